Context: an optimization exercise on an open-source flow, tuned for small area and a short achievable clock period. The choices shown serve that exercise and are no tape-out recipe.
Where RTL was checked, it was by simulation tests only, not by an equivalence proof against the original.
The runs stand in the order in which they began. Some may have run side by side, so a run need not build on the results above it, and the first need not be the original design.
Some runs may be left out. An edit can pass the tests and still lose a function that they never use.
Function not checked in runs 12 to 15 and 17 to 22: the RTL went through the layout flow alone.
No driver is modelled on the clock port, so clocking that relies on it looks cheaper here than on a real chip.
Power figures rest on the tool's default switching activity, not on a simulated workload.

==> flow/design.v <==
module memory_design(output reg [7:0] data_output, input [7:0] data_input, input [5:0] address, input enable, read_write, clk);
    reg [7:0] memory[63:0];
    always @(posedge clk)
	begin
	    if (enable) 
		begin
		    if (read_write)
			memory[address] <= data_input;
		    else 
			data_output <= memory[address];
		end
	end
endmodule
==> flow/run.sh <==
#!/bin/bash
# synth_recipe.tcl (not shown) runs the flow's synth.tcl, then flattens the netlist and writes it again
# the make line also repeats each setting of config.mk as NAME=value (left out here)
make -C /OpenROAD-flow-scripts/flow DESIGN_CONFIG=/design/flow/config.mk WORK_HOME=/design/flow/orfs CLKGATE_MAP_FILE= SYNTH_SCRIPT=/design/flow/synth_recipe.tcl finish
==> flow/config.mk <==
export PLATFORM = sky130hd
export DESIGN_NAME = memory_design
export DESIGN_NICKNAME = memory_design
export VERILOG_FILES = /design/flow/design.v
export SDC_FILE = /design/flow/constraint.sdc
export NUM_CORES = 4
export LEC_CHECK = 0
export CAP_MARGIN = 20
export CORE_MARGIN = 2
export CORE_UTILIZATION = 40
export SLEW_MARGIN = 20
==> flow/constraint.sdc <==
create_clock -name core_clock -period 3.0 [get_ports {clk}]
set_input_delay 0.6000 -clock core_clock [delete_from_list [all_inputs] [get_ports {clk}]]
set_output_delay 0.6000 -clock core_clock [all_outputs]
set_load 0.01 [all_outputs]
==> flow_summary.ini, run 1 <==
[sta]
skew_ps = 24.91
worst_slew_pin_slew_ps = 1065
final_max_slew_viol_count = 0
hold_viol = 0
finalSetupViolCount = 0
maxSlewHeadroom_pct = 28.44
tns_ps = 0
fin_crit_ps = 2414
fmax_mhz = 414.3
fin_crit_sh_pct = 80.46
grt_setup_unrepaired = false

[logic_synthesis]
ys_ff_latch = 520
synth_most_common_cell = edfxtp_1
synthesis.nets = 1161
avgSynthCellArea_um2 = 17.86
seq_area_frac_synth_pct = 76.44
synth.top_cell.area_share_pct = 76.44
synthArstFlopShare_pct = 0
synth_area_um2 = 20430
synth_edf_count = 520
yosys_most_used_dff = edfxtp_1
synth_commonest_cells = 520 x edfxtp_1, 78 x nor2_1, 67 x a22oi_1, 56 x a221oi_1, 43 x mux2_2
synthCells = 1144
synthTopCellsByArea = edfxtp_1 76%, mux4_2 3.9%, a22oi_1 2.5%
ys_warn_count = 1
post-synth-top-area-cell = edfxtp_1
ys_types = 53

[floorplan]
die_w_um = 230.0
initial_core_util_pct = 40.63
rows = 82
core-area_um2 = 50270
dieArea_um2 = 52900
io_pins = 25
die_y_um = 230.0

[critical_path]
cp-end-kind = register
worstPathArrival_ps = 2760
crit_path_top_delay_cell = a2111oi_1
crit_chain = buf_4, buf_4, mux4_2, nand2_1, a21oi_1, a2111oi_1, buf_4, nand4b_1
cp_max_fo = 17
cp_data_required_time_ps = 3350
cp-start-kind = input pin
path_common_cell = buf_4
cpPeakStageDelay_ps = 570
critical_path_class = in -> reg

[placed_design]
dp_hpwl_um = 36870
gp_congestion = 0.9267
portBuffers = 24

[clock_network]
postCtsHoldBufs = 0
cts_tree = yes
clk_pin_slew_ps = 60
cts_sinks = 520
htree_levels = 2
numCtsBuffers = 53
cts_root_buf = clkbuf_16
clock_latency_ps = 610
clockBufferDepth = 3
post_cts_resized = 0
post-cts-setup-buffer-count = 0

[global_routing]
antenna_found_initial = 1
grt_max_degree = 65
gr-usage-all-layers_pct = 21.30
grt_pass1_wl_um = 81900
overflow = 0
grt_pass1_vias = 11863

[finish]
post-route-util_pct = 48.43
drive_gt1_share_pct = 26.15
nFillCells = 4234
num_antenna_cells = 0
final_nets = 1339
areaGrowthSynthToFinish_pct = 19.18

[route]
ant_nets = 0
vias_per_cell = 5.873
wirelength_um = 55850
drt_pre_antenna_iters = 7
drc_errors = 0
wl_per_cell_um = 27.42
vias = 11963
drtIter0Drc = 1451

[power]
powerDensity_nw_per_um2 = 635.0
ir_drop_mv = 0.4497
p_leak_nw = 7.945
finalPower_w = 0.01546

[run]
max_cap_viol_count = 0

[hold_path]
min_path_type = in -> reg

[outcome]
outcome = complete, no violations
[metrics by stage]
stage | instances | hold WS [ps] | setup WS, ps | cell area (um2)
6_report | 2037 | 550.6 | 586.2 | 24350
5_1_grt | 2037 | 545.0 | 508.4 | 24350
4_1_cts | 2037 | 523.7 | 642.6 | 24350
3_5_place_dp | 1939 | 809.8 | 9.516 | 22650
3_3_place_gp | 1939 | 787.8 | 10.20 | 22650
2_1_floorplan | 1144 | 677.2 | 594.7 | 20430
[cells in the final DEF (no fill, tap or decap), types with 4 or more instances in the layout]
cell type / synthesis / layout
buf_2: 32 / 8
a221o_1: 19 / 19
a22oi_1: 67 / 67
buf_12: 0 / 20
a211oi_1: 11 / 11
o211ai_1: 4 / 4
clkbuf_16: 0 / 55
nor2b_1: 7 / 6
a221oi_1: 56 / 56
clkdlybuf4s50_1: 0 / 13
clkinv_1: 2 / 16
o21ai_0: 16 / 16
and3_1: 8 / 8
nand2_1: 34 / 34
o22ai_1: 16 / 16
a21oi_1: 15 / 15
buf_4: 9 / 168
nand4_1: 5 / 5
o221ai_1: 6 / 6
clkinv_2: 0 / 11
mux4_2: 35 / 35
mux2_2: 43 / 43
nand2b_1: 7 / 7
o2bb2ai_1: 8 / 8
a22o_1: 9 / 9
and3b_1: 5 / 5
nor3_1: 12 / 12
nor3b_1: 6 / 6
bufinv_16: 0 / 5
o32ai_1: 4 / 4
a21boi_0: 4 / 4
mux2i_1: 25 / 25
edfxtp_1: 520 / 520
clkbuf_1: 33 / 9
nor2_1: 78 / 77
a311oi_1: 4 / 4
[power by group]
group	switching [W]	leakage, nW	total (W)	internal [W]
Sequential	0.0000147	4.68	0.00805	0.00803
Clock	0.00272	0.829	0.00648	0.00376
Combinational	0.000590	2.44	0.000935	0.000345
Total	0.00332	7.94	0.0155	0.0121
[worst paths after layout]
kind            startpoint             end  slack [ps]  cells after the start
max reg2reg  memory[31][0]  data_output[0]         810                      6
min          data_input[7]   memory[10][7]         550                      1
max             address[0]  data_output[0]         590                      8
min reg2reg   memory[0][0]  data_output[0]         820                      4
[registers in the layout (all words and copies together) (netlist names)]
name / flops
data_output: 8
memory: 512
[kinds of logic (layout without fill, tap and decap cells)]
family	Yosys count	after routing	share of synthesized area [%]
compound gates	252	252	9.610
simple gates	179	179	4.183
mux	103	103	7.454
flops	520	520	76.44
buf+inv	90	311	2.315
[worst max-delay path, delay by kind of cell]
family | cells | cell delay [ps]
buffers and inverters | 3 | 760
AO/OA/AOI/OAI | 2 | 680
multiplexers | 1 | 530
AND/OR/NAND/NOR | 2 | 180
[layout make-up]
cell class,instances,area [um2],area share [%]
sequential,520,15620,64.13
multi-input combinational,534,4345,17.85
clock inverter,34,289.0,1.187
inverter,4,15.01,0.06167
tap,672,840.8,3.453
timing repair buffer,209,1832,7.524
clock buffer,64,1410,5.792
[routing by layer]
metal	part of all wire (%)	GRT usage, %
met3	8.2	4.390
met5	0.029	0
met1	42	29.77
met4	3.2	7.298
met2	46	33.33
==> run 2, diff against run 1 <==
--- a/flow/config.mk
+++ b/flow/config.mk
@@ -7,5 +7,7 @@
 export LEC_CHECK = 0
 export CAP_MARGIN = 20
 export CORE_MARGIN = 2
-export CORE_UTILIZATION = 40
+export CORE_UTILIZATION = 65
+export CTS_BUF_LIST = sky130_fd_sc_hd__clkbuf_4 sky130_fd_sc_hd__clkbuf_8
+export SETUP_SLACK_MARGIN = 1.0
 export SLEW_MARGIN = 20
==> run 2 against run 1 <==
Net effect:
- still clean on timing, DRC and antenna
- utilization grew 31 points
- clock skew is 2.0 ps lower
- die area down 38%
- non-clock buffer count decreased by 51
- critical path depth decreased by 4
- wire length is 1.0% lower
- flip-flop and latch count unchanged
- first-iteration DRC count increased by 17%
- sequential share of layout area is 0.053 points lower
- highest routed layer is now met4
==> flow_summary.ini, run 2 <==
[clock_network]
clk_pin_slew_ps = 60
numCtsBuffers = 80
cts_sinks = 520
clockBufferDepth = 3
clock_latency_ps = 610
htree_levels = 3
cts_tree = yes
cts_root_buf = clkbuf_8

[critical_path]
cp-end-kind = register
cp_num_buf_inv = 0
critical_path_class = reg -> reg
worstPathArrival_ps = 2360
cp_max_fo = 2
cp_data_required_time_ps = 3320
cp-start-kind = register
crit_chain = mux2_2, a221o_2, a2111oi_4, nand4b_1
cp_top_family = compound AO/OA/AOI/OAI gates
cpPeakStageDelay_ps = 500
crit_path_top_delay_cell = a2111oi_4

[sta]
skew_ps = 22.88
maxSlewHeadroom_pct = 32.46
worst_slew_pin_slew_ps = 1012
hold_viol = 0
tns_ps = 0
final_max_slew_viol_count = 0
grt_setup_unrepaired = true
finalSetupViolCount = 0
fin_crit_sh_pct = 68.25
fin_crit_ps = 2047
fmax_mhz = 488.4

[global_routing]
grt_pass1_vias = 11924
grt_pass1_wl_um = 79940
grt_max_degree = 65
overflow = 0
antenna_found_initial = 2
gr-usage-all-layers_pct = 34.26

[power]
powerDensity_nw_per_um2 = 596.3
p_leak_nw = 7.852
p_sw_share_pct = 22.63
p_clk_share_pct = 37.5
ir_drop_mv = 0.4893
p_switching_w = 0.003288
intPower_w = 0.01124
p_seq_share_pct = 55.4
pwr-share-comb_pct = 7.1

[finish]
nFillCells = 1688
register_area_um2 = 15620
final_common_cell = edfxtp_1
final_nets = 1317
areaGrowthSynthToFinish_pct = 19.28
mostFrequentLayoutCells = 520 x edfxtp_1, 97 x buf_4, 80 x clkbuf_8
regMostFlops = memory
drive_gt1_share_pct = 32.92
reg_top3 = memory x512, data_output x8
fin_cells = 1756
multiInputGateArea_um2 = 5085
largest_reg_flops = 512

[floorplan]
dieArea_um2 = 32860
rows = 64
initial_core_util_pct = 66.43
io_pins = 25
die_w_um = 181.3
die_y_um = 181.3
core-area_um2 = 30750

[logic_synthesis]
synthAdderAreaFrac_pct = 0
avgSynthCellArea_um2 = 17.86
synth_commonest_cells = 520 x edfxtp_1, 78 x nor2_1, 67 x a22oi_1, 56 x a221oi_1, 43 x mux2_2
synth.area.mux_share_pct = 7.454
synth.top_cell.area_share_pct = 76.44
synth_xor_area_share_pct = 0
synth_area_um2 = 20430
synthCells = 1144
yosys_most_used_dff = edfxtp_1
synth_top_family_by_area = compound AO/OA/AOI/OAI gates
synthArstFlopShare_pct = 0
ys_ff_latch = 520
synthTopCellsByArea = edfxtp_1 76%, mux4_2 3.9%, a22oi_1 2.5%
seq_area_frac_synth_pct = 76.44
ys_types = 53
synth-simple-area-share_pct = 4.183
synth_compound_area_share_pct = 9.610
synth_edf_count = 520
synthesis.nets = 1161
post-synth-top-area-cell = edfxtp_1
ys_warn_count = 1
synth_most_common_cell = edfxtp_1

[placed_design]
dp_hpwl_um = 35040
portBuffers = 24
dp.cells = 1604
gp_congestion = 0.8904

[run]
max_cap_viol_count = 0

[outcome]
outcome = complete, no violations

[route]
drtIter0Drc = 1697
ant_nets = 0
wirelength_um = 55270
drt_pre_antenna_iters = 6
drc_errors = 0
wl_per_cell_um = 31.48
vias = 12239
vias_per_cell = 6.970

[hold_path]
min_path_type = in -> reg
==> run 2: layout make-up <==
cell class | count | share of cell area, %
inverter | 4 | 0.09756
antenna | 2 | 0.02054
tap | 396 | 2.033
multi-input combinational | 536 | 20.87
timing repair buffer | 158 | 6.922
sequential | 520 | 64.08
clock inverter | 40 | 0.8421
clock buffer | 100 | 5.135
==> run 2: worst register-to-register path: cells and delay by family (launching register included) <==
kind | cells | cell delay, ps
flops | 1 | 390
simple gates | 1 | 170
compound gates | 2 | 940
mux | 1 | 270
==> run 2: path summary, 6_finish.rpt <==
check	startpoint	to	slack (ps)	cells after the start
worst min-delay path	data_input[5]	memory[57][5]	370	1
worst min register to register	memory[9][1]	data_output[1]	810	4
worst max-delay path	memory[25][4]	data_output[4]	950	4
worst max register to register	memory[25][4]	data_output[4]	950	4
==> run 2: power groups by stage <==
stage	clock network, W	logic, W	registers [W]
final	0.00545	0.00103	0.00805
after global routing	0.00580	0.00107	0.00804
after CTS	0.00550	0.000981	0.00805
after detailed placement	0	0.000945	0.00820
after global placement	0	0.000934	0.00820
after floorplan	0	0.000502	0.00820
==> run 2: timing repair <==
action / CTS / global route
setup buffers: 2 / 2
cloned: 3 / 3
endpoints found under the setup margin: 442 / 116
resized for setup: 54 / 28
pin swaps: 6 / 12
hold buffers: 0 / 0
==> run 2: cell families after synthesis <==
kind of cell | after synthesis
AO/OA/AOI/OAI | 252
buffers and inverters | 90
flip-flops | 520
multiplexers | 103
AND/OR/NAND/NOR | 179
==> run 2: metrics by stage <==
step | util, % | setup slack (ps) | hold WS, ps | instance area (um2) | total power [W]
floorplan | - | 727.4 | 668.6 | 21140 | 0.008699
global placement | 72.96 | -218.6 | 779.1 | 22430 | 0.009132
detailed placement | 72.96 | -254.2 | 794.3 | 22430 | 0.009143
CTS | 78.44 | 927.6 | 342.3 | 24120 | 0.01452
global route | 79.23 | 926.9 | 370.5 | 24360 | 0.01491
finish | 79.24 | 952.6 | 370.3 | 24370 | 0.01453
==> run 2: layer usage <==
metal	GRT usage, %	up-vias	share of wire (%)
met5	0	-	0
li1	-	5076	-
met1	48.23	6147	38
met3	8.385	162	11
met4	13.46	0	4.3
met2	52.66	854	47
==> run 3, diff against run 2 <==
--- a/flow/config.mk
+++ b/flow/config.mk
@@ -7,7 +7,6 @@
 export LEC_CHECK = 0
 export CAP_MARGIN = 20
 export CORE_MARGIN = 2
-export CORE_UTILIZATION = 65
-export CTS_BUF_LIST = sky130_fd_sc_hd__clkbuf_4 sky130_fd_sc_hd__clkbuf_8
+export CORE_UTILIZATION = 40
 export SETUP_SLACK_MARGIN = 1.0
 export SLEW_MARGIN = 20
==> run 3 against run 2 <==
Net effect:
- register-to-register slack improved by 160 ps
- power increased by 4.8%
- synthesized cell count unchanged
- count of clock-buffer cells in the layout decreased by 37
- sequential share of layout area decreased by 2.9 points
- wire length increased by 4.1%
- area after synthesis unchanged
- via count decreased by 2.5%
- clock skew increased by 9.2 ps
- combinational power increased by 5%
- critical path type is now in -> reg
- largest power group unchanged
==> flow_summary.ini, run 3 <==
[outcome]
outcome = complete, no violations

[logic_synthesis]
synth_area_um2 = 20430
synthArstFlopShare_pct = 0
synthesis.nets = 1161
yosys_most_used_dff = edfxtp_1
synthTopCellsByArea = edfxtp_1 76%, mux4_2 3.9%, a22oi_1 2.5%
ys_warn_count = 1
avgSynthCellArea_um2 = 17.86
ys_ff_latch = 520
post-synth-top-area-cell = edfxtp_1
seq_area_frac_synth_pct = 76.44
synth_edf_count = 520
synth_commonest_cells = 520 x edfxtp_1, 78 x nor2_1, 67 x a22oi_1, 56 x a221oi_1, 43 x mux2_2
synthCells = 1144
synth_most_common_cell = edfxtp_1
ys_types = 53
synth.top_cell.area_share_pct = 76.44

[global_routing]
grt_pass1_wl_um = 81970
antenna_found_initial = 2
grt_max_degree = 65
grt_pass1_vias = 11703
gr-usage-all-layers_pct = 21.35
overflow = 0

[sta]
hold_viol = 0
fin_crit_sh_pct = 66.89
fin_crit_ps = 2007
fmax_mhz = 498.3
setup_slack_ps = 993.4
worst_slew_pin_slew_ps = 1030
finalSetupViolCount = 0
tns_ps = 0
maxSlewHeadroom_pct = 31.02
final_max_slew_viol_count = 0
skew_ps = 32.07
grt_setup_unrepaired = true

[finish]
final_nets = 1333
mostFrequentLayoutCells = 520 x edfxtp_1, 114 x buf_4, 66 x a22oi_1
drive_gt1_share_pct = 34.24
final_common_cell = edfxtp_1
reg_top3 = memory x512, data_output x8
num_antenna_cells = 0
regMostFlops = memory
nFillCells = 4045
largest_reg_flops = 512
areaGrowthSynthToFinish_pct = 25.03

[floorplan]
die_y_um = 230.0
core-area_um2 = 50270
die_w_um = 230.0
io_pins = 25
dieArea_um2 = 52900
initial_core_util_pct = 40.63
rows = 82

[route]
vias_per_cell = 5.886
drtIter0Drc = 1474
wirelength_um = 57540
vias = 11930
wl_per_cell_um = 28.39
drc_errors = 0
ant_nets = 0
drt_pre_antenna_iters = 7

[power]
p_switching_w = 0.003318
intPower_w = 0.01190
ir_drop_mv = 0.3865
powerDensity_nw_per_um2 = 596.0
pwr-share-comb_pct = 7.1
p_leak_nw = 8.202
p_sw_share_pct = 21.80
p_seq_share_pct = 52.8
p_clk_share_pct = 40.1

[critical_path]
r2r_start = memory[38][3]
cp_data_required_time_ps = 3340
cp-start-kind = input pin
r2r.worst_path.cells = 6
cp_max_fo = 20
r2r_slack_ps = 1110
reg2reg_to = data_output[3]
critical_path_class = in -> reg
worstPathArrival_ps = 2350
cp-end-kind = register

[clock_network]
numCtsBuffers = 51
clk_pin_slew_ps = 60
postCtsHoldBufs = 0
cts_root_buf = clkbuf_16
clockBufferDepth = 3
clock_latency_ps = 600
cts_sinks = 520
htree_levels = 2
cts_tree = yes

[hold_path]
min_path_type = in -> reg
holdPathStages = 1
hp-start = data_input[7]
hold_end = memory[50][7]

[placed_design]
gp_congestion = 0.9166
dp_hpwl_um = 35900
post-place-ws_ps = -101.3
portBuffers = 24

[run]
max_cap_viol_count = 0
-- run 3: cell counts after synthesis --
Identical to the previous run, type by type.
-- run 3: cell families (layout without fill, tap and decap cells) --
logic type,count (synthesis),in the layout,synth area share [%]
multiplexers,103,103,7.454
AND/OR/NAND/NOR,179,181,4.183
flip-flops,520,520,76.44
buffers and inverters,90,299,2.315
AO/OA/AOI/OAI,252,252,9.610
-- run 3: layer usage --
metal	track usage, %	wire [um]	vias up
met5	0	15	-
met4	6.774	1611	2
met3	4.551	4573	108
met2	33.50	27040	560
met1	29.85	24300	6165
li1	-	-	5095
-- run 3: what timing repair did --
item | 4_1_cts | 5_1_grt
buffers inserted | 20 | 31
endpoints found under the setup margin | 528 | 316
cloned | 4 | 2
pin swaps | 14 | 35
resized for setup | 41 | 55
-- run 3: worst max-delay path: stages --
cell	delay, ps
buf_16	160
buf_12	200
nor2b_1	150
buf_4	210
a221oi_2	370
o22ai_4	160
a221oi_2	330
nand4_1	120
-- run 3: worst max path at each step --
stage	endpoint	cells past startpoint	startpoint	slack, ps
floorplan	memory[44][0]	7	address[2]	730
global placement	memory[23][2]	8	address[1]	-100
detailed placement	memory[23][4]	8	address[1]	-100
CTS	memory[23][4]	7	address[3]	910
global route	data_output[1]	8	address[1]	940
finish	data_output[1]	8	address[1]	990
-- run 3: final cells by class --
type                    instances  area [um2]  area share [%]
flip-flops and latches        520       15620           61.14
multi-input cells             536        5213           20.41
repair buffers                203        2283           8.940
clock buffers                  63        1364           5.340
well taps                     672       840.8           3.292
clock inverters                29       206.4          0.8083
inverters                       4       18.77         0.07348
-- run 3: metrics by stage --
stage	instance area, um2	total power [W]	hold slack [ps]	util [%]	cells
after floorplan	21140	0.008699	668.6	-	1144
after global placement	22730	0.009157	798.1	45.22	1878
after detailed placement	22730	0.009162	802.8	45.22	1878
after CTS	24780	0.01523	412.9	49.29	1994
after global routing	25540	0.01564	417.5	50.80	2027
final	25540	0.01522	435.9	50.80	2027
-- run 3: power by group through the flow --
stage	Clock (W)	Combinational (W)	Sequential (W)
3_3_place_gp	0	0.000960	0.00820
5_1_grt	0.00647	0.00113	0.00804
3_5_place_dp	0	0.000964	0.00820
4_1_cts	0.00618	0.00101	0.00804
6_report	0.00610	0.00108	0.00804
2_1_floorplan	0	0.000502	0.00820
==> run 4, diff against run 3 <==
==> flow/design.v (replaced) <==
module g_oai22(input a1, input a2, input b1, input b2, output y);
    assign y = ~((a1 | a2) & (b1 | b2));
endmodule
module g_nor4(input a, input b, input c, input d, output y);
    assign y = ~(a | b | c | d);
endmodule
module g_nor2(input a, input b, output y);
    assign y = ~(a | b);
endmodule
module g_oa211(input a1, input a2, input b, input c, output y);
    assign y = (a1 | a2) & b & c;
endmodule
module rd_grp(input [7:0] d, input [7:0] sel_n, output y);
    wire [3:0] z;
    g_oai22 o0(.a1(d[0]), .a2(sel_n[0]), .b1(d[1]), .b2(sel_n[1]), .y(z[0]));
    g_oai22 o1(.a1(d[2]), .a2(sel_n[2]), .b1(d[3]), .b2(sel_n[3]), .y(z[1]));
    g_oai22 o2(.a1(d[4]), .a2(sel_n[4]), .b1(d[5]), .b2(sel_n[5]), .y(z[2]));
    g_oai22 o3(.a1(d[6]), .a2(sel_n[6]), .b1(d[7]), .b2(sel_n[7]), .y(z[3]));
    g_nor4 n(.a(z[0]), .b(z[1]), .c(z[2]), .d(z[3]), .y(y));
endmodule
module rd_col(input [7:0] g, input [7:0] sel_n, input rd, input q, output y);
    wire [3:0] z;
    wire [1:0] p;
    g_oai22 o0(.a1(g[0]), .a2(sel_n[0]), .b1(g[1]), .b2(sel_n[1]), .y(z[0]));
    g_oai22 o1(.a1(g[2]), .a2(sel_n[2]), .b1(g[3]), .b2(sel_n[3]), .y(z[1]));
    g_oai22 o2(.a1(g[4]), .a2(sel_n[4]), .b1(g[5]), .b2(sel_n[5]), .y(z[2]));
    g_oai22 o3(.a1(g[6]), .a2(sel_n[6]), .b1(g[7]), .b2(sel_n[7]), .y(z[3]));
    g_nor2 n0(.a(z[0]), .b(z[1]), .y(p[0]));
    g_nor2 n1(.a(z[2]), .b(z[3]), .y(p[1]));
    g_oa211 f(.a1(q), .a2(rd), .b(p[0]), .c(p[1]), .y(y));
endmodule
module dec_lo(input [2:0] a, output [7:0] lo_n);
    assign lo_n = ~(8'b1 << a);
endmodule
module dec_hi(input [2:0] a, input enable, input read_write,
              output [7:0] hi_n, output [7:0] hw_n, output rd);
    wire wr = enable & read_write;
    assign rd = enable & ~read_write;
    wire [7:0] hi = 8'b1 << a;
    assign hi_n = ~(hi & {8{rd}});
    assign hw_n = ~(hi & {8{wr}});
endmodule
module memory_design(output reg [7:0] data_output, input [7:0] data_input, input [5:0] address, input enable, read_write, clk);
    wire [7:0] lo_n [0:3];
    wire [7:0] hi_n, hw_n;
    wire       rd;
    dec_hi dh(.a(address[5:3]), .enable(enable), .read_write(read_write),
              .hi_n(hi_n), .hw_n(hw_n), .rd(rd));
    wire [7:0] word [0:63];
    wire [7:0] grp  [0:7];
    wire [7:0] nxt;
    genvar i, j, b;
    generate
        for (j = 0; j < 4; j = j + 1) begin : dl
            dec_lo m(.a(address[2:0]), .lo_n(lo_n[j]));
        end
        for (i = 0; i < 64; i = i + 1) begin : w
            reg [7:0] q;
            always @(posedge clk)
                if (~(hw_n[i/8] | lo_n[i/16][i%8]))
                    q <= data_input;
            assign word[i] = q;
        end
        for (j = 0; j < 8; j = j + 1) begin : g
            for (b = 0; b < 8; b = b + 1) begin : c
                rd_grp m(.d({word[8*j+7][b], word[8*j+6][b], word[8*j+5][b], word[8*j+4][b],
                             word[8*j+3][b], word[8*j+2][b], word[8*j+1][b], word[8*j][b]}),
                         .sel_n(lo_n[j/2]), .y(grp[j][b]));
            end
        end
        for (b = 0; b < 8; b = b + 1) begin : r
            rd_col m(.g({grp[7][b], grp[6][b], grp[5][b], grp[4][b],
                         grp[3][b], grp[2][b], grp[1][b], grp[0][b]}),
                     .sel_n(hi_n), .rd(rd), .q(data_output[b]), .y(nxt[b]));
        end
    endgenerate
    always @(posedge clk)
        data_output <= nxt;
endmodule
--- a/flow/config.mk
+++ b/flow/config.mk
@@ -7,6 +7,7 @@
 export LEC_CHECK = 0
 export CAP_MARGIN = 20
 export CORE_MARGIN = 2
-export CORE_UTILIZATION = 40
-export SETUP_SLACK_MARGIN = 1.0
+export CORE_UTILIZATION = 60
+export SETUP_SLACK_MARGIN = 1.2
 export SLEW_MARGIN = 20
+export SYNTH_HIERARCHICAL = 1
==> run 4 against run 3 <==
Net effect:
- setup slack gained 50 ps
- power decreased by 2.2%
- flip-flop and latch count is the same
- area after synthesis down 6.6%
- combinational power fell by 6%
- clock power is 4.8% lower
- non-clock buffer count decreased by 25
- sequential share of layout area grew 3.2 points
- sequential power hardly changed
- wire length is 12% lower
- via count is 3.1% lower
- largest power group unchanged
==> flow_summary.ini, run 4 <==
[critical_path]
worstPathArrival_ps = 2400
cp_data_required_time_ps = 3440
r2r_start = w[57].q[2]
r2r_slack_ps = 1570
critPathLaunch = read_write
cp_max_fo = 8
endpoint = data_output[2]
r2r.worst_path.cells = 6
crit_path_top_delay_cell = clkdlybuf4s50_1
cp-start-kind = input pin
cpPeakStageDelay_ps = 500
reg2reg_to = data_output[2]
cp-end-kind = register
critical_path_class = in -> reg
crit_chain = clkdlybuf4s50_1, buf_4, and2b_2, nand2_4, o22ai_1, nor2_1, o211a_1

[floorplan]
core-area_um2 = 31390
dieArea_um2 = 33230
die_w_um = 182.3
io_pins = 25
initial_core_util_pct = 60.75
die_y_um = 182.3
rows = 65

[clock_network]
clk_pin_slew_ps = 70
clock_latency_ps = 560
postCtsHoldBufs = 0
cts_sinks = 520
clockBufferDepth = 3
numCtsBuffers = 49
htree_levels = 2
cts_root_buf = clkbuf_16
cts_tree = yes

[hold_path]
min_path_type = reg -> reg

[finish]
mostFrequentLayoutCells = 512 x edfxtp_1, 199 x o22ai_1, 107 x buf_4
drive_gt1_share_pct = 38.69
areaGrowthSynthToFinish_pct = 26.75
largest_reg_flops = 512
nFillCells = 1743
reg_top3 = w.q x512, data_output x8
final_common_cell = edfxtp_1
post-route-util_pct = 77.01
final_nets = 1274
fin_cells = 1697
num_antenna_cells = 0
regMostFlops = w.q

[logic_synthesis]
synth_area_um2 = 19070
synthAdderAreaFrac_pct = 0
synthesis.nets = 1041
synth_commonest_cells = 512 x edfxtp_1, 288 x o22ai_1, 64 x nor4_2, 44 x nor2_1, 37 x nor2_2
synthCells = 1024
synth_edf_count = 512
ys_warn_count = 7
synthArstFlopShare_pct = 0
seq_area_frac_synth_pct = 81.45
synth_top_family_by_area = compound AO/OA/AOI/OAI gates
synth_xor_area_share_pct = 0
synthTopCellsByArea = edfxtp_1 81%, o22ai_1 9.4%, nor4_2 4.2%
synth_compound_area_share_pct = 9.867
synth.area.mux_share_pct = 0
synth_most_common_cell = edfxtp_1
synth.top_cell.area_share_pct = 80.61
ys_types = 17
synth-simple-area-share_pct = 8.207
avgSynthCellArea_um2 = 18.63
yosys_most_used_dff = edfxtp_1
post-synth-top-area-cell = edfxtp_1
ys_ff_latch = 520

[power]
p_leak_nw = 7.553
ir_drop_mv = 0.6821
powerDensity_nw_per_um2 = 615.8

[sta]
fmax_mhz = 511.0
hold_viol = 0
maxSlewHeadroom_pct = 36.59
worst_slew_pin_slew_ps = 951.1
skew_ps = 17.61
fin_crit_sh_pct = 65.23
final_max_slew_viol_count = 0
grt_setup_unrepaired = true
finalSetupViolCount = 0
setup_slack_ps = 1043
fin_crit_ps = 1957
tns_ps = 0

[run]
max_cap_viol_count = 0

[route]
wirelength_um = 50610
drc_errors = 0
drt_pre_antenna_iters = 5
wl_per_cell_um = 29.82
vias = 11564
vias_per_cell = 6.814
ant_nets = 0
drtIter0Drc = 1385

[placed_design]
dp.cells = 1519
gp_congestion = 0.8199
post-place-ws_ps = -23.76
portBuffers = 24
dp_hpwl_um = 28180

[global_routing]
grt_pass1_vias = 11148
grt_max_degree = 43
gr-usage-all-layers_pct = 29.88
overflow = 0
grt_pass1_wl_um = 72230
antenna_found_initial = 0

[outcome]
outcome = complete, no violations
run 4: worst min-delay path by stage:
| stage | startpoint | slack (ps) | end | cells after the start |
|---|---|---|---|---|
| 2_1_floorplan | data_output[0] | 520 | data_output[0] | 1 |
| 3_3_place_gp | data_output[6] | 500 | data_output[6] | 1 |
| 3_5_place_dp | data_output[6] | 500 | data_output[6] | 1 |
| 4_1_cts | data_output[6] | 510 | data_output[6] | 1 |
| 5_1_grt | data_output[6] | 530 | data_output[6] | 1 |
| 6_report | data_output[6] | 510 | data_output[6] | 1 |
run 4: area by class of cell:
type / count / area [um2] / share of cell area (%)
flip-flops and latches: 520 / 15540 / 64.29
multi-input cells: 508 / 4761 / 19.69
repair buffers: 178 / 1876 / 7.758
clock buffers: 61 / 1271 / 5.259
well taps: 402 / 503.0 / 2.081
clock inverters: 28 / 221.5 / 0.9161
run 4: power breakdown:
group / switching (W) / internal [W] / total, W / leakage (nW)
clock network: 0.00248 / 0.00333 / 0.00581 / 0.725
registers: 0.0000385 / 0.00803 / 0.00807 / 4.67
logic: 0.000600 / 0.000409 / 0.00101 / 2.16
run 4: logic make-up (layout without fill, tap and decap cells):
| kind of cell | after synthesis | count (layout) |
|---|---|---|
| AND/OR/NAND/NOR | 200 | 212 |
| flip-flops | 520 | 520 |
| AO/OA/AOI/OAI | 296 | 296 |
| buffers and inverters | 8 | 267 |
run 4: metal layers:
layer  share of wire [%]  vias to the layer above  wire length, um  track usage [%]
li1                    -                     4943                -                -
met1                  42                     5915            21110            46.12
met2                  46                      619            23390            45.22
met3                 9.6                       87             4880            4.490
met4                 2.4                        0             1229            8.516
met5                   0                        -                0                0
run 4: critical path: cells and delay by family:
family | cells | cell delay [ps]
AO/OA/AOI/OAI | 2 | 450
buffers and inverters | 2 | 720
AND/OR/NAND/NOR | 3 | 630
run 4: repair_timing:
| action | 4_1_cts | 5_1_grt |
|---|---|---|
| buffers inserted | 44 | 22 |
| pin swaps | 39 | 34 |
| gates resized for setup | 181 | 75 |
| cloned | 13 | 10 |
| setup endpoints to repair | 490 | 217 |
run 4: through the flow:
stage | hold slack (ps) | power (W) | instance area, um2
2_1_floorplan | 519.5 | 0.008538 | 19230
3_3_place_gp | 504.5 | 0.008968 | 20650
3_5_place_dp | 503.6 | 0.008980 | 20650
4_1_cts | 513.4 | 0.01483 | 23450
5_1_grt | 530.1 | 0.01524 | 24170
6_report | 505.5 | 0.01489 | 24170
run 4: Yosys stat by module (local to each module, per instance), excerpt:
module | cell area (um2) | copies in the design | flops+latches
g_oai22 | 6.256 | 288 | 0
g_oa211 | 10.01 | 8 | 0
dec_hi | 131.4 | 1 | 0
dec_lo | 60.06 | 4 | 0
memory_design | 15960 | 1 | 520
g_nor2 | 3.754 | 16 | 0
g_nor4 | 12.51 | 64 | 0
==> run 5, diff against run 4 <==
--- a/flow/config.mk
+++ b/flow/config.mk
@@ -8,6 +8,8 @@
 export CAP_MARGIN = 20
 export CORE_MARGIN = 2
 export CORE_UTILIZATION = 60
+export CTS_CLUSTER_DIAMETER = 100
+export CTS_CLUSTER_SIZE = 30
 export SETUP_SLACK_MARGIN = 1.2
 export SLEW_MARGIN = 20
 export SYNTH_HIERARCHICAL = 1
==> run 5 against run 4 <==
Net effect:
- hold slack improved by 15 ps
- design area fell by 2.7%
- highest routed layer unchanged
- critical path depth did not move
- still clean
- flip-flop and latch count did not move
==> flow_summary.ini, run 5 <==
[outcome]
outcome = complete, no violations

[global_routing]
gr-usage-all-layers_pct = 29.85
gr-usage-met2_pct = 45.02
grt-busiest-layer = met1
grt_max_degree = 43
antenna_found_initial = 0
grt_pass1_vias = 10918
grtUsageMet3_pct = 4.350
grt_pass1_wl_um = 72280
overflow = 0
use_met1_pct = 47.34

[route]
vias_per_cell = 6.784
drtIter0Drc = 1273
drc_errors = 0
wirelength_um = 49330
ant_nets = 0
vias = 11254
wl_per_cell_um = 29.73
drt_pre_antenna_iters = 7

[critical_path]
r2r_slack_ps = 1570
cp-end-kind = register
reg2reg_to = data_output[5]
worstPathArrival_ps = 2350
endpoint = data_output[4]
r2r_start = w[60].q[5]
critPathLaunch = read_write
cp_max_fo = 8
cp-start-kind = input pin
cp_data_required_time_ps = 3460
r2r.worst_path.cells = 5
critical_path_class = in -> reg

[power]
ir_drop_mv = 0.5053
finalPower_w = 0.01259
p_leak_nw = 7.225
powerDensity_nw_per_um2 = 535.3

[logic_synthesis]
synth_edf_count = 512
synthArstFlopShare_pct = 0
synth_commonest_cells = 512 x edfxtp_1, 288 x o22ai_1, 64 x nor4_2, 44 x nor2_1, 37 x nor2_2
post-synth-top-area-cell = edfxtp_1
ys_warn_count = 7
ys_ff_latch = 520
synthCells = 1024
synthesis.nets = 1041
synth_area_um2 = 19070
seq_area_frac_synth_pct = 81.45
ys_types = 17
synth_most_common_cell = edfxtp_1
synthTopCellsByArea = edfxtp_1 81%, o22ai_1 9.4%, nor4_2 4.2%
yosys_most_used_dff = edfxtp_1
avgSynthCellArea_um2 = 18.63
synth.top_cell.area_share_pct = 80.61

[hold_path]
hp-start = data_output[6]
min_path_type = reg -> reg

[finish]
drive_gt1_share_pct = 38.82
num_antenna_cells = 0
regMostFlops = w.q
reg_top3 = w.q x512, data_output x8
final_nets = 1260
multiInputGateArea_um2 = 4817
largest_reg_flops = 512
nFillCells = 1867
register_area_um2 = 15550
mostFrequentLayoutCells = 512 x edfxtp_1, 193 x o22ai_1, 116 x buf_4
final_common_cell = edfxtp_1
areaGrowthSynthToFinish_pct = 23.27

[run]
max_cap_viol_count = 0

[floorplan]
rows = 65
core-area_um2 = 31390
io_pins = 25
die_y_um = 182.3
initial_core_util_pct = 60.75
dieArea_um2 = 33230
die_w_um = 182.3

[clock_network]
clock_latency_ps = 560
postCtsHoldBufs = 0
cts_sinks = 520
clk_pin_slew_ps = 120
cts_tree = yes
htree_levels = 1
numCtsBuffers = 21
clockBufferDepth = 3
cts_root_buf = clkbuf_16

[sta]
worst_slew_pin_slew_ps = 948.6
fin_crit_sh_pct = 63.00
fin_crit_ps = 1890
final_max_slew_viol_count = 0
skew_ps = 28.31
finalSetupViolCount = 0
setup_slack_ps = 1110
hold_viol = 0
maxSlewHeadroom_pct = 36.76
fmax_mhz = 529.1
grt_setup_unrepaired = true

[placed_design]
portBuffers = 24
gp_congestion = 0.8199
dp_hpwl_um = 28180
post-place-ws_ps = -23.76
==> run 5: changes by cell type in the layout (fill, tap and decap cells not counted), moves of 4 or more <==
cell,change
clkbuf_16,-34
clkinv_1,-17
buf_4,+9
o22ai_2,+8
clkinv_2,-6
o22ai_1,-6
nor4_2,-5
nor4_4,+5
buf_16,+4
or3b_4,-4
==> run 5: per-module statistics from Yosys, one instance, submodules excluded, excerpt <==
module | cells | area (um2) | times used
g_nor2 | 1 | 3.754 | 16
dec_lo | 8 | 60.06 | 4
g_oai22 | 1 | 6.256 | 288
g_nor4 | 1 | 12.51 | 64
dec_hi | 24 | 131.4 | 1
memory_design | 592 | 15960 | 1
==> run 5: metrics by stage <==
step                      setup TNS (ps)  util (%)  cells  area, um2  hold slack, ps
after detailed placement          -52.29     65.78   1519      20650           503.6
after floorplan                        0         -   1024      19230           519.5
after global placement            -58.08     65.78   1519      20650           504.5
after CTS                              0     73.50   1644      23070           520.1
final                                  0     74.89   1659      23510           520.2
after global routing                   0     74.89   1659      23510           528.5
==> run 5: timing repair <==
item,4_1_cts,5_1_grt
gates cloned,16,3
pin swaps,62,23
setup buffers,72,12
setup endpoints to repair,472,184
gates resized for setup,224,61
==> run 5: logic make-up after synthesis <==
kind of cell           after synthesis  share of synthesized area, %
buffers and inverters                8                        0.4724
AND/OR/NAND/NOR                    200                         8.207
AO/OA/AOI/OAI                      296                         9.867
flip-flops                         520                         81.45
==> run 5: worst min path at each step <==
stage	to	slack [ps]	cells after the start
after floorplan	data_output[0]	520	1
after global placement	data_output[6]	500	1
after detailed placement	data_output[6]	500	1
after CTS	data_output[4]	520	1
after global routing	data_output[4]	530	1
final	data_output[6]	520	1
==> run 5: layer usage <==
layer | wire length, um | share of wire [%]
met5 | 0 | 0
met4 | 1002 | 2.0
met3 | 4271 | 8.7
met2 | 22780 | 46
met1 | 21280 | 43
==> run 5: cell type report <==
type | count | area share, %
Clock buffer | 35 | 2.459
Clock inverter | 2 | 0.1969
Multi-Input combinational cell | 506 | 20.49
Sequential cell | 520 | 66.13
Tap cell | 402 | 2.139
Timing Repair Buffer | 194 | 8.590
==> run 5: worst max-delay path, stage by stage <==
cell and delay [ps]:
clkdlybuf4s50_1 510, buf_4 220, and2b_4 370, nand2_4 180, o22ai_2 230, nor2_1 100, o211a_1 130
==> run 5: where the power goes <==
part	total [W]	internal [W]	switching [W]
Sequential	0.00806	0.00802	0.0000354
Clock	0.00351	0.00144	0.00206
Combinational	0.00102	0.000423	0.000600
==> run 6, diff against run 5 <==
==> flow/flow/run.sh (new file) <==
#!/bin/bash
# The standard layout, with the port buffers made as buf_4 cells instead of
# the resizer's default pick (a slow delay buffer). Tool output goes to std.log.
bash standard.sh 'BUFFER_PORTS_ARGS=-buffer_cell sky130_fd_sc_hd__buf_4' finish > std.log 2>&1
==> flow/standard.sh (new file) <==
#!/bin/bash
# synth_recipe.tcl (not shown) runs the flow's synth.tcl, then flattens the netlist and writes it again
# the make line also repeats each setting of config.mk as NAME=value (left out here)
make -C /OpenROAD-flow-scripts/flow DESIGN_CONFIG=/design/flow/config.mk WORK_HOME=/design/flow/orfs CLKGATE_MAP_FILE= SYNTH_SCRIPT=/design/flow/synth_recipe.tcl "${@:-finish}"
--- a/flow/config.mk
+++ b/flow/config.mk
@@ -8,8 +8,6 @@
 export CAP_MARGIN = 20
 export CORE_MARGIN = 2
 export CORE_UTILIZATION = 60
-export CTS_CLUSTER_DIAMETER = 100
-export CTS_CLUSTER_SIZE = 30
 export SETUP_SLACK_MARGIN = 1.2
 export SLEW_MARGIN = 20
 export SYNTH_HIERARCHICAL = 1
removed: flow/run.sh
==> run 6 against run 5 <==
Net effect:
- critical endpoint is now w[29].q[6]
- hold slack improved by 4.6 ps
- global-route usage down 2.3 points
- maximum frequency is 2.3% higher
- highest routed layer is now met5
- largest power group unchanged
- wire length fell by 7.1%
- sequential share of layout area increased by 3.0 points
==> flow_summary.ini, run 6 <==
[finish]
nFillCells = 1970
largest_reg_flops = 512
final_common_cell = edfxtp_1
areaGrowthSynthToFinish_pct = 17.79
fin_cells = 1605
drive_gt1_share_pct = 29.95
register_area_um2 = 15540
final_nets = 1179
post-route-util_pct = 71.56
reg_top3 = w.q x512, data_output x8
mostFrequentLayoutCells = 512 x edfxtp_1, 247 x o22ai_1, 72 x buf_4
multiInputGateArea_um2 = 4044
regMostFlops = w.q

[placed_design]
dp_hpwl_um = 25790
portBuffers = 24
gp_congestion = 0.7823
post-place-ws_ps = 251.9
dp.cells = 1462

[sta]
final_max_slew_viol_count = 0
tns_ps = 0
worst_slew_pin_slew_ps = 832.0
skew_ps = 14.28
grt_setup_unrepaired = true
hold_viol = 0
fin_crit_ps = 1847
fin_crit_sh_pct = 61.58
fmax_mhz = 541.3
setup_slack_ps = 1153
finalSetupViolCount = 0
maxSlewHeadroom_pct = 44.53

[logic_synthesis]
synth_area_um2 = 19070
synth_most_common_cell = edfxtp_1
synthCells = 1024
synthArstFlopShare_pct = 0
seq_area_frac_synth_pct = 81.45
synth_commonest_cells = 512 x edfxtp_1, 288 x o22ai_1, 64 x nor4_2, 44 x nor2_1, 37 x nor2_2
synth.top_cell.area_share_pct = 80.61
ys_ff_latch = 520
avgSynthCellArea_um2 = 18.63
ys_types = 17
synthesis.nets = 1041
synthTopCellsByArea = edfxtp_1 81%, o22ai_1 9.4%, nor4_2 4.2%
yosys_most_used_dff = edfxtp_1
ys_warn_count = 7
synth_edf_count = 512
post-synth-top-area-cell = edfxtp_1

[global_routing]
grtUsageMet3_pct = 5.248
grt_pass1_wl_um = 66960
grt_pass1_vias = 10303
gr-usage-all-layers_pct = 27.58
gr-usage-met2_pct = 40.03
antenna_found_initial = 2
overflow = 0
use_met1_pct = 43.80
grt_max_degree = 65
grt-busiest-layer = met1

[hold_path]
holdPathStages = 1
hold_end = data_output[5]
min_path_type = reg -> reg
hp-start = data_output[5]

[power]
finalPower_w = 0.01503
powerDensity_nw_per_um2 = 669.0
ir_drop_mv = 0.5184
p_leak_nw = 6.821

[floorplan]
die_w_um = 182.3
core-area_um2 = 31390
initial_core_util_pct = 60.75
io_pins = 25
rows = 65
die_y_um = 182.3
dieArea_um2 = 33230

[critical_path]
critical_path_class = in -> reg
cp_data_required_time_ps = 3190
worstPathArrival_ps = 2040
cp-start-kind = input pin
r2r.worst_path.cells = 5
r2r_start = w[40].q[2]
r2r_slack_ps = 1500
reg2reg_to = data_output[2]
cp_max_fo = 8
cp-end-kind = register

[route]
drc_errors = 0
wl_per_cell_um = 28.57
drt_pre_antenna_iters = 5
drtIter0Drc = 1251
wirelength_um = 45850
vias = 10729
ant_nets = 0
vias_per_cell = 6.685

[clock_network]
cts_sinks = 520
numCtsBuffers = 50
clock_latency_ps = 560
cts_root_buf = clkbuf_16
htree_levels = 2
cts_tree = yes
clk_pin_slew_ps = 60
postCtsHoldBufs = 0
clockBufferDepth = 3

[outcome]
outcome = complete, no violations

[run]
max_cap_viol_count = 0
-- run 6: cell types whose count changed in the layout (fill, tap and decap cells not counted), moves of 33 or more --
cell / change
buf_4: -44
nor2_4: -35
clkbuf_16: +33
nor2_2: +35
o22ai_2: -45
o22ai_1: +54
-- run 6: layout make-up --
cell class	instances	share of cell area, %
Clock inverter	27	1.103
Clock buffer	65	6.104
Antenna cell	1	0.01114
Multi-Input combinational cell	505	18.00
Sequential cell	520	69.16
Tap cell	402	2.239
Timing Repair Buffer	85	3.381
-- run 6: layer usage --
layer	routed length (um)	vias to the layer above
li1	-	4728
met2	20280	497
met1	20310	5433
met3	4197	69
met5	13	-
met4	1040	2
-- run 6: cell families (layout without fill, tap and decap cells) --
| group | Yosys count | in the layout | synth area share (%) |
|---|---|---|---|
| buffers and inverters | 8 | 177 | 0.4724 |
| AOI/OAI and AO/OA | 296 | 296 | 9.867 |
| DFF | 520 | 520 | 81.45 |
| and+or+nand+nor | 200 | 209 | 8.207 |
| other | 0 | 1 | 0 |
-- run 6: worst max path at each step --
stage,startpoint,endpoint,cells past startpoint
global route,address[3],w[56].q[2],4
floorplan,address[0],data_output[0],6
CTS,address[1],data_output[3],7
global placement,address[2],data_output[3],8
finish,address[5],w[29].q[6],4
detailed placement,address[2],data_output[3],8
-- run 6: power by group --
| group | leakage, nW | switching (W) | internal, W |
|---|---|---|---|
| combinational | 1.36 | 0.000500 | 0.000285 |
| sequential | 4.67 | 0.0000414 | 0.00803 |
| clock | 0.792 | 0.00254 | 0.00364 |
| total | 6.82 | 0.00308 | 0.0120 |
-- run 6: through the flow --
stage	area (um2)	hold slack, ps
2_1_floorplan	19230	519.5
3_3_place_gp	19980	518.7
3_5_place_dp	19980	503.3
4_1_cts	22150	520.2
5_1_grt	22460	553.3
6_report	22470	524.8
-- run 6: worst max-delay path, stage by stage --
cell     delay, ps
buf_4          140
and2b_2        250
nand2_1        450
nor2_2         580
-- run 6: modules after synthesis, one instance, submodules excluded, a selection --
module	cells	flip-flops and latches	cell area, um2	times used
dec_hi	24	0	131.4	1
dec_lo	8	0	60.06	4
g_nor2	1	0	3.754	16
g_nor4	1	0	12.51	64
g_oa211	1	0	10.01	8
g_oai22	1	0	6.256	288
memory_design	592	520	15960	1
-- run 6: repair_timing --
action,CTS,global route
hold endpoints to repair,0,0
cloned,5,5
endpoints found under the setup margin,49,172
setup buffers,30,10
resized for setup,50,34
pin swaps,9,13
==> run 7, diff against run 6 <==
--- a/flow/config.mk
+++ b/flow/config.mk
@@ -8,6 +8,8 @@
 export CAP_MARGIN = 20
 export CORE_MARGIN = 2
 export CORE_UTILIZATION = 60
-export SETUP_SLACK_MARGIN = 1.2
+export CTS_CLUSTER_DIAMETER = 80
+export CTS_CLUSTER_SIZE = 24
+export SETUP_SLACK_MARGIN = 1.4
 export SLEW_MARGIN = 20
 export SYNTH_HIERARCHICAL = 1
==> run 7 against run 6 <==
Net effect:
- area after synthesis did not move
- still clean
- wire length rose by 11%
- critical path type unchanged
- setup slack improved by 100 ps
==> flow_summary.ini, run 7 <==
[critical_path]
crit_path_top_delay_cell = or3b_4
cp-end-kind = register
path_common_cell = o22ai_1
crit_chain = clkbuf_16, or3b_4, o22ai_1, nor4_4, o22ai_1, nor2_1, o211a_1
cp_top_family = compound AO/OA/AOI/OAI gates
worstPathArrival_ps = 2210
reg2reg_to = data_output[3]
r2r_start = w[50].q[3]
cp_num_buf_inv = 1
r2r.worst_path.cells = 5
cp_data_required_time_ps = 3470
cpPeakStageDelay_ps = 450
critical_path_class = in -> reg
r2r_slack_ps = 1520
critPathLaunch = address[0]
cp-start-kind = input pin
cp_max_fo = 7

[clock_network]
htree_levels = 1
cts_root_buf = clkbuf_16
numCtsBuffers = 25
cts_sinks = 520
cts_tree = yes
clock_latency_ps = 570
clk_pin_slew_ps = 100
clockBufferDepth = 3
postCtsHoldBufs = 0

[sta]
tns_ps = 0
finalSetupViolCount = 0
fin_crit_ps = 1744
maxSlewHeadroom_pct = 43.17
fin_crit_sh_pct = 58.12
final_max_slew_viol_count = 0
grt_setup_unrepaired = true
skew_ps = 18.27
hold_viol = 0
worst_slew_pin_slew_ps = 852.5
fmax_mhz = 573.5

[hold_path]
hold_end = data_output[2]
min_path_type = reg -> reg
holdPathStages = 1
hp-start = data_output[2]

[global_routing]
overflow = 0
grt_pass1_wl_um = 71980
gr-usage-all-layers_pct = 29.92
grt_max_degree = 65
antenna_found_initial = 1
grt_pass1_vias = 10874

[logic_synthesis]
yosys_most_used_dff = edfxtp_1
synth_commonest_cells = 512 x edfxtp_1, 288 x o22ai_1, 64 x nor4_2, 44 x nor2_1, 37 x nor2_2
synthArstFlopShare_pct = 0
avgSynthCellArea_um2 = 18.63
synth_most_common_cell = edfxtp_1
synth.top_cell.area_share_pct = 80.61
synth_area_um2 = 19070
seq_area_frac_synth_pct = 81.45
ys_warn_count = 7
synthesis.nets = 1041
synthTopCellsByArea = edfxtp_1 81%, o22ai_1 9.4%, nor4_2 4.2%
post-synth-top-area-cell = edfxtp_1
ys_types = 17
ys_ff_latch = 520
synthCells = 1024
synth_edf_count = 512

[route]
drtIter0Drc = 1264
drt_pre_antenna_iters = 5
wl_per_cell_um = 30.87
wirelength_um = 50840
drc_errors = 0
vias = 11368
vias_per_cell = 6.902
ant_nets = 0

[placed_design]
portBuffers = 24
dp_hpwl_um = 25680
dpl_cell_area_um2 = 20180
gp_congestion = 0.8023

[floorplan]
core-area_um2 = 31390
die_y_um = 182.3
die_w_um = 182.3
rows = 65
dieArea_um2 = 33230
io_pins = 25
initial_core_util_pct = 60.75

[finish]
mostFrequentLayoutCells = 512 x edfxtp_1, 150 x o22ai_1, 111 x o22ai_2
final_common_cell = edfxtp_1
final_nets = 1243
drive_gt1_share_pct = 41.37
final_area_um2 = 23920
areaGrowthSynthToFinish_pct = 25.43
largest_reg_flops = 512
regMostFlops = w.q
num_antenna_cells = 0
reg_top3 = w.q x512, data_output x8

[outcome]
outcome = complete, no violations

[run]
max_cap_viol_count = 0

[power]
finalPower_w = 0.01289
powerDensity_nw_per_um2 = 538.7
ir_drop_mv = 0.4666
p_leak_nw = 7.152
## run 7: cell counts after synthesis
No cell type changed its count.
## run 7: timing repair
action,in CTS,in global routing
buffers inserted,78,21
pin swaps,64,55
gates cloned,29,8
resized for setup,209,91
setup endpoints to repair,96,91
## run 7: where the power goes
| group | total [W] | internal (W) | switching (W) |
|---|---|---|---|
| Combinational | 0.00109 | 0.000470 | 0.000617 |
| Clock | 0.00373 | 0.00160 | 0.00213 |
| Sequential | 0.00807 | 0.00803 | 0.0000469 |
## run 7: area by class of cell
type	count	area, um2
clock buffers	44	696.9
fillers	1785	7470
multi-input cells	513	5283
flip-flops and latches	520	15560
well taps	402	503.0
repair buffers	166	1866
clock inverters	2	17.52
## run 7: metal layers
layer	GRT usage (%)	share of wire, %	routed length (um)
met2	46.75	47	23980
met4	7.516	2.3	1144
met1	45.01	41	21010
met3	4.809	9.2	4693
met5	0	0.022	11
## run 7: worst max path at each step
| stage | end | depth (start not counted) |
|---|---|---|
| after floorplan | data_output[0] | 6 |
| after global placement | data_output[3] | 8 |
| after detailed placement | data_output[3] | 8 |
| after CTS | w[29].q[1] | 4 |
| after global routing | data_output[5] | 7 |
| final | data_output[5] | 7 |
## run 7: metrics by stage
step	hold WS (ps)	worst slack [ps]	utilization (%)	cells
after detailed placement	524.1	335.9	64.29	1465
after global routing	534.4	1231	76.21	1647
after floorplan	519.5	1180	-	1024
after global placement	533.2	369.8	64.29	1465
after CTS	528.8	1292	73.31	1618
final	523.0	1256	76.21	1647
## run 7: modules after synthesis (local to each module, per instance), excerpt
module | flops+latches | copies in the design | cells | cell area, um2
memory_design | 520 | 1 | 592 | 15960
dec_lo | 0 | 4 | 8 | 60.06
g_nor4 | 0 | 64 | 1 | 12.51
g_oa211 | 0 | 8 | 1 | 10.01
g_oai22 | 0 | 288 | 1 | 6.256
g_nor2 | 0 | 16 | 1 | 3.754
## run 7: kinds of logic (layout without fill, tap and decap cells)
logic type,after synthesis,in the layout,synth area share [%]
compound gates,296,296,9.867
simple gates,200,217,8.207
flops,520,520,81.45
buf+inv,8,212,0.4724
==> run 8, diff against run 7 <==
--- a/flow/config.mk
+++ b/flow/config.mk
@@ -8,8 +8,8 @@
 export CAP_MARGIN = 20
 export CORE_MARGIN = 2
 export CORE_UTILIZATION = 60
-export CTS_CLUSTER_DIAMETER = 80
-export CTS_CLUSTER_SIZE = 24
-export SETUP_SLACK_MARGIN = 1.4
+export CTS_CLUSTER_DIAMETER = 100
+export CTS_CLUSTER_SIZE = 30
+export SETUP_SLACK_MARGIN = 1.6
 export SLEW_MARGIN = 20
 export SYNTH_HIERARCHICAL = 1
==> run 8 against run 7 <==
Net effect:
- count of clock-buffer cells in the layout shrank 8
- sequential share of layout area is 0.33 points lower
- utilization up 0.43 points
- register-to-register slack got worse by 30 ps
- synthesized cell count unchanged
- critical endpoint is now data_output[1]
==> flow_summary.ini, run 8 <==
[sta]
skew_ps = 30.78
fin_crit_ps = 1805
finalSetupViolCount = 0
final_max_slew_viol_count = 0
hold_viol = 0
hold_ws_ps = 551.7
fin_crit_sh_pct = 60.17
tns_ps = 0
worst_slew_pin_slew_ps = 816.9
grt_setup_unrepaired = true
maxSlewHeadroom_pct = 45.54
fmax_mhz = 554.0

[route]
ant_nets = 0
wl_per_cell_um = 31.09
drc_errors = 0
vias = 11698
drtIter0Drc = 1479
drt_pre_antenna_iters = 5
wirelength_um = 51730
vias_per_cell = 7.030

[critical_path]
critPathLaunch = address[1]
cp-end-kind = register
r2r_start = w[44].q[1]
critical_path_class = in -> reg
worstPathArrival_ps = 2320
cp-start-kind = input pin
cp_data_required_time_ps = 3520
cp_max_fo = 7

[hold_path]
hp-start = data_output[5]
min_path_type = reg -> reg

[placed_design]
dp.cells = 1461
portBuffers = 24
dp_hpwl_um = 25370
gp_congestion = 0.7876
dpl_cell_area_um2 = 20160

[floorplan]
rows = 65
initial_core_util_pct = 60.75
dieArea_um2 = 33230
core-area_um2 = 31390
die_w_um = 182.3
die_y_um = 182.3
io_pins = 25

[logic_synthesis]
ys_warn_count = 7
synth_top_family_by_area = compound AO/OA/AOI/OAI gates
avgSynthCellArea_um2 = 18.63
synthArstFlopShare_pct = 0
seq_area_frac_synth_pct = 81.45
synth_edf_count = 512
synthCells = 1024
synth.top_cell.area_share_pct = 80.61
synthTopCellsByArea = edfxtp_1 81%, o22ai_1 9.4%, nor4_2 4.2%
synth_commonest_cells = 512 x edfxtp_1, 288 x o22ai_1, 64 x nor4_2, 44 x nor2_1, 37 x nor2_2
synth.area.mux_share_pct = 0
ys_ff_latch = 520
synth-simple-area-share_pct = 8.207
synth_xor_area_share_pct = 0
post-synth-top-area-cell = edfxtp_1
synth_compound_area_share_pct = 9.867
synthesis.nets = 1041
synth_area_um2 = 19070
synthAdderAreaFrac_pct = 0
ys_types = 17
synth_most_common_cell = edfxtp_1
yosys_most_used_dff = edfxtp_1

[clock_network]
clk_pin_slew_ps = 120
htree_levels = 1
numCtsBuffers = 21
cts_root_buf = clkbuf_16
clock_latency_ps = 570
cts_sinks = 520
cts_tree = yes
clockBufferDepth = 3

[global_routing]
antenna_found_initial = 0
gr-usage-all-layers_pct = 29.65
grt_max_degree = 65
grt_pass1_vias = 10792
grt_pass1_wl_um = 71530
overflow = 0

[power]
finalPower_w = 0.01269
p_leak_nw = 7.306
ir_drop_mv = 0.5387
powerDensity_nw_per_um2 = 527.4

[finish]
reg_top3 = w.q x512, data_output x8
final_common_cell = edfxtp_1
num_antenna_cells = 0
mostFrequentLayoutCells = 512 x edfxtp_1, 188 x o22ai_1, 86 x o22ai_2
drive_gt1_share_pct = 40.17
final_area_um2 = 24060
largest_reg_flops = 512
areaGrowthSynthToFinish_pct = 26.14
regMostFlops = w.q
final_nets = 1264
fin_cells = 1664

[outcome]
outcome = complete, no violations

[run]
max_cap_viol_count = 0
run 8: changes by cell type in the layout (fill, tap and decap cells not counted), moves of 10 or more:
| cell | change |
|---|---|
| o22ai_1 | +38 |
| buf_6 | +25 |
| o22ai_2 | -25 |
| buf_4 | -20 |
| nor2_4 | +20 |
| nor2_2 | -18 |
| o22ai_4 | -13 |
| buf_12 | +10 |
run 8: cells by family after synthesis:
kind of cell	after synthesis
simple gates	200
flops	520
buf+inv	8
compound gates	296
run 8: metrics by stage:
stage	util, %	setup slack, ps
after detailed placement	64.22	293.6
after global routing	76.63	1227
after floorplan	-	1180
final	76.63	1195
after CTS	72.86	1299
after global placement	64.22	279.0
run 8: timing repair:
action,CTS,global route
pin swaps,62,88
buffers inserted,78,46
hold buffers,0,0
endpoints found under the setup margin,519,316
resized for setup,216,108
cloned,26,15
run 8: path summary, 6_finish.rpt:
check,endpoint,slack [ps],cells after the start
worst max-delay path,data_output[1],1200,10
worst max register to register,data_output[1],1490,5
worst min-delay path,data_output[5],550,1
worst min register to register,data_output[5],550,1
run 8: layout make-up:
class | instances | area (um2)
sequential | 520 | 15560
fill | 1738 | 7336
multi-input combinational | 520 | 5134
timing repair buffer | 184 | 2245
clock buffer | 36 | 581.8
tap | 402 | 503.0
clock inverter | 2 | 28.78
run 8: per-layer routing:
layer	wire (um)	up-vias	track usage, %
met5	0	-	0
met4	1531	0	6.516
met3	5165	105	4.211
met2	23720	744	45.24
met1	21310	5921	46.44
li1	-	4928	-
run 8: Yosys stat by module (local to each module, per instance), a selection:
| module | flops+latches | cells | copies in the design |
|---|---|---|---|
| dec_hi | 0 | 24 | 1 |
| dec_lo | 0 | 8 | 4 |
| g_nor2 | 0 | 1 | 16 |
| g_nor4 | 0 | 1 | 64 |
| g_oa211 | 0 | 1 | 8 |
| g_oai22 | 0 | 1 | 288 |
| memory_design | 520 | 592 | 1 |
run 8: where the power goes:
part | internal [W] | leakage (nW) | switching [W] | total, W
Sequential | 0.00803 | 4.67 | 0.0000544 | 0.00808
Combinational | 0.000489 | 2.34 | 0.000630 | 0.00112
Clock | 0.00137 | 0.291 | 0.00211 | 0.00349
run 8: critical path: stages:
cell	delay, ps
buf_16	110
nand3b_1	160
buf_6	130
buf_6	130
buf_8	150
o22ai_1	110
nor4_2	330
o22ai_2	210
nor2_1	190
o211a_1	180
==> run 9, diff against run 8 <==
==> flow/design.v (replaced) <==
module g_inv(input a, output y);
    assign y = ~a;
endmodule
module g_nand3(input a, input b, input c, output y);
    assign y = ~(a & b & c);
endmodule
module g_nand4(input a, input b, input c, input d, output y);
    assign y = ~(a & b & c & d);
endmodule
module g_aoi22(input a1, input a2, input b1, input b2, output y);
    assign y = ~((a1 & a2) | (b1 & b2));
endmodule
module g_oai22(input a1, input a2, input b1, input b2, output y);
    assign y = ~((a1 | a2) & (b1 | b2));
endmodule
module g_nor2(input a, input b, output y);
    assign y = ~(a | b);
endmodule
module g_oa211(input a1, input a2, input b, input c, output y);
    assign y = (a1 | a2) & b & c;
endmodule
module dec_lo(input [2:0] a, output [7:0] lo_n, output [7:0] lo);
    wire [2:0] an;
    genvar k;
    generate
        for (k = 0; k < 3; k = k + 1) begin : i
            g_inv m(.a(a[k]), .y(an[k]));
        end
        for (k = 0; k < 8; k = k + 1) begin : d
            g_nand3 m(.a(k & 1 ? a[0] : an[0]), .b(k & 2 ? a[1] : an[1]),
                      .c(k & 4 ? a[2] : an[2]), .y(lo_n[k]));
            g_inv   v(.a(lo_n[k]), .y(lo[k]));
        end
    endgenerate
endmodule
module dec_hi(input [2:0] a, input enable, input read_write,
              output [7:0] hi_n, output [7:0] hw_n, output rd);
    wire wr = enable & read_write;
    assign rd = enable & ~read_write;
    wire [7:0] hi = 8'b1 << a;
    assign hi_n = ~(hi & {8{rd}});
    assign hw_n = ~(hi & {8{wr}});
endmodule
module rd_grp(input [7:0] d, input [7:0] sel, output y);
    wire [3:0] z;
    g_aoi22 o0(.a1(d[0]), .a2(sel[0]), .b1(d[1]), .b2(sel[1]), .y(z[0]));
    g_aoi22 o1(.a1(d[2]), .a2(sel[2]), .b1(d[3]), .b2(sel[3]), .y(z[1]));
    g_aoi22 o2(.a1(d[4]), .a2(sel[4]), .b1(d[5]), .b2(sel[5]), .y(z[2]));
    g_aoi22 o3(.a1(d[6]), .a2(sel[6]), .b1(d[7]), .b2(sel[7]), .y(z[3]));
    g_nand4 n(.a(z[0]), .b(z[1]), .c(z[2]), .d(z[3]), .y(y));
endmodule
module rd_col(input [7:0] g, input [7:0] sel_n, input rd, input q, output y);
    wire [3:0] z;
    wire [1:0] p;
    g_oai22 o0(.a1(g[0]), .a2(sel_n[0]), .b1(g[1]), .b2(sel_n[1]), .y(z[0]));
    g_oai22 o1(.a1(g[2]), .a2(sel_n[2]), .b1(g[3]), .b2(sel_n[3]), .y(z[1]));
    g_oai22 o2(.a1(g[4]), .a2(sel_n[4]), .b1(g[5]), .b2(sel_n[5]), .y(z[2]));
    g_oai22 o3(.a1(g[6]), .a2(sel_n[6]), .b1(g[7]), .b2(sel_n[7]), .y(z[3]));
    g_nor2 n0(.a(z[0]), .b(z[1]), .y(p[0]));
    g_nor2 n1(.a(z[2]), .b(z[3]), .y(p[1]));
    g_oa211 f(.a1(q), .a2(rd), .b(p[0]), .c(p[1]), .y(y));
endmodule
module memory_design(output reg [7:0] data_output, input [7:0] data_input, input [5:0] address, input enable, read_write, clk);
    wire [7:0] lo_n [0:3];
    wire [7:0] lo   [0:3];
    wire [7:0] hi_n, hw_n;
    wire       rd;
    dec_hi dh(.a(address[5:3]), .enable(enable), .read_write(read_write),
              .hi_n(hi_n), .hw_n(hw_n), .rd(rd));
    wire [7:0] word [0:63];
    wire [7:0] grp  [0:7];
    wire [7:0] nxt;
    genvar i, j, b;
    generate
        for (j = 0; j < 4; j = j + 1) begin : dl
            dec_lo m(.a(address[2:0]), .lo_n(lo_n[j]), .lo(lo[j]));
        end
        for (i = 0; i < 64; i = i + 1) begin : w
            reg [7:0] q;
            always @(posedge clk)
                if (~(hw_n[i/8] | lo_n[i/16][i%8]))
                    q <= data_input;
            assign word[i] = q;
        end
        for (j = 0; j < 8; j = j + 1) begin : g
            for (b = 0; b < 8; b = b + 1) begin : c
                rd_grp m(.d({word[8*j+7][b], word[8*j+6][b], word[8*j+5][b], word[8*j+4][b],
                             word[8*j+3][b], word[8*j+2][b], word[8*j+1][b], word[8*j][b]}),
                         .sel(lo[j/2]), .y(grp[j][b]));
            end
        end
        for (b = 0; b < 8; b = b + 1) begin : r
            rd_col m(.g({grp[7][b], grp[6][b], grp[5][b], grp[4][b],
                         grp[3][b], grp[2][b], grp[1][b], grp[0][b]}),
                     .sel_n(hi_n), .rd(rd), .q(data_output[b]), .y(nxt[b]));
        end
    endgenerate
    always @(posedge clk)
        data_output <= nxt;
endmodule
==> flow/flow/run.sh (replaced) <==
#!/bin/bash
# The standard layout with two changes: the port buffers are buf_4 cells
# (not the resizer's default pick, a slow delay buffer), and before
# floorplanning, combinational cells are set back to drive 1 (downsize.tcl),
# leaving their sizing to the flow's timing repairs. Tool output: std.log.
bash standard.sh 'BUFFER_PORTS_ARGS=-buffer_cell sky130_fd_sc_hd__buf_4' \
  "PRE_FLOORPLAN_TCL=$PWD/flow/downsize.tcl" finish > std.log 2>&1
==> flow/flow/downsize.tcl (new file) <==
# Before floorplanning: set every combinational cell that synthesis sized up
# back to its smallest (drive 1) variant of the same footprint; the timing
# repairs later in the flow size up what the layout's timing needs.
set db [ord::get_db]
set n 0
foreach inst [[ord::get_db_block] getInsts] {
  set name [[$inst getMaster] getName]
  if {![regexp {^(sky130_fd_sc_hd__[a-z0-9]+)_([0-9]+)$} $name -> base drive]} { continue }
  if {$drive == 1} { continue }
  if {[regexp {__(df|edf|sdf|sedf|dl|conb|tap|fill|decap|buf|clkbuf|clkdly|dlygate|dlymetal)} $base]} { continue }
  set m [$db findMaster ${base}_1]
  if {$m eq "NULL" || $m eq ""} { continue }
  $inst swapMaster $m
  incr n
}
puts "downsize.tcl: set $n cells to drive 1"
--- a/flow/config.mk
+++ b/flow/config.mk
@@ -10,6 +10,6 @@
 export CORE_UTILIZATION = 60
 export CTS_CLUSTER_DIAMETER = 100
 export CTS_CLUSTER_SIZE = 30
-export SETUP_SLACK_MARGIN = 1.6
+export SETUP_SLACK_MARGIN = 1.4
 export SLEW_MARGIN = 20
 export SYNTH_HIERARCHICAL = 1
==> run 9 against run 8 <==
Net effect:
- design area is 8.6% lower
- global-route usage is 2.4 points lower
- still clean
- flip-flop and latch count stayed put
- combinational power is 29% lower
- synthesized cell count is 4.3% higher
- die area is 0.50% lower
- count of clock-buffer cells in the layout stayed put
- clock skew is 8.1 ps lower
- hold slack worse by 39 ps
- setup slack worse by 20 ps
- sequential power hardly changed
- critical path type unchanged
==> flow_summary.ini, run 9 <==
[power]
p_leak_nw = 6.480
ir_drop_mv = 0.5888
powerDensity_nw_per_um2 = 561.1

[hold_path]
min_path_type = reg -> reg

[sta]
fin_crit_sh_pct = 60.84
hold_viol = 0
tns_ps = 0
setup_slack_ps = 1175
final_max_slew_viol_count = 0
grt_setup_unrepaired = true
finalSetupViolCount = 0
skew_ps = 22.69
fin_crit_ps = 1825
worst_slew_pin_slew_ps = 806.9
fmax_mhz = 547.9
maxSlewHeadroom_pct = 46.20

[route]
ant_nets = 0
drc_errors = 0
vias = 10623
wl_per_cell_um = 28.52
drtIter0Drc = 1125
wirelength_um = 44770
drt_pre_antenna_iters = 5
vias_per_cell = 6.766

[floorplan]
dieArea_um2 = 33060
core-area_um2 = 31310
io_pins = 25
die_y_um = 181.8
rows = 65
initial_core_util_pct = 60.60
die_w_um = 181.8

[clock_network]
cts_root_buf = clkbuf_16
clk_pin_slew_ps = 120
cts_tree = yes
numCtsBuffers = 21
cts_sinks = 520
clockBufferDepth = 3
clock_latency_ps = 560
htree_levels = 1
postCtsHoldBufs = 0

[global_routing]
grt_max_degree = 65
use_met1_pct = 43.23
grt_pass1_wl_um = 65900
grt_pass1_vias = 10081
gr-usage-all-layers_pct = 27.22
grtUsageMet3_pct = 4.452
grt-busiest-layer = met1
antenna_found_initial = 0
gr-usage-met2_pct = 40.49
overflow = 0

[logic_synthesis]
synthesis.nets = 1085
ys_warn_count = 7
synthCells = 1068

[placed_design]
gp_congestion = 0.8628
portBuffers = 24
dp_hpwl_um = 26510
post-place-ws_ps = 162.4

[critical_path]
worstPathArrival_ps = 2280
critical_path_class = in -> reg
cp-end-kind = register
cp_data_required_time_ps = 3460
cp_max_fo = 8
cp-start-kind = input pin

[finish]
largest_reg_flops = 512
drive_gt1_share_pct = 25.00
final_nets = 1171
multiInputGateArea_um2 = 4238
final_common_cell = edfxtp_1
regMostFlops = w.q
nFillCells = 2026
num_antenna_cells = 0
mostFrequentLayoutCells = 512 x edfxtp_1, 208 x a22oi_1, 64 x nand4_1
reg_top3 = w.q x512, data_output x8
register_area_um2 = 15550

[outcome]
outcome = complete, no violations

[run]
max_cap_viol_count = 0
[run 9: worst paths after layout]
path	cells after the start	end	start	slack (ps)
min reg2reg	1	data_output[2]	data_output[2]	510
max	11	data_output[3]	address[0]	1170
min	1	data_output[2]	data_output[2]	510
max reg2reg	5	data_output[5]	w[54].q[5]	1450
[run 9: final cells by class]
type	instances	share of cell area [%]
Clock buffer	36	2.647
Clock inverter	1	0.09110
Timing Repair Buffer	71	3.763
Multi-Input combinational cell	496	19.28
Inverter	44	1.167
Tap cell	402	2.289
Sequential cell	520	70.76
[run 9: power breakdown]
group / internal [W] / switching, W
Clock: 0.00136 / 0.00210
Combinational: 0.000273 / 0.000522
Sequential: 0.00803 / 0.0000402
Total: 0.00966 / 0.00267
[run 9: through the flow]
step	util [%]	hold WS (ps)	area, um2	total power (W)	instances
3_5_place_dp	63.98	485.3	20030	0.008840	1499
4_1_cts	69.34	505.1	21710	0.01231	1568
5_1_grt	70.19	515.6	21980	0.01264	1570
6_report	70.19	512.7	21980	0.01233	1570
2_1_floorplan	-	519.5	19340	0.008494	1068
3_3_place_gp	63.98	488.8	20030	0.008830	1499
[run 9: per-layer routing]
metal | vias to the layer above | share of wire [%]
met1 | 5476 | 44
li1 | 4651 | -
met2 | 448 | 46
met3 | 48 | 7.8
met5 | - | 0
met4 | 0 | 2.1
[run 9: worst max-delay path, cell delays in order]
cell,delay [ps]
buf_16,110
clkinvlp_4,130
buf_12,160
nand3_4,90
clkinvlp_4,100
buf_6,150
a22oi_2,250
nand4_1,220
o22ai_4,250
nor2_4,90
o211a_1,130
[run 9: timing repair]
item                                    4_1_cts  5_1_grt
pin swaps                                    28       32
gates cloned                                  5        0
endpoints found under the setup margin      186      128
setup buffers                                27        2
gates resized for setup                     147       55
==> run 10, diff against run 9 <==
==> flow/design.v: back to that of run 4 <==
==> flow/flow/run.sh (replaced) <==
#!/bin/bash
# The standard layout, with the port buffers made as buf_4 cells instead of
# the resizer's default pick (a slow delay buffer). Tool output goes to std.log.
bash standard.sh 'BUFFER_PORTS_ARGS=-buffer_cell sky130_fd_sc_hd__buf_4' finish > std.log 2>&1
removed: flow/flow/downsize.tcl
==> run 10 against run 9 <==
Net effect:
- setup slack improved by 150 ps
- still clean
- critical path depth fell by 4
- register-to-register slack improved by 80 ps
- design area rose by 9.5%
- critical path type unchanged
- sequential share of layout area fell by 6.1 points
- global-route usage rose by 2.7 points
- via count rose by 6.8%
- power rose by 2.4%
- clock power barely moved
- sequential power barely moved
- utilization rose by 6.5 points
- flip-flop and latch count did not move
==> flow_summary.ini, run 10 <==
[outcome]
outcome = complete, no violations

[sta]
skew_ps = 28.14
tns_ps = 0
maxSlewHeadroom_pct = 42.91
fin_crit_sh_pct = 55.73
worst_slew_pin_slew_ps = 856.4
fin_crit_ps = 1672
fmax_mhz = 598.1
hold_viol = 0
finalSetupViolCount = 0
final_max_slew_viol_count = 0
grt_setup_unrepaired = true

[floorplan]
io_pins = 25
die_y_um = 182.3
die_w_um = 182.3
core-area_um2 = 31390
dieArea_um2 = 33230
initial_core_util_pct = 60.75
rows = 65

[critical_path]
worstPathArrival_ps = 2180
cpPeakStageDelay_ps = 410
critical_path_class = in -> reg
cp_max_fo = 14
r2r_slack_ps = 1530
path_common_cell = o22ai_2
crit_path_top_delay_cell = nor4_2
r2r_start = w[0].q[0]
crit_chain = buf_16, or3b_4, o22ai_2, nor4_2, o22ai_2, nor2_2, o211a_1
cp-start-kind = input pin
cp_top_family = simple AND/OR/NAND/NOR gates
cp_num_buf_inv = 1
reg2reg_to = data_output[0]
cp_data_required_time_ps = 3510
r2r.worst_path.cells = 5
cp-end-kind = register

[hold_path]
holdPathStages = 1
min_path_type = reg -> reg
hp-start = data_output[3]
hold_end = data_output[3]

[logic_synthesis]
synth.top_cell.area_share_pct = 80.61
ys_ff_latch = 520
synth_most_common_cell = edfxtp_1
synth_edf_count = 512
synth_area_um2 = 19070
ys_types = 17
avgSynthCellArea_um2 = 18.63
seq_area_frac_synth_pct = 81.45
yosys_most_used_dff = edfxtp_1
synthArstFlopShare_pct = 0
post-synth-top-area-cell = edfxtp_1
synthTopCellsByArea = edfxtp_1 81%, o22ai_1 9.4%, nor4_2 4.2%
ys_warn_count = 7
synth_commonest_cells = 512 x edfxtp_1, 288 x o22ai_1, 64 x nor4_2, 44 x nor2_1, 37 x nor2_2
synthesis.nets = 1041
synthCells = 1024

[power]
p_switching_w = 0.002753
p_seq_share_pct = 63.9
intPower_w = 0.009874
pwr-share-comb_pct = 8.7
ir_drop_mv = 0.5283
p_sw_share_pct = 21.80
p_leak_nw = 7.208
finalPower_w = 0.01263
powerDensity_nw_per_um2 = 524.8
p_clk_share_pct = 27.3

[finish]
areaGrowthSynthToFinish_pct = 26.16
final_area_um2 = 24060
drive_gt1_share_pct = 42.71
mostFrequentLayoutCells = 512 x edfxtp_1, 148 x o22ai_1, 132 x buf_4
num_antenna_cells = 0
reg_top3 = w.q x512, data_output x8
regMostFlops = w.q
final_nets = 1265
final_common_cell = edfxtp_1
largest_reg_flops = 512

[clock_network]
clk_pin_slew_ps = 110
htree_levels = 1
cts_root_buf = clkbuf_16
cts_sinks = 520
clockBufferDepth = 3
clock_latency_ps = 550
numCtsBuffers = 21
cts_tree = yes

[global_routing]
grt_max_degree = 65
gr-usage-all-layers_pct = 29.94
antenna_found_initial = 0
grt_pass1_wl_um = 71840
overflow = 0
grt_pass1_vias = 10974

[placed_design]
gp_congestion = 0.8023
portBuffers = 24
dp_hpwl_um = 25680
dpl_cell_area_um2 = 20180

[route]
wirelength_um = 50490
wl_per_cell_um = 30.34
ant_nets = 0
vias_per_cell = 6.818
drtIter0Drc = 1123
drc_errors = 0
vias = 11345
drt_pre_antenna_iters = 7

[run]
max_cap_viol_count = 0
[run 10: kinds of logic (layout without fill, tap and decap cells)]
family / Yosys count / in the layout / share of synthesized area (%)
AOI/OAI and AO/OA: 296 / 296 / 9.867
buffers and inverters: 8 / 230 / 0.4724
DFF: 520 / 520 / 81.45
and+or+nand+nor: 200 / 216 / 8.207
[run 10: worst max path at each step]
| stage | startpoint | end | slack, ps | cells after the start |
|---|---|---|---|---|
| floorplan | address[0] | data_output[0] | 1180 | 6 |
| global placement | address[2] | data_output[3] | 370 | 8 |
| detailed placement | address[2] | data_output[3] | 340 | 8 |
| CTS | address[3] | w[29].q[1] | 1300 | 4 |
| global route | address[1] | data_output[0] | 1300 | 8 |
| finish | address[1] | data_output[3] | 1330 | 7 |
[run 10: repair_timing]
item                       in CTS  in global routing
hold endpoints to repair        0                  0
resized for setup             230                 85
cloned                         29                  2
setup buffers                 108                 23
setup endpoints to repair      96                113
pin swaps                      71                 46
hold buffers                    0                  0
[run 10: area by class of cell]
type | count | area (um2)
clock buffers | 36 | 581.8
well taps | 402 | 503.0
repair buffers | 193 | 2011
clock inverters | 1 | 20.02
multi-input cells | 512 | 5388
flip-flops and latches | 520 | 15560
fillers | 1783 | 7332
[run 10: per-layer routing]
layer | global-route usage, % | up-vias | wire [um]
li1 | - | 4893 | -
met1 | 44.51 | 5894 | 21430
met2 | 47.60 | 493 | 24000
met3 | 4.670 | 65 | 3969
met4 | 7.258 | 0 | 1095
met5 | 0 | - | 0
[run 10: worst register-to-register path, delay by kind of cell, from the launching register on]
family           cells  cell delay (ps)
flip-flops           1              370
AND/OR/NAND/NOR      2              590
AO/OA/AOI/OAI        3              460
[run 10: stage by stage]
stage / setup WS [ps] / hold slack (ps) / utilization (%) / instances
CTS: 1304 / 529.3 / 74.35 / 1639
finish: 1328 / 522.8 / 76.64 / 1664
global placement: 369.8 / 533.2 / 64.29 / 1465
detailed placement: 335.9 / 524.1 / 64.29 / 1465
floorplan: 1180 / 519.5 / - / 1024
global route: 1297 / 537.6 / 76.64 / 1664
[run 10: Yosys stat by module, one instance, submodules excluded, excerpt]
module,flops+latches,area [um2],cells inside,times used
g_oai22,0,6.256,1,288
g_nor4,0,12.51,1,64
g_oa211,0,10.01,1,8
dec_lo,0,60.06,8,4
g_nor2,0,3.754,1,16
dec_hi,0,131.4,24,1
memory_design,520,15960,592,1
[run 10: power groups by stage]
stage / clock [W] / sequential [W] / combinational (W)
global route: 0.00369 / 0.00808 / 0.00115
detailed placement: 0 / 0.00822 / 0.000695
finish: 0.00345 / 0.00807 / 0.00110
floorplan: 0 / 0.00821 / 0.000339
CTS: 0.00348 / 0.00807 / 0.00101
global placement: 0 / 0.00822 / 0.000681
==> run 11, diff against run 10 <==
==> flow/design.v: back to that of run 9 <==
==> flow/flow/run.sh (replaced) <==
#!/bin/bash
# The standard layout with two changes: the port buffers are buf_4 cells
# (not the resizer's default pick, a slow delay buffer), and before
# floorplanning, combinational cells are set back to drive 1 (downsize.tcl),
# leaving their sizing to the flow's timing repairs. Tool output: std.log.
bash standard.sh 'BUFFER_PORTS_ARGS=-buffer_cell sky130_fd_sc_hd__buf_4' \
  "PRE_FLOORPLAN_TCL=$PWD/flow/downsize.tcl" finish > std.log 2>&1
==> flow/flow/downsize.tcl (new file) <==
# Before floorplanning: set every combinational cell that synthesis sized up
# back to its smallest (drive 1) variant of the same footprint; the timing
# repairs later in the flow size up what the layout's timing needs.
set db [ord::get_db]
set n 0
foreach inst [[ord::get_db_block] getInsts] {
  set name [[$inst getMaster] getName]
  if {![regexp {^(sky130_fd_sc_hd__[a-z0-9]+)_([0-9]+)$} $name -> base drive]} { continue }
  if {$drive == 1} { continue }
  if {[regexp {__(df|edf|sdf|sedf|dl|conb|tap|fill|decap|buf|clkbuf|clkdly|dlygate|dlymetal)} $base]} { continue }
  set m [$db findMaster ${base}_1]
  if {$m eq "NULL" || $m eq ""} { continue }
  $inst swapMaster $m
  incr n
}
puts "downsize.tcl: set $n cells to drive 1"
--- a/flow/config.mk
+++ b/flow/config.mk
@@ -10,6 +10,6 @@
 export CORE_UTILIZATION = 60
 export CTS_CLUSTER_DIAMETER = 100
 export CTS_CLUSTER_SIZE = 30
-export SETUP_SLACK_MARGIN = 1.4
+export SETUP_SLACK_MARGIN = 1.6
 export SLEW_MARGIN = 20
 export SYNTH_HIERARCHICAL = 1
==> run 11 against run 10 <==
Net effect:
- still clean on timing, DRC and antenna
- largest power group unchanged
- wire length decreased by 8.7%
- count of clock-buffer cells in the layout fell by 7
- sequential share of layout area is 4.2 points higher
- final cell count decreased by 4.3%
==> flow_summary.ini, run 11 <==
[clock_network]
postCtsHoldBufs = 0
clockBufferDepth = 3
cts_root_buf = clkbuf_16
clk_pin_slew_ps = 110
numCtsBuffers = 21
clock_latency_ps = 560
htree_levels = 1
cts_sinks = 520
cts_tree = yes

[finish]
final_nets = 1198
regMostFlops = w.q
largest_reg_flops = 512
nFillCells = 1923
final_common_cell = edfxtp_1
reg_top3 = w.q x512, data_output x8
num_antenna_cells = 0
final_area_um2 = 22580
drive_gt1_share_pct = 29.66
post-route-util_pct = 72.12
mostFrequentLayoutCells = 512 x edfxtp_1, 206 x a22oi_1, 68 x nor2_4

[placed_design]
portBuffers = 24
gp_congestion = 0.8441
dp_hpwl_um = 26520
dpl_cell_area_um2 = 20280

[sta]
finalSetupViolCount = 0
hold_viol = 0
fin_crit_ps = 1803
grt_setup_unrepaired = true
skew_ps = 20.71
fin_crit_sh_pct = 60.11
maxSlewHeadroom_pct = 44.58
fmax_mhz = 554.5
worst_slew_pin_slew_ps = 831.3
final_max_slew_viol_count = 0
tns_ps = 0

[floorplan]
initial_core_util_pct = 60.60
rows = 65
dieArea_um2 = 33060
die_y_um = 181.8
io_pins = 25
die_w_um = 181.8
core-area_um2 = 31310

[critical_path]
cp_max_fo = 8
cp-start-kind = input pin
r2r_start = w[34].q[6]
critPathLaunch = address[0]
cp-end-kind = register
cp_data_required_time_ps = 3470
cp_top_family = compound AO/OA/AOI/OAI gates
path_common_cell = buf_6
cp_num_buf_inv = 5
worstPathArrival_ps = 2270
crit_chain = buf_16, clkinvlp_4, buf_6, nand3_4, inv_4, buf_6, a22oi_2, nand4_1, o22ai_4, nor2_4, o211a_1
crit_path_top_delay_cell = o22ai_4
r2r_slack_ps = 1480
critical_path_class = in -> reg
cpPeakStageDelay_ps = 310

[route]
wirelength_um = 46090
ant_nets = 0
drc_errors = 0
vias = 10688
drtIter0Drc = 1107
drt_pre_antenna_iters = 5
wl_per_cell_um = 28.95
vias_per_cell = 6.714

[power]
pwr-share-comb_pct = 7.0
ir_drop_mv = 0.5080
p_switching_w = 0.002667
p_sw_share_pct = 21.62
intPower_w = 0.009666
p_clk_share_pct = 27.6
p_seq_share_pct = 65.4
powerDensity_nw_per_um2 = 546.2
p_leak_nw = 6.712
finalPower_w = 0.01233

[hold_path]
min_path_type = reg -> reg
hp-start = data_output[0]

[global_routing]
overflow = 0
grt_pass1_vias = 10304
grt_pass1_wl_um = 67280
gr-usage-all-layers_pct = 27.92
grt_max_degree = 65
antenna_found_initial = 0

[outcome]
outcome = complete, no violations

[logic_synthesis]
synthCells = 1068
synthesis.nets = 1085
ys_warn_count = 7

[run]
max_cap_viol_count = 0
==> run 11: power by group through the flow <==
stage / Clock, W / Combinational, W / Sequential, W
floorplan: 0 / 0.000303 / 0.00821
global placement: 0 / 0.000648 / 0.00822
detailed placement: 0 / 0.000660 / 0.00822
CTS: 0.00343 / 0.000803 / 0.00806
global route: 0.00365 / 0.000915 / 0.00807
finish: 0.00340 / 0.000867 / 0.00806
==> run 11: metrics by stage <==
| stage | std cells | hold WS [ps] | setup slack [ps] |
|---|---|---|---|
| 2_1_floorplan | 1068 | 519.5 | 1382 |
| 3_3_place_gp | 1494 | 474.5 | 79.86 |
| 3_5_place_dp | 1494 | 475.5 | 28.14 |
| 4_1_cts | 1567 | 498.0 | 1300 |
| 5_1_grt | 1592 | 525.2 | 1223 |
| 6_report | 1592 | 496.2 | 1197 |
==> run 11: what timing repair did <==
item / 4_1_cts / 5_1_grt
gates resized for setup: 154 / 67
gates cloned: 3 / 1
pin swaps: 38 / 47
setup endpoints to repair: 231 / 249
setup buffers: 38 / 24
==> run 11: path summary, 6_finish.rpt <==
check / endpoint / cells after the start
min: data_output[0] / 1
max: data_output[1] / 11
min reg2reg: data_output[0] / 1
max reg2reg: data_output[6] / 5
==> run 11: area by class of cell <==
cell class                 instances  area [um2]  area share, %
inverter                          44       329.1          1.457
sequential                       520       15550          68.88
timing repair buffer              97        1137          5.037
clock inverter                     3       32.53         0.1441
clock buffer                      29       555.5          2.460
multi-input combinational        496        4461          19.75
tap                              402       503.0          2.227
timing repair inverter             1       8.758        0.03879
==> run 11: per-layer routing <==
metal	vias to the layer above	share of wire, %	global-route usage (%)
met3	40	7.2	3.690
met1	5515	44	43.45
li1	4709	-	-
met4	0	1.6	6.276
met5	-	0	0
met2	424	48	42.97
==> run 12, diff against run 11 <==
==> flow/design.v (replaced) <==
module g_inv(input a, output y);
    assign y = ~a;
endmodule
module g_nor3(input a, input b, input c, output y);
    assign y = ~(a | b | c);
endmodule
module g_nand4(input a, input b, input c, input d, output y);
    assign y = ~(a & b & c & d);
endmodule
module g_and2(input a, input b, output y);
    assign y = a & b;
endmodule
module g_aoi22(input a1, input a2, input b1, input b2, output y);
    assign y = ~((a1 & a2) | (b1 & b2));
endmodule
module g_aoi222(input a1, input a2, input b1, input b2, input c1, input c2, output y);
    assign y = ~((a1 & a2) | (b1 & b2) | (c1 & c2));
endmodule
module dec_lo(input [2:0] a, output [7:0] lo);
    wire [2:0] an;
    genvar k;
    generate
        for (k = 0; k < 3; k = k + 1) begin : i
            g_inv m(.a(a[k]), .y(an[k]));
        end
        for (k = 0; k < 8; k = k + 1) begin : d
            g_nor3 m(.a(k & 1 ? an[0] : a[0]), .b(k & 2 ? an[1] : a[1]),
                     .c(k & 4 ? an[2] : a[2]), .y(lo[k]));
        end
    endgenerate
endmodule
module dec_hi(input [2:0] a, input enable, input read_write,
              output [7:0] hi, output [7:0] hw, output nrd);
    wire wr = enable & read_write;
    wire rd = enable & ~read_write;
    wire [7:0] h = 8'b1 << a;
    assign hi  = h & {8{rd}};
    assign hw  = h & {8{wr}};
    assign nrd = ~rd;
endmodule
module rd_grp(input [7:0] d, input [7:0] sel, output y);
    wire [3:0] z;
    g_aoi22 o0(.a1(d[0]), .a2(sel[0]), .b1(d[1]), .b2(sel[1]), .y(z[0]));
    g_aoi22 o1(.a1(d[2]), .a2(sel[2]), .b1(d[3]), .b2(sel[3]), .y(z[1]));
    g_aoi22 o2(.a1(d[4]), .a2(sel[4]), .b1(d[5]), .b2(sel[5]), .y(z[2]));
    g_aoi22 o3(.a1(d[6]), .a2(sel[6]), .b1(d[7]), .b2(sel[7]), .y(z[3]));
    g_nand4 n(.a(z[0]), .b(z[1]), .c(z[2]), .d(z[3]), .y(y));
endmodule
module rd_col(input [7:0] g, input [7:0] sel, input nrd, input q, output y);
    wire [3:0] z;
    g_aoi22  o0(.a1(g[0]), .a2(sel[0]), .b1(g[1]), .b2(sel[1]), .y(z[0]));
    g_aoi22  o1(.a1(g[2]), .a2(sel[2]), .b1(g[3]), .b2(sel[3]), .y(z[1]));
    g_aoi22  o2(.a1(g[4]), .a2(sel[4]), .b1(g[5]), .b2(sel[5]), .y(z[2]));
    g_aoi222 o3(.a1(g[6]), .a2(sel[6]), .b1(g[7]), .b2(sel[7]), .c1(q), .c2(nrd), .y(z[3]));
    g_nand4 n(.a(z[0]), .b(z[1]), .c(z[2]), .d(z[3]), .y(y));
endmodule
module memory_design(output reg [7:0] data_output, input [7:0] data_input, input [5:0] address, input enable, read_write, clk);
    wire [7:0] lo [0:3];
    wire [7:0] hi, hw;
    wire       nrd;
    dec_hi dh(.a(address[5:3]), .enable(enable), .read_write(read_write),
              .hi(hi), .hw(hw), .nrd(nrd));
    wire [7:0] word [0:63];
    wire [7:0] grp  [0:7];
    wire [7:0] nxt;
    genvar i, j, b;
    generate
        for (j = 0; j < 4; j = j + 1) begin : dl
            dec_lo m(.a(address[2:0]), .lo(lo[j]));
        end
        for (i = 0; i < 64; i = i + 1) begin : w
            reg [7:0] q;
            wire we;
            g_and2 e(.a(hw[i/8]), .b(lo[i/16][i%8]), .y(we));
            always @(posedge clk)
                if (we)
                    q <= data_input;
            assign word[i] = q;
        end
        for (j = 0; j < 8; j = j + 1) begin : g
            for (b = 0; b < 8; b = b + 1) begin : c
                rd_grp m(.d({word[8*j+7][b], word[8*j+6][b], word[8*j+5][b], word[8*j+4][b],
                             word[8*j+3][b], word[8*j+2][b], word[8*j+1][b], word[8*j][b]}),
                         .sel(lo[j/2]), .y(grp[j][b]));
            end
        end
        for (b = 0; b < 8; b = b + 1) begin : r
            rd_col m(.g({grp[7][b], grp[6][b], grp[5][b], grp[4][b],
                         grp[3][b], grp[2][b], grp[1][b], grp[0][b]}),
                     .sel(hi), .nrd(nrd), .q(data_output[b]), .y(nxt[b]));
        end
    endgenerate
    always @(posedge clk)
        data_output <= nxt;
endmodule
==> flow/flow/run.sh (replaced) <==
#!/bin/bash
# The standard layout with these changes:
# - the port buffers are buf_4 cells, not the resizer's default pick (a slow
#   delay buffer);
# - before floorplanning, combinational cells are set back to drive 1
#   (downsize.tcl), leaving their sizing to the flow's timing repairs;
# - the steps that size or insert cells don't use delay or low-power cells
#   (dontuse.tcl).
# Tool output goes to std.log.
F=$PWD/flow
bash standard.sh 'BUFFER_PORTS_ARGS=-buffer_cell sky130_fd_sc_hd__buf_4' \
  "PRE_FLOORPLAN_TCL=$F/pre_floorplan.tcl" \
  "PRE_GLOBAL_PLACE_TCL=$F/dontuse.tcl" \
  "PRE_RESIZE_TCL=$F/dontuse.tcl" \
  "PRE_DETAIL_PLACE_TCL=$F/dontuse.tcl" \
  "PRE_CTS_TCL=$F/dontuse.tcl" \
  "PRE_GLOBAL_ROUTE_TCL=$F/dontuse.tcl" \
  "PRE_REPAIR_TIMING_POST_PLACE_TCL=$F/dontuse.tcl" \
  finish > std.log 2>&1
==> flow/flow/dontuse.tcl (new file) <==
# Keep the timing repairs from picking slow delay and low-power cells for
# logic and port buffers.
set_dont_use {sky130_fd_sc_hd__clkinvlp_* sky130_fd_sc_hd__clkdlybuf4s* sky130_fd_sc_hd__dlygate* sky130_fd_sc_hd__dlymetal*}
==> flow/flow/pre_floorplan.tcl (new file) <==
source [file join [file dirname [info script]] dontuse.tcl]
source [file join [file dirname [info script]] downsize.tcl]
--- a/flow/config.mk
+++ b/flow/config.mk
@@ -10,6 +10,6 @@
 export CORE_UTILIZATION = 60
 export CTS_CLUSTER_DIAMETER = 100
 export CTS_CLUSTER_SIZE = 30
-export SETUP_SLACK_MARGIN = 1.6
+export SETUP_SLACK_MARGIN = 1.4
 export SLEW_MARGIN = 20
 export SYNTH_HIERARCHICAL = 1
==> run 12 against run 11 <==
Net effect:
- clock skew grew 11 ps
- sequential power is essentially flat
- synthesized cell count shrank 5.2%
- largest power group unchanged
- combinational power shrank 2%
- non-clock buffer count grew 42
- first-iteration DRC count grew 11%
- global-route usage shrank 0.70 points
- die area shrank 0.43%
- sequential share of layout area grew 0.90 points
- maximum frequency shrank 6.7%
- count of clock-buffer cells in the layout grew 7
- clock power is essentially flat
==> flow_summary.ini, run 12 <==
[floorplan]
die_y_um = 181.4
die_w_um = 181.4
rows = 64
core-area_um2 = 30830
initial_core_util_pct = 61.27
dieArea_um2 = 32920
io_pins = 25

[sta]
fmax_mhz = 517.3
finalSetupViolCount = 0
tns_ps = 0
final_max_slew_viol_count = 0
maxSlewHeadroom_pct = 46.51
grt_setup_unrepaired = true
hold_viol = 0
fin_crit_sh_pct = 64.44
worst_slew_pin_slew_ps = 802.4
skew_ps = 31.77
fin_crit_ps = 1933

[critical_path]
worstPathArrival_ps = 2350
cp-end-kind = register
cp-start-kind = input pin
reg2reg_to = data_output[7]
r2r_start = w[48].q[7]
critical_path_class = in -> reg
cp_max_fo = 14
cp_data_required_time_ps = 3420
r2r_slack_ps = 1220
r2r.worst_path.cells = 4

[route]
vias_per_cell = 6.702
drt_pre_antenna_iters = 5
wirelength_um = 44840
drtIter0Drc = 1229
ant_nets = 0
wl_per_cell_um = 28.31
vias = 10616
drc_errors = 0

[global_routing]
grt_pass1_vias = 10146
grt_pass1_wl_um = 65530
grt_max_degree = 65
overflow = 0
antenna_found_initial = 1
gr-usage-all-layers_pct = 27.22

[finish]
drive_gt1_share_pct = 27.86
fin_cells = 1584
mostFrequentLayoutCells = 512 x edfxtp_1, 207 x a22oi_1, 73 x a22oi_2
num_antenna_cells = 0
regMostFlops = w.q
final_common_cell = edfxtp_1
final_nets = 1191
reg_top3 = w.q x512, data_output x8
final_area_um2 = 22300
largest_reg_flops = 512

[power]
powerDensity_nw_per_um2 = 553.5
p_seq_share_pct = 65.4
ir_drop_mv = 0.6566
finalPower_w = 0.01234
intPower_w = 0.009694
p_switching_w = 0.002647
p_clk_share_pct = 27.7
p_leak_nw = 6.795
pwr-share-comb_pct = 6.9
p_sw_share_pct = 21.45

[hold_path]
min_path_type = reg -> reg
holdPathStages = 2
hp-start = data_output[4]
hold_end = data_output[4]

[outcome]
outcome = complete, no violations

[logic_synthesis]
synthCells = 1012
synthesis.nets = 1029
ys_warn_count = 7

[clock_network]
clock_latency_ps = 560
numCtsBuffers = 21
cts_tree = yes
postCtsHoldBufs = 0
cts_sinks = 520
clk_pin_slew_ps = 110

[placed_design]
dp.cells = 1490
portBuffers = 24
gp_congestion = 0.8159
dpl_cell_area_um2 = 20580
dp_hpwl_um = 27000

[run]
max_cap_viol_count = 0
==> run 12: worst max path at each step <==
stage,start,to,slack (ps),cells past startpoint
2_1_floorplan,address[5],w[9].q[0],1330,3
5_1_grt,address[0],data_output[3],1080,9
3_5_place_dp,address[0],data_output[3],110,9
6_report,address[0],data_output[7],1070,10
3_3_place_gp,address[0],data_output[7],130,9
4_1_cts,address[1],data_output[3],1180,10
==> run 12: metal layers <==
layer / routed length (um) / GRT usage [%] / part of all wire, % / vias up
met1: 18670 / 40.60 / 42 / 5408
met3: 3038 / 3.510 / 6.8 / 58
met5: 14 / 0 / 0.031 / -
met4: 1207 / 7.187 / 2.7 / 2
met2: 21910 / 43.51 / 49 / 453
li1: - / - / - / 4695
==> run 12: final cells by class <==
class,count,area [um2]
clock buffers,36,581.8
clock inverters,1,20.02
fillers,1876,8533
inverters,12,180.2
multi-input cells,480,4245
flip-flops and latches,520,15560
well taps,396,495.5
repair buffers,139,1214
==> run 12: timing repair <==
item / in CTS / in global routing
pin swaps: 41 / 38
endpoints found under the setup margin: 412 / 89
gates resized for setup: 132 / 61
buffers inserted: 35 / 20
cloned: 1 / 1
==> run 12: through the flow <==
stage                     hold WS [ps]  utilization (%)  setup WS (ps)
after floorplan                  560.3                -           1328
after global placement           587.8            66.74          126.3
after detailed placement         591.6            66.74          106.0
after CTS                        584.8            71.15           1181
after global routing             602.9            72.32           1080
final                            595.9            72.32           1067
==> run 12: worst max-delay path: stages <==
cell and delay (ps):
buf_16 130, buf_8 130, inv_12 60, nor3_4 40
buf_12 140, buf_1 100, a22oi_2 130, nand4_1 250
a222oi_1 610, nand4_1 140
==> run 12: power by group through the flow <==
stage          clock network [W]  logic [W]  registers (W)
2_1_floorplan                  0   0.000294        0.00821
3_3_place_gp                   0   0.000707        0.00823
3_5_place_dp                   0   0.000716        0.00822
4_1_cts                  0.00346   0.000809        0.00807
5_1_grt                  0.00368   0.000902        0.00808
6_report                 0.00342   0.000851        0.00807
==> run 13, diff against run 12 <==
--- a/flow/design.v
+++ b/flow/design.v
@@ -13,8 +13,8 @@
 module g_aoi22(input a1, input a2, input b1, input b2, output y);
     assign y = ~((a1 & a2) | (b1 & b2));
 endmodule
-module g_aoi222(input a1, input a2, input b1, input b2, input c1, input c2, output y);
-    assign y = ~((a1 & a2) | (b1 & b2) | (c1 & c2));
+module g_aoi221(input a1, input a2, input b1, input b2, input c, output y);
+    assign y = ~((a1 & a2) | (b1 & b2) | c);
 endmodule
 module dec_lo(input [2:0] a, output [7:0] lo);
     wire [2:0] an;
@@ -51,11 +51,13 @@
     g_aoi22  o0(.a1(g[0]), .a2(sel[0]), .b1(g[1]), .b2(sel[1]), .y(z[0]));
     g_aoi22  o1(.a1(g[2]), .a2(sel[2]), .b1(g[3]), .b2(sel[3]), .y(z[1]));
     g_aoi22  o2(.a1(g[4]), .a2(sel[4]), .b1(g[5]), .b2(sel[5]), .y(z[2]));
-    g_aoi222 o3(.a1(g[6]), .a2(sel[6]), .b1(g[7]), .b2(sel[7]), .c1(q), .c2(nrd), .y(z[3]));
+    wire h;
+    g_and2   a(.a(q), .b(nrd), .y(h));
+    g_aoi221 o3(.a1(g[6]), .a2(sel[6]), .b1(g[7]), .b2(sel[7]), .c(h), .y(z[3]));
     g_nand4 n(.a(z[0]), .b(z[1]), .c(z[2]), .d(z[3]), .y(y));
 endmodule
 module memory_design(output reg [7:0] data_output, input [7:0] data_input, input [5:0] address, input enable, read_write, clk);
-    wire [7:0] lo [0:3];
+    wire [7:0] lo [0:7];
     wire [7:0] hi, hw;
     wire       nrd;
     dec_hi dh(.a(address[5:3]), .enable(enable), .read_write(read_write),
@@ -65,13 +67,13 @@
     wire [7:0] nxt;
     genvar i, j, b;
     generate
-        for (j = 0; j < 4; j = j + 1) begin : dl
+        for (j = 0; j < 8; j = j + 1) begin : dl
             dec_lo m(.a(address[2:0]), .lo(lo[j]));
         end
         for (i = 0; i < 64; i = i + 1) begin : w
             reg [7:0] q;
             wire we;
-            g_and2 e(.a(hw[i/8]), .b(lo[i/16][i%8]), .y(we));
+            g_and2 e(.a(hw[i/8]), .b(lo[i/8][i%8]), .y(we));
             always @(posedge clk)
                 if (we)
                     q <= data_input;
@@ -81,7 +83,7 @@
             for (b = 0; b < 8; b = b + 1) begin : c
                 rd_grp m(.d({word[8*j+7][b], word[8*j+6][b], word[8*j+5][b], word[8*j+4][b],
                              word[8*j+3][b], word[8*j+2][b], word[8*j+1][b], word[8*j][b]}),
-                         .sel(lo[j/2]), .y(grp[j][b]));
+                         .sel(lo[j]), .y(grp[j][b]));
             end
         end
         for (b = 0; b < 8; b = b + 1) begin : r
==> run 13 against run 12 <==
Net effect:
- critical path type is now reg -> out
- design area down 0.44%
- non-clock buffer count shrank 33
- combinational power up 2.5%
- global-route usage shrank 0.62 points
==> flow_summary.ini, run 13 <==
[sta]
final_max_slew_viol_count = 0
grt_setup_unrepaired = true
maxSlewHeadroom_pct = 46.38
skew_ps = 22.91
fin_crit_sh_pct = 56.42
fin_crit_ps = 1693
worst_slew_pin_slew_ps = 804.3
hold_viol = 0
fmax_mhz = 590.8
tns_ps = 0
hold_ws_ps = 605.1
finalSetupViolCount = 0

[power]
powerDensity_nw_per_um2 = 557.0
ir_drop_mv = 0.6536
finalPower_w = 0.01236
p_leak_nw = 6.686

[route]
wirelength_um = 45900
drc_errors = 0
drtIter0Drc = 1524
drt_pre_antenna_iters = 7
vias = 10852
vias_per_cell = 6.745
ant_nets = 0
wl_per_cell_um = 28.52

[critical_path]
worstPathArrival_ps = 1090
crit_path_top_delay_cell = dfxtp_4
r2r_slack_ps = 1440
crit_chain = buf_6
critical_path_class = reg -> out
cp-end-kind = output pin
cp_data_required_time_ps = 2400
cp_top_family = flip-flops
cpPeakStageDelay_ps = 410
cp_num_buf_inv = 1
r2r.worst_path.cells = 4
path_depth = 1
cp-start-kind = register
cp_max_fo = 2

[clock_network]
cts_sinks = 520
clock_latency_ps = 570
numCtsBuffers = 21
cts_tree = yes
postCtsHoldBufs = 0
clk_pin_slew_ps = 110

[finish]
fin_cells = 1609
mostFrequentLayoutCells = 512 x edfxtp_1, 219 x a22oi_1, 72 x nand4_1
num_antenna_cells = 0
regMostFlops = w.q
nFillCells = 1976
drive_gt1_share_pct = 28.17
final_common_cell = edfxtp_1
largest_reg_flops = 512
final_nets = 1211
reg_top3 = w.q x512, data_output x8

[outcome]
outcome = complete, no violations

[global_routing]
gr-usage-all-layers_pct = 26.60
antenna_found_initial = 1
grt_pass1_vias = 10045
grt_pass1_wl_um = 64620
grt_max_degree = 65
overflow = 0

[placed_design]
dp.cells = 1528
gp_congestion = 0.8786
portBuffers = 24
dp_hpwl_um = 27150

[logic_synthesis]
synthCells = 1064
synthesis.nets = 1081
ys_warn_count = 7

[floorplan]
core-area_um2 = 31470
initial_core_util_pct = 60.80
die_y_um = 182.6
die_w_um = 182.6
dieArea_um2 = 33340
rows = 65
io_pins = 25

[hold_path]
holdPathStages = 1
min_path_type = in -> reg

[run]
max_cap_viol_count = 0
[run 13: final cells by class]
cell class / count / area (um2) / share of cell area (%)
multi-input combinational: 521 / 4582 / 20.64
sequential: 520 / 15560 / 70.08
timing repair buffer: 106 / 808.3 / 3.641
inverter: 24 / 145.1 / 0.6538
tap: 402 / 503.0 / 2.266
clock buffer: 34 / 574.3 / 2.587
clock inverter: 2 / 28.78 / 0.1296
[run 13: path summary, 6_finish.rpt]
path	startpoint	endpoint
max	data_output[0]	data_output[0]
min	data_input[4]	w[46].q[4]
max reg2reg	w[48].q[2]	data_output[2]
min reg2reg	data_output[4]	data_output[4]
[run 13: per-layer routing]
layer | track usage, % | vias up | part of all wire [%]
met5 | 0 | - | 0.028
met4 | 6.484 | 2 | 2.8
met3 | 3.891 | 85 | 8.4
met2 | 41.67 | 474 | 47
met1 | 40.26 | 5486 | 41
li1 | - | 4805 | -
[run 13: metrics by stage]
step / util (%) / setup slack [ps] / instance area (um2)
4_1_cts: 68.19 / 1301 / 21460
6_report: 70.53 / 1307 / 22200
3_3_place_gp: 65.14 / 203.9 / 20500
2_1_floorplan: - / 1334 / 19640
5_1_grt: 70.53 / 1287 / 22200
3_5_place_dp: 65.14 / 196.6 / 20500
[run 13: report_power, final]
| part | internal [W] | switching (W) | total, W |
|---|---|---|---|
| Sequential | 0.00803 | 0.0000470 | 0.00807 |
| Clock | 0.00136 | 0.00206 | 0.00342 |
| Combinational | 0.000285 | 0.000586 | 0.000872 |
[run 13: timing repair]
action                     in CTS  in global routing
cloned                          0                  6
setup endpoints to repair     512                386
gates resized for setup        89                114
buffers inserted                0                 39
pin swaps                      13                 36
==> run 14, diff against run 13 <==
==> flow/design.v (replaced) <==
module g_inv(input a, output y);
    assign y = ~a;
endmodule
module g_nand3(input a, input b, input c, output y);
    assign y = ~(a & b & c);
endmodule
module g_nand4(input a, input b, input c, input d, output y);
    assign y = ~(a & b & c & d);
endmodule
module g_aoi22(input a1, input a2, input b1, input b2, output y);
    assign y = ~((a1 & a2) | (b1 & b2));
endmodule
module g_oai22(input a1, input a2, input b1, input b2, output y);
    assign y = ~((a1 | a2) & (b1 | b2));
endmodule
module g_nor2(input a, input b, output y);
    assign y = ~(a | b);
endmodule
module g_oa211(input a1, input a2, input b, input c, output y);
    assign y = (a1 | a2) & b & c;
endmodule
module dec_lo(input [2:0] a, output [7:0] lo_n, output [7:0] lo);
    wire [2:0] an;
    genvar k;
    generate
        for (k = 0; k < 3; k = k + 1) begin : i
            g_inv m(.a(a[k]), .y(an[k]));
        end
        for (k = 0; k < 8; k = k + 1) begin : d
            g_nand3 m(.a(k & 1 ? a[0] : an[0]), .b(k & 2 ? a[1] : an[1]),
                      .c(k & 4 ? a[2] : an[2]), .y(lo_n[k]));
            g_inv   v(.a(lo_n[k]), .y(lo[k]));
        end
    endgenerate
endmodule
module dec_hi(input [2:0] a, input enable, input read_write,
              output [7:0] hi_n, output [7:0] hw_n, output rd);
    wire wr = enable & read_write;
    assign rd = enable & ~read_write;
    wire [7:0] hi = 8'b1 << a;
    assign hi_n = ~(hi & {8{rd}});
    assign hw_n = ~(hi & {8{wr}});
endmodule
module rd_grp(input [7:0] d, input [7:0] sel, output y);
    wire [3:0] z;
    g_aoi22 o0(.a1(d[0]), .a2(sel[0]), .b1(d[1]), .b2(sel[1]), .y(z[0]));
    g_aoi22 o1(.a1(d[2]), .a2(sel[2]), .b1(d[3]), .b2(sel[3]), .y(z[1]));
    g_aoi22 o2(.a1(d[4]), .a2(sel[4]), .b1(d[5]), .b2(sel[5]), .y(z[2]));
    g_aoi22 o3(.a1(d[6]), .a2(sel[6]), .b1(d[7]), .b2(sel[7]), .y(z[3]));
    g_nand4 n(.a(z[0]), .b(z[1]), .c(z[2]), .d(z[3]), .y(y));
endmodule
module rd_col(input [7:0] g, input [7:0] sel_n, input rd, input q, output y, output yf);
    wire [3:0] z;
    wire [1:0] p;
    g_oai22 o0(.a1(g[0]), .a2(sel_n[0]), .b1(g[1]), .b2(sel_n[1]), .y(z[0]));
    g_oai22 o1(.a1(g[2]), .a2(sel_n[2]), .b1(g[3]), .b2(sel_n[3]), .y(z[1]));
    g_oai22 o2(.a1(g[4]), .a2(sel_n[4]), .b1(g[5]), .b2(sel_n[5]), .y(z[2]));
    g_oai22 o3(.a1(g[6]), .a2(sel_n[6]), .b1(g[7]), .b2(sel_n[7]), .y(z[3]));
    g_nor2 n0(.a(z[0]), .b(z[1]), .y(p[0]));
    g_nor2 n1(.a(z[2]), .b(z[3]), .y(p[1]));
    g_oa211 f(.a1(q), .a2(rd), .b(p[0]), .c(p[1]), .y(y));
    g_oa211 h(.a1(q), .a2(rd), .b(p[0]), .c(p[1]), .y(yf));
endmodule
module memory_design(output reg [7:0] data_output, input [7:0] data_input, input [5:0] address, input enable, read_write, clk);
    wire [7:0] lo_n [0:3];
    wire [7:0] lo   [0:3];
    wire [7:0] hi_n, hw_n;
    wire       rd;
    dec_hi dh(.a(address[5:3]), .enable(enable), .read_write(read_write),
              .hi_n(hi_n), .hw_n(hw_n), .rd(rd));
    wire [7:0] word [0:63];
    wire [7:0] grp  [0:7];
    wire [7:0] nxt, nxt_fb;
    reg  [7:0] fb;       
    genvar i, j, b;
    generate
        for (j = 0; j < 4; j = j + 1) begin : dl
            dec_lo m(.a(address[2:0]), .lo_n(lo_n[j]), .lo(lo[j]));
        end
        for (i = 0; i < 64; i = i + 1) begin : w
            reg [7:0] q;
            always @(posedge clk)
                if (~(hw_n[i/8] | lo_n[i/16][i%8]))
                    q <= data_input;
            assign word[i] = q;
        end
        for (j = 0; j < 8; j = j + 1) begin : g
            for (b = 0; b < 8; b = b + 1) begin : c
                rd_grp m(.d({word[8*j+7][b], word[8*j+6][b], word[8*j+5][b], word[8*j+4][b],
                             word[8*j+3][b], word[8*j+2][b], word[8*j+1][b], word[8*j][b]}),
                         .sel(lo[j/2]), .y(grp[j][b]));
            end
        end
        for (b = 0; b < 8; b = b + 1) begin : r
            rd_col m(.g({grp[7][b], grp[6][b], grp[5][b], grp[4][b],
                         grp[3][b], grp[2][b], grp[1][b], grp[0][b]}),
                     .sel_n(hi_n), .rd(rd), .q(fb[b]), .y(nxt[b]), .yf(nxt_fb[b]));
        end
    endgenerate
    always @(posedge clk) begin
        data_output <= nxt;
        fb          <= nxt_fb;
    end
endmodule
--- a/flow/config.mk
+++ b/flow/config.mk
@@ -7,9 +7,9 @@
 export LEC_CHECK = 0
 export CAP_MARGIN = 20
 export CORE_MARGIN = 2
-export CORE_UTILIZATION = 60
+export CORE_UTILIZATION = 70
 export CTS_CLUSTER_DIAMETER = 100
 export CTS_CLUSTER_SIZE = 30
-export SETUP_SLACK_MARGIN = 1.4
+export SETUP_SLACK_MARGIN = 1.5
 export SLEW_MARGIN = 20
 export SYNTH_HIERARCHICAL = 1
==> run 14 against run 13 <==
Net effect:
- critical endpoint is now fb[2]
- sequential share of layout area decreased by 1.3 points
- wire length shrank 2.8%
- critical path depth grew 10
- clock power about the same
- utilization grew 14 points
- register-to-register slack gained 80 ps
- first-iteration DRC count fell by 5.7%
- still clean
==> flow_summary.ini, run 14 <==
[clock_network]
cts_tree = yes
cts_sinks = 528
postCtsHoldBufs = 0
numCtsBuffers = 21
clk_pin_slew_ps = 110
clock_latency_ps = 550

[critical_path]
critical_path_class = in -> reg
reg2reg_to = data_output[1]
cpPeakStageDelay_ps = 210
r2r_start = w[22].q[1]
crit_path_top_delay_cell = a22oi_1
crit_chain = buf_16, buf_12, buf_6, nand3_4, inv_6, buf_1, a22oi_1, nand4_1, o22ai_2, nor2_2, o211a_1
worstPathArrival_ps = 2150
cp-start-kind = input pin
cp_top_family = buffers and inverters
cp-end-kind = register
r2r.worst_path.cells = 5
cp_num_buf_inv = 5
r2r_slack_ps = 1520
cp_data_required_time_ps = 3450
cp_max_fo = 8

[finish]
final_common_cell = edfxtp_1
regMostFlops = w.q
fin_cells = 1541
drive_gt1_share_pct = 32.42
mostFrequentLayoutCells = 512 x edfxtp_1, 146 x a22oi_1, 110 x a22oi_2
final_nets = 1204
reg_top3 = w.q x512, data_output x8, fb x8
nFillCells = 1198
num_antenna_cells = 0
largest_reg_flops = 512

[placed_design]
gp_congestion = 0.8220
dp_hpwl_um = 26620
portBuffers = 24
dp.cells = 1456

[logic_synthesis]
ys_warn_count = 7
synthesis.nets = 1101
synthCells = 1084

[sta]
maxSlewHeadroom_pct = 44.93
fmax_mhz = 587.0
finalSetupViolCount = 0
fin_crit_ps = 1704
hold_viol = 0
skew_ps = 19.72
grt_setup_unrepaired = true
tns_ps = 0
final_max_slew_viol_count = 0
fin_crit_sh_pct = 56.78
worst_slew_pin_slew_ps = 826.0

[power]
powerDensity_nw_per_um2 = 547.5
ir_drop_mv = 0.6263
p_leak_nw = 6.693

[global_routing]
gr-usage-all-layers_pct = 31.02
overflow = 0
gr-usage-met2_pct = 49.58
grt_pass1_vias = 10507
antenna_found_initial = 0
grt_pass1_wl_um = 65630
use_met1_pct = 47.95
grt-busiest-layer = met2
grt_max_degree = 65
grtUsageMet3_pct = 3.871

[outcome]
outcome = complete, no violations

[route]
drt_pre_antenna_iters = 8
drtIter0Drc = 1437
vias = 11094
vias_per_cell = 7.199
ant_nets = 0
drc_errors = 0
wl_per_cell_um = 28.94
wirelength_um = 44600

[floorplan]
io_pins = 25
die_y_um = 169.7
initial_core_util_pct = 71.30
die_w_um = 169.7
rows = 60
core-area_um2 = 26950
dieArea_um2 = 28790

[run]
max_cap_viol_count = 0

[hold_path]
hold_end = fb[3]
hp-start = fb[3]
min_path_type = reg -> reg
holdPathStages = 1
## run 14: cell type report
type	instances	area [um2]	share of cell area [%]
Inverter	44	425.4	1.861
Tap cell	341	426.7	1.867
Clock inverter	1	16.27	0.07117
Sequential cell	528	15710	68.74
Timing Repair inverter	1	8.758	0.03832
Multi-Input combinational cell	504	4969	21.74
Clock buffer	35	578.1	2.529
Timing Repair Buffer	87	719.4	3.148
## run 14: what timing repair did
action | in CTS | in global routing
buffers inserted | 32 | 16
pin swaps | 59 | 19
endpoints found under the setup margin | 472 | 321
gates resized for setup | 133 | 47
endpoints found under the hold margin | 0 | 0
gates cloned | 1 | 0
## run 14: worst max path at each step
| stage | startpoint | endpoint | depth (start not counted) |
|---|---|---|---|
| 2_1_floorplan | address[4] | w[47].q[0] | 4 |
| 3_3_place_gp | address[2] | fb[0] | 9 |
| 3_5_place_dp | address[2] | data_output[0] | 9 |
| 4_1_cts | data_output[3] | data_output[3] | 1 |
| 5_1_grt | address[0] | fb[2] | 11 |
| 6_report | address[0] | fb[2] | 11 |
## run 14: report_power, final
part	leakage (nW)	internal, W	switching, W
clock network	0.282	0.00135	0.00206
logic	1.67	0.000302	0.000597
registers	4.74	0.00816	0.0000495
total	6.69	0.00981	0.00270
## run 14: metrics by stage
stage | util [%] | power, W | area, um2 | hold WS [ps] | worst slack (ps)
finish | 84.80 | 0.01251 | 22850 | 499.7 | 1296
global route | 84.80 | 0.01277 | 22850 | 516.9 | 1277
CTS | 83.57 | 0.01247 | 22520 | 497.6 | 1345
detailed placement | 78.77 | 0.009123 | 21230 | 472.7 | 392.3
global placement | 78.77 | 0.009101 | 21230 | 460.7 | 411.5
floorplan | - | 0.008741 | 20640 | 454.9 | 1405
## run 14: layer usage
layer	up-vias	wire, um	part of all wire (%)
met3	60	4408	9.9
met1	5621	17630	40
met4	0	810	1.8
met5	-	0	0
li1	4763	-	-
met2	650	21750	49
==> run 15, diff against run 14 <==
--- a/flow/config.mk
+++ b/flow/config.mk
@@ -7,7 +7,7 @@
 export LEC_CHECK = 0
 export CAP_MARGIN = 20
 export CORE_MARGIN = 2
-export CORE_UTILIZATION = 70
+export CORE_UTILIZATION = 60
 export CTS_CLUSTER_DIAMETER = 100
 export CTS_CLUSTER_SIZE = 30
 export SETUP_SLACK_MARGIN = 1.5
==> run 15 against run 14 <==
Net effect:
- first-iteration DRC count fell by 14%
- sequential share of layout area fell by 1.7 points
- count of clock-buffer cells in the layout rose by 1
- global-route usage fell by 2.4 points
- setup slack improved by 53 ps
- clock skew barely moved
- maximum frequency rose by 3.2%
- die area rose by 16%
- critical path depth fell by 10
- design area rose by 2.6%
- flip-flop and latch count did not move
- utilization fell by 11 points
- highest routed layer unchanged
==> flow_summary.ini, run 15 <==
[outcome]
outcome = complete, no violations

[sta]
grt_setup_unrepaired = true
fin_crit_ps = 1651
fin_crit_sh_pct = 55.02
hold_viol = 0
worst_slew_pin_slew_ps = 836.8
skew_ps = 20.04
finalSetupViolCount = 0
maxSlewHeadroom_pct = 44.21
final_max_slew_viol_count = 0
tns_ps = 0
hold_ws_ps = 494.1
fmax_mhz = 605.8

[route]
ant_nets = 0
wirelength_um = 47380
drt_pre_antenna_iters = 5
wl_per_cell_um = 28.61
drc_errors = 0
vias_per_cell = 6.734
vias = 11152
drtIter0Drc = 1230

[critical_path]
critPathLaunch = data_output[3]
cp_max_fo = 1
reg2reg_to = data_output[3]
cp_data_required_time_ps = 2400
worstPathArrival_ps = 1050
path_depth = 1
r2r_start = w[50].q[3]
cp_num_buf_inv = 1
r2r_slack_ps = 1510
cp_top_family = flip-flops
crit_path_top_delay_cell = dfxtp_4
critical_path_class = reg -> out
crit_chain = buf_6
cp-start-kind = register
r2r.worst_path.cells = 5
cpPeakStageDelay_ps = 380
cp-end-kind = output pin
endpoint = data_output[3]

[global_routing]
grt_pass1_vias = 10715
overflow = 0
antenna_found_initial = 0
grt_max_degree = 65
grt-busiest-layer = met2
gr-usage-all-layers_pct = 28.58
grtUsageMet3_pct = 3.912
gr-usage-met2_pct = 44.95
use_met1_pct = 43.80
grt_pass1_wl_um = 69420

[logic_synthesis]
synthesis.nets = 1101
synthCells = 1084
ys_warn_count = 7

[clock_network]
clk_pin_slew_ps = 110
clock_latency_ps = 570
postCtsHoldBufs = 0
cts_sinks = 528
cts_tree = yes
numCtsBuffers = 21

[floorplan]
io_pins = 25
rows = 65
dieArea_um2 = 33470
die_y_um = 183.0
die_w_um = 183.0
initial_core_util_pct = 60.90
core-area_um2 = 31560

[finish]
reg_top3 = w.q x512, data_output x8, fb x8
regMostFlops = w.q
mostFrequentLayoutCells = 512 x edfxtp_1, 130 x a22oi_2, 126 x a22oi_1
largest_reg_flops = 512
drive_gt1_share_pct = 34.37
final_nets = 1256
nFillCells = 1902
num_antenna_cells = 0
final_common_cell = edfxtp_1
fin_cells = 1656

[power]
powerDensity_nw_per_um2 = 538.8
ir_drop_mv = 0.5767
p_leak_nw = 6.886

[placed_design]
gp_congestion = 0.8120
dp.cells = 1515
dp_hpwl_um = 28190
portBuffers = 24

[hold_path]
min_path_type = reg -> reg

[run]
max_cap_viol_count = 0
==> run 15: what timing repair did <==
item	CTS	global route
setup buffers	63	34
endpoints found under the setup margin	264	92
gates resized for setup	175	66
pin swaps	75	53
gates cloned	6	0
==> run 15: worst min-delay path by stage <==
stage / cells past startpoint / start / endpoint / slack [ps]
after floorplan: 1 / fb[0] / data_output[0] / 450
after global placement: 1 / fb[3] / fb[3] / 460
after detailed placement: 1 / fb[3] / data_output[3] / 460
after CTS: 1 / fb[6] / fb[6] / 500
after global routing: 1 / fb[2] / fb[2] / 510
final: 1 / fb[6] / fb[6] / 490
==> run 15: stage by stage <==
step	total power, W	area, um2	utilization, %	setup slack, ps
6_report	0.01263	23440	74.29	1349
5_1_grt	0.01296	23440	74.29	1325
4_1_cts	0.01263	23050	73.06	1330
3_5_place_dp	0.009138	21280	67.45	187.5
3_3_place_gp	0.009119	21280	67.45	252.0
2_1_floorplan	0.008741	20640	-	1405
==> run 15: cell type report <==
type                       instances  area [um2]  share of cell area [%]
sequential                       528       15710                   67.02
clock buffer                      36       581.8                   2.482
tap                              402       503.0                   2.146
clock inverter                     2       25.02                  0.1067
timing repair inverter             2       12.51                 0.05337
timing repair buffer             138        1095                   4.670
inverter                          44       467.9                   1.996
multi-input combinational        504        5047                   21.53
==> run 15: report_power, final <==
group | leakage (nW) | internal [W] | switching (W)
Sequential | 4.74 | 0.00816 | 0.0000462
Clock | 0.288 | 0.00136 | 0.00210
Combinational | 1.86 | 0.000342 | 0.000625
==> run 15: per-layer routing <==
layer / vias to the layer above / routed length, um
li1: 4863 / -
met1: 5770 / 20230
met2: 468 / 22790
met3: 51 / 3565
met4: 0 / 796
met5: - / 0
==> run 16, diff against run 15 <==
--- a/flow/design.v
+++ b/flow/design.v
@@ -49,7 +49,7 @@
     g_aoi22 o3(.a1(d[6]), .a2(sel[6]), .b1(d[7]), .b2(sel[7]), .y(z[3]));
     g_nand4 n(.a(z[0]), .b(z[1]), .c(z[2]), .d(z[3]), .y(y));
 endmodule
-module rd_col(input [7:0] g, input [7:0] sel_n, input rd, input q, output y, output yf);
+module rd_col(input [7:0] g, input [7:0] sel_n, input rd, input q, output y);
     wire [3:0] z;
     wire [1:0] p;
     g_oai22 o0(.a1(g[0]), .a2(sel_n[0]), .b1(g[1]), .b2(sel_n[1]), .y(z[0]));
@@ -59,7 +59,6 @@
     g_nor2 n0(.a(z[0]), .b(z[1]), .y(p[0]));
     g_nor2 n1(.a(z[2]), .b(z[3]), .y(p[1]));
     g_oa211 f(.a1(q), .a2(rd), .b(p[0]), .c(p[1]), .y(y));
-    g_oa211 h(.a1(q), .a2(rd), .b(p[0]), .c(p[1]), .y(yf));
 endmodule
 module memory_design(output reg [7:0] data_output, input [7:0] data_input, input [5:0] address, input enable, read_write, clk);
     wire [7:0] lo_n [0:3];
@@ -70,8 +69,7 @@
               .hi_n(hi_n), .hw_n(hw_n), .rd(rd));
     wire [7:0] word [0:63];
     wire [7:0] grp  [0:7];
-    wire [7:0] nxt, nxt_fb;
-    reg  [7:0] fb;       
+    wire [7:0] nxt;
     genvar i, j, b;
     generate
         for (j = 0; j < 4; j = j + 1) begin : dl
@@ -94,11 +92,9 @@
         for (b = 0; b < 8; b = b + 1) begin : r
             rd_col m(.g({grp[7][b], grp[6][b], grp[5][b], grp[4][b],
                          grp[3][b], grp[2][b], grp[1][b], grp[0][b]}),
-                     .sel_n(hi_n), .rd(rd), .q(fb[b]), .y(nxt[b]), .yf(nxt_fb[b]));
+                     .sel_n(hi_n), .rd(rd), .q(data_output[b]), .y(nxt[b]));
         end
     endgenerate
-    always @(posedge clk) begin
+    always @(posedge clk)
         data_output <= nxt;
-        fb          <= nxt_fb;
-    end
 endmodule
--- a/flow/config.mk
+++ b/flow/config.mk
@@ -10,6 +10,6 @@
 export CORE_UTILIZATION = 60
 export CTS_CLUSTER_DIAMETER = 100
 export CTS_CLUSTER_SIZE = 30
-export SETUP_SLACK_MARGIN = 1.5
+export SETUP_SLACK_MARGIN = 1.4
 export SLEW_MARGIN = 20
 export SYNTH_HIERARCHICAL = 1
==> run 16 against run 15 <==
Net effect:
- global-route usage fell by 1.5 points
- power decreased by 2.6%
- count of clock-buffer cells in the layout is the same
- synthesized cell count decreased by 1.5%
- clock power about the same
- via count decreased by 4.9%
- wire length decreased by 5.5%
- combinational power fell by 19%
- utilization decreased by 4.6 points
- critical endpoint is now data_output[7]
- largest cell class unchanged
==> flow_summary.ini, run 16 <==
[finish]
multiInputGateArea_um2 = 4300
nFillCells = 2045
largest_reg_flops = 512
num_antenna_cells = 0
final_nets = 1169
regMostFlops = w.q
drive_gt1_share_pct = 24.61
final_area_um2 = 21820
reg_top3 = w.q x512, data_output x8
post-route-util_pct = 69.70
final_common_cell = edfxtp_1
mostFrequentLayoutCells = 512 x edfxtp_1, 209 x a22oi_1, 64 x nand4_1
register_area_um2 = 15560

[logic_synthesis]
synthCells = 1068
ys_warn_count = 7
synthesis.nets = 1085

[sta]
grt_setup_unrepaired = true
final_max_slew_viol_count = 0
maxSlewHeadroom_pct = 44.05
tns_ps = 0
fmax_mhz = 593.7
fin_crit_sh_pct = 56.15
worst_slew_pin_slew_ps = 839.3
fin_crit_ps = 1684
hold_viol = 0
hold_ws_ps = 522.6
skew_ps = 23.55
finalSetupViolCount = 0

[route]
ant_nets = 0
drt_pre_antenna_iters = 6
vias = 10602
wirelength_um = 44790
wl_per_cell_um = 28.57
drtIter0Drc = 1192
vias_per_cell = 6.761
drc_errors = 0

[run]
max_cap_viol_count = 0

[power]
intPower_w = 0.009640
p_leak_nw = 6.430
ir_drop_mv = 0.5233
finalPower_w = 0.01230
p_switching_w = 0.002662
p_clk_share_pct = 28.0
p_sw_share_pct = 21.64
pwr-share-comb_pct = 6.3
p_seq_share_pct = 65.6
powerDensity_nw_per_um2 = 563.7

[critical_path]
r2r_slack_ps = 1540
crit_chain = buf_6
cp-end-kind = output pin
cp_num_buf_inv = 1
r2r.worst_path.cells = 5
crit_path_top_delay_cell = dfxtp_4
cp_max_fo = 2
cp_data_required_time_ps = 2400
reg2reg_to = data_output[7]
worstPathArrival_ps = 1080
critical_path_class = reg -> out
cp_top_family = flip-flops
cp-start-kind = register
r2r_start = w[54].q[7]
cpPeakStageDelay_ps = 410

[placed_design]
dp_hpwl_um = 26800
portBuffers = 24
dpl_cell_area_um2 = 20030
gp_congestion = 0.8583

[global_routing]
overflow = 0
gr-usage-all-layers_pct = 27.08
grt_max_degree = 65
antenna_found_initial = 0
grt_pass1_vias = 10165
grt_pass1_wl_um = 66020

[hold_path]
hp-start = data_output[2]
hold_end = data_output[2]
holdPathStages = 1
min_path_type = reg -> reg

[clock_network]
clock_latency_ps = 560
clk_pin_slew_ps = 110
numCtsBuffers = 21
cts_tree = yes
postCtsHoldBufs = 0
cts_sinks = 520

[floorplan]
core-area_um2 = 31310
io_pins = 25
dieArea_um2 = 33060
die_w_um = 181.8
die_y_um = 181.8
rows = 65
initial_core_util_pct = 60.60

[outcome]
outcome = complete, no violations
## run 16: metal layers
metal / vias up / global-route usage, % / part of all wire [%]
li1: 4646 / - / -
met1: 5508 / 43.09 / 45
met2: 399 / 41.35 / 47
met3: 49 / 3.710 / 7.1
met4: 0 / 4.618 / 1.8
met5: - / 0 / 0
## run 16: final cells by class
| class | instances | area share, % |
|---|---|---|
| Sequential cell | 520 | 71.29 |
| Multi-Input combinational cell | 496 | 19.70 |
| Clock buffer | 36 | 2.666 |
| Timing Repair Buffer | 65 | 2.505 |
| Timing Repair inverter | 4 | 0.08026 |
| Tap cell | 402 | 2.305 |
| Clock inverter | 1 | 0.09173 |
| Inverter | 44 | 1.353 |
## run 16: power by group through the flow
stage                     Clock (W)  Sequential [W]  Combinational [W]
after global placement            0         0.00823           0.000614
final                       0.00345         0.00808           0.000780
after detailed placement          0         0.00823           0.000624
after CTS                   0.00350         0.00808           0.000725
after global routing        0.00373         0.00808           0.000830
after floorplan                   0         0.00821           0.000281
## run 16: worst max-delay path by stage
stage	end	slack, ps	from	depth (start not counted)
6_report	data_output[7]	1320	data_output[7]	1
5_1_grt	data_output[0]	1270	address[5]	6
4_1_cts	data_output[7]	1300	data_output[7]	1
3_5_place_dp	data_output[3]	190	address[0]	9
3_3_place_gp	data_output[3]	230	address[0]	9
2_1_floorplan	w[24].q[0]	1250	address[5]	4
## run 16: repair_timing
item,4_1_cts,5_1_grt
pin swaps,12,26
resized for setup,169,87
buffers inserted,6,10
cloned,5,2
setup endpoints to repair,245,164
## run 16: stage by stage
stage | instances | setup slack (ps)
after CTS | 1556 | 1304
after floorplan | 1068 | 1249
after global routing | 1568 | 1271
final | 1568 | 1316
after global placement | 1508 | 225.2
after detailed placement | 1508 | 187.3
==> run 17, diff against run 16 <==
--- a/flow/design.v
+++ b/flow/design.v
@@ -12,6 +12,9 @@
 endmodule
 module g_oai22(input a1, input a2, input b1, input b2, output y);
     assign y = ~((a1 | a2) & (b1 | b2));
+endmodule
+module g_and2(input a, input b, output y);
+    assign y = a & b;
 endmodule
 module g_nor2(input a, input b, output y);
     assign y = ~(a | b);
@@ -35,11 +38,23 @@
 endmodule
 module dec_hi(input [2:0] a, input enable, input read_write,
               output [7:0] hi_n, output [7:0] hw_n, output rd);
-    wire wr = enable & read_write;
-    assign rd = enable & ~read_write;
-    wire [7:0] hi = 8'b1 << a;
-    assign hi_n = ~(hi & {8{rd}});
-    assign hw_n = ~(hi & {8{wr}});
+    wire [2:0] an;
+    wire       en_n, wr;
+    g_inv  ie(.a(enable), .y(en_n));
+    g_nor2 r(.a(en_n), .b(read_write), .y(rd));
+    g_and2 w(.a(enable), .b(read_write), .y(wr));
+    genvar k;
+    generate
+        for (k = 0; k < 3; k = k + 1) begin : i
+            g_inv m(.a(a[k]), .y(an[k]));
+        end
+        for (k = 0; k < 8; k = k + 1) begin : d
+            g_nand4 h(.a(rd), .b(k & 1 ? a[0] : an[0]), .c(k & 2 ? a[1] : an[1]),
+                      .d(k & 4 ? a[2] : an[2]), .y(hi_n[k]));
+            g_nand4 v(.a(wr), .b(k & 1 ? a[0] : an[0]), .c(k & 2 ? a[1] : an[1]),
+                      .d(k & 4 ? a[2] : an[2]), .y(hw_n[k]));
+        end
+    endgenerate
 endmodule
 module rd_grp(input [7:0] d, input [7:0] sel, output y);
     wire [3:0] z;
==> run 17 against run 16 <==
Net effect:
- utilization increased by 0.58 points
- hold slack got worse by 21 ps
- setup slack improved by 27 ps
- sequential power about the same
- clock skew decreased by 1.7 ps
- die area about the same
- combinational power increased by 3.2%
- sequential share of layout area decreased by 0.63 points
- flip-flop and latch count unchanged
- design area increased by 0.84%
- wire length decreased by 1.6%
- largest cell class unchanged
==> flow_summary.ini, run 17 <==
[floorplan]
dieArea_um2 = 33070
io_pins = 25
rows = 65
die_y_um = 181.9
die_w_um = 181.9
core-area_um2 = 31310
initial_core_util_pct = 60.61

[power]
intPower_w = 0.009631
powerDensity_nw_per_um2 = 558.1
ir_drop_mv = 0.4732
p_switching_w = 0.002651
p_clk_share_pct = 27.8
p_seq_share_pct = 65.7
finalPower_w = 0.01228
pwr-share-comb_pct = 6.6
p_sw_share_pct = 21.58
p_leak_nw = 6.413

[finish]
final_nets = 1200
largest_reg_flops = 512
reg_top3 = w.q x512, data_output x8
regMostFlops = w.q
fin_cells = 1596
final_common_cell = edfxtp_1
num_antenna_cells = 0
post-route-util_pct = 70.29
drive_gt1_share_pct = 25.88
mostFrequentLayoutCells = 512 x edfxtp_1, 201 x a22oi_1, 80 x nand4_1
final_area_um2 = 22010

[clock_network]
cts_tree = yes
clk_pin_slew_ps = 120
numCtsBuffers = 21
postCtsHoldBufs = 0
clock_latency_ps = 550
cts_sinks = 520

[critical_path]
crit_chain = buf_6
worstPathArrival_ps = 1060
cp_data_required_time_ps = 2400
cp_num_buf_inv = 1
critical_path_class = reg -> out
cp_max_fo = 2
crit_path_top_delay_cell = dfxtp_4
cp-end-kind = output pin
cp_top_family = flip-flops
cp-start-kind = register
cpPeakStageDelay_ps = 380

[global_routing]
gr-usage-all-layers_pct = 26.82
grt_pass1_wl_um = 65590
grt_pass1_vias = 10179
grt_max_degree = 65
antenna_found_initial = 1
overflow = 0

[sta]
fin_crit_sh_pct = 55.24
hold_viol = 0
finalSetupViolCount = 0
grt_setup_unrepaired = true
final_max_slew_viol_count = 0
maxSlewHeadroom_pct = 46.55
fin_crit_ps = 1657
worst_slew_pin_slew_ps = 801.7
tns_ps = 0
skew_ps = 21.82
fmax_mhz = 603.5

[run]
max_cap_viol_count = 0

[route]
vias = 10579
wirelength_um = 44100
drtIter0Drc = 1082
drc_errors = 0
wl_per_cell_um = 27.63
vias_per_cell = 6.628
drt_pre_antenna_iters = 5
ant_nets = 0

[logic_synthesis]
synthesis.nets = 1083
ys_warn_count = 7
synthCells = 1066

[placed_design]
gp_congestion = 0.8258
dp_hpwl_um = 26950
dpl_cell_area_um2 = 20340
portBuffers = 24
dp.cells = 1497

[hold_path]
min_path_type = reg -> reg

[outcome]
outcome = complete, no violations
run 17: worst paths after layout:
path / slack, ps / start / endpoint / cells past startpoint
worst min-delay path: 500 / data_output[1] / data_output[1] / 1
worst max register to register: 1550 / w[2].q[4] / data_output[4] / 5
worst min register to register: 500 / data_output[1] / data_output[1] / 1
worst max-delay path: 1340 / data_output[2] / data_output[2] / 1
run 17: power by group through the flow:
stage                     combinational, W  clock [W]  sequential (W)
final                             0.000805    0.00341         0.00806
after global routing              0.000859    0.00368         0.00807
after global placement            0.000677          0         0.00822
after CTS                         0.000749    0.00344         0.00806
after floorplan                   0.000317          0         0.00821
after detailed placement          0.000687          0         0.00822
run 17: layout make-up:
cell class | instances | area [um2]
clock buffer | 33 | 570.5
inverter | 48 | 315.3
fill | 1983 | 9304
clock inverter | 1 | 20.02
tap | 402 | 503.0
timing repair inverter | 1 | 6.256
multi-input combinational | 490 | 4383
timing repair buffer | 101 | 656.9
sequential | 520 | 15550
run 17: repair_timing:
action | 4_1_cts | 5_1_grt
pin swaps | 22 | 29
setup buffers | 27 | 37
gates cloned | 0 | 1
setup endpoints to repair | 224 | 96
gates resized for setup | 97 | 75
run 17: metrics by stage:
step	hold slack (ps)	setup slack, ps
floorplan	519.5	1357
global placement	463.6	337.3
detailed placement	472.0	302.8
CTS	489.8	1293
global route	524.2	1306
finish	501.2	1343
run 17: metal layers:
| layer | vias up | track usage [%] | share of wire [%] |
|---|---|---|---|
| met5 | - | 0 | 0.020 |
| met4 | 2 | 4.871 | 1.5 |
| met3 | 46 | 4.452 | 7.1 |
| met2 | 345 | 41.81 | 47 |
| met1 | 5456 | 41.19 | 44 |
| li1 | 4730 | - | - |
==> run 18, diff against run 17 <==
--- a/flow/flow/run.sh
+++ b/flow/flow/run.sh
@@ -5,7 +5,9 @@
 # - before floorplanning, combinational cells are set back to drive 1
 #   (downsize.tcl), leaving their sizing to the flow's timing repairs;
 # - the steps that size or insert cells don't use delay or low-power cells
-#   (dontuse.tcl).
+#   (dontuse.tcl);
+# - after the timing repair on global routes, cells on paths with slack are
+#   sized down again (RECOVER_POWER).
 # Tool output goes to std.log.
 F=$PWD/flow
 bash standard.sh 'BUFFER_PORTS_ARGS=-buffer_cell sky130_fd_sc_hd__buf_4' \
@@ -16,4 +18,4 @@
   "PRE_CTS_TCL=$F/dontuse.tcl" \
   "PRE_GLOBAL_ROUTE_TCL=$F/dontuse.tcl" \
   "PRE_REPAIR_TIMING_POST_PLACE_TCL=$F/dontuse.tcl" \
-  finish > std.log 2>&1
+  RECOVER_POWER=100 finish > std.log 2>&1
==> run 18 against run 17 <==
Net effect:
- the layout now fails its checks (max-capacitance violations, max-slew violations)
- sequential power about the same
- via count down 0.20%
- critical path depth up 8
- power down 0.23%
- utilization down 1.6 points
- final cell count unchanged
- maximum frequency down 24%
- combinational power down 3.6%
- clock power about the same
- global-route usage unchanged
- critical path type is now in -> reg
==> flow_summary.ini, run 18 <==
[finish]
final_common_cell = edfxtp_1
mostFrequentLayoutCells = 512 x edfxtp_1, 204 x a22oi_1, 80 x nand4_1
nFillCells = 2082
regMostFlops = w.q
register_area_um2 = 15530
num_antenna_cells = 0
reg_top3 = w.q x512, data_output x8
drive_gt1_share_pct = 18.76
largest_reg_flops = 512
final_nets = 1200
multiInputGateArea_um2 = 3928

[floorplan]
rows = 65
die_y_um = 181.9
dieArea_um2 = 33070
initial_core_util_pct = 60.61
core-area_um2 = 31310
die_w_um = 181.9
io_pins = 25

[route]
drc_errors = 0
vias_per_cell = 6.615
vias = 10558
wirelength_um = 44310
drtIter0Drc = 1074
wl_per_cell_um = 27.77
drt_pre_antenna_iters = 5
ant_nets = 0

[critical_path]
cp_max_fo = 16
worstPathArrival_ps = 2680
cp-start-kind = input pin
cp_top_family = buffers and inverters
cpPeakStageDelay_ps = 470
cp_data_required_time_ps = 3500
cp-end-kind = register
cp_num_buf_inv = 3
crit_path_top_delay_cell = inv_1
crit_chain = buf_16, clkbuf_1, nand3_4, inv_1, a22oi_1, nand4_1, o22ai_1, nor2_2, o211a_1
critical_path_class = in -> reg

[sta]
fin_crit_ps = 2182
final_max_slew_viol_count = 325
maxSlewHeadroom_pct = -5.427
fin_crit_sh_pct = 72.73
skew_ps = 28.55
finalSetupViolCount = 0
grt_setup_unrepaired = true
worst_slew_pin_slew_ps = 1581
fmax_mhz = 458.3
setup_slack_ps = 818.1
tns_ps = 0
hold_viol = 0

[placed_design]
portBuffers = 24
gp_congestion = 0.8258
post-place-ws_ps = 302.8
dp_hpwl_um = 26950

[global_routing]
grt_max_degree = 65
antenna_found_initial = 1
gr-usage-all-layers_pct = 26.82
grt_pass1_wl_um = 65590
grt_pass1_vias = 10179
overflow = 0

[power]
powerDensity_nw_per_um2 = 569.9
ir_drop_mv = 0.4803
p_leak_nw = 6.390

[clock_network]
postCtsHoldBufs = 0
numCtsBuffers = 21
clock_latency_ps = 550
cts_tree = yes
clk_pin_slew_ps = 110
cts_sinks = 520

[outcome]
outcome = failed layout checks
failed_checks = max-capacitance violations, max-slew violations

[logic_synthesis]
synthCells = 1066
ys_warn_count = 7
synthesis.nets = 1083

[run]
max_cap_viol_count = 5

[hold_path]
min_path_type = reg -> reg
[run 18: final cells by class]
cell class | count | share of cell area [%]
flip-flops and latches | 520 | 72.24
multi-input cells | 490 | 18.26
repair buffers | 101 | 2.933
clock buffers | 33 | 2.653
well taps | 402 | 2.339
inverters | 48 | 1.443
clock inverters | 1 | 0.09310
repair inverters | 1 | 0.02909
[run 18: final timing paths]
check | from | cells after the start | end | slack, ps
max | address[2] | 9 | data_output[6] | 820
min | data_output[1] | 1 | data_output[1] | 520
max reg2reg | w[44].q[3] | 5 | data_output[3] | 1500
min reg2reg | data_output[1] | 1 | data_output[1] | 520
[run 18: what timing repair did]
action,CTS,global route
pin swaps,22,29
endpoints found under the setup margin,224,96
buffers inserted,27,37
resized for setup,97,75
endpoints found under the hold margin,0,0
cloned,0,1
[run 18: power by group]
group	internal, W	switching [W]
Clock	0.00135	0.00206
Sequential	0.00803	0.0000376
Combinational	0.000247	0.000528
[run 18: worst register-to-register path, delay by kind of cell, from the launching register on]
kind | cells | cell delay [ps]
and+or+nand+nor | 2 | 340
AOI/OAI and AO/OA | 3 | 680
DFF | 1 | 410
[run 18: per-stage QoR]
step / power (W) / area [um2] / utilization, % / hold slack, ps / std cells
final: 0.01225 / 21500 / 68.68 / 522.2 / 1596
after global routing: 0.01258 / 21500 / 68.68 / 555.7 / 1596
after CTS: 0.01225 / 21460 / 68.55 / 489.8 / 1558
after detailed placement: 0.008904 / 20340 / 64.96 / 472.0 / 1497
after global placement: 0.008893 / 20340 / 64.96 / 463.6 / 1497
after floorplan: 0.008530 / 19690 / - / 519.5 / 1066
[run 18: routing by layer]
| layer | part of all wire [%] | track usage (%) | vias up |
|---|---|---|---|
| li1 | - | - | 4719 |
| met4 | 1.7 | 4.871 | 2 |
| met1 | 46 | 41.19 | 5487 |
| met3 | 5.7 | 4.452 | 52 |
| met5 | 0.020 | 0 | - |
| met2 | 47 | 41.81 | 298 |
==> run 19, diff against run 18 <==
--- a/flow/design.v
+++ b/flow/design.v
@@ -64,7 +64,7 @@
     g_aoi22 o3(.a1(d[6]), .a2(sel[6]), .b1(d[7]), .b2(sel[7]), .y(z[3]));
     g_nand4 n(.a(z[0]), .b(z[1]), .c(z[2]), .d(z[3]), .y(y));
 endmodule
-module rd_col(input [7:0] g, input [7:0] sel_n, input rd, input q, output y);
+module rd_col(input [7:0] g, input [7:0] sel_n, input rd, input q, output y, output yf);
     wire [3:0] z;
     wire [1:0] p;
     g_oai22 o0(.a1(g[0]), .a2(sel_n[0]), .b1(g[1]), .b2(sel_n[1]), .y(z[0]));
@@ -74,6 +74,7 @@
     g_nor2 n0(.a(z[0]), .b(z[1]), .y(p[0]));
     g_nor2 n1(.a(z[2]), .b(z[3]), .y(p[1]));
     g_oa211 f(.a1(q), .a2(rd), .b(p[0]), .c(p[1]), .y(y));
+    g_oa211 h(.a1(q), .a2(rd), .b(p[0]), .c(p[1]), .y(yf));
 endmodule
 module memory_design(output reg [7:0] data_output, input [7:0] data_input, input [5:0] address, input enable, read_write, clk);
     wire [7:0] lo_n [0:3];
@@ -84,7 +85,8 @@
               .hi_n(hi_n), .hw_n(hw_n), .rd(rd));
     wire [7:0] word [0:63];
     wire [7:0] grp  [0:7];
-    wire [7:0] nxt;
+    wire [7:0] nxt, nxt_fb;
+    reg  [7:0] fb;       
     genvar i, j, b;
     generate
         for (j = 0; j < 4; j = j + 1) begin : dl
@@ -107,9 +109,11 @@
         for (b = 0; b < 8; b = b + 1) begin : r
             rd_col m(.g({grp[7][b], grp[6][b], grp[5][b], grp[4][b],
                          grp[3][b], grp[2][b], grp[1][b], grp[0][b]}),
-                     .sel_n(hi_n), .rd(rd), .q(data_output[b]), .y(nxt[b]));
+                     .sel_n(hi_n), .rd(rd), .q(fb[b]), .y(nxt[b]), .yf(nxt_fb[b]));
         end
     endgenerate
-    always @(posedge clk)
+    always @(posedge clk) begin
         data_output <= nxt;
+        fb          <= nxt_fb;
+    end
 endmodule
--- a/flow/flow/run.sh
+++ b/flow/flow/run.sh
@@ -5,9 +5,7 @@
 # - before floorplanning, combinational cells are set back to drive 1
 #   (downsize.tcl), leaving their sizing to the flow's timing repairs;
 # - the steps that size or insert cells don't use delay or low-power cells
-#   (dontuse.tcl);
-# - after the timing repair on global routes, cells on paths with slack are
-#   sized down again (RECOVER_POWER).
+#   (dontuse.tcl).
 # Tool output goes to std.log.
 F=$PWD/flow
 bash standard.sh 'BUFFER_PORTS_ARGS=-buffer_cell sky130_fd_sc_hd__buf_4' \
@@ -18,4 +16,4 @@
   "PRE_CTS_TCL=$F/dontuse.tcl" \
   "PRE_GLOBAL_ROUTE_TCL=$F/dontuse.tcl" \
   "PRE_REPAIR_TIMING_POST_PLACE_TCL=$F/dontuse.tcl" \
-  RECOVER_POWER=100 finish > std.log 2>&1
+  finish > std.log 2>&1
==> run 19 against run 18 <==
Net effect:
- now clean on timing, DRC and antenna
- clock skew decreased by 9.8 ps
- combinational power grew 16%
- via count is 6.6% higher
- maximum frequency up 28%
- die area increased by 1.2%
- count of clock-buffer cells in the layout shrank 5
- hold slack worse by 30 ps
- flip-flop and latch count grew 8
- setup slack better by 480 ps
- global-route usage grew 0.36 points
- critical path depth fell by 4
- final cell count increased by 3.8%
- critical endpoint is now w[41].q[4]
==> flow_summary.ini, run 19 <==
[critical_path]
critical_path_class = in -> reg
r2r.worst_path.cells = 5
cp-start-kind = input pin
crit_chain = buf_4, and2_2, nand4_1, buf_1, nor2_2
critPathLaunch = enable
cp_top_family = simple AND/OR/NAND/NOR gates
cp_data_required_time_ps = 3210
worstPathArrival_ps = 1910
cp_num_buf_inv = 2
reg2reg_to = data_output[4]
cp-end-kind = register
r2r_start = w[20].q[4]
cpPeakStageDelay_ps = 470
r2r_slack_ps = 1550
cp_max_fo = 8
crit_path_top_delay_cell = nor2_2

[power]
p_sw_share_pct = 21.61
powerDensity_nw_per_um2 = 544.7
pwr-share-comb_pct = 7.2
intPower_w = 0.009787
p_clk_share_pct = 27.0
p_switching_w = 0.002698
p_leak_nw = 6.851
ir_drop_mv = 0.6037
p_seq_share_pct = 65.8

[route]
vias_per_cell = 6.791
dr_wl_met2_um = 23050
wl_per_cell_um = 28.65
drtIter0Drc = 1210
drt_pre_antenna_iters = 6
ant_nets = 0
wirelength_um = 47480
met1_length_um = 20080
drc_errors = 0
top_layer = met4
vias = 11253
dr_wl_met3_um = 3525

[placed_design]
portBuffers = 24
dp_hpwl_um = 27550
gp_congestion = 0.8358

[global_routing]
grt_max_degree = 65
grt_pass1_vias = 10280
grt_pass1_wl_um = 66890
gr-usage-all-layers_pct = 27.18
antenna_found_initial = 0
overflow = 0

[finish]
final_nets = 1266
reg_top3 = w.q x512, data_output x8, fb x8
nFillCells = 1944
regMostFlops = w.q
final_common_cell = edfxtp_1
drive_gt1_share_pct = 31.55
largest_reg_flops = 512
post-route-util_pct = 72.63
mostFrequentLayoutCells = 512 x edfxtp_1, 168 x a22oi_1, 88 x a22oi_2
num_antenna_cells = 0

[floorplan]
dieArea_um2 = 33480
die_y_um = 183.0
die_w_um = 183.0
core-area_um2 = 31560
io_pins = 25
initial_core_util_pct = 60.90
rows = 65

[clock_network]
cts_tree = yes
cts_sinks = 528
numCtsBuffers = 21
clock_latency_ps = 560
postCtsHoldBufs = 0
clk_pin_slew_ps = 110

[hold_path]
holdPathStages = 3
hold_end = data_output[2]
hp-start = read_write
min_path_type = in -> reg

[sta]
tns_ps = 0
worst_slew_pin_slew_ps = 790.6
maxSlewHeadroom_pct = 47.29
fin_crit_sh_pct = 56.65
final_max_slew_viol_count = 0
fin_crit_ps = 1700
grt_setup_unrepaired = true
hold_viol = 0
fmax_mhz = 588.4
skew_ps = 18.77
finalSetupViolCount = 0

[run]
max_cap_viol_count = 0

[logic_synthesis]
ys_warn_count = 7
synthesis.nets = 1099
synthCells = 1082

[outcome]
outcome = complete, no violations
## run 19: cell count changes in the layout (fill, tap and decap cells not counted), sizes merged
cell	previous run	this run
inv	50	51
clkinv	0	2
buf	88	142
o211a	8	16
clkbuf	46	34
dfxtp	8	16
## run 19: power by group through the flow
stage,clock [W],sequential [W],combinational (W)
2_1_floorplan,0,0.00835,0.000301
3_3_place_gp,0,0.00836,0.000644
3_5_place_dp,0,0.00836,0.000658
4_1_cts,0.00342,0.00821,0.000771
5_1_grt,0.00366,0.00822,0.000949
6_report,0.00337,0.00821,0.000903
## run 19: layout make-up
class | instances | area (um2) | area share [%]
timing repair buffer | 148 | 1114 | 4.859
inverter | 48 | 390.4 | 1.703
tap | 402 | 503.0 | 2.195
multi-input combinational | 498 | 4607 | 20.10
sequential | 528 | 15720 | 68.57
clock buffer | 28 | 551.8 | 2.407
timing repair inverter | 4 | 22.52 | 0.09826
clock inverter | 1 | 16.27 | 0.07097
## run 19: metrics by stage
step	total power [W]	setup WS (ps)	cell area (um2)	hold slack [ps]	instances
global route	0.01282	1262	22920	481.5	1657
CTS	0.01240	1309	21850	469.0	1584
floorplan	0.008651	1259	19530	454.9	1082
global placement	0.009008	316.8	20220	461.0	1524
finish	0.01248	1300	22920	491.7	1657
detailed placement	0.009021	273.0	20220	469.4	1524
## run 19: routing by layer
layer / vias to the layer above / GRT usage, %
met1: 5823 / 41.23
met2: 469 / 43.52
met4: 0 / 5.152
met5: - / 0
met3: 57 / 3.495
li1: 4904 / -
## run 19: tightest hold or removal path, stage by stage
cell     delay, ps
buf_4          110
nor2_4          70
o211a_1        220
## run 19: worst max-delay path by stage
stage                      to  depth (start not counted)
5_1_grt            w[46].q[3]                          5
2_1_floorplan  data_output[0]                          6
3_5_place_dp            fb[7]                         10
6_report           w[41].q[4]                          5
4_1_cts             w[8].q[1]                          5
3_3_place_gp            fb[4]                          9
## run 19: timing repair
item,in CTS,in global routing
gates resized for setup,209,157
setup endpoints to repair,384,161
cloned,2,5
setup buffers,29,68
pin swaps,26,50
==> run 20, diff against run 19 <==
--- a/flow/design.v
+++ b/flow/design.v
@@ -64,7 +64,7 @@
     g_aoi22 o3(.a1(d[6]), .a2(sel[6]), .b1(d[7]), .b2(sel[7]), .y(z[3]));
     g_nand4 n(.a(z[0]), .b(z[1]), .c(z[2]), .d(z[3]), .y(y));
 endmodule
-module rd_col(input [7:0] g, input [7:0] sel_n, input rd, input q, output y, output yf);
+module rd_col(input [7:0] g, input [7:0] sel_n, input rd, input q, output y);
     wire [3:0] z;
     wire [1:0] p;
     g_oai22 o0(.a1(g[0]), .a2(sel_n[0]), .b1(g[1]), .b2(sel_n[1]), .y(z[0]));
@@ -74,7 +74,6 @@
     g_nor2 n0(.a(z[0]), .b(z[1]), .y(p[0]));
     g_nor2 n1(.a(z[2]), .b(z[3]), .y(p[1]));
     g_oa211 f(.a1(q), .a2(rd), .b(p[0]), .c(p[1]), .y(y));
-    g_oa211 h(.a1(q), .a2(rd), .b(p[0]), .c(p[1]), .y(yf));
 endmodule
 module memory_design(output reg [7:0] data_output, input [7:0] data_input, input [5:0] address, input enable, read_write, clk);
     wire [7:0] lo_n [0:3];
@@ -85,8 +84,7 @@
               .hi_n(hi_n), .hw_n(hw_n), .rd(rd));
     wire [7:0] word [0:63];
     wire [7:0] grp  [0:7];
-    wire [7:0] nxt, nxt_fb;
-    reg  [7:0] fb;       
+    wire [7:0] nxt;
     genvar i, j, b;
     generate
         for (j = 0; j < 4; j = j + 1) begin : dl
@@ -109,11 +107,9 @@
         for (b = 0; b < 8; b = b + 1) begin : r
             rd_col m(.g({grp[7][b], grp[6][b], grp[5][b], grp[4][b],
                          grp[3][b], grp[2][b], grp[1][b], grp[0][b]}),
-                     .sel_n(hi_n), .rd(rd), .q(fb[b]), .y(nxt[b]), .yf(nxt_fb[b]));
+                     .sel_n(hi_n), .rd(rd), .q(data_output[b]), .y(nxt[b]));
         end
     endgenerate
-    always @(posedge clk) begin
+    always @(posedge clk)
         data_output <= nxt;
-        fb          <= nxt_fb;
-    end
 endmodule
--- a/flow/config.mk
+++ b/flow/config.mk
@@ -10,6 +10,6 @@
 export CORE_UTILIZATION = 60
 export CTS_CLUSTER_DIAMETER = 100
 export CTS_CLUSTER_SIZE = 30
-export SETUP_SLACK_MARGIN = 1.4
+export SETUP_SLACK_MARGIN = 1.3
 export SLEW_MARGIN = 20
 export SYNTH_HIERARCHICAL = 1
==> run 20 against run 19 <==
Net effect:
- still clean on timing, DRC and antenna
- count of clock-buffer cells in the layout is 7 higher
- utilization fell by 3.5 points
- first-iteration DRC count up 7.4%
- critical path depth up 4
- synthesized cell count fell by 1.5%
- final cell count down 2.7%
- setup slack got worse by 87 ps
- non-clock buffer count fell by 31
- wire length is 1.6% lower
- global-route usage increased by 0.51 points
- critical endpoint is now data_output[3]
==> flow_summary.ini, run 20 <==
[finish]
mostFrequentLayoutCells = 512 x edfxtp_1, 232 x a22oi_1, 80 x nand4_1
regMostFlops = w.q
final_nets = 1215
final_common_cell = edfxtp_1
drive_gt1_share_pct = 22.05
multiInputGateArea_um2 = 3915
nFillCells = 2072
reg_top3 = w.q x512, data_output x8
num_antenna_cells = 0
post-route-util_pct = 69.10
register_area_um2 = 15540
largest_reg_flops = 512

[critical_path]
cp_max_fo = 16
cp_num_buf_inv = 3
crit_path_top_delay_cell = a22oi_1
cp-end-kind = register
worstPathArrival_ps = 2240
cp_data_required_time_ps = 3450
cp-start-kind = input pin
critical_path_class = in -> reg
cpPeakStageDelay_ps = 270
crit_chain = buf_16, inv_1, nand3_1, inv_4, a22oi_1, nand4_1, o22ai_1, nor2_2, o211a_1
cp_top_family = compound AO/OA/AOI/OAI gates

[global_routing]
grt_pass1_vias = 10339
gr-usage-all-layers_pct = 27.68
overflow = 0
grt_max_degree = 65
antenna_found_initial = 2
grt_pass1_wl_um = 67190

[floorplan]
rows = 65
die_y_um = 181.9
die_w_um = 181.9
dieArea_um2 = 33070
core-area_um2 = 31310
io_pins = 25
initial_core_util_pct = 60.61

[sta]
fmax_mhz = 559.9
fin_crit_ps = 1786
tns_ps = 0
maxSlewHeadroom_pct = 43.60
final_max_slew_viol_count = 0
skew_ps = 25.39
finalSetupViolCount = 0
grt_setup_unrepaired = true
fin_crit_sh_pct = 59.54
worst_slew_pin_slew_ps = 846.0
hold_viol = 0

[placed_design]
dp_hpwl_um = 27360
portBuffers = 24
gp_congestion = 0.8356

[clock_network]
clk_pin_slew_ps = 110
clock_latency_ps = 550
cts_tree = yes
numCtsBuffers = 21
cts_sinks = 520

[logic_synthesis]
synthCells = 1066
synthesis.nets = 1083
ys_warn_count = 7

[hold_path]
min_path_type = reg -> reg

[route]
drtIter0Drc = 1299
wl_per_cell_um = 28.97
drc_errors = 0
ant_nets = 0
vias = 10961
wirelength_um = 46730
drt_pre_antenna_iters = 5
vias_per_cell = 6.795

[power]
pwr-share-comb_pct = 6.1
p_switching_w = 0.002633
p_clk_share_pct = 28.1
ir_drop_mv = 0.5177
p_sw_share_pct = 21.51
p_leak_nw = 6.562
p_seq_share_pct = 65.8
intPower_w = 0.009607
powerDensity_nw_per_um2 = 565.7

[outcome]
outcome = complete, no violations

[run]
max_cap_viol_count = 0
run 20: power by group through the flow:
stage	Combinational, W	Clock, W	Sequential [W]
CTS	0.000673	0.00349	0.00805
global placement	0.000608	0	0.00821
floorplan	0.000267	0	0.00821
detailed placement	0.000617	0	0.00821
global route	0.000789	0.00372	0.00806
finish	0.000743	0.00344	0.00805
run 20: area by class of cell:
type	instances	share of cell area (%)
clock inverter	1	0.09253
multi-input combinational	490	18.10
timing repair buffer	117	3.713
clock buffer	35	2.672
sequential	520	71.84
inverter	48	1.261
tap	402	2.325
run 20: metal layers:
| metal | wire, um | GRT usage, % | share of wire [%] | vias up |
|---|---|---|---|---|
| met4 | 981 | 5.677 | 2.1 | 4 |
| li1 | - | - | - | 4758 |
| met5 | 23 | 0 | 0.049 | - |
| met2 | 21280 | 41.38 | 46 | 555 |
| met1 | 19840 | 43.77 | 42 | 5583 |
| met3 | 4602 | 4.854 | 9.8 | 61 |
run 20: timing repair:
item | in CTS | in global routing
setup buffers | 23 | 19
hold buffers | 0 | 0
gates cloned | 0 | 3
endpoints found under the setup margin | 477 | 266
resized for setup | 133 | 86
pin swaps | 21 | 24
run 20: stage by stage:
stage | setup WS, ps | power, W | instance area, um2 | instances | hold WS (ps)
2_1_floorplan | 1154 | 0.008480 | 19140 | 1066 | 519.5
3_5_place_dp | 165.6 | 0.008830 | 19940 | 1532 | 480.8
3_3_place_gp | 153.3 | 0.008821 | 19940 | 1532 | 486.1
4_1_cts | 1175 | 0.01221 | 21050 | 1591 | 510.3
6_report | 1214 | 0.01224 | 21640 | 1613 | 500.0
5_1_grt | 1214 | 0.01256 | 21640 | 1613 | 529.2
run 20: worst reg2reg max path: cells and delay by family, from the launching register on:
family             cells  cell delay, ps
AOI/OAI and AO/OA      3             710
DFF                    1             410
and+or+nand+nor        2             330
run 20: path summary, 6_finish.rpt:
kind | depth (start not counted) | to | slack [ps] | start
min reg2reg | 1 | data_output[1] | 500 | data_output[1]
max reg2reg | 5 | data_output[7] | 1460 | w[54].q[7]
max | 9 | data_output[3] | 1210 | address[1]
min | 1 | data_output[1] | 500 | data_output[1]
==> run 21, diff against run 20 <==
--- a/flow/design.v
+++ b/flow/design.v
@@ -1,8 +1,11 @@
 module g_inv(input a, output y);
     assign y = ~a;
 endmodule
-module g_nand3(input a, input b, input c, output y);
-    assign y = ~(a & b & c);
+module g_nor3(input a, input b, input c, output y);
+    assign y = ~(a | b | c);
+endmodule
+module g_nand2(input a, input b, output y);
+    assign y = ~(a & b);
 endmodule
 module g_nand4(input a, input b, input c, input d, output y);
     assign y = ~(a & b & c & d);
@@ -16,13 +19,16 @@
 module g_and2(input a, input b, output y);
     assign y = a & b;
 endmodule
+module g_ao22(input a1, input a2, input b1, input b2, output y);
+    assign y = (a1 & a2) | (b1 & b2);
+endmodule
 module g_nor2(input a, input b, output y);
     assign y = ~(a | b);
 endmodule
 module g_oa211(input a1, input a2, input b, input c, output y);
     assign y = (a1 | a2) & b & c;
 endmodule
-module dec_lo(input [2:0] a, output [7:0] lo_n, output [7:0] lo);
+module dec_lo(input [2:0] a, output [7:0] lo);
     wire [2:0] an;
     genvar k;
     generate
@@ -30,15 +36,15 @@
             g_inv m(.a(a[k]), .y(an[k]));
         end
         for (k = 0; k < 8; k = k + 1) begin : d
-            g_nand3 m(.a(k & 1 ? a[0] : an[0]), .b(k & 2 ? a[1] : an[1]),
-                      .c(k & 4 ? a[2] : an[2]), .y(lo_n[k]));
-            g_inv   v(.a(lo_n[k]), .y(lo[k]));
+            g_nor3 m(.a(k & 1 ? an[0] : a[0]), .b(k & 2 ? an[1] : a[1]),
+                     .c(k & 4 ? an[2] : a[2]), .y(lo[k]));
         end
     endgenerate
 endmodule
 module dec_hi(input [2:0] a, input enable, input read_write,
-              output [7:0] hi_n, output [7:0] hw_n, output rd);
+              output [7:0] hi_n, output [7:0] hw, output rd);
     wire [2:0] an;
+    wire [7:0] hw_n;
     wire       en_n, wr;
     g_inv  ie(.a(enable), .y(en_n));
     g_nor2 r(.a(en_n), .b(read_write), .y(rd));
@@ -53,6 +59,7 @@
                       .d(k & 4 ? a[2] : an[2]), .y(hi_n[k]));
             g_nand4 v(.a(wr), .b(k & 1 ? a[0] : an[0]), .c(k & 2 ? a[1] : an[1]),
                       .d(k & 4 ? a[2] : an[2]), .y(hw_n[k]));
+            g_inv   u(.a(hw_n[k]), .y(hw[k]));
         end
     endgenerate
 endmodule
@@ -76,25 +83,30 @@
     g_oa211 f(.a1(q), .a2(rd), .b(p[0]), .c(p[1]), .y(y));
 endmodule
 module memory_design(output reg [7:0] data_output, input [7:0] data_input, input [5:0] address, input enable, read_write, clk);
-    wire [7:0] lo_n [0:3];
     wire [7:0] lo   [0:3];
-    wire [7:0] hi_n, hw_n;
+    wire [7:0] hi_n, hw;
     wire       rd;
     dec_hi dh(.a(address[5:3]), .enable(enable), .read_write(read_write),
-              .hi_n(hi_n), .hw_n(hw_n), .rd(rd));
+              .hi_n(hi_n), .hw(hw), .rd(rd));
     wire [7:0] word [0:63];
     wire [7:0] grp  [0:7];
     wire [7:0] nxt;
     genvar i, j, b;
     generate
         for (j = 0; j < 4; j = j + 1) begin : dl
-            dec_lo m(.a(address[2:0]), .lo_n(lo_n[j]), .lo(lo[j]));
+            dec_lo m(.a(address[2:0]), .lo(lo[j]));
         end
         for (i = 0; i < 64; i = i + 1) begin : w
-            reg [7:0] q;
+            reg  [7:0] q;
+            wire [7:0] d;
+            wire       we, we_n;
+            g_nand2 n(.a(hw[i/8]), .b(lo[i/16][i%8]), .y(we_n));
+            g_inv   e(.a(we_n), .y(we));
+            for (b = 0; b < 8; b = b + 1) begin : s
+                g_ao22 m(.a1(data_input[b]), .a2(we), .b1(q[b]), .b2(we_n), .y(d[b]));
+            end
             always @(posedge clk)
-                if (~(hw_n[i/8] | lo_n[i/16][i%8]))
-                    q <= data_input;
+                q <= d;
             assign word[i] = q;
         end
         for (j = 0; j < 8; j = j + 1) begin : g
--- a/flow/config.mk
+++ b/flow/config.mk
@@ -10,6 +10,6 @@
 export CORE_UTILIZATION = 60
 export CTS_CLUSTER_DIAMETER = 100
 export CTS_CLUSTER_SIZE = 30
-export SETUP_SLACK_MARGIN = 1.3
+export SETUP_SLACK_MARGIN = 1.45
 export SLEW_MARGIN = 20
 export SYNTH_HIERARCHICAL = 1
==> run 21 against run 20 <==
Net effect:
- power up 3.9%
- critical path type unchanged
- first-iteration DRC count up 55%
- largest power group unchanged
- synthesized cell count increased by 51%
- via count increased by 44%
- flip-flop and latch count unchanged
- critical path depth grew 1
- still clean
- maximum frequency grew 5.3%
- utilization is 3.5 points higher
- wire length up 20%
- combinational power increased by 91%
==> flow_summary.ini, run 21 <==
[power]
p_leak_nw = 8.910
ir_drop_mv = 0.4806
p_switching_w = 0.003193
p_clk_share_pct = 26.6
powerDensity_nw_per_um2 = 575.5
intPower_w = 0.009526
p_seq_share_pct = 62.3
p_sw_share_pct = 25.10
pwr-share-comb_pct = 11.2
finalPower_w = 0.01272

[finish]
largest_reg_flops = 512
regMostFlops = w.q
multiInputGateArea_um2 = 8562
mostFrequentLayoutCells = 512 x a22o_1, 512 x dfxtp_1, 218 x a22oi_1
reg_top3 = w.q x512, data_output x8
final_nets = 1835
drive_gt1_share_pct = 23.17
nFillCells = 2198
register_area_um2 = 10430

[route]
drc_errors = 0
vias_per_cell = 7.110
wl_per_cell_um = 25.35
dr_wl_met3_um = 4575
vias = 15749
drt_pre_antenna_iters = 5
drtIter0Drc = 2009
wirelength_um = 56150
top_layer = met4
met1_length_um = 24830
dr_wl_met2_um = 25080
ant_nets = 0

[global_routing]
gr-usage-all-layers_pct = 33.40
grt_max_degree = 65
overflow = 0
grt_pass1_vias = 14255
antenna_found_initial = 2
grt_pass1_wl_um = 84400

[sta]
fin_crit_sh_pct = 56.53
grt_setup_unrepaired = true
worst_slew_pin_slew_ps = 1043
fmax_mhz = 589.7
skew_ps = 27.53
maxSlewHeadroom_pct = 30.49
hold_viol = 0
final_max_slew_viol_count = 0
fin_crit_ps = 1696
tns_ps = 0
finalSetupViolCount = 0

[critical_path]
cp_max_fo = 18
cp-end-kind = register
critical_path_class = in -> reg
reg2reg_to = data_output[1]
cp_num_buf_inv = 4
r2r_start = w[28].q[1]
crit_chain = buf_16, buf_12, inv_12, nor3_4, buf_8, a22oi_2, nand4_1, o22ai_4, nor2_4, o211a_1
cpPeakStageDelay_ps = 310
cp-start-kind = input pin
worstPathArrival_ps = 2150
cp_top_family = compound AO/OA/AOI/OAI gates
crit_path_top_delay_cell = o22ai_4
r2r_slack_ps = 1570
cp_data_required_time_ps = 3450
r2r.worst_path.cells = 5

[clock_network]
clk_pin_slew_ps = 110
clock_latency_ps = 560
numCtsBuffers = 21
cts_sinks = 520
cts_tree = yes
postCtsHoldBufs = 0

[hold_path]
hold_end = w[12].q[2]
hp-start = w[12].q[2]
min_path_type = reg -> reg
holdPathStages = 1

[floorplan]
initial_core_util_pct = 60.46
io_pins = 25
rows = 64
die_w_um = 179.1
dieArea_um2 = 32080
die_y_um = 179.1
core-area_um2 = 30430

[logic_synthesis]
ys_warn_count = 7
synthCells = 1610
synthesis.nets = 1627

[outcome]
outcome = complete, no violations

[placed_design]
gp_congestion = 0.9006
portBuffers = 24
dp_hpwl_um = 33800

[run]
max_cap_viol_count = 0
==> run 21: layout make-up <==
class | instances | area share, %
sequential | 520 | 47.19
multi-input combinational | 1002 | 38.74
timing repair buffer | 185 | 7.127
clock buffer | 21 | 2.378
tap | 396 | 2.242
inverter | 88 | 2.208
clock inverter | 1 | 0.09058
antenna | 2 | 0.02264
==> run 21: worst max-delay path by stage <==
stage,cells after the start,slack [ps],to,startpoint
floorplan,7,1280,data_output[0],address[2]
global placement,9,30,data_output[1],address[0]
detailed placement,9,-10,data_output[1],address[0]
CTS,11,1320,data_output[5],address[2]
global route,10,1290,data_output[1],address[0]
finish,10,1300,data_output[1],address[2]
==> run 21: repair_timing <==
item	CTS	global route
endpoints found under the setup margin	499	98
pin swaps	25	23
resized for setup	110	71
setup buffers	58	42
gates cloned	1	5
==> run 21: per-layer routing <==
metal / vias to the layer above / track usage [%]
met5: - / 0
met1: 7749 / 50.45
met2: 848 / 50.14
li1: 7053 / -
met3: 99 / 3.329
met4: 0 / 10.72
==> run 21: power groups by stage <==
stage | Combinational, W | Sequential (W) | Clock, W
after global placement | 0.00118 | 0.00802 | 0
after global routing | 0.00151 | 0.00797 | 0.00362
final | 0.00142 | 0.00792 | 0.00338
after CTS | 0.00133 | 0.00789 | 0.00342
after floorplan | 0.000751 | 0.00791 | 0
after detailed placement | 0.00122 | 0.00801 | 0
==> run 21: per-stage QoR <==
stage | instance area [um2] | hold WS [ps] | cells | setup WS (ps) | util [%]
finish | 22100 | 484.7 | 2215 | 1304 | 72.63
global route | 22100 | 500.1 | 2214 | 1291 | 72.62
CTS | 21490 | 482.9 | 2166 | 1316 | 70.61
detailed placement | 20090 | 455.0 | 2085 | -10.44 | 66.03
global placement | 20090 | 456.1 | 2085 | 31.06 | 66.03
floorplan | 19060 | 442.6 | 1610 | 1279 | -
==> run 22, diff against run 21 <==
--- a/flow/config.mk
+++ b/flow/config.mk
@@ -10,6 +10,6 @@
 export CORE_UTILIZATION = 60
 export CTS_CLUSTER_DIAMETER = 100
 export CTS_CLUSTER_SIZE = 30
-export SETUP_SLACK_MARGIN = 1.45
+export SETUP_SLACK_MARGIN = 1.4
 export SLEW_MARGIN = 20
 export SYNTH_HIERARCHICAL = 1
==> run 22 against run 21 <==
Net effect:
- still clean on timing, DRC and antenna
- via count down 0.69%
- first-iteration DRC count fell by 8.8%
- power hardly changed
- count of clock-buffer cells in the layout stayed put
- maximum frequency decreased by 1.9%
- clock skew shrank 8.5 ps
- sequential share of layout area grew 0.36 points
- critical path type unchanged
- critical endpoint is now data_output[4]
- highest routed layer unchanged
==> flow_summary.ini, run 22 <==
[placed_design]
dp_hpwl_um = 34360
portBuffers = 24
dp.cells = 2079
post-place-ws_ps = -2.163
gp_congestion = 0.9773

[finish]
mostFrequentLayoutCells = 512 x a22o_1, 512 x dfxtp_1, 202 x a22oi_1
reg_top3 = w.q x512, data_output x8
final_nets = 1810
fin_cells = 2188
largest_reg_flops = 512
drive_gt1_share_pct = 22.54
regMostFlops = w.q
num_antenna_cells = 0

[floorplan]
die_y_um = 179.1
die_w_um = 179.1
dieArea_um2 = 32080
io_pins = 25
rows = 64
core-area_um2 = 30430
initial_core_util_pct = 60.46

[critical_path]
cp-end-kind = register
cp_data_required_time_ps = 3460
cp-start-kind = input pin
crit_path_top_delay_cell = o22ai_2
path_common_cell = buf_6
worstPathArrival_ps = 2190
cp_top_family = compound AO/OA/AOI/OAI gates
crit_chain = buf_16, buf_12, buf_6, nor3_4, buf_2, buf_6, a22oi_2, nand4_1, o22ai_2, nor2_2, o211a_1
critical_path_class = in -> reg
cp_max_fo = 5
cp_num_buf_inv = 5
cpPeakStageDelay_ps = 330

[global_routing]
overflow = 0
grt_pass1_vias = 14488
gr-usage-all-layers_pct = 33.91
grt_pass1_wl_um = 84970
grt_max_degree = 65
antenna_found_initial = 0

[sta]
finalSetupViolCount = 0
fin_crit_sh_pct = 57.62
fin_crit_ps = 1729
maxSlewHeadroom_pct = 29.65
skew_ps = 19.08
worst_slew_pin_slew_ps = 1055
grt_setup_unrepaired = true
fmax_mhz = 578.5
hold_viol = 0
setup_slack_ps = 1271
final_max_slew_viol_count = 0

[route]
vias = 15640
ant_nets = 0
drc_errors = 0
wirelength_um = 56260
drt_pre_antenna_iters = 6
vias_per_cell = 7.148
wl_per_cell_um = 25.71
drtIter0Drc = 1833

[clock_network]
clock_latency_ps = 560
numCtsBuffers = 21
cts_sinks = 520
clk_pin_slew_ps = 110
cts_tree = yes

[hold_path]
min_path_type = reg -> reg

[logic_synthesis]
ys_warn_count = 7
synthCells = 1610
synthesis.nets = 1627

[outcome]
outcome = complete, no violations

[power]
powerDensity_nw_per_um2 = 579.5
ir_drop_mv = 0.4933
p_leak_nw = 8.773

[run]
max_cap_viol_count = 0
==> run 22: cell type report <==
class | instances | area (um2)
clock buffer | 21 | 525.5
clock inverter | 1 | 20.02
fill | 2196 | 8484
inverter | 88 | 485.5
multi-input combinational | 1002 | 8608
sequential | 520 | 10440
tap | 396 | 495.5
timing repair buffer | 160 | 1375
==> run 22: timing repair <==
item	4_1_cts	5_1_grt
endpoints found under the hold margin	0	0
resized for setup	109	70
pin swaps	43	46
gates cloned	1	2
buffers inserted	66	18
endpoints found under the setup margin	425	56
hold buffers	0	0
==> run 22: layer usage <==
metal / track usage (%) / routed length, um / vias up / part of all wire, %
met5: 0 / 0 / - / 0
met4: 8.837 / 1640 / 0 / 2.9
met3: 5.471 / 4999 / 107 / 8.9
met2: 51.89 / 25330 / 821 / 45
met1: 49.88 / 24290 / 7716 / 43
li1: - / - / 6996 / -
==> run 22: worst paths after layout <==
check,to,cells after the start,slack [ps],startpoint
worst min register to register,w[63].q[6],1,490,w[63].q[6]
worst max register to register,data_output[7],5,1540,w[2].q[7]
worst min-delay path,w[63].q[6],1,490,w[63].q[6]
worst max-delay path,data_output[4],11,1270,address[0]
==> run 22: stage by stage <==
| stage | setup TNS, ps | area (um2) | hold WS (ps) | total power, W | util (%) |
|---|---|---|---|---|---|
| global route | 0 | 21940 | 496.6 | 0.01311 | 72.12 |
| detailed placement | -2.163 | 20040 | 455.0 | 0.009262 | 65.86 |
| floorplan | 0 | 19060 | 442.6 | 0.008662 | - |
| finish | 0 | 21940 | 487.2 | 0.01272 | 72.12 |
| global placement | 0 | 20040 | 456.2 | 0.009234 | 65.86 |
| CTS | 0 | 21540 | 487.2 | 0.01266 | 70.78 |
==> run 22: report_power, final <==
group	switching (W)	internal (W)	total (W)
Clock	0.00208	0.00129	0.00336
Sequential	0.000422	0.00752	0.00794
Combinational	0.000708	0.000702	0.00141
Total	0.00321	0.00951	0.0127
==> run 23, diff against run 22 <==
--- a/flow/design.v
+++ b/flow/design.v
@@ -1,11 +1,8 @@
 module g_inv(input a, output y);
     assign y = ~a;
 endmodule
-module g_nor3(input a, input b, input c, output y);
-    assign y = ~(a | b | c);
-endmodule
-module g_nand2(input a, input b, output y);
-    assign y = ~(a & b);
+module g_nand3(input a, input b, input c, output y);
+    assign y = ~(a & b & c);
 endmodule
 module g_nand4(input a, input b, input c, input d, output y);
     assign y = ~(a & b & c & d);
@@ -19,6 +16,9 @@
 module g_and2(input a, input b, output y);
     assign y = a & b;
 endmodule
+module g_or2(input a, input b, output y);
+    assign y = a | b;
+endmodule
 module g_ao22(input a1, input a2, input b1, input b2, output y);
     assign y = (a1 & a2) | (b1 & b2);
 endmodule
@@ -28,7 +28,7 @@
 module g_oa211(input a1, input a2, input b, input c, output y);
     assign y = (a1 | a2) & b & c;
 endmodule
-module dec_lo(input [2:0] a, output [7:0] lo);
+module dec_lo(input [2:0] a, output [7:0] lo_n, output [7:0] lo);
     wire [2:0] an;
     genvar k;
     generate
@@ -36,15 +36,15 @@
             g_inv m(.a(a[k]), .y(an[k]));
         end
         for (k = 0; k < 8; k = k + 1) begin : d
-            g_nor3 m(.a(k & 1 ? an[0] : a[0]), .b(k & 2 ? an[1] : a[1]),
-                     .c(k & 4 ? an[2] : a[2]), .y(lo[k]));
+            g_nand3 m(.a(k & 1 ? a[0] : an[0]), .b(k & 2 ? a[1] : an[1]),
+                      .c(k & 4 ? a[2] : an[2]), .y(lo_n[k]));
+            g_inv   v(.a(lo_n[k]), .y(lo[k]));
         end
     endgenerate
 endmodule
 module dec_hi(input [2:0] a, input enable, input read_write,
-              output [7:0] hi_n, output [7:0] hw, output rd);
+              output [7:0] hi_n, output [7:0] hw_n, output rd);
     wire [2:0] an;
-    wire [7:0] hw_n;
     wire       en_n, wr;
     g_inv  ie(.a(enable), .y(en_n));
     g_nor2 r(.a(en_n), .b(read_write), .y(rd));
@@ -59,7 +59,6 @@
                       .d(k & 4 ? a[2] : an[2]), .y(hi_n[k]));
             g_nand4 v(.a(wr), .b(k & 1 ? a[0] : an[0]), .c(k & 2 ? a[1] : an[1]),
                       .d(k & 4 ? a[2] : an[2]), .y(hw_n[k]));
-            g_inv   u(.a(hw_n[k]), .y(hw[k]));
         end
     endgenerate
 endmodule
@@ -83,25 +82,26 @@
     g_oa211 f(.a1(q), .a2(rd), .b(p[0]), .c(p[1]), .y(y));
 endmodule
 module memory_design(output reg [7:0] data_output, input [7:0] data_input, input [5:0] address, input enable, read_write, clk);
+    wire [7:0] lo_n [0:3];
     wire [7:0] lo   [0:3];
-    wire [7:0] hi_n, hw;
+    wire [7:0] hi_n, hw_n;
     wire       rd;
     dec_hi dh(.a(address[5:3]), .enable(enable), .read_write(read_write),
-              .hi_n(hi_n), .hw(hw), .rd(rd));
+              .hi_n(hi_n), .hw_n(hw_n), .rd(rd));
     wire [7:0] word [0:63];
     wire [7:0] grp  [0:7];
     wire [7:0] nxt;
     genvar i, j, b;
     generate
         for (j = 0; j < 4; j = j + 1) begin : dl
-            dec_lo m(.a(address[2:0]), .lo(lo[j]));
+            dec_lo m(.a(address[2:0]), .lo_n(lo_n[j]), .lo(lo[j]));
         end
         for (i = 0; i < 64; i = i + 1) begin : w
             reg  [7:0] q;
             wire [7:0] d;
             wire       we, we_n;
-            g_nand2 n(.a(hw[i/8]), .b(lo[i/16][i%8]), .y(we_n));
-            g_inv   e(.a(we_n), .y(we));
+            g_nor2 e(.a(hw_n[i/8]), .b(lo_n[i/16][i%8]), .y(we));
+            g_or2  n(.a(hw_n[i/8]), .b(lo_n[i/16][i%8]), .y(we_n));
             for (b = 0; b < 8; b = b + 1) begin : s
                 g_ao22 m(.a1(data_input[b]), .a2(we), .b1(q[b]), .b2(we_n), .y(d[b]));
             end
==> run 23 against run 22 <==
Net effect:
- global-route usage is 2.5 points lower
- sequential power hardly changed
- via count is 2.5% lower
- largest power group unchanged
- sequential share of layout area is 1.6 points higher
==> flow_summary.ini, run 23 <==
[outcome]
outcome = complete, no violations

[finish]
drive_gt1_share_pct = 17.80
post-route-util_pct = 69.38
regMostFlops = w.q
fin_cells = 2132
final_nets = 1754
nFillCells = 2304
largest_reg_flops = 512
mostFrequentLayoutCells = 512 x a22o_1, 512 x dfxtp_1, 206 x a22oi_1
reg_top3 = w.q x512, data_output x8
num_antenna_cells = 0

[clock_network]
numCtsBuffers = 21
cts_sinks = 520
clock_latency_ps = 570
postCtsHoldBufs = 0
cts_tree = yes
clk_pin_slew_ps = 120

[critical_path]
crit_path_top_delay_cell = o22ai_4
cp_data_required_time_ps = 3460
cp_num_buf_inv = 3
worstPathArrival_ps = 2120
cp-start-kind = input pin
critical_path_class = in -> reg
cpPeakStageDelay_ps = 270
critPathLaunch = address[1]
crit_chain = buf_12, inv_2, nand3_2, inv_4, a22oi_1, nand4_1, o22ai_4, nor2_1, o211a_1
r2r_start = w[54].q[3]
cp-end-kind = register
cp_max_fo = 20
cp_top_family = compound AO/OA/AOI/OAI gates

[sta]
worst_slew_pin_slew_ps = 1001
hold_viol = 0
setup_slack_ps = 1335
fmax_mhz = 600.8
tns_ps = 0
finalSetupViolCount = 0
grt_setup_unrepaired = true
fin_crit_sh_pct = 55.48
skew_ps = 31.34
maxSlewHeadroom_pct = 33.28
fin_crit_ps = 1665
final_max_slew_viol_count = 0

[logic_synthesis]
ys_warn_count = 7
synthesis.nets = 1651
synthCells = 1634

[floorplan]
initial_core_util_pct = 60.96
die_w_um = 180.3
io_pins = 25
die_y_um = 180.3
core-area_um2 = 30590
dieArea_um2 = 32510
rows = 64

[placed_design]
dp.cells = 2066
post-place-ws_ps = 277.8
dp_hpwl_um = 33840
gp_congestion = 0.8827
portBuffers = 24

[global_routing]
gr-usage-all-layers_pct = 31.41
grt_max_degree = 65
grt_pass1_vias = 14019
overflow = 0
antenna_found_initial = 0
grt_pass1_wl_um = 82790

[power]
powerDensity_nw_per_um2 = 591.7
ir_drop_mv = 0.6235
finalPower_w = 0.01256
p_leak_nw = 7.960

[hold_path]
hp-start = read_write
min_path_type = in -> reg

[route]
wirelength_um = 53730
drtIter0Drc = 2066
ant_nets = 0
vias_per_cell = 7.156
drc_errors = 0
vias = 15256
wl_per_cell_um = 25.20
drt_pre_antenna_iters = 8

[run]
max_cap_viol_count = 0
## run 23: cell count changes in the layout (fill, tap and decap cells not counted), sizes merged, moves of 5 or more
cell,delta
buf,-74
clkbuf,-5
inv,-40
nand2,-64
nand3,+32
nor2,+64
nor3,-32
or2,+64
## run 23: cell type report
cell class	count	area (um2)	area share (%)
Timing Repair Buffer	80	583.1	2.747
Clock inverter	1	20.02	0.09432
Tap cell	396	495.5	2.334
Clock buffer	21	525.5	2.476
Sequential cell	520	10420	49.11
Multi-Input combinational cell	1066	8907	41.97
Inverter	48	270.3	1.273
## run 23: final timing paths
| check | slack (ps) | to | depth (start not counted) |
|---|---|---|---|
| min reg2reg | 480 | w[63].q[3] | 1 |
| max | 1340 | data_output[1] | 9 |
| min | 470 | data_output[4] | 3 |
| max reg2reg | 1580 | data_output[3] | 5 |
## run 23: timing repair
item                                    CTS  global route
gates cloned                              0             0
gates resized for setup                 121            66
endpoints found under the setup margin  443            16
pin swaps                                20            15
buffers inserted                         42             2
## run 23: where the power goes
group / leakage (nW) / switching (W) / total, W / internal (W)
clock network: 0.269 / 0.00208 / 0.00337 / 0.00129
registers: 4.25 / 0.000398 / 0.00792 / 0.00752
logic: 3.44 / 0.000656 / 0.00127 / 0.000612
## run 23: layer usage
layer | track usage (%) | up-vias | share of wire [%]
met4 | 7.968 | 0 | 2.7
met5 | 0 | - | 0
li1 | - | 6937 | -
met3 | 3.961 | 71 | 8.6
met2 | 46.66 | 770 | 43
met1 | 48.39 | 7478 | 46
## run 23: worst min-delay path: cells and delay by family
| kind | cells | cell delay (ps) |
|---|---|---|
| AOI/OAI and AO/OA | 1 | 220 |
| buffers and inverters | 1 | 110 |
| and+or+nand+nor | 1 | 90 |
## run 23: per-stage QoR
step | hold WS, ps | cell area, um2
global route | 475.6 | 21220
CTS | 456.5 | 20900
finish | 474.4 | 21220
global placement | 456.3 | 19660
detailed placement | 455.0 | 19660
floorplan | 443.0 | 18930
==> run 24, diff against run 23 <==
--- a/flow/design.v
+++ b/flow/design.v
@@ -15,9 +15,6 @@
 endmodule
 module g_and2(input a, input b, output y);
     assign y = a & b;
-endmodule
-module g_or2(input a, input b, output y);
-    assign y = a | b;
 endmodule
 module g_ao22(input a1, input a2, input b1, input b2, output y);
     assign y = (a1 & a2) | (b1 & b2);
@@ -101,7 +98,7 @@
             wire [7:0] d;
             wire       we, we_n;
             g_nor2 e(.a(hw_n[i/8]), .b(lo_n[i/16][i%8]), .y(we));
-            g_or2  n(.a(hw_n[i/8]), .b(lo_n[i/16][i%8]), .y(we_n));
+            g_inv  n(.a(we), .y(we_n));
             for (b = 0; b < 8; b = b + 1) begin : s
                 g_ao22 m(.a1(data_input[b]), .a2(we), .b1(q[b]), .b2(we_n), .y(d[b]));
             end
==> run 24 against run 23 <==
Net effect:
- combinational power is essentially flat
- power rose by 0.21%
- clock skew is 7.9 ps lower
- wire length is 3.6% higher
- register-to-register slack improved by 40 ps
- first-iteration DRC count down 14%
- die area shrank 0.84%
- clock power about the same
- setup slack worse by 17 ps
- design area down 0.34%
- critical endpoint is now data_output[7]
==> flow_summary.ini, run 24 <==
[power]
finalPower_w = 0.01258
pwr-share-comb_pct = 10.0
p_switching_w = 0.003166
powerDensity_nw_per_um2 = 594.9
p_sw_share_pct = 25.16
p_seq_share_pct = 63.1
p_leak_nw = 7.919
ir_drop_mv = 0.4648
p_clk_share_pct = 26.9
intPower_w = 0.009418

[finish]
largest_reg_flops = 512
mostFrequentLayoutCells = 512 x a22o_1, 512 x dfxtp_1, 181 x a22oi_1
drive_gt1_share_pct = 15.17
num_antenna_cells = 0
regMostFlops = w.q
final_nets = 1791
reg_top3 = w.q x512, data_output x8
final_area_um2 = 21150
fin_cells = 2169

[critical_path]
cp-end-kind = output pin
cp_num_buf_inv = 1
reg2reg_to = data_output[1]
cp_top_family = flip-flops
cp_data_required_time_ps = 2400
r2r_slack_ps = 1620
r2r_start = w[36].q[1]
crit_path_top_delay_cell = dfxtp_4
worstPathArrival_ps = 1080
r2r.worst_path.cells = 5
cp-start-kind = register
cpPeakStageDelay_ps = 410
critical_path_class = reg -> out
crit_chain = buf_6
cp_max_fo = 2

[route]
top_layer = met4
vias = 15260
drtIter0Drc = 1779
wirelength_um = 55670
ant_nets = 0
drt_pre_antenna_iters = 5
vias_per_cell = 7.036
wl_per_cell_um = 25.67
dr_wl_met2_um = 24490
met1_length_um = 24950
drc_errors = 0
dr_wl_met3_um = 4453

[sta]
worst_slew_pin_slew_ps = 1044
fin_crit_sh_pct = 56.06
fin_crit_ps = 1682
tns_ps = 0
maxSlewHeadroom_pct = 30.39
skew_ps = 23.46
hold_viol = 0
finalSetupViolCount = 0
fmax_mhz = 594.6
grt_setup_unrepaired = true
final_max_slew_viol_count = 0

[global_routing]
overflow = 0
antenna_found_initial = 0
grt_pass1_wl_um = 84770
grt_max_degree = 65
grt_pass1_vias = 14222
gr-usage-all-layers_pct = 32.80

[placed_design]
portBuffers = 24
dpl_cell_area_um2 = 19450
dp.cells = 2110
dp_hpwl_um = 34600
gp_congestion = 0.9372

[clock_network]
clock_latency_ps = 550
cts_sinks = 520
cts_tree = yes
clk_pin_slew_ps = 120
numCtsBuffers = 21

[hold_path]
min_path_type = reg -> reg
hold_end = w[44].q[6]
holdPathStages = 1
hp-start = w[44].q[6]

[floorplan]
die_w_um = 179.5
dieArea_um2 = 32230
io_pins = 25
rows = 64
initial_core_util_pct = 60.76
die_y_um = 179.5
core-area_um2 = 30430

[logic_synthesis]
synthesis.nets = 1651
synthCells = 1634
ys_warn_count = 7

[outcome]
outcome = complete, no violations

[run]
max_cap_viol_count = 0
[run 24: stage by stage]
step / utilization (%) / setup WS (ps) / hold WS, ps
after floorplan: - / 1058 / 443.0
after global placement: 63.92 / 406.4 / 456.4
after detailed placement: 63.92 / 363.6 / 455.0
after CTS: 68.19 / 1321 / 477.5
after global routing: 69.51 / 1303 / 492.1
final: 69.51 / 1318 / 486.5
[run 24: worst max-delay path by stage]
stage / startpoint / end / slack, ps / depth (start not counted)
floorplan: enable / w[17].q[0] / 1060 / 5
global placement: address[0] / data_output[3] / 410 / 9
detailed placement: address[0] / data_output[2] / 360 / 8
CTS: data_output[7] / data_output[7] / 1320 / 1
global route: address[0] / data_output[1] / 1300 / 9
finish: data_output[7] / data_output[7] / 1320 / 1
[run 24: repair_timing]
item | in CTS | in global routing
cloned | 1 | 2
resized for setup | 139 | 86
setup buffers | 26 | 8
pin swaps | 21 | 16
endpoints found under the setup margin | 428 | 73
hold buffers | 0 | 0
[run 24: cell type report]
type / count / area (um2)
Sequential cell: 520 / 10430
Fill cell: 2342 / 9276
Multi-Input combinational cell: 1002 / 8427
Timing Repair Buffer: 114 / 708.2
Inverter: 112 / 533.0
Clock buffer: 21 / 525.5
Tap cell: 396 / 495.5
Clock inverter: 1 / 20.02
Timing Repair inverter: 3 / 16.27
[run 24: routing by layer]
layer | vias to the layer above | global-route usage [%]
li1 | 6939 | -
met1 | 7449 | 49.12
met2 | 762 | 50.18
met3 | 110 | 3.586
met4 | 0 | 9.626
met5 | - | 0
[run 24: power groups by stage]
stage                     clock (W)  combinational [W]  sequential, W
after floorplan                   0           0.000709        0.00791
after CTS                   0.00343            0.00120        0.00791
after global placement            0            0.00108        0.00804
after detailed placement          0            0.00111        0.00803
after global routing        0.00363            0.00134        0.00800
final                       0.00338            0.00126        0.00794
==> run 25, diff against run 24 <==
--- a/flow/config.mk
+++ b/flow/config.mk
@@ -10,6 +10,6 @@
 export CORE_UTILIZATION = 60
 export CTS_CLUSTER_DIAMETER = 100
 export CTS_CLUSTER_SIZE = 30
-export SETUP_SLACK_MARGIN = 1.4
+export SETUP_SLACK_MARGIN = 1.5
 export SLEW_MARGIN = 20
 export SYNTH_HIERARCHICAL = 1
==> run 25 against run 24 <==
Net effect:
- clock skew increased by 6.3 ps
- hold slack about the same
- die area unchanged
- first-iteration DRC count increased by 8.3%
- sequential power about the same
- largest cell class unchanged
==> flow_summary.ini, run 25 <==
[outcome]
outcome = complete, no violations

[placed_design]
post-place-ws_ps = 363.6
gp_congestion = 0.9372
dp.cells = 2110
portBuffers = 24
dp_hpwl_um = 34600

[route]
ant_nets = 0
vias = 15602
drt_pre_antenna_iters = 6
vias_per_cell = 7.085
wl_per_cell_um = 25.94
wirelength_um = 57110
drtIter0Drc = 1926
drc_errors = 0

[logic_synthesis]
ys_warn_count = 7
synthesis.nets = 1651
synthCells = 1634

[critical_path]
cp_max_fo = 2
r2r.worst_path.cells = 5
worstPathArrival_ps = 1080
cp_num_buf_inv = 1
cp_data_required_time_ps = 2400
cp-start-kind = register
critical_path_class = reg -> out
cp-end-kind = output pin
r2r_slack_ps = 1610
cp_top_family = flip-flops
reg2reg_to = data_output[3]
crit_chain = buf_6
r2r_start = w[26].q[3]
crit_path_top_delay_cell = dfxtp_4
cpPeakStageDelay_ps = 420

[floorplan]
rows = 64
core-area_um2 = 30430
die_w_um = 179.5
die_y_um = 179.5
initial_core_util_pct = 60.76
dieArea_um2 = 32230
io_pins = 25

[sta]
fin_crit_sh_pct = 56.17
fin_crit_ps = 1685
final_max_slew_viol_count = 0
grt_setup_unrepaired = true
hold_viol = 0
hold_ws_ps = 486.1
maxSlewHeadroom_pct = 30.30
setup_slack_ps = 1315
skew_ps = 29.80
fmax_mhz = 593.5
worst_slew_pin_slew_ps = 1046
tns_ps = 0
finalSetupViolCount = 0

[finish]
num_antenna_cells = 0
drive_gt1_share_pct = 18.27
mostFrequentLayoutCells = 512 x a22o_1, 512 x dfxtp_1, 170 x a22oi_1
fin_cells = 2202
final_nets = 1824
reg_top3 = w.q x512, data_output x8
largest_reg_flops = 512
regMostFlops = w.q

[clock_network]
clk_pin_slew_ps = 120
numCtsBuffers = 21
cts_sinks = 520
cts_tree = yes
clock_latency_ps = 560

[global_routing]
gr-usage-all-layers_pct = 33.05
grt_pass1_wl_um = 85190
grt_max_degree = 65
antenna_found_initial = 0
overflow = 0
grt_pass1_vias = 14304

[hold_path]
hold_end = w[31].q[3]
holdPathStages = 1
hp-start = w[31].q[3]
min_path_type = reg -> reg

[power]
powerDensity_nw_per_um2 = 583.0
p_leak_nw = 8.140
ir_drop_mv = 0.4815

[run]
max_cap_viol_count = 0
==> run 25: area by class of cell <==
class | instances | area (um2)
clock inverters | 1 | 20.02
repair inverters | 5 | 28.78
flip-flops and latches | 520 | 10430
well taps | 396 | 495.5
inverters | 112 | 590.6
fillers | 2262 | 8715
clock buffers | 21 | 525.5
repair buffers | 145 | 989.7
multi-input cells | 1002 | 8637
==> run 25: metal layers <==
layer | vias up | GRT usage (%) | routed length, um
met5 | - | 0 | 0
met4 | 0 | 11.32 | 2018
met3 | 131 | 3.566 | 5056
met2 | 878 | 49.62 | 25050
met1 | 7574 | 49.68 | 24990
li1 | 7019 | - | -
==> run 25: timing repair <==
item / in CTS / in global routing
endpoints found under the setup margin: 528 / 291
pin swaps: 40 / 49
cloned: 3 / 6
hold buffers: 0 / 0
gates resized for setup: 194 / 117
buffers inserted: 31 / 30
==> run 25: report_power, final <==
group          leakage [nW]  switching (W)  total [W]  internal, W
logic                  3.62       0.000692    0.00134     0.000646
registers              4.25       0.000424    0.00795      0.00752
clock network         0.269        0.00208    0.00337      0.00129
==> run 25: how the worst max path moves through the flow <==
| stage | depth (start not counted) | from | to |
|---|---|---|---|
| floorplan | 5 | enable | w[17].q[0] |
| global placement | 9 | address[0] | data_output[3] |
| detailed placement | 8 | address[0] | data_output[2] |
| CTS | 1 | data_output[7] | data_output[7] |
| global route | 1 | data_output[6] | data_output[6] |
| finish | 1 | data_output[6] | data_output[6] |
==> run 25: metrics by stage <==
step                power [W]  util (%)  area [um2]
floorplan            0.008620         -       18570
global placement     0.009113     63.92       19450
detailed placement   0.009139     63.92       19450
CTS                   0.01257     69.22       21060
global route          0.01305     71.36       21710
finish                0.01266     71.36       21710
==> run 26, diff against run 25 <==
--- a/flow/config.mk
+++ b/flow/config.mk
@@ -9,7 +9,7 @@
 export CORE_MARGIN = 2
 export CORE_UTILIZATION = 60
 export CTS_CLUSTER_DIAMETER = 100
-export CTS_CLUSTER_SIZE = 30
-export SETUP_SLACK_MARGIN = 1.5
+export CTS_CLUSTER_SIZE = 26
+export SETUP_SLACK_MARGIN = 1.4
 export SLEW_MARGIN = 20
 export SYNTH_HIERARCHICAL = 1
==> run 26 against run 25 <==
Net effect:
- sequential power about the same
- via count down 2.1%
- combinational power down 7%
==> flow_summary.ini, run 26 <==
[clock_network]
cts_sinks = 520
postCtsHoldBufs = 0
clock_latency_ps = 570
cts_tree = yes
numCtsBuffers = 23
clk_pin_slew_ps = 100

[route]
vias_per_cell = 7.052
ant_nets = 0
drtIter0Drc = 1835
wirelength_um = 55160
drt_pre_antenna_iters = 5
vias = 15268
drc_errors = 0
wl_per_cell_um = 25.48

[hold_path]
min_path_type = in -> reg

[sta]
fin_crit_sh_pct = 55.97
fin_crit_ps = 1679
finalSetupViolCount = 0
hold_ws_ps = 471.8
worst_slew_pin_slew_ps = 1042
final_max_slew_viol_count = 0
hold_viol = 0
fmax_mhz = 595.5
skew_ps = 21.64
maxSlewHeadroom_pct = 30.56
setup_slack_ps = 1321
grt_setup_unrepaired = true
tns_ps = 0

[placed_design]
portBuffers = 24
post-place-ws_ps = 363.6
dp_hpwl_um = 34600
gp_congestion = 0.9372

[finish]
largest_reg_flops = 512
reg_top3 = w.q x512, data_output x8
num_antenna_cells = 0
mostFrequentLayoutCells = 512 x a22o_1, 512 x dfxtp_1, 186 x a22oi_1
final_nets = 1788
post-route-util_pct = 69.42
regMostFlops = w.q
drive_gt1_share_pct = 14.30

[global_routing]
gr-usage-all-layers_pct = 32.65
grt_max_degree = 65
antenna_found_initial = 0
grt_pass1_wl_um = 84520
overflow = 0
grt_pass1_vias = 14175

[power]
p_switching_w = 0.003145
pwr-share-comb_pct = 9.9
p_sw_share_pct = 24.86
p_leak_nw = 7.893
p_clk_share_pct = 27.3
p_seq_share_pct = 62.7
intPower_w = 0.009503
ir_drop_mv = 0.5308
powerDensity_nw_per_um2 = 598.7

[floorplan]
dieArea_um2 = 32230
initial_core_util_pct = 60.76
die_w_um = 179.5
die_y_um = 179.5
core-area_um2 = 30430
rows = 64
io_pins = 25

[run]
max_cap_viol_count = 0

[critical_path]
cp_num_buf_inv = 1
crit_chain = buf_6
crit_path_top_delay_cell = dfxtp_4
worstPathArrival_ps = 1080
cp-end-kind = output pin
cp_top_family = flip-flops
cpPeakStageDelay_ps = 400
cp-start-kind = register
cp_data_required_time_ps = 2400
cp_max_fo = 2
critical_path_class = reg -> out

[logic_synthesis]
synthCells = 1634
ys_warn_count = 7
synthesis.nets = 1651

[outcome]
outcome = complete, no violations
[run 26: path summary, 6_finish.rpt]
path                                        to  slack [ps]      startpoint  depth (start not counted)
worst max-delay path            data_output[7]        1320  data_output[7]                          1
worst min-delay path            data_output[3]         470      read_write                          3
worst max register to register  data_output[5]        1620      w[26].q[5]                          5
worst min register to register      w[20].q[6]         480      w[20].q[6]                          1
[run 26: area by class of cell]
type / instances / area (um2)
fill: 2369 / 9304
timing repair buffer: 110 / 686.9
clock buffer: 23 / 575.6
sequential: 520 / 10430
tap: 396 / 495.5
multi-input combinational: 1002 / 8394
timing repair inverter: 2 / 12.51
inverter: 112 / 533.0
[run 26: what timing repair did]
action	4_1_cts	5_1_grt
resized for setup	128	83
hold endpoints to repair	0	0
pin swaps	20	27
setup endpoints to repair	418	27
gates cloned	0	2
buffers inserted	21	9
[run 26: per-layer routing]
| layer | GRT usage (%) | vias to the layer above | share of wire (%) |
|---|---|---|---|
| met5 | 0 | - | 0 |
| met4 | 8.878 | 0 | 3.0 |
| met3 | 3.363 | 109 | 7.4 |
| met2 | 49.70 | 728 | 44 |
| met1 | 49.52 | 7499 | 45 |
| li1 | - | 6932 | - |
[run 26: through the flow]
| step | power [W] | cells | cell area, um2 |
|---|---|---|---|
| floorplan | 0.008620 | 1634 | 18570 |
| global placement | 0.009113 | 2110 | 19450 |
| detailed placement | 0.009139 | 2110 | 19450 |
| CTS | 0.01259 | 2154 | 20700 |
| global route | 0.01305 | 2165 | 21130 |
| finish | 0.01265 | 2165 | 21130 |
[run 26: power by group through the flow]
stage	combinational, W	clock (W)	sequential (W)
2_1_floorplan	0.000709	0	0.00791
3_3_place_gp	0.00108	0	0.00804
3_5_place_dp	0.00111	0	0.00803
4_1_cts	0.00119	0.00350	0.00790
5_1_grt	0.00133	0.00373	0.00799
6_report	0.00125	0.00346	0.00794
==> run 27, diff against run 26 <==
--- a/flow/config.mk
+++ b/flow/config.mk
@@ -9,7 +9,7 @@
 export CORE_MARGIN = 2
 export CORE_UTILIZATION = 60
 export CTS_CLUSTER_DIAMETER = 100
-export CTS_CLUSTER_SIZE = 26
+export CTS_CLUSTER_SIZE = 22
 export SETUP_SLACK_MARGIN = 1.4
 export SLEW_MARGIN = 20
 export SYNTH_HIERARCHICAL = 1
==> run 27 against run 26 <==
Net effect:
- still clean
- critical path depth unchanged
- final cell count is essentially flat
- highest routed layer unchanged
- clock power is 8.1% higher
- first-iteration DRC count fell by 14%
- global-route usage about the same
==> flow_summary.ini, run 27 <==
[outcome]
outcome = complete, no violations

[placed_design]
dpl_cell_area_um2 = 19450
gp_congestion = 0.9372
portBuffers = 24
dp_hpwl_um = 34600

[critical_path]
r2r.worst_path.cells = 5
crit_path_top_delay_cell = dfxtp_4
cp_top_family = flip-flops
crit_chain = buf_6
cp_max_fo = 2
cp_num_buf_inv = 1
worstPathArrival_ps = 1100
critical_path_class = reg -> out
cp-end-kind = output pin
cp_data_required_time_ps = 2400
cp-start-kind = register
path_depth = 1
cpPeakStageDelay_ps = 400

[route]
drt_pre_antenna_iters = 5
drtIter0Drc = 1571
drc_errors = 0
vias = 15233
vias_per_cell = 7.043
ant_nets = 0
wirelength_um = 55290
wl_per_cell_um = 25.56

[finish]
nFillCells = 2377
drive_gt1_share_pct = 13.36
largest_reg_flops = 512
num_antenna_cells = 0
final_nets = 1785
reg_top3 = w.q x512, data_output x8
multiInputGateArea_um2 = 8292
final_area_um2 = 21050
regMostFlops = w.q
mostFrequentLayoutCells = 512 x a22o_1, 512 x dfxtp_1, 199 x a22oi_1
register_area_um2 = 10430

[sta]
grt_setup_unrepaired = true
worst_slew_pin_slew_ps = 1034
fmax_mhz = 589.7
fin_crit_ps = 1696
final_max_slew_viol_count = 0
hold_viol = 0
skew_ps = 17.47
fin_crit_sh_pct = 56.53
finalSetupViolCount = 0
tns_ps = 0
maxSlewHeadroom_pct = 31.08

[clock_network]
clock_latency_ps = 580
numCtsBuffers = 27
cts_tree = yes
cts_sinks = 520
clk_pin_slew_ps = 90

[power]
ir_drop_mv = 0.6693
p_leak_nw = 7.907
powerDensity_nw_per_um2 = 613.3

[global_routing]
grt_pass1_vias = 14224
antenna_found_initial = 0
grt_pass1_wl_um = 84160
grt_max_degree = 65
gr-usage-all-layers_pct = 32.67
overflow = 0

[hold_path]
min_path_type = in -> reg
holdPathStages = 3

[floorplan]
initial_core_util_pct = 60.76
die_y_um = 179.5
io_pins = 25
rows = 64
dieArea_um2 = 32230
die_w_um = 179.5
core-area_um2 = 30430

[logic_synthesis]
synthesis.nets = 1651
synthCells = 1634
ys_warn_count = 7

[run]
max_cap_viol_count = 0
[run 27: path summary, 6_finish.rpt]
check | start | to | slack [ps]
worst max-delay path | data_output[7] | data_output[7] | 1300
worst min-delay path | read_write | data_output[1] | 460
worst max register to register | w[28].q[7] | data_output[7] | 1640
worst min register to register | w[40].q[2] | w[40].q[2] | 480
[run 27: per-layer routing]
| layer | up-vias | GRT usage [%] | part of all wire, % |
|---|---|---|---|
| li1 | 6926 | - | - |
| met1 | 7457 | 48.66 | 45 |
| met2 | 733 | 48.60 | 44 |
| met3 | 117 | 4.376 | 8.0 |
| met4 | 0 | 11.93 | 3.6 |
| met5 | - | 0 | 0 |
[run 27: what timing repair did]
item | CTS | global route
setup endpoints to repair | 394 | 16
cloned | 0 | 2
resized for setup | 123 | 53
endpoints found under the hold margin | 0 | 0
buffers inserted | 21 | 2
pin swaps | 20 | 16
hold buffers | 0 | 0
[run 27: per-stage QoR]
| stage | hold slack [ps] | util, % | power, W | cells | setup slack [ps] |
|---|---|---|---|---|---|
| 2_1_floorplan | 443.0 | - | 0.008620 | 1634 | 1058 |
| 3_3_place_gp | 456.4 | 63.92 | 0.009113 | 2110 | 406.4 |
| 3_5_place_dp | 455.0 | 63.92 | 0.009139 | 2110 | 363.6 |
| 4_1_cts | 452.7 | 68.32 | 0.01288 | 2159 | 1302 |
| 5_1_grt | 462.7 | 69.19 | 0.01333 | 2163 | 1284 |
| 6_report | 461.9 | 69.19 | 0.01291 | 2163 | 1304 |
[run 27: final cells by class]
cell class / count / share of cell area [%]
clock buffer: 27 / 3.209
clock inverter: 1 / 0.04160
inverter: 112 / 2.401
multi-input combinational: 1002 / 39.39
sequential: 520 / 49.53
tap: 396 / 2.353
timing repair buffer: 103 / 3.031
timing repair inverter: 2 / 0.04755
[run 27: report_power, final]
group / total, W / switching (W) / leakage [nW] / internal (W)
Clock: 0.00374 / 0.00214 / 0.337 / 0.00161
Combinational: 0.00124 / 0.000640 / 3.32 / 0.000595
Sequential: 0.00793 / 0.000411 / 4.25 / 0.00752
Total: 0.0129 / 0.00319 / 7.91 / 0.00972
==> run 28, diff against run 27 <==
--- a/flow/config.mk
+++ b/flow/config.mk
@@ -7,9 +7,9 @@
 export LEC_CHECK = 0
 export CAP_MARGIN = 20
 export CORE_MARGIN = 2
-export CORE_UTILIZATION = 60
+export CORE_UTILIZATION = 65
 export CTS_CLUSTER_DIAMETER = 100
-export CTS_CLUSTER_SIZE = 22
+export CTS_CLUSTER_SIZE = 26
 export SETUP_SLACK_MARGIN = 1.4
 export SLEW_MARGIN = 20
 export SYNTH_HIERARCHICAL = 1
==> run 28 against run 27 <==
Net effect:
- still clean
- critical path depth unchanged
- wire length down 0.27%
- setup slack lost 14 ps
- combinational power about the same
- global-route usage is 2.3 points higher
- sequential power is essentially flat
- die area down 7.5%
- via count up 2.8%
- register-to-register slack lost 100 ps
- count of clock-buffer cells in the layout decreased by 4
- synthesized cell count unchanged
- final cell count fell by 0.74%
- largest cell class unchanged
- largest power group unchanged
==> flow_summary.ini, run 28 <==
[outcome]
outcome = complete, no violations

[critical_path]
cpPeakStageDelay_ps = 420
r2r_slack_ps = 1540
r2r_start = w[36].q[7]
reg2reg_to = data_output[7]
r2r.worst_path.cells = 5
cp_max_fo = 2
cp-end-kind = output pin
critical_path_class = reg -> out
cp-start-kind = register
crit_path_top_delay_cell = dfxtp_4
cp_num_buf_inv = 1
crit_chain = buf_6
worstPathArrival_ps = 1110
cp_data_required_time_ps = 2400
cp_top_family = flip-flops

[global_routing]
grt_pass1_wl_um = 84720
grt_max_degree = 65
antenna_found_initial = 1
grt_pass1_vias = 14670
overflow = 0
gr-usage-all-layers_pct = 35.00

[floorplan]
die_y_um = 172.7
core-area_um2 = 27860
rows = 61
die_w_um = 172.7
initial_core_util_pct = 66.36
io_pins = 25
dieArea_um2 = 29810

[placed_design]
post-place-ws_ps = 352.1
dp_hpwl_um = 34550
gp_congestion = 0.8976
dpl_cell_area_um2 = 19470
portBuffers = 24

[sta]
setup_slack_ps = 1290
fin_crit_ps = 1710
worst_slew_pin_slew_ps = 1037
skew_ps = 19.42
maxSlewHeadroom_pct = 30.83
final_max_slew_viol_count = 0
fin_crit_sh_pct = 56.99
fmax_mhz = 584.9
hold_viol = 0
hold_ws_ps = 484.0
grt_setup_unrepaired = true
tns_ps = 0
finalSetupViolCount = 0

[clock_network]
clock_latency_ps = 560
clk_pin_slew_ps = 100
postCtsHoldBufs = 0
cts_tree = yes
numCtsBuffers = 23
cts_sinks = 520

[finish]
final_nets = 1788
largest_reg_flops = 512
reg_top3 = w.q x512, data_output x8
drive_gt1_share_pct = 13.00
mostFrequentLayoutCells = 512 x a22o_1, 512 x dfxtp_1, 219 x a22oi_1
num_antenna_cells = 0
final_area_um2 = 20980
post-route-util_pct = 75.31
regMostFlops = w.q
nFillCells = 1955

[route]
wl_per_cell_um = 25.68
vias = 15652
wirelength_um = 55140
drtIter0Drc = 2066
ant_nets = 0
drc_errors = 0
drt_pre_antenna_iters = 6
vias_per_cell = 7.290

[hold_path]
min_path_type = reg -> reg
hp-start = w[49].q[0]
hold_end = w[49].q[0]
holdPathStages = 1

[logic_synthesis]
ys_warn_count = 7
synthCells = 1634
synthesis.nets = 1651

[run]
max_cap_viol_count = 0

[power]
powerDensity_nw_per_um2 = 601.9
p_leak_nw = 7.943
ir_drop_mv = 0.6267
==> run 28: worst max path at each step <==
stage	depth (start not counted)	endpoint	from
2_1_floorplan	5	w[17].q[0]	enable
3_3_place_gp	9	data_output[2]	address[0]
3_5_place_dp	9	data_output[2]	address[0]
4_1_cts	1	data_output[2]	data_output[2]
5_1_grt	1	data_output[3]	data_output[3]
6_report	1	data_output[2]	data_output[2]
==> run 28: through the flow <==
step                      std cells  total power [W]
after global routing           2147          0.01299
after floorplan                1634         0.008620
after global placement         2097         0.009108
after CTS                      2144          0.01254
after detailed placement       2097         0.009145
final                          2147          0.01263
==> run 28: cell type report <==
cell class / instances / area (um2) / area share (%)
sequential: 520 / 10440 / 49.74
timing repair buffer: 112 / 764.5 / 3.644
multi-input combinational: 1002 / 8212 / 39.14
tap: 378 / 473.0 / 2.254
clock buffer: 23 / 575.6 / 2.743
inverter: 112 / 520.5 / 2.481
==> run 28: metal layers <==
metal,global-route usage (%),vias to the layer above,part of all wire [%]
met5,0,-,0.013
met2,51.61,901,43
li1,-,6929,-
met1,53.64,7718,44
met3,6.223,102,9.9
met4,7.804,2,2.4
==> run 28: repair_timing <==
item | in CTS | in global routing
gates cloned | 0 | 2
setup buffers | 24 | 1
resized for setup | 107 | 79
endpoints found under the setup margin | 312 | 153
pin swaps | 23 | 20
==> run 28: power by group <==
part           internal (W)  switching [W]  total (W)  leakage, nW
logic              0.000607       0.000647    0.00125         3.41
clock network       0.00138        0.00206    0.00343        0.283
registers           0.00752       0.000417    0.00794         4.25
total               0.00951        0.00312     0.0126         7.94
==> run 29, diff against run 28 <==
--- a/flow/config.mk
+++ b/flow/config.mk
@@ -7,9 +7,9 @@
 export LEC_CHECK = 0
 export CAP_MARGIN = 20
 export CORE_MARGIN = 2
-export CORE_UTILIZATION = 65
+export CORE_UTILIZATION = 60
 export CTS_CLUSTER_DIAMETER = 100
 export CTS_CLUSTER_SIZE = 26
-export SETUP_SLACK_MARGIN = 1.4
+export SETUP_SLACK_MARGIN = 1.45
 export SLEW_MARGIN = 20
 export SYNTH_HIERARCHICAL = 1
==> run 29 against run 28 <==
Net effect:
- highest routed layer is now met4
- non-clock buffer count up 14
- clock power about the same
- largest power group unchanged
- count of clock-buffer cells in the layout unchanged
==> flow_summary.ini, run 29 <==
[critical_path]
crit_chain = buf_6
r2r.worst_path.cells = 5
crit_path_top_delay_cell = dfxtp_4
r2r_slack_ps = 1620
critPathLaunch = data_output[6]
cp_top_family = flip-flops
cp_max_fo = 2
cp_data_required_time_ps = 2400
cp_num_buf_inv = 1
reg2reg_to = data_output[4]
worstPathArrival_ps = 1080
cpPeakStageDelay_ps = 410
cp-start-kind = register
critical_path_class = reg -> out
r2r_start = w[30].q[4]
cp-end-kind = output pin

[placed_design]
dp_hpwl_um = 34600
gp_congestion = 0.9372
post-place-ws_ps = 363.6
portBuffers = 24

[sta]
hold_viol = 0
grt_setup_unrepaired = true
tns_ps = 0
fin_crit_sh_pct = 56.05
fin_crit_ps = 1682
fmax_mhz = 594.7
maxSlewHeadroom_pct = 29.56
setup_slack_ps = 1318
skew_ps = 19.66
worst_slew_pin_slew_ps = 1057
finalSetupViolCount = 0
final_max_slew_viol_count = 0

[global_routing]
overflow = 0
grt_max_degree = 65
gr-usage-all-layers_pct = 32.64
grt_pass1_vias = 14167
grt_pass1_wl_um = 84500
antenna_found_initial = 0

[clock_network]
postCtsHoldBufs = 0
numCtsBuffers = 23
cts_tree = yes
clk_pin_slew_ps = 100
cts_sinks = 520
clock_latency_ps = 570

[finish]
register_area_um2 = 10430
regMostFlops = w.q
largest_reg_flops = 512
num_antenna_cells = 0
reg_top3 = w.q x512, data_output x8
final_nets = 1802
mostFrequentLayoutCells = 512 x a22o_1, 512 x dfxtp_1, 191 x a22oi_1
nFillCells = 2320
drive_gt1_share_pct = 15.82
multiInputGateArea_um2 = 8469

[floorplan]
die_w_um = 179.5
core-area_um2 = 30430
rows = 64
io_pins = 25
die_y_um = 179.5
initial_core_util_pct = 60.76
dieArea_um2 = 32230

[hold_path]
hold_end = w[2].q[0]
min_path_type = reg -> reg
hp-start = w[2].q[0]
holdPathStages = 1

[run]
max_cap_viol_count = 0

[route]
vias = 15513
dr_wl_met2_um = 24650
wl_per_cell_um = 25.71
drc_errors = 0
wirelength_um = 56020
dr_wl_met3_um = 4761
drt_pre_antenna_iters = 6
top_layer = met4
met1_length_um = 24900
ant_nets = 0
drtIter0Drc = 1918
vias_per_cell = 7.119

[logic_synthesis]
synthCells = 1634
synthesis.nets = 1651
ys_warn_count = 7

[outcome]
outcome = complete, no violations

[power]
ir_drop_mv = 0.5320
powerDensity_nw_per_um2 = 593.2
p_leak_nw = 8.025
==> run 29: area by class of cell <==
| cell class | count | area share, % |
|---|---|---|
| well taps | 396 | 2.316 |
| flip-flops and latches | 520 | 48.75 |
| inverters | 112 | 2.597 |
| clock buffers | 23 | 2.691 |
| repair buffers | 126 | 4.059 |
| multi-input cells | 1002 | 39.59 |
==> run 29: timing repair <==
action | CTS | global route
pin swaps | 16 | 26
cloned | 0 | 3
gates resized for setup | 127 | 120
endpoints found under the setup margin | 478 | 89
buffers inserted | 22 | 21
==> run 29: worst max-delay path by stage <==
stage / endpoint / slack (ps) / depth (start not counted)
final: data_output[6] / 1320 / 1
after global routing: data_output[7] / 1310 / 1
after CTS: data_output[7] / 1310 / 1
after detailed placement: data_output[2] / 360 / 8
after global placement: data_output[3] / 410 / 9
after floorplan: w[17].q[0] / 1060 / 5
==> run 29: report_power, final <==
group | internal [W] | switching, W | total [W]
sequential | 0.00752 | 0.000414 | 0.00793
clock | 0.00138 | 0.00208 | 0.00346
combinational | 0.000626 | 0.000666 | 0.00129
total | 0.00953 | 0.00316 | 0.0127
==> run 29: stage by stage <==
stage | hold WS, ps | instances | total power [W] | instance area [um2] | util (%)
CTS | 458.4 | 2155 | 0.01259 | 20710 | 68.06
finish | 482.5 | 2179 | 0.01269 | 21390 | 70.30
floorplan | 443.0 | 1634 | 0.008620 | 18570 | -
global route | 492.2 | 2179 | 0.01309 | 21390 | 70.30
global placement | 456.4 | 2110 | 0.009113 | 19450 | 63.92
detailed placement | 455.0 | 2110 | 0.009139 | 19450 | 63.92
==> run 29: routing by layer <==
| layer | up-vias | track usage (%) |
|---|---|---|
| met1 | 7627 | 49.68 |
| met4 | 0 | 8.293 |
| met5 | - | 0 |
| li1 | 6971 | - |
| met2 | 804 | 49.89 |
| met3 | 111 | 3.201 |

## static timing again, ports no longer ideal
The flow's constraints put no driver on any port. The routed layouts listed below were extracted and timed again, unchanged, in two steps. Step 1 (the two cells are an assumption about what drives the block):
set clk [get_ports {clk}]
set_driving_cell -lib_cell sky130_fd_sc_hd__clkbuf_16 $clk
set_driving_cell -lib_cell sky130_fd_sc_hd__buf_2 [delete_from_list [all_inputs] $clk]
Step 2, shift: input delay + t, output delay - t, t = (earliest + latest rising clock arrival at the registers) / 2. This alone moves slack from input paths to output paths. a / b / c = no drivers / after step 1 / after step 2; a / b = the first two.
| run | t (ns) | setup slack, ns | latest minus earliest clock arrival (ns) |
|---|---|---|---|
| run 1 | 0.654 | 0.586 / 0.607 / -0.047 | 0.028 / 0.028 |
| run 2 | 0.647 | 0.953 / 0.824 / 0.177 | 0.024 / 0.024 |
| run 3 | 0.644 | 0.993 / 0.923 / 0.279 | 0.034 / 0.034 |
| run 4 | 0.601 | 1.043 / 1.070 / 0.469 | 0.020 / 0.020 |
| run 5 | 0.594 | 1.110 / 1.121 / 0.527 | 0.030 / 0.030 |
| run 6 | 0.601 | 1.153 / 1.079 / 0.478 | 0.017 / 0.017 |
| run 7 | 0.613 | 1.256 / 0.868 / 0.256 | 0.020 / 0.019 |
| run 8 | 0.609 | 1.195 / 0.841 / 0.232 | 0.031 / 0.032 |
| run 9 | 0.609 | 1.175 / 1.031 / 0.423 | 0.031 / 0.031 |
| run 10 | 0.597 | 1.328 / 1.000 / 0.403 | 0.034 / 0.035 |
| run 11 | 0.609 | 1.197 / 1.077 / 0.469 | 0.024 / 0.023 |
| run 12 | 0.595 | 1.067 / 1.055 / 0.460 | 0.034 / 0.034 |
| run 13 | 0.611 | 1.307 / 1.198 / 0.587 | 0.028 / 0.028 |
| run 14 | 0.593 | 1.296 / 1.286 / 0.693 | 0.025 / 0.025 |
| run 15 | 0.612 | 1.349 / 1.237 / 0.625 | 0.024 / 0.024 |
| run 16 | 0.599 | 1.316 / 1.245 / 0.646 | 0.028 / 0.028 |
| run 17 | 0.591 | 1.343 / 1.293 / 0.776 | 0.028 / 0.027 |
| run 18 | 0.589 | 0.818 / 0.782 / 0.193 | 0.028 / 0.029 |
| run 19 | 0.599 | 1.300 / 1.178 / 0.579 | 0.023 / 0.023 |
| run 20 | 0.602 | 1.214 / 1.075 / 0.473 | 0.041 / 0.040 |
| run 21 | 0.605 | 1.304 / 1.221 / 0.616 | 0.031 / 0.031 |
| run 22 | 0.610 | 1.271 / 1.190 / 0.580 | 0.025 / 0.026 |
| run 23 | 0.611 | 1.335 / 1.288 / 0.706 | 0.035 / 0.035 |
| run 24 | 0.599 | 1.318 / 1.264 / 0.692 | 0.027 / 0.027 |
| run 25 | 0.599 | 1.315 / 1.259 / 0.695 | 0.030 / 0.031 |
| run 26 | 0.614 | 1.321 / 1.267 / 0.726 | 0.026 / 0.026 |
| run 27 | 0.625 | 1.304 / 1.250 / 0.655 | 0.018 / 0.018 |
| run 28 | 0.609 | 1.290 / 1.219 / 0.610 | 0.020 / 0.020 |
| run 29 | 0.613 | 1.318 / 1.264 / 0.677 | 0.021 / 0.021 |
With both steps, setup timing fails in run 1, where it was met with ideal ports. For run 7, which loses most, drivers alone change the setup slack by -0.388 ns; drivers and shift together by -1.000 ns.
